Context: an optimization exercise on an open-source flow, tuned for small area. The choices shown serve that exercise and are no tape-out recipe.
Only simulation tests tie the RTL to the original design; equivalence was not proved.
Runs are listed by start time; runs that overlapped did not see each other's results, and the first one shown may already differ from the original design.
Not every run is shown, and edits may drop behaviour that the tests do not exercise.
No activity file was given, so power comes from the tool's default toggle rates.

==> design.v <==
module Cpu_Alu #(
    parameter DATA_WIDTH = 32
)(
    input [DATA_WIDTH-1:0] A, 
    input [DATA_WIDTH-1:0] B, 
    input [4:0] ALU_Sel, 
    output reg [DATA_WIDTH-1:0] ALU_Out, 
    output reg CarryOut, Zero, Overflow, Negative  
);
    always @(*) begin
        CarryOut = 0;
        Zero = 0;
        Overflow = 0;
        Negative = 0;
        case (ALU_Sel)
            5'b00000: {CarryOut, ALU_Out} = A + B;  
            5'b00001: {CarryOut, ALU_Out} = A - B;  
            5'b00010: ALU_Out = A & B;  
            5'b00011: ALU_Out = A | B;  
            5'b00100: ALU_Out = A ^ B;  
            5'b00101: ALU_Out = ~(A | B);  
            5'b00110: ALU_Out = ($signed(A) < $signed(B)) ? {DATA_WIDTH{1'b1}} : {DATA_WIDTH{1'b0}};  
            5'b00111: begin
                CarryOut = A[DATA_WIDTH-1];
                ALU_Out = A << 1;  
            end
            5'b01000: begin
                CarryOut = A[0];
                ALU_Out = A >> 1;  
            end
            5'b01001: ALU_Out = ~A;  
            5'b01010: ALU_Out = A + 1;  
            5'b01011: ALU_Out = A - 1;  
            5'b01100: begin
                CarryOut = A[DATA_WIDTH-1];
                ALU_Out = {A[DATA_WIDTH-2:0], A[DATA_WIDTH-1]};  
            end
            5'b01101: begin
                CarryOut = A[0];
                ALU_Out = {A[0], A[DATA_WIDTH-1:1]};  
            end
            5'b01110: ALU_Out = B;  
            5'b01111: ALU_Out = A;  
            default: ALU_Out = 32'b0;
        endcase
        Zero = (ALU_Out == 32'b0);
        Negative = ALU_Out[31];
        if (ALU_Sel == 5'b00000)
            Overflow = (A[DATA_WIDTH-1] == B[DATA_WIDTH-1]) && (ALU_Out[DATA_WIDTH-1] != A[DATA_WIDTH-1]);
        else if (ALU_Sel == 5'b00001)
            Overflow = (A[DATA_WIDTH-1] != B[DATA_WIDTH-1]) && (ALU_Out[DATA_WIDTH-1] != A[DATA_WIDTH-1]);
        else if (ALU_Sel == 5'b01010)
            Overflow = (A == {DATA_WIDTH{1'b1}} << (DATA_WIDTH-1));
        else if (ALU_Sel == 5'b01011)
            Overflow = (A == {DATA_WIDTH{1'b1}} << (DATA_WIDTH-1));
    end
endmodule
module Register_File #(
    parameter DATA_WIDTH = 32,
    parameter ADDR_WIDTH = 5 
)(
    input clk,
    input reset,  
    input write_en,
    input [ADDR_WIDTH-1:0] read_reg1, 
    input [ADDR_WIDTH-1:0] read_reg2,
    input [ADDR_WIDTH-1:0] write_reg,
    input [DATA_WIDTH-1:0] write_data,  
    output [DATA_WIDTH-1:0] read_data1,  
    output [DATA_WIDTH-1:0] read_data2  
);
    reg [DATA_WIDTH-1:0] registers [0:(1<<ADDR_WIDTH)-1];  
    assign read_data1 = registers[read_reg1];
    assign read_data2 = registers[read_reg2];
    always @(posedge clk or posedge reset) begin
        integer i;
        if (reset) begin
            for (i = 0; i < (1<<ADDR_WIDTH); i = i + 1) begin
                registers[i] <= {DATA_WIDTH{1'b0}};
            end
        end else if (write_en && write_reg != {ADDR_WIDTH{1'b0}}) begin
            registers[write_reg] <= write_data;
        end
    end
endmodule
module Instruction_Register #(
    parameter DATA_WIDTH = 32
)(  
    input clk,
    input reset,
    input load,
    input [DATA_WIDTH-1:0] data_in,
    output reg [DATA_WIDTH-1:0] instruction
);
    always @(posedge clk or posedge reset) begin
        if (reset) 
            instruction <= {DATA_WIDTH{1'b0}};  
        else if (load) 
            instruction <= data_in;  
    end
endmodule
module Program_Counter #(
    parameter DATA_WIDTH = 32
)(
    input clk,
    input reset,
    input increment,
    input load,
    input [DATA_WIDTH-1:0] pc_in,
    output reg [DATA_WIDTH-1:0] pc_out 
);
    always @(posedge clk or posedge reset) begin
        if (reset) 
            pc_out <= {DATA_WIDTH{1'b0}};  
        else if (load) 
            pc_out <= pc_in;  
        else if (increment) 
            pc_out <= pc_out + 4;  
    end
endmodule
module Memory_Address_Register #(
    parameter ADDR_WIDTH = 8
)(
    input clk,
    input reset,
    input load,
    input [ADDR_WIDTH-1:0] address_in,
    output reg [ADDR_WIDTH-1:0] address_out
);
    always @(posedge clk or posedge reset) begin
        if (reset)
            address_out <= {ADDR_WIDTH{1'b0}};
        else if (load)
            address_out <= address_in;
    end
endmodule
module Memory_Data_Register #(
    parameter DATA_WIDTH = 32
)(
    input wire clk,
    input wire reset,
    input wire [DATA_WIDTH-1:0] data_in,
    input wire write_enable,
    output reg [DATA_WIDTH-1:0] data_out
);
    always @(posedge clk or posedge reset) begin 
        if (reset) 
            data_out <= {DATA_WIDTH{1'b0}};
        else if (write_enable) 
            data_out <= data_in;
    end 
endmodule
module Control_Unit(
    input clk,
    input reset,
    input [31:0] instruction,
    input zero_flag,
    input negative_flag,
    output reg [4:0] AluControl,
    output reg AluSrc,  
    output reg MemtoReg,  
    output reg RegDst,  
    output reg RegWrite,  
    output reg MemRead,  
    output reg MemWrite,  
    output reg Jump,
    output reg Branch,  
    output reg branch_taken,  
    output reg [3:0] current_state 
);
    localparam FETCH= 4'b0000,
               DECODE= 4'b0001,
               EXECUTE= 4'b0010,
               MEMORY= 4'b0011,
               WRITEBACK= 4'b0100;
    reg [3:0] next_state;
    wire [4:0] opcode;
    assign opcode = instruction[31:27];
    always @(posedge clk or posedge reset) begin
        if (reset)
            current_state <= FETCH;
        else
            current_state <= next_state;
    end
    always @(*) begin 
        next_state = current_state;
        AluSrc   = 1'b0;
        MemtoReg = 1'b0;
        RegDst   = 1'b0;
        MemRead  = 1'b0;
        MemWrite = 1'b0;
        RegWrite = 1'b0;
        AluControl    = 5'b00000;
        Jump     = 1'b0;
        Branch   = 1'b0;
        branch_taken = 1'b0;
        case (current_state)
            FETCH: begin
                next_state = DECODE;
                AluSrc     = 1'b0;
                MemtoReg   = 1'b0;
                RegDst     = 1'b0;
                RegWrite   = 1'b0;
                MemRead    = 1'b1;
                MemWrite   = 1'b0;
            end
            DECODE: begin
                next_state = EXECUTE;
                AluSrc     = 1'b0;
                MemtoReg   = 1'b0;
                RegDst     = 1'b0;
                RegWrite   = 1'b0;
                MemRead    = 1'b0;
                MemWrite   = 1'b0;
            end
            EXECUTE: begin
                case (opcode)
                    5'b00000: begin  
                        next_state = WRITEBACK;
                        AluControl      = 5'b00000;
                        AluSrc     = 1'b0;
                        MemtoReg   = 1'b0;
                        RegDst     = 1'b1;
                        RegWrite   = 1'b1;
                        MemRead    = 1'b0;
                        MemWrite   = 1'b0;
                    end
                    5'b00001: begin  
                        next_state = WRITEBACK;
                        AluControl      = 5'b00001;
                        AluSrc     = 1'b0;
                        MemtoReg   = 1'b0;
                        RegDst     = 1'b1;
                        RegWrite   = 1'b1;
                        MemRead    = 1'b0;
                        MemWrite   = 1'b0;
                    end
                    5'b00010: begin  
                        next_state = WRITEBACK;
                        AluControl      = 5'b00010;
                        AluSrc     = 1'b0;
                        MemtoReg   = 1'b0;
                        RegDst     = 1'b1;
                        RegWrite   = 1'b1;
                        MemRead    = 1'b0;
                        MemWrite   = 1'b0;
                    end
                    5'b00011: begin  
                        next_state = WRITEBACK;
                        AluControl      = 5'b00011;
                        AluSrc     = 1'b0;
                        MemtoReg   = 1'b0;
                        RegDst     = 1'b1;
                        RegWrite   = 1'b1;
                        MemRead    = 1'b0;
                        MemWrite   = 1'b0;
                    end
                    5'b00100: begin  
                        next_state = WRITEBACK;
                        AluControl      = 5'b00100;
                        AluSrc     = 1'b0;
                        MemtoReg   = 1'b0;
                        RegDst     = 1'b1;
                        RegWrite   = 1'b1;
                        MemRead    = 1'b0;
                        MemWrite   = 1'b0;
                    end
                    5'b00101: begin  
                        next_state = WRITEBACK;
                        AluControl      = 5'b00101;
                        AluSrc     = 1'b0;
                        MemtoReg   = 1'b0;
                        RegDst     = 1'b1;
                        RegWrite   = 1'b1;
                        MemRead    = 1'b0;
                        MemWrite   = 1'b0;
                    end
                    5'b00110: begin  
                        next_state = WRITEBACK;
                        AluControl      = 5'b00110;
                        AluSrc     = 1'b0;
                        MemtoReg   = 1'b0;
                        RegDst     = 1'b1;
                        RegWrite   = 1'b1;
                        MemRead    = 1'b0;
                        MemWrite   = 1'b0;
                    end
                    5'b00111: begin  
                        next_state = WRITEBACK;
                        AluControl      = 5'b00111;
                        AluSrc     = 1'b0;
                        MemtoReg   = 1'b0;
                        RegDst     = 1'b1;
                        RegWrite   = 1'b1;
                        MemRead    = 1'b0;
                        MemWrite   = 1'b0;
                    end
                    5'b01000: begin  
                        next_state = WRITEBACK;
                        AluControl      = 5'b01000;
                        AluSrc     = 1'b0;
                        MemtoReg   = 1'b0;
                        RegDst     = 1'b1;
                        RegWrite   = 1'b1;
                        MemRead    = 1'b0;
                        MemWrite   = 1'b0;
                    end
                    5'b01001: begin  
                        next_state = WRITEBACK;
                        AluControl      = 5'b01001;
                        AluSrc     = 1'b0;
                        MemtoReg   = 1'b0;
                        RegDst     = 1'b1;
                        RegWrite   = 1'b1;
                        MemRead    = 1'b0;
                        MemWrite   = 1'b0;
                    end
                    5'b01010: begin  
                        next_state = WRITEBACK;
                        AluControl      = 5'b01010;
                        AluSrc     = 1'b0;
                        MemtoReg   = 1'b0;
                        RegDst     = 1'b1;
                        RegWrite   = 1'b1;
                        MemRead    = 1'b0;
                        MemWrite   = 1'b0;
                    end
                    5'b01011: begin  
                        next_state = WRITEBACK;
                        AluControl      = 5'b01011;
                        AluSrc     = 1'b0;
                        MemtoReg   = 1'b0;
                        RegDst     = 1'b1;
                        RegWrite   = 1'b1;
                        MemRead    = 1'b0;
                        MemWrite   = 1'b0;
                    end
                    5'b01100: begin  
                        next_state = WRITEBACK;
                        AluControl      = 5'b01100;
                        AluSrc     = 1'b0;
                        MemtoReg   = 1'b0;
                        RegDst     = 1'b1;
                        RegWrite   = 1'b1;
                        MemRead    = 1'b0;
                        MemWrite   = 1'b0;
                    end
                    5'b01101: begin  
                        next_state = WRITEBACK;
                        AluControl      = 5'b01101;
                        AluSrc     = 1'b0;
                        MemtoReg   = 1'b0;
                        RegDst     = 1'b1;
                        RegWrite   = 1'b1;
                        MemRead    = 1'b0;
                        MemWrite   = 1'b0;
                    end
                    5'b01110: begin  
                        next_state = WRITEBACK;
                        AluControl      = 5'b01110;
                        AluSrc     = 1'b0;
                        MemtoReg   = 1'b0;
                        RegDst     = 1'b1;
                        RegWrite   = 1'b1;
                        MemRead    = 1'b0;
                        MemWrite   = 1'b0;
                    end
                    5'b01111: begin  
                        next_state = WRITEBACK;
                        AluControl      = 5'b01111;
                        AluSrc     = 1'b0;
                        MemtoReg   = 1'b0;
                        RegDst     = 1'b1;
                        RegWrite   = 1'b1;
                        MemRead    = 1'b0;
                        MemWrite   = 1'b0;
                    end
                    5'b10000: begin  
                        next_state = MEMORY;
                        AluControl      = 5'b00000;  
                        AluSrc     = 1'b1;
                        MemtoReg   = 1'b1;
                        RegDst     = 1'b0;
                        RegWrite   = 1'b1;
                        MemRead    = 1'b1;
                        MemWrite   = 1'b0;
                    end
                    5'b10001: begin  
                        next_state = MEMORY;
                        AluControl      = 5'b00000;  
                        AluSrc     = 1'b1;
                        MemtoReg   = 1'b0;
                        RegDst     = 1'b0;
                        RegWrite   = 1'b0;
                        MemRead    = 1'b0;
                        MemWrite   = 1'b1;
                    end
                    5'b10010: begin  
                        next_state = FETCH;
                        Jump       = 1'b1;
                        AluSrc     = 1'b0;
                        MemtoReg   = 1'b0;
                        RegDst     = 1'b0;
                        RegWrite   = 1'b0;
                        MemRead    = 1'b0;
                        MemWrite   = 1'b0;
                    end
                    5'b10011: begin  
                        next_state = FETCH;
                        Branch     = 1'b1;
                        branch_taken = (zero_flag) ? 1'b1 : 1'b0;
                        AluSrc     = 1'b0;
                        MemtoReg   = 1'b0;
                        RegDst     = 1'b0;
                        RegWrite   = 1'b0;
                        MemRead    = 1'b0;
                        MemWrite   = 1'b0;
                    end
                    5'b10100: begin  
                        next_state = FETCH;
                        Branch=1'b1;
                        branch_taken = (!zero_flag) ? 1'b1 : 1'b0;
                        AluSrc     = 1'b0;
                        MemtoReg   = 1'b0;
                        RegDst     = 1'b0;
                        RegWrite   = 1'b0;
                        MemRead    = 1'b0;
                        MemWrite   = 1'b0;
                    end
                    5'b10101: begin  
                        next_state=FETCH;
                        Branch=1'b1;
                        branch_taken=(negative_flag)?1'b1:1'b0;
                        AluSrc=1'b0;
                        MemtoReg=1'b0;
                        RegDst=1'b0;
                        RegWrite=1'b0;
                        MemRead=1'b0;
                        MemWrite=1'b0;
                    end
                    5'b10110: begin  
                        next_state=FETCH;
                        Branch=1'b1;
                        branch_taken=(~negative_flag & ~zero_flag)?1'b1:1'b0;
                        AluSrc=1'b0;
                        MemtoReg=1'b0;
                        RegDst=1'b0;
                        RegWrite=1'b0;
                        MemRead=1'b0;
                        MemWrite=1'b0;
                    end
                    5'b10111: begin  
                        next_state=FETCH;
                        Branch=1'b1;
                        branch_taken=(~negative_flag)?1'b1:1'b0;
                        AluSrc=1'b0;
                        MemtoReg=1'b0;
                        RegDst=1'b0;
                        RegWrite=1'b0;
                        MemRead=1'b0;
                        MemWrite=1'b0;
                    end
                    5'b11000: begin  
                        next_state=FETCH;
                        Branch=1'b1;
                        branch_taken=(negative_flag | zero_flag)?1'b1:1'b0;
                        AluSrc=1'b0;
                        MemtoReg=1'b0;
                        RegDst=1'b0;
                        RegWrite=1'b0;
                        MemRead=1'b0;
                        MemWrite=1'b0;
                    end
                    default: begin  
                        next_state = FETCH;
                        AluSrc     = 1'b0;
                        MemtoReg   = 1'b0;
                        RegDst     = 1'b0;
                        RegWrite   = 1'b0;
                        MemRead    = 1'b0;
                        MemWrite   = 1'b0;
                    end
                endcase
            end
            MEMORY: begin
                case (opcode)
                    5'b10000: begin  
                        next_state = WRITEBACK;
                        AluSrc     = 1'b1;  
                        MemtoReg   = 1'b1;  
                        RegDst     = 1'b0;
                        RegWrite   = 1'b1;  
                        MemRead    = 1'b1;  
                        MemWrite   = 1'b0;
                    end
                    5'b10001: begin  
                        next_state = FETCH;
                        AluSrc     = 1'b1;  
                        MemtoReg   = 1'b0;
                        RegDst     = 1'b0;
                        RegWrite   = 1'b0;
                        MemRead    = 1'b0;
                        MemWrite   = 1'b1;  
                    end
                    default: begin
                        next_state = FETCH;
                        AluSrc     = 1'b0;
                        MemtoReg   = 1'b0;
                        RegDst     = 1'b0;
                        RegWrite   = 1'b0;
                        MemRead    = 1'b0;
                        MemWrite   = 1'b0;
                    end
                endcase
            end
            WRITEBACK: begin
                next_state = FETCH;
                case (opcode)
                    5'b10000: begin  
                        AluSrc   = 1'b1;
                        MemtoReg = 1'b1;
                        RegDst   = 1'b0;
                        RegWrite = 1'b1;
                    end
                    default:begin
                        AluSrc   = 1'b0;
                        MemtoReg = 1'b0;
                        RegDst   = 1'b0;
                        RegWrite = 1'b0;
                    end
                endcase
                MemRead  = 1'b0;
                MemWrite = 1'b0;
            end
        endcase
    end
endmodule
module CPU_Top #(
    parameter DATA_WIDTH = 32,
    parameter ADDR_WIDTH = 8
) (
    input clk,
    input reset, 
    input [DATA_WIDTH-1:0] instruction_data, 
    input [DATA_WIDTH-1:0] read_data, 
    output [ADDR_WIDTH-1:0] instruction_address, 
    output [ADDR_WIDTH-1:0] data_address, 
    output [DATA_WIDTH-1:0] write_data, 
    output write_enable 
);
wire [DATA_WIDTH-1:0] alu_A, alu_B, write_back, address_bus, pc_next, pc_current;
wire [DATA_WIDTH-1:0] jump_target, branch_target;
wire [DATA_WIDTH-1:0] reg_data1, reg_data2, mdr, ir, immediate;
wire [ADDR_WIDTH-1:0] mar;
wire [4:0] rs1_addr, rs2_addr, rd_addr;
wire ir_load, pc_inc, pc_load, mar_load, mdr_load;
wire [DATA_WIDTH-1:0] alu_result;
wire alu_carry, alu_zero, alu_overflow, alu_negative;
wire [4:0] AluControl;
wire AluSrc, MemtoReg, RegDst, RegWrite, MemRead, MemWrite, Jump, Branch, branch_taken;
wire [3:0] current_state;
Cpu_Alu #(.DATA_WIDTH(DATA_WIDTH)) alu (
    .A(alu_A),
    .B(alu_B),
    .ALU_Sel(AluControl),
    .ALU_Out(alu_result),
    .CarryOut(alu_carry),
    .Zero(alu_zero),
    .Overflow(alu_overflow),
    .Negative(alu_negative)
);
Register_File #(.DATA_WIDTH(DATA_WIDTH), .ADDR_WIDTH(5)) reg_file (
    .clk(clk),
    .reset(reset),
    .write_en(RegWrite),
    .read_reg1(rs1_addr),
    .read_reg2(rs2_addr),
    .write_reg(rd_addr),
    .write_data(write_back),
    .read_data1(reg_data1),
    .read_data2(reg_data2)
);
Instruction_Register #(.DATA_WIDTH(DATA_WIDTH)) ir_reg (
    .clk(clk),
    .reset(reset),
    .load(ir_load),
    .data_in(instruction_data),
    .instruction(ir)
);
Program_Counter #(.DATA_WIDTH(DATA_WIDTH)) pc_reg (
    .clk(clk),
    .reset(reset),
    .increment(pc_inc),
    .load(pc_load),
    .pc_in(pc_next),
    .pc_out(pc_current)
);
Memory_Address_Register #(.ADDR_WIDTH(ADDR_WIDTH)) mar_reg (
    .clk(clk),
    .reset(reset),
    .load(mar_load),
    .address_in(address_bus[ADDR_WIDTH-1:0]),
    .address_out(mar)
);
Memory_Data_Register #(.DATA_WIDTH(DATA_WIDTH)) mdr_reg (
    .clk(clk),
    .reset(reset),
    .data_in(read_data),
    .write_enable(mdr_load),
    .data_out(mdr)
);
Control_Unit cu (
    .clk(clk),
    .reset(reset),
    .instruction(ir),
    .zero_flag(alu_zero),
    .negative_flag(alu_negative),
    .AluControl(AluControl),
    .AluSrc(AluSrc),
    .MemtoReg(MemtoReg),
    .RegDst(RegDst),
    .RegWrite(RegWrite),
    .MemRead(MemRead),
    .MemWrite(MemWrite),
    .Jump(Jump),
    .Branch(Branch),
    .branch_taken(branch_taken),
    .current_state(current_state)
);
assign rd_addr = ir[26:22];    
assign rs1_addr = ir[21:17];  
assign rs2_addr = ir[16:12];  
assign immediate = {{20{ir[11]}}, ir[11:0]};  
assign jump_target = {pc_current[DATA_WIDTH-1:DATA_WIDTH-4], ir[25:0], 2'b00};  
assign branch_target = pc_current + 4 + (immediate << 2);  
assign alu_A = reg_data1; 
assign alu_B = AluSrc ? immediate : reg_data2; 
assign write_back = MemtoReg ? mdr : alu_result; 
assign address_bus = MemRead || MemWrite ? (reg_data1 + immediate) : pc_current; 
assign pc_next = Jump ? jump_target :
                 (Branch && branch_taken) ? branch_target :
                 pc_current + 4;
assign instruction_address=pc_current[9:2]; 
assign data_address=mar[7:0]; 
assign write_data=reg_data2; 
assign write_enable=MemWrite; 
assign ir_load = current_state == 4'b0000;  
assign pc_inc = current_state == 4'b0001;  
assign pc_load = Jump || (Branch && branch_taken);  
assign mar_load = MemRead || MemWrite;  
assign mdr_load = MemRead;  
endmodule
==> run.sh <==
#!/bin/bash
# synth_recipe.tcl (not shown) runs the flow's synth.tcl, then flattens the netlist and writes it again
# the make line also repeats each setting of config.mk as NAME=value (left out here)
make -C /OpenROAD-flow-scripts/flow DESIGN_CONFIG=/design/flow/config.mk WORK_HOME=/design/flow/orfs CLKGATE_MAP_FILE= SYNTH_SCRIPT=/design/flow/synth_recipe.tcl finish
==> config.mk <==
export PLATFORM = sky130hd
export DESIGN_NAME = CPU_Top
export DESIGN_NICKNAME = CPU_Top
export VERILOG_FILES = /design/flow/design.v
export SDC_FILE = /design/flow/constraint.sdc
export NUM_CORES = 4
export LEC_CHECK = 0
export CAP_MARGIN = 20
export CORE_MARGIN = 2
export CORE_UTILIZATION = 25
export GPL_ROUTABILITY_DRIVEN = 1
export PLACE_DENSITY = 0.35
export SLEW_MARGIN = 20
==> constraint.sdc <==
create_clock -name core_clock -period 17.5 [get_ports {clk}]
set_input_delay 3.5000 -clock core_clock [delete_from_list [all_inputs] [get_ports {clk}]]
set_output_delay 3.5000 -clock core_clock [all_outputs]
set_load 0.01 [all_outputs]
==> flow_metrics.tcl, run 1 <==
set metrics [dict create \
    status "complete, no violations" \
    async_reset_ff_share_pct 100 \
    cp.arrival_ps 13560 \
    synth-seq-area-share_pct 42.6 \
    ant_nets 0 \
    cp_max_fo 45 \
    rows 187 \
    ys_warn_count 8 \
    die_h_um 514 \
    clockBufferDepth 3 \
    tightest_slew_ps 1300 \
    finalNonFillerCells 11000 \
    synth_area_um2 65100 \
    reg2reg_slack_ps 4710 \
    worstPathRequired_ps 18270 \
    hpwl_um 319000 \
    min_period_over_period_pct 73.1 \
    worstSetupPathType "flop to flop" \
    fin_skew_ps 39.8 \
    synth.most_common_cell "nand2_1" \
    grt_pass1_wl_um 620000 \
    route.detailed.drc 0 \
    first_global_vias 63900 \
    numCtsBuffers 146 \
    r2r-end "pc_reg.pc_out[5]" \
    finalNetCount 7665 \
    yosys.area.top_type "dfrtp_1" \
    synth_top_area_share_pct 42.6 \
    core_region_area_um2 259000 \
    wl_met1_um 190000 \
    wirelength_um 469000 \
    start_util_pct 25.1 \
    ys_top_cells_by_area "dfrtp_1, o21ai_0, nand2_1" \
    rsz0062_at_grt "false" \
    rr_startpoint "ir_reg.instruction[15]" \
    grt.total_usage_pct 34.5 \
    detail_route.first_pass.iterations 9 \
    ctsResizeCount 0 \
    r2r_cells 33 \
    drt-initial-drc-count 10100 \
    synth_cells 7622 \
    synth-edff-count 0 \
    vias 68500 \
    ios 115 \
    clk_pin_slew_ps 60 \
    dieArea_um2 264000 \
    ys.flop_type "dfrtp_1" \
    whs_endpoint "reg_file.registers[0][6]" \
    cp-end-kind "flop" \
    ys_seq_elements 1107 \
    top_layer "met5" \
    holdBufCountCts 0 \
    hold_class "flop to flop" \
    avgSynthCellArea_um2 8.53 \
    max_stage_delay_ps 890 \
    routedWlPerCell_um 42.6 \
    relSlewSlack_pct 12.8 \
    synth_common_cells "nand2_1, o21ai_0, dfrtp_1" \
    cts_tree "yes" \
    clk_latency_ps 860 \
    final_max_slew_viol_count 0 \
    h-tree-depth 4 \
    io_buffer_count 114 \
    whs_ps 383 \
    dp_cells 10700 \
    cp_common_cell "a21oi_1" \
    finalCriticalPeriod_ps 12790 \
    grt_overflow 0 \
    setup_viol 0 \
    hp-start "reg_file.registers[0][6]" \
    crit_slowest_cell "or3_1" \
    tns_ps 0 \
    via_per_inst 6.23 \
    synth_nets 7835 \
    min_path_cells 0 \
    antenna_found_initial 49 \
    cp-start-kind "flop" \
    cts.sinks 1107 \
    place.gp.congestion 0.986 \
    layout-drive-gt1-share_pct 11.7 \
    met2_wirelength_um 196000 \
    ys_types 96 \
    finalHoldViolations 0 \
    fmax_ghz 0.0782 \
    fp.dieW_um 514 \
    fillCellCount 27600 \
    syn2layout_area_growth_pct 16.7 \
    grt_start_max_net_pins 167 \
    wl_met3_um 45600 \
    cap_violations 0 \
    root_buffer "clkbuf_16" \
    cts_setup_buffers 0 \
]
layer usage:
layer  GRT usage, %  vias to the layer above
met1           44.9                    34700
met5              0                        -
met2           50.5                     4749
li1               -                    27600
met4           22.9                       22
met3           8.51                     1330
cells in the final DEF, fill, tap and decap left out, types with 23 or more instances in the layout:
cell / Yosys / final
dfrtp_1: 1107 / 1097
and4_1: 35 / 35
nand3b_1: 53 / 53
a21o_1: 28 / 28
a22oi_1: 299 / 299
o211ai_1: 28 / 28
mux2_2: 98 / 98
clkbuf_16: 0 / 147
nand4_1: 161 / 161
nand2_1: 1246 / 1225
nand2b_1: 38 / 37
a21oi_1: 202 / 199
ha_1: 143 / 143
a2111oi_0: 116 / 114
a211oi_1: 34 / 33
nor4_1: 53 / 50
diode_2: 0 / 26
nor2_1: 242 / 178
clkbuf_1: 630 / 36
o22ai_1: 51 / 31
or3_1: 24 / 23
and3_1: 378 / 376
nor3_1: 94 / 84
nand3_1: 399 / 387
xnor2_1: 59 / 59
o21ai_0: 1122 / 1114
nor2_2: 0 / 49
nor2b_1: 37 / 32
a22o_1: 44 / 44
buf_4: 6 / 291
clkbuf_8: 0 / 33
mux2i_1: 136 / 133
inv_1: 108 / 107
a221oi_1: 64 / 64
a32oi_1: 23 / 23
clkdlybuf4s50_1: 0 / 114
xor2_1: 23 / 23
critical path, delay by kind of cell, from the launching register on:
kind                     cells  cell delay (ps)
AO/OA/AOI/OAI               12             3670
XOR/XNOR                     1              160
adder cells (fa/ha/maj)      2              890
buffers and inverters        2             1050
flip-flops                   1              630
multiplexers                 1              410
AND/OR/NAND/NOR             15             5810
kinds of logic after synthesis:
group / after synthesis / share of synthesized area [%]
AO/OA/AOI/OAI: 2277 / 22.1
XOR/XNOR: 82 / 1.10
adder cells (fa/ha/maj): 147 / 2.87
buffers and inverters: 843 / 5.10
flip-flops: 1107 / 42.6
multiplexers: 243 / 4.07
AND/OR/NAND/NOR: 2923 / 22.2
how the worst max path moves through the flow:
stage	cells past startpoint	startpoint	slack (ps)	end
after CTS	33	ir_reg.instruction[15]	4970	pc_reg.pc_out[5]
after floorplan	1	reset	-1270	cu.current_state[0]
after detailed placement	33	ir_reg.instruction[15]	5010	pc_reg.pc_out[5]
final	33	ir_reg.instruction[15]	4710	pc_reg.pc_out[5]
after global routing	33	ir_reg.instruction[15]	4390	pc_reg.pc_out[8]
after global placement	33	ir_reg.instruction[15]	5040	pc_reg.pc_out[9]
stage by stage:
step,area (µm²),worst slack (ps),util (%)
3_5_place_dp,70900,5010,27.4
4_1_cts,75800,4970,29.3
6_report,75900,4710,29.3
2_1_floorplan,65100,-1270,-
5_1_grt,75900,4390,29.3
3_3_place_gp,70900,5040,27.4
flip-flops by register name (all words and copies together), names as in the netlist:
register             count
reg_file.registers    1024
ir_reg.instruction      32
mdr_reg.data_out        32
mar_reg.address_out      8
pc_reg.pc_out            8
cu.current_state         3
cell type report:
| type | instances | area (µm²) | share of cell area [%] |
|---|---|---|---|
| multi-input combinational | 5672 | 35100 | 46.2 |
| antenna | 26 | 65.1 | 0.0857 |
| clock inverter | 48 | 646 | 0.850 |
| clock buffer | 216 | 4270 | 5.62 |
| timing repair buffer | 414 | 3490 | 4.60 |
| tap | 3402 | 4260 | 5.60 |
| inverter | 111 | 420 | 0.554 |
| sequential | 1107 | 27700 | 36.5 |
Power of run 1 is not shown: default switching activity piles up to over one toggle a cycle in this logic, so the estimate is an artifact.
==> run 2: changes to the inputs <==
==> design.v (replaced) <==
module CPU_Top #(
    parameter DATA_WIDTH = 32,
    parameter ADDR_WIDTH = 8
) (
    input clk,
    input reset,
    input [DATA_WIDTH-1:0] instruction_data,
    input [DATA_WIDTH-1:0] read_data,
    output [ADDR_WIDTH-1:0] instruction_address,
    output [ADDR_WIDTH-1:0] data_address,
    output [DATA_WIDTH-1:0] write_data,
    output write_enable
);
    localparam FETCH = 3'd0, DECODE = 3'd1, EXECUTE = 3'd2, MEMORY = 3'd3, WRITEBACK = 3'd4;
    reg  [2:0]  state;
    reg  [31:0] ir;
    reg  [31:0] mdr;
    reg  [7:0]  mar;
    reg  [7:0]  pc;
    reg  [31:0] wd_q;       
    reg  [31:1] valid;
    wire s_f = state == FETCH;
    wire s_d = state == DECODE;
    wire s_e = state == EXECUTE;
    wire s_m = state == MEMORY;
    wire s_w = state == WRITEBACK;
    wire [4:0] opcode = ir[31:27];
    wire [4:0] rd     = ir[26:22];
    wire [4:0] rs1    = ir[21:17];
    wire [4:0] rs2    = ir[16:12];
    wire [7:0] imm8   = ir[7:0];
    wire op_alu   = ~opcode[4];
    wire op_load  = opcode == 5'b10000;
    wire op_store = opcode == 5'b10001;
    wire op_jump  = opcode == 5'b10010;
    wire op_ls    = op_load | op_store;
    wire        reg_write = (s_e & (op_alu | op_load)) | ((s_m | s_w) & op_load);
    wire [31:0] alu_out;
    wire [31:0] wdata = opcode[4] ? mdr : alu_out;
    wire [4:0]  ridx  = s_d ? rs2 : rs1;
    wire [31:0] rf_q [1:31];
    wire [31:1] rsel;
    genvar gi;
    generate
        for (gi = 1; gi < 32; gi = gi + 1) begin : g_rf
            reg [31:0] r;
            always @(posedge clk)
                if (reg_write && rd == gi)
                    r <= wdata;
            assign rf_q[gi] = r;
            assign rsel[gi] = (ridx == gi) & valid[gi];
        end
    endgenerate
    always @(posedge clk or posedge reset)
        if (reset)
            valid <= 31'b0;
        else if (reg_write && rd != 5'd0)
            valid[rd] <= 1'b1;
    reg [31:0] port;
    integer k;
    always @(*) begin
        port = 32'b0;
        for (k = 1; k < 32; k = k + 1)
            port = port | (rf_q[k] & {32{rsel[k]}});
    end
    always @(posedge clk or posedge reset)
        if (reset)
            wd_q <= 32'b0;
        else if (s_d)
            wd_q <= port;
        else if (reg_write && rd == rs2 && rd != 5'd0)
            wd_q <= wdata;
    wire [31:0] a = port;
    wire [31:0] b = wd_q;
    wire [3:0] aop = opcode[3:0];
    wire alu = ~opcode[4];
    wire bsel = ~alu | aop == 4'd0 | aop == 4'd1 | aop == 4'd6;
    wire inv  = alu & (aop == 4'd1 | aop == 4'd6 | aop == 4'd11);
    wire cin  = alu & (aop == 4'd1 | aop == 4'd6 | aop == 4'd10);
    wire [31:0] x = (b & {32{bsel}}) ^ {32{inv}};
    wire [32:0] cy;
    wire [31:0] s;
    assign cy[0] = cin;
    genvar i;
    generate for (i = 0; i < 32; i = i + 1) begin : g
        assign s[i] = a[i] ^ x[i] ^ cy[i];
        assign cy[i+1] = (a[i] & x[i]) | (a[i] & cy[i]) | (x[i] & cy[i]);
    end endgenerate
    wire lt = (a[31] ^ b[31]) ? a[31] : s[31];
    wire e_sum = aop == 4'd0 | aop == 4'd1 | aop == 4'd10 | aop == 4'd11;
    wire e_and = aop == 4'd2, e_or = aop == 4'd3, e_xor = aop == 4'd4, e_nor = aop == 4'd5;
    wire e_slt = aop == 4'd6, e_not = aop == 4'd9, e_pb = aop == 4'd14, e_pa = aop == 4'd15;
    wire e_shl = aop == 4'd7 | aop == 4'd12, e_shr = aop == 4'd8 | aop == 4'd13, rot = aop[3] & aop[2];
    wire [31:0] shl = {a[30:0], rot & a[31]};
    wire [31:0] shr = {rot & a[0], a[31:1]};
    wire k11 = e_and | e_or | e_pb | e_pa;
    wire k10 = e_or | e_xor | e_pa;
    wire k01 = e_or | e_xor | e_not | e_pb;
    wire k00 = e_nor | e_not;
    wire [31:0] lg = (a & b & {32{k11}}) | (a & ~b & {32{k10}}) | (~a & b & {32{k01}}) | (~a & ~b & {32{k00}});
    wire [31:0] alu_r = ({32{e_sum}} & s) | lg | ({32{e_shl}} & shl) | ({32{e_shr}} & shr) | {32{e_slt & lt}};
    wire zero = ~|s;
    wire neg  = s[31];
    reg c;
    always @(*) begin
        case (opcode)
            5'd19: c = zero;
            5'd20: c = ~zero;
            5'd21: c = neg;
            5'd22: c = ~neg & ~zero;
            5'd23: c = ~neg;
            5'd24: c = neg | zero;
            default: c = 1'b0;
        endcase
    end
    assign alu_out = alu_r;
    wire cond = c;
    wire taken = s_e & cond;
    reg [2:0] next_state;
    always @(*) begin
        case (state)
            FETCH:     next_state = DECODE;
            DECODE:    next_state = EXECUTE;
            EXECUTE:   next_state = op_alu ? WRITEBACK : op_ls ? MEMORY : FETCH;
            MEMORY:    next_state = op_load ? WRITEBACK : FETCH;
            default:   next_state = FETCH;
        endcase
    end
    always @(posedge clk or posedge reset)
        if (reset)
            state <= FETCH;
        else
            state <= next_state;
    always @(posedge clk or posedge reset)
        if (reset)
            ir[7:0] <= 8'b0;
        else if (s_f)
            ir[7:0] <= instruction_data[7:0];
    always @(posedge clk)
        if (s_f)
            ir[31:8] <= instruction_data[31:8];
    wire mem_ls = (s_e | s_m) & op_ls;
    always @(posedge clk)
        if (s_f | (mem_ls & op_load))
            mdr <= read_data;
    wire [7:0] addr = a[7:0] + imm8;
    always @(posedge clk or posedge reset)
        if (reset)
            mar <= 8'b0;
        else if (s_f | mem_ls)
            mar <= addr;
    wire jump = s_e & op_jump;
    wire [7:0] pc_add = (taken ? imm8 : 8'b0) + {7'b0, s_d | taken};
    always @(posedge clk or posedge reset)
        if (reset)
            pc <= 8'b0;
        else if (jump)
            pc <= ir[7:0];
        else if (s_d | taken)
            pc <= pc + pc_add;
    assign instruction_address = pc;
    assign data_address = mar;
    assign write_data = s_d ? port : wd_q;
    assign write_enable = mem_ls & op_store;
endmodule
--- a/config.mk
+++ b/config.mk
@@ -5,9 +5,10 @@
 export SDC_FILE = /design/flow/constraint.sdc
 export NUM_CORES = 4
 export LEC_CHECK = 0
+export ABC_AREA = 1
 export CAP_MARGIN = 20
 export CORE_MARGIN = 2
-export CORE_UTILIZATION = 25
+export CORE_UTILIZATION = 55
 export GPL_ROUTABILITY_DRIVEN = 1
-export PLACE_DENSITY = 0.35
+export PLACE_DENSITY = 0.65
 export SLEW_MARGIN = 20
==> flow_metrics.tcl, run 2 <==
set metrics [dict create \
    grt_start_max_net_pins 60 \
    top_usage_layer "met2" \
    cap_violations 0 \
    detail_route.first_pass.iterations 8 \
    start_util_pct 55.7 \
    wirelength_um 155000 \
    synth_cells 3981 \
    fin_util_pct 65.7 \
    first_global_vias 31700 \
    holdBufCountCts 0 \
    antenna_found_initial 0 \
    grt_pass1_wl_um 221000 \
    syn2layout_area_growth_pct 18.0 \
    power_frac_seq_pct 44.4 \
    tns_ps 0 \
    fp.dieW_um 298 \
    hp-start "valid[13]" \
    clockBufferDepth 3 \
    io_buffer_count 110 \
    drt-initial-drc-count 4690 \
    combPwrFrac_pct 27.8 \
    synth-edff-count 1044 \
    rows 107 \
    powerDensity_nw_per_um2 152 \
    rr_startpoint "state[0]" \
    avgSynthCellArea_um2 12.0 \
    ir_worst_vdd_v 0.000122 \
    root_buffer "clkbuf_16" \
    cp-start-kind "flop" \
    p_int_uw 5730 \
    cp-end-kind "flop" \
    clk_pin_slew_ps 60 \
    min_path_cells 2 \
    cp.depth 79 \
    numCtsBuffers 112 \
    grt_overflow 0 \
    relSlewSlack_pct 23.6 \
    cp_max_fo 6 \
    synth_common_cells "nand2_1, edfxtp_1, inv_1" \
    grtUsageMet3_pct 5.86 \
    async_reset_ff_share_pct 7.94 \
    mostFrequentLayoutCell "nand2_1" \
    tightest_slew_ps 1140 \
    core_region_area_um2 85500 \
    synth_area_um2 47600 \
    p_sw_uw 2830 \
    status "complete, no violations" \
    layout-drive-gt1-share_pct 14.8 \
    setup_viol 0 \
    yosys.area.top_type "edfxtp_1" \
    critPathBufInv 14 \
    cp.arrival_ps 17310 \
    route.detailed.drc 0 \
    fin_skew_ps 40.5 \
    cp_common_cell "fa_2" \
    min_period_over_period_pct 95.5 \
    largest_reg_flops 992 \
    place.gp.congestion 0.907 \
    synth_top_area_share_pct 65.8 \
    synth.most_common_cell "nand2_1" \
    switching_share_pct 33.1 \
    hold_class "flop to flop" \
    finalNetCount 4484 \
    worstSetupPathType "flop to flop" \
    dieArea_um2 89000 \
    fmax_ghz 0.0598 \
    ys_seq_elements 1134 \
    synth-seq-area-share_pct 70.5 \
    multi_input_area_um2 13000 \
    top_regs "g_rf.r x992, mdr x32, wd_q x32" \
    h-tree-depth 3 \
    ys_types 55 \
    r2r_cells 79 \
    pwr-share-clk_pct 27.9 \
    final_max_slew_viol_count 0 \
    grt_use_met1_pct 49.0 \
    ys.flop_type "edfxtp_1" \
    final_cell_mix "nand2_1, edfxtp_1, buf_4" \
    vias 34100 \
    hpwl_um 95300 \
    grt.total_usage_pct 34.9 \
    clk_latency_ps 710 \
    worstPathRequired_ps 18090 \
    finalHoldViolations 0 \
    diodes 0 \
    cts.sinks 1134 \
    via_per_inst 6.10 \
    grt_use_met2_pct 54.2 \
    critical-path-top-delay-family "adder cells" \
    crit_slowest_cell "fa_1" \
    cts_tree "yes" \
    ios 115 \
    layout.area.seq_um2 33600 \
    routedWlPerCell_um 27.7 \
    ys_warn_count 1 \
    whs_ps 453 \
    cp-startpoint "state[0]" \
    synth_nets 4108 \
    die_h_um 298 \
    max_stage_delay_ps 550 \
    regMostFlops "g_rf.r" \
    finalCriticalPeriod_ps 16710 \
    ant_nets 0 \
    leakage_uw 0.0202 \
    fillCellCount 6366 \
    ys_top_cells_by_area "edfxtp_1, nand2_1, dfrtp_1" \
]
[run 2: cell types whose count changed after synthesis, sizes merged, moves of 69 or more]
cell     delta
edfxtp   +1044
o21ai    -1025
a22oi     -293
mux2       -98
a2111oi   -118
and3      -378
nand3     -269
dfrtp    -1017
mux2i     -136
nor3       -69
ha        -115
clkbuf    -558
a21oi     -138
inv       +149
[run 2: logic make-up after synthesis]
family,synth area share [%]
flip-flops,70.5
AND/OR/NAND/NOR,17.4
multiplexers,0.0473
XOR/XNOR,0.791
AO/OA/AOI/OAI,5.62
buffers and inverters,3.47
adder cells (fa/ha/maj),2.12
[run 2: final timing paths]
path                       slack [ps]        end
min reg2reg                       450  valid[13]
max reg2reg                       790      pc[7]
min                               450  valid[13]
max                               790      pc[7]
max in group asynchronous       13060   state[0]
min in group asynchronous        3150  valid[15]
[run 2: power groups by stage]
stage                     combinational [µW]  sequential [µW]  clock, µW
final                                   2380             3800       2390
after global routing                    2560             3810       2500
after CTS                               2310             3800       2400
after detailed placement                2260             3850          0
after global placement                  2230             3850          0
after floorplan                         1240             3840          0
[run 2: per-stage QoR]
step / instances / power [µW] / setup WS, ps / instance area [µm²]
after global routing: 5594 / 8870 / -11.2 / 56200
final: 5594 / 8560 / 787 / 56200
after detailed placement: 5382 / 6110 / -1070 / 52200
after CTS: 5592 / 8510 / 35.2 / 56100
after floorplan: 3981 / 5080 / 294 / 47600
after global placement: 5382 / 6080 / -926 / 52200
[run 2: area by class of cell]
class	instances	area share, %
Clock buffer	143	5.32
Inverter	262	1.77
Sequential cell	1134	59.8
Multi-Input combinational cell	2436	23.1
Tap cell	1144	2.55
Clock inverter	64	1.19
Timing Repair Buffer	411	6.25
[run 2: per-layer routing]
layer / wire, µm / share of wire [%] / vias to the layer above
met5: 0 / 0 / -
met2: 70000 / 45 / 2135
met4: 8040 / 5.2 / 0
met1: 59700 / 38 / 16800
met3: 17500 / 11 / 425
li1: - / - / 14800
[run 2: repair_timing]
action | CTS | global route
cloned | 1 | 0
buffers inserted | 2 | 1
pin swaps | 8 | 12
resized for setup | 58 | 26
setup endpoints to repair | 25 | 7
[run 2: tightest hold or removal path: stages (launching register included)]
cell and delay, ps:
dfrtp_1 320, inv_1 50, nand2_1 50
==> run 3: changes to the inputs <==
--- a/design.v
+++ b/design.v
@@ -38,31 +38,72 @@
     wire [31:0] alu_out;
     wire [31:0] wdata = opcode[4] ? mdr : alu_out;
     wire [4:0]  ridx  = s_d ? rs2 : rs1;
-    wire [31:0] rf_q [1:31];
-    wire [31:1] rsel;
-    genvar gi;
+    reg  [1:0]  phase;
+    always @(posedge clk or posedge reset)
+        if (reset)
+            phase <= 2'd0;
+        else
+            phase <= phase + 2'd1;
+    reg         p_v;
+    reg  [4:0]  p_rd;
+    reg  [31:0] p_data;
+    wire wn = reg_write & (rd != 5'd0);
+    wire [1:0] rd_pos = rd[1:0] + phase;
+    wire [1:0] p_pos  = p_rd[1:0] + phase;
+    wire p_commit = p_v & (p_pos == 2'd3) & ~(wn & (rd == p_rd));
+    wire direct   = wn & (rd_pos == 2'd3) & ~p_commit;
+    wire [31:0] cdata = p_commit ? p_data : wdata;
+    always @(posedge clk or posedge reset)
+        if (reset)
+            p_v <= 1'b0;
+        else if (wn)
+            p_v <= ~direct;
+        else if (p_commit)
+            p_v <= 1'b0;
+    always @(posedge clk)
+        if (wn) begin
+            p_rd   <= rd;
+            p_data <= wdata;
+        end
+    wire [1:0] r_pos = ridx[1:0] + phase;
+    wire [31:0] slot_q [0:31];
+    wire [31:0] slot_sel;
+    genvar gg, gi;
     generate
-        for (gi = 1; gi < 32; gi = gi + 1) begin : g_rf
-            reg [31:0] r;
-            always @(posedge clk)
-                if (reg_write && rd == gi)
-                    r <= wdata;
-            assign rf_q[gi] = r;
-            assign rsel[gi] = (ridx == gi) & valid[gi];
+        for (gg = 0; gg < 8; gg = gg + 1) begin : g_ring
+            reg [31:0] s0, s1, s2, s3;
+            wire commit_g = (p_commit & (p_rd[4:2] == gg)) | (direct & (rd[4:2] == gg));
+            always @(posedge clk) begin
+                s0 <= commit_g ? cdata : s3;
+                s1 <= s0;
+                s2 <= s1;
+                s3 <= s2;
+            end
+            assign slot_q[4*gg+0] = s0;
+            assign slot_q[4*gg+1] = s1;
+            assign slot_q[4*gg+2] = s2;
+            assign slot_q[4*gg+3] = s3;
+            for (gi = 0; gi < 4; gi = gi + 1) begin : g_sel
+                assign slot_sel[4*gg+gi] = (ridx[4:2] == gg) & (r_pos == gi);
+            end
         end
     endgenerate
     always @(posedge clk or posedge reset)
         if (reset)
             valid <= 31'b0;
-        else if (reg_write && rd != 5'd0)
+        else if (wn)
             valid[rd] <= 1'b1;
-    reg [31:0] port;
+    wire [31:0] valid0 = {valid, 1'b0};
+    wire r_valid = valid0[ridx];
+    wire r_fwd   = p_v & (p_rd == ridx);
+    reg [31:0] ring;
     integer k;
     always @(*) begin
-        port = 32'b0;
-        for (k = 1; k < 32; k = k + 1)
-            port = port | (rf_q[k] & {32{rsel[k]}});
+        ring = 32'b0;
+        for (k = 0; k < 32; k = k + 1)
+            ring = ring | (slot_q[k] & {32{slot_sel[k]}});
     end
+    wire [31:0] port = {32{r_valid}} & (r_fwd ? p_data : ring);
     always @(posedge clk or posedge reset)
         if (reset)
             wd_q <= 32'b0;
--- a/config.mk
+++ b/config.mk
@@ -9,6 +9,7 @@
 export CAP_MARGIN = 20
 export CORE_MARGIN = 2
 export CORE_UTILIZATION = 55
+export CTS_BUF_LIST = sky130_fd_sc_hd__clkbuf_8
 export GPL_ROUTABILITY_DRIVEN = 1
 export PLACE_DENSITY = 0.65
 export SLEW_MARGIN = 20
==> flow_metrics.tcl, run 3 <==
set metrics [dict create \
    status "complete, no violations" \
    max_stage_delay_ps 430 \
    wirelength_um 162000 \
    clk_latency_ps 930 \
    clk_pin_slew_ps 70 \
    min_path_cells 0 \
    min_period_over_period_pct 98.4 \
    detail_route.first_pass.iterations 8 \
    ys_top_cells_by_area "dfxtp_1, nand2_1, edfxtp_1" \
    cp-end-kind "flop" \
    ys_warn_count 1 \
    holdBufCountCts 0 \
    via_per_inst 5.52 \
    ant_nets 0 \
    r2r_cells 82 \
    cts_tree "yes" \
    cts.sinks 1206 \
    cp_max_fo 8 \
    leakage_uw 0.0245 \
    synth_area_um2 45100 \
    dieArea_um2 84300 \
    clockBufferDepth 3 \
    hpwl_um 102000 \
    synth_compound_area_share_pct 5.47 \
    synth-edff-count 89 \
    synth-simple-area-share_pct 29.4 \
    io_buffer_count 110 \
    powerDensity_nw_per_um2 198 \
    routedWlPerCell_um 22.8 \
    final_max_slew_viol_count 0 \
    synth_nets 5701 \
    reg2reg_slack_ps 270 \
    hold_class "flop to flop" \
    root_buffer "clkbuf_8" \
    vias 39300 \
    ir_worst_vdd_v 0.000117 \
    start_util_pct 55.3 \
    synth.most_common_cell "nand2_1" \
    drt-initial-drc-count 3940 \
    ys_types 53 \
    fp.dieW_um 290 \
    pwr-share-clk_pct 22.4 \
    whs_endpoint "g_ring[5].s1[17]" \
    final_cell_mix "nand2_1, dfxtp_1, inv_1" \
    synth_xor_area_share_pct 1.03 \
    worstPathRequired_ps 18280 \
    yosys.area.top_type "dfxtp_1" \
    tns_ps 0 \
    power_frac_seq_pct 39.5 \
    worstSetupPathType "flop to flop" \
    synth-seq-area-share_pct 56.5 \
    fin_skew_ps 70.5 \
    cp-start-kind "flop" \
    crit_slowest_cell "fa_2" \
    relSlewSlack_pct 18.1 \
    hp-start "g_ring[5].s0[17]" \
    total_power_uw 10500 \
    ios 115 \
    p_sw_uw 4390 \
    finalCriticalPeriod_ps 17230 \
    cap_violations 0 \
    place.gp.congestion 0.952 \
    ys_seq_elements 1206 \
    switching_share_pct 42.0 \
    antenna_found_initial 4 \
    grt_start_max_net_pins 62 \
    synth_top_area_share_pct 45.5 \
    cp_common_cell "fa_2" \
    core_region_area_um2 81600 \
    rr_startpoint "state[2]" \
    synth_cells 5573 \
    finalHoldViolations 0 \
    pre_cts_ws_ps -771 \
    syn2layout_area_growth_pct 17.4 \
    cp.arrival_ps 18000 \
    p_int_uw 6070 \
    r2r-end "pc[7]" \
    grt.total_usage_pct 38.2 \
    grt_overflow 0 \
    muxShareOfSynthArea_pct 0 \
    grt_pass1_wl_um 239000 \
    die_h_um 290 \
    fmax_ghz 0.0581 \
    finalNetCount 6049 \
    synth_top_family_by_area "simple AND/OR/NAND/NOR gates" \
    mostFrequentLayoutCell "nand2_1" \
    combPwrFrac_pct 38.0 \
    whs_ps 314 \
    numCtsBuffers 187 \
    layout-drive-gt1-share_pct 11.9 \
    avgSynthCellArea_um2 8.09 \
    synth_fa_ha_area_share_pct 2.29 \
    async_reset_ff_share_pct 7.71 \
    first_global_vias 38400 \
    setup_viol 0 \
    setup_ws_ps 274 \
    route.detailed.drc 0 \
    tightest_slew_ps 1230 \
    rows 105 \
    h-tree-depth 4 \
    synth_common_cells "nand2_1, dfxtp_1, nor2_1" \
    rsz0062_at_grt "true" \
    ys.flop_type "dfxtp_1" \
]
## run 3: cell count changes in the layout (fill, tap and decap cells not counted), sizes merged, moves of 84 or more
cell    before   now
clkbuf     143   227
dfxtp        0  1024
edfxtp    1044    89
inv        246   435
nand2     1282  2395
nand3      131   287
nor2       245   403
o21ai      100   188
## run 3: worst max-delay path, delay by kind of cell (launching register included)
family	cells	cell delay, ps
AO/OA/AOI/OAI	3	480
adder cells (fa/ha/maj)	32	11980
buffers and inverters	11	1000
flip-flops	1	400
AND/OR/NAND/NOR	36	3200
## run 3: layer usage
layer | up-vias | global-route usage (%) | part of all wire, %
met5 | - | 0 | 0.0049
met4 | 2 | 20.3 | 5.4
met3 | 476 | 7.71 | 11
met2 | 2122 | 60.1 | 44
met1 | 18400 | 49.9 | 39
li1 | 18300 | - | -
## run 3: through the flow
stage	cell area [µm²]	cells	utilization [%]
2_1_floorplan	45200	5573	-
3_3_place_gp	48800	6785	59.8
3_5_place_dp	48800	6785	59.8
4_1_cts	52500	7112	64.4
5_1_grt	52900	7125	64.9
6_report	53000	7127	64.9
## run 3: power by group through the flow
stage / combinational, µW / clock (µW) / sequential [µW]
finish: 3980 / 2350 / 4140
global placement: 3710 / 0 / 4150
CTS: 3780 / 2360 / 4120
floorplan: 2050 / 0 / 4020
detailed placement: 3730 / 0 / 4160
global route: 4250 / 2480 / 4220
## run 3: kinds of logic after synthesis
logic type	count (synthesis)
buffers and inverters	585
XOR/XNOR	53
flip-flops	1206
AND/OR/NAND/NOR	3271
AO/OA/AOI/OAI	396
adder cells (fa/ha/maj)	62
## run 3: timing repair
item / in CTS / in global routing
pin swaps: 16 / 90
resized for setup: 18 / 67
setup endpoints to repair: 7 / 5
setup buffers: 5 / 12
## run 3: how the worst max path moves through the flow
stage	start	end	slack (ps)	depth (start not counted)
floorplan	state[2]	pc[7]	9	84
global placement	state[2]	pc[7]	-700	83
detailed placement	state[2]	pc[7]	-770	83
CTS	state[1]	pc[7]	60	84
global route	state[2]	pc[7]	-310	84
finish	state[2]	pc[7]	270	82
## run 3: area by class of cell
class	count	area, µm²
repair buffers	382	3230
well taps	1070	1340
fillers	7056	28600
clock inverters	95	556
flip-flops and latches	1206	25500
clock buffers	227	3120
inverters	362	1370
diodes	3	7.51
multi-input cells	3782	17800
==> run 4: changes to the inputs <==
--- a/design.v
+++ b/design.v
@@ -191,14 +191,14 @@
         else if (s_f | mem_ls)
             mar <= addr;
     wire jump = s_e & op_jump;
-    wire [7:0] pc_add = (taken ? imm8 : 8'b0) + {7'b0, s_d | taken};
+    wire [7:0] pc_sum = pc + (s_e ? imm8 : 8'b0) + 8'd1;
     always @(posedge clk or posedge reset)
         if (reset)
             pc <= 8'b0;
         else if (jump)
             pc <= ir[7:0];
         else if (s_d | taken)
-            pc <= pc + pc_add;
+            pc <= pc_sum;
     assign instruction_address = pc;
     assign data_address = mar;
     assign write_data = s_d ? port : wd_q;
==> flow/run.sh (new file) <==
#!/bin/bash
# Own layout flow: the standard synthesis, then the combinational logic
# between the (unchanged) registers is re-mapped by ABC for area, then the standard flow's
# standard layout from floorplan to finish on that netlist.
# Each tool's full output goes to a log file of its own in this folder.
set -euo pipefail
WORK=$(pwd)
R=$WORK/orfs/results/$FLOW_PLATFORM/CPU_Top/base

# 1. standard synthesis (registers, their names and cell types come from here)
bash standard.sh synth > "$WORK/log_1_standard_synth.log" 2>&1

# 2. re-map the combinational logic for area
cp "$R/1_2_yosys.v" "$WORK/standard_1_2_yosys.v"
REOPT_IN="$WORK/standard_1_2_yosys.v" REOPT_OUT="$WORK/reopt_1_2_yosys.v" \
REOPT_SCRIPT="$WORK/flow/area.abc" \
  yosys -c flow/reopt.tcl > "$WORK/log_2_reopt.log" 2>&1
cp "$WORK/reopt_1_2_yosys.v" "$R/1_2_yosys.v"
rm -f "$R/1_synth.odb" "$R/1_synth.sdc"
touch "$R/1_2_yosys.v"

# 3. standard layout from the re-mapped netlist
bash standard.sh finish > "$WORK/log_3_standard_layout.log" 2>&1
==> flow/area.abc (new file) <==
strash
dch -f
amap
topo
==> flow/reopt.tcl (new file) <==
# Re-map the combinational cells of a mapped netlist for area, keeping every
# flip-flop instance (name and cell type) as it is.
yosys -import
set lib $::env(FLOW_HOME)/platforms/$::env(FLOW_PLATFORM)/lib/sky130_fd_sc_hd__tt_025C_1v80.lib
set top $::env(FLOW_TOP)
set dont_use {}
foreach c {
  sky130_fd_sc_hd__probe_p_8 sky130_fd_sc_hd__probec_p_8 sky130_fd_sc_hd__lpflow_bleeder_1
  sky130_fd_sc_hd__lpflow_clkbufkapwr_1 sky130_fd_sc_hd__lpflow_clkbufkapwr_16
  sky130_fd_sc_hd__lpflow_clkbufkapwr_2 sky130_fd_sc_hd__lpflow_clkbufkapwr_4
  sky130_fd_sc_hd__lpflow_clkbufkapwr_8 sky130_fd_sc_hd__lpflow_clkinvkapwr_1
  sky130_fd_sc_hd__lpflow_clkinvkapwr_16 sky130_fd_sc_hd__lpflow_clkinvkapwr_2
  sky130_fd_sc_hd__lpflow_clkinvkapwr_4 sky130_fd_sc_hd__lpflow_clkinvkapwr_8
  sky130_fd_sc_hd__lpflow_inputiso0n_1 sky130_fd_sc_hd__lpflow_inputiso0p_1
  sky130_fd_sc_hd__lpflow_inputiso1n_1 sky130_fd_sc_hd__lpflow_inputiso1p_1
  sky130_fd_sc_hd__lpflow_inputisolatch_1 sky130_fd_sc_hd__lpflow_isobufsrc_1
  sky130_fd_sc_hd__lpflow_isobufsrc_16 sky130_fd_sc_hd__lpflow_isobufsrc_2
  sky130_fd_sc_hd__lpflow_isobufsrc_4 sky130_fd_sc_hd__lpflow_isobufsrc_8
  sky130_fd_sc_hd__lpflow_isobufsrckapwr_16
} { lappend dont_use -dont_use $c }

# combinational cells as logic, sequential cells kept as instances
read_liberty -ignore_miss_func $lib
read_verilog $::env(REOPT_IN)
hierarchy -top $top
set seq {}
foreach c [regexp -all -inline {sky130_fd_sc_hd__[a-z0-9_]+} [read [open $::env(REOPT_IN)]]] {
  if {[regexp {__(df|edf|sdf|dl|sedf)} $c] && [lsearch $seq $c] < 0} { lappend seq $c }
}
puts "sequential cell types kept: $seq"
foreach c $seq { setattr -mod -set keep_hierarchy 1 $c }
tee -o before_stat.txt stat
flatten
opt_clean
abc -liberty $lib {*}$dont_use -script $::env(REOPT_SCRIPT)
opt_clean
read_liberty -lib -overwrite $lib
setattr -mod -unset keep_hierarchy
splitnets
opt_clean -purge
hilomap -singleton -hicell sky130_fd_sc_hd__conb_1 HI -locell sky130_fd_sc_hd__conb_1 LO
insbuf -buf sky130_fd_sc_hd__buf_4 A X
# left out here: clean up, hide names made inside functions
tee -o reopt_stat.txt stat -liberty $lib
check -assert -mapped
write_verilog -noattr -nohex -nodec $::env(REOPT_OUT)
==> standard.sh (new file) <==
#!/bin/bash
# synth_recipe.tcl (not shown) runs the flow's synth.tcl, then flattens the netlist and writes it again
# the make line also repeats each setting of config.mk as NAME=value (left out here)
make -C /OpenROAD-flow-scripts/flow DESIGN_CONFIG=/design/flow/config.mk WORK_HOME=/design/flow/orfs CLKGATE_MAP_FILE= SYNTH_SCRIPT=/design/flow/synth_recipe.tcl "${@:-finish}"
removed: run.sh
==> flow_metrics.tcl, run 4 <==
set metrics [dict create \
    first_global_vias 34300 \
    fp.dieW_um 272 \
    crit_slowest_cell "dfrtp_1" \
    detail_route.first_pass.iterations 7 \
    rows 98 \
    cp-start-kind "flop" \
    root_buffer "clkbuf_8" \
    cts.sinks 1206 \
    avgSynthCellArea_um2 10.7 \
    cp.arrival_ps 16580 \
    min_period_over_period_pct 90.8 \
    worstPathRequired_ps 18190 \
    relSlewSlack_pct 20.6 \
    fillCellCount 5631 \
    wirelength_um 153000 \
    routedWlPerCell_um 29.2 \
    fmax_ghz 0.0629 \
    worstSetupPathType "flop to flop" \
    finalCriticalPeriod_ps 15890 \
    cap_violations 0 \
    dp_cells 4888 \
    setup_viol 0 \
    numCtsBuffers 182 \
    drt-initial-drc-count 4715 \
    tns_ps 0 \
    layout-drive-gt1-share_pct 11.7 \
    hpwl_um 95500 \
    cp-end-kind "flop" \
    grt_start_max_net_pins 64 \
    grt_overflow 0 \
    route.detailed.drc 0 \
    synth_cells 3718 \
    mostFrequentLayoutCell "dfxtp_1" \
    synth_area_um2 39600 \
    ios 115 \
    syn2layout_area_growth_pct 18.8 \
    ys_warn_count 1 \
    dieArea_um2 74200 \
    place.gp.congestion 0.954 \
    ant_nets 0 \
    die_h_um 272 \
    tightest_slew_ps 1180 \
    whs_ps 320 \
    finalHoldViolations 0 \
    cp_common_cell "nor2_1" \
    via_per_inst 6.64 \
    holdBufCountCts 0 \
    start_util_pct 55.5 \
    vias 34700 \
    cts_tree "yes" \
    top_layer "met5" \
    final_cell_mix "dfxtp_1, nor2_1, o22ai_1" \
    rsz0062_at_grt "false" \
    hold_class "flop to flop" \
    finalNonFillerCells 5222 \
    clk_latency_ps 890 \
    wl_met1_um 57700 \
    met2_wirelength_um 66900 \
    max_stage_delay_ps 390 \
    status "complete, no violations" \
    fin_skew_ps 59.1 \
    clockBufferDepth 3 \
    wl_met3_um 19700 \
    finalNetCount 4192 \
    antenna_found_initial 5 \
    io_buffer_count 110 \
    final_max_slew_viol_count 0 \
    clk_pin_slew_ps 70 \
    grt_pass1_wl_um 222000 \
    h-tree-depth 4 \
    synth_nets 3784 \
    cp_max_fo 32 \
    core_region_area_um2 71400 \
    grt.total_usage_pct 40.6 \
]
==> run 4: worst paths after layout <==
kind	endpoint	slack, ps	from	cells after the start
setup / recovery	g_ring[5].s0[3]	1610	state[2]	95
hold / removal	g_ring[0].s3[7]	320	g_ring[0].s2[7]	0
setup reg to reg	g_ring[5].s0[3]	1610	state[2]	95
hold reg to reg	g_ring[0].s3[7]	320	g_ring[0].s2[7]	0
max in group asynchronous	pc[2]	13170	reset	3
min in group asynchronous	valid[10]	2990	reset	2
==> run 4: final cells by class <==
type                            count  area [µm²]  area share, %
Antenna cell                        2        5.00         0.0106
Tap cell                          950        1190           2.52
Inverter                          324        1220           2.60
Multi-Input combinational cell   2140       13100           27.7
Clock inverter                    101         659           1.40
Sequential cell                  1206       25500           54.2
Timing Repair Buffer              272        2330           4.95
Clock buffer                      227        3120           6.63
==> run 4: what timing repair did <==
item,4_1_cts,5_1_grt
resized for setup,11,33
pin swaps,1,3
setup endpoints to repair,174,328
gates cloned,0,0
buffers inserted,1,3
==> run 4: stage by stage <==
| step | worst slack [ps] | utilization (%) | cell area (µm²) |
|---|---|---|---|
| floorplan | 82.4 | - | 39700 |
| global placement | -69.8 | 60.5 | 43200 |
| finish | 1610 | 66.0 | 47100 |
| CTS | 267 | 65.9 | 47000 |
| global route | 21.6 | 66.0 | 47100 |
| detailed placement | -271 | 60.5 | 43200 |
==> run 4: critical path: cells and delay by family (launching register included) <==
kind                   cells  cell delay [ps]
DFF                        1              390
buffers and inverters     10             1850
AOI/OAI and AO/OA         39             7730
and+or+nand+nor           46             5680
==> run 4: per-layer routing <==
| layer | global-route usage (%) | vias to the layer above |
|---|---|---|
| met4 | 20.5 | 4 |
| met3 | 10.6 | 630 |
| met2 | 62.9 | 2599 |
| li1 | - | 14800 |
| met1 | 52.8 | 16600 |
| met5 | 0 | - |
Power of run 4 is not shown: the default activity estimate is doubtful for this run.
==> run 5: changes to the inputs <==
==> run.sh (new file) <==
#!/bin/bash
# synth_recipe.tcl (not shown) runs the flow's synth.tcl, then flattens the netlist and writes it again
# the make line also repeats each setting of config.mk as NAME=value (left out here)
make -C /OpenROAD-flow-scripts/flow DESIGN_CONFIG=/design/flow/config.mk WORK_HOME=/design/flow/orfs CLKGATE_MAP_FILE= SYNTH_SCRIPT=/design/flow/synth_recipe.tcl finish
--- a/config.mk
+++ b/config.mk
@@ -9,7 +9,9 @@
 export CAP_MARGIN = 20
 export CORE_MARGIN = 2
 export CORE_UTILIZATION = 55
-export CTS_BUF_LIST = sky130_fd_sc_hd__clkbuf_8
+export CTS_BUF_LIST = sky130_fd_sc_hd__clkbuf_16
+export CTS_CLUSTER_DIAMETER = 100
+export CTS_CLUSTER_SIZE = 30
 export GPL_ROUTABILITY_DRIVEN = 1
 export PLACE_DENSITY = 0.65
 export SLEW_MARGIN = 20
removed: flow/run.sh
removed: flow/area.abc
removed: flow/reopt.tcl
removed: standard.sh
==> flow_metrics.tcl, run 5 <==
set metrics [dict create \
    status "complete, no violations" \
    route.detailed.drc 0 \
    synth_nets 6028 \
    synth-edff-count 89 \
    powerDensity_nw_per_um2 190 \
    synth_area_um2 46300 \
    via_per_inst 5.61 \
    tightest_slew_ps 1210 \
    numCtsBuffers 48 \
    clk_latency_ps 690 \
    fin_skew_ps 40.6 \
    total_power_uw 9790 \
    detail_route.first_pass.iterations 7 \
    start_util_pct 55.4 \
    r2r_cells 65 \
    finalHoldViolations 0 \
    hold_class "flop to flop" \
    ys_top_cells_by_area "dfxtp_1, nand2_1, nand3_1" \
    grt_pass1_wl_um 238000 \
    yosys.area.top_type "dfxtp_1" \
    synth-seq-area-share_pct 55.1 \
    whs_endpoint "g_ring[0].s1[24]" \
    drt-initial-drc-count 4182 \
    r2r-end "pc[1]" \
    whs_ps 340 \
    crit_slowest_cell "fa_1" \
    antenna_found_initial 1 \
    finalCriticalPeriod_ps 16920 \
    leakage_uw 0.0247 \
    worstSetupPathType "flop to flop" \
    diodes 0 \
    relSlewSlack_pct 19.3 \
    synth_cells 5900 \
    async_reset_ff_share_pct 7.71 \
    hp-start "g_ring[0].s0[24]" \
    cts_tree "yes" \
    routedWlPerCell_um 22.5 \
    io_buffer_count 110 \
    fp.dieW_um 294 \
    min_path_cells 0 \
    cp_common_cell "fa_2" \
    synth_common_cells "nand2_1, dfxtp_1, nand3_1" \
    wirelength_um 161000 \
    cp-start-kind "flop" \
    max_stage_delay_ps 460 \
    ys_warn_count 1 \
    ios 115 \
    synth_top_area_share_pct 44.3 \
    min_period_over_period_pct 96.7 \
    fmax_ghz 0.0591 \
    rr_startpoint "state[2]" \
    finalNetCount 6195 \
    cp_max_fo 8 \
    mostFrequentLayoutCell "nand2_1" \
    pre_cts_ws_ps -1080 \
    rsz0062_at_grt "false" \
    cp-end-kind "flop" \
    ys_types 54 \
    first_global_vias 37800 \
    grt_start_max_net_pins 67 \
    avgSynthCellArea_um2 7.84 \
    cp.arrival_ps 17540 \
    final_max_slew_viol_count 0 \
    synth.most_common_cell "nand2_1" \
    root_buffer "clkbuf_16" \
    worstPathRequired_ps 18120 \
    rows 106 \
    final_cell_mix "nand2_1, dfxtp_1, nand3_1" \
    dieArea_um2 86400 \
    layout-drive-gt1-share_pct 7.99 \
    h-tree-depth 2 \
    ys.flop_type "dfxtp_1" \
    grt_overflow 0 \
    place.gp.congestion 0.947 \
    setup_ws_ps 584 \
    hpwl_um 104000 \
    die_h_um 294 \
    setup_viol 0 \
    ys_seq_elements 1206 \
    clk_pin_slew_ps 120 \
    vias 40200 \
    cap_violations 0 \
    ant_nets 0 \
    syn2layout_area_growth_pct 11.3 \
    core_region_area_um2 83400 \
    cts.sinks 1206 \
    ir_worst_vdd_v 0.000132 \
    grt.total_usage_pct 37.1 \
    clockBufferDepth 3 \
    fin_util_pct 61.7 \
    reg2reg_slack_ps 580 \
]
## run 5: worst max-delay path by stage
stage	from	end	cells after the start
2_1_floorplan	state[2]	pc[7]	66
3_3_place_gp	state[2]	pc[1]	65
3_5_place_dp	state[2]	pc[5]	65
4_1_cts	state[1]	pc[5]	65
5_1_grt	state[2]	pc[1]	65
6_report	state[2]	pc[1]	65
## run 5: critical path: cells and delay by family (launching register included)
family          cells  cell delay [ps]
flops               1              430
buf+inv             7              760
simple gates       25             3050
fa+ha+maj          32            12610
compound gates      1               40
## run 5: final cells by class
type	instances	area, µm²
fill	7627	32000
multi-input combinational	4175	18900
sequential	1206	25500
clock buffer	49	1230
timing repair buffer	373	3350
tap	1080	1350
clock inverter	15	169
inverter	263	991
## run 5: routing by layer
layer	part of all wire [%]	GRT usage [%]	routed length, µm
met5	0	0	0
met4	3.9	13.0	6340
met3	9.8	5.20	15700
met2	45	59.8	72600
met1	41	51.1	66800
## run 5: cells by family (layout without fill, tap and decap cells)
group,count (synthesis),after routing,share of synthesized area (%)
xor+xnor,56,56,1.06
simple gates,3775,3776,33.3
flops,1206,1206,55.1
compound gates,281,281,3.37
buf+inv,520,700,4.94
fa+ha+maj,62,62,2.21
## run 5: metrics by stage
step / instance area [µm²] / TNS [ps] / instances
floorplan: 46300 / 0 / 5900
global placement: 49900 / -104730 / 7093
detailed placement: 49900 / -202440 / 7093
CTS: 51400 / 0 / 7159
global route: 51500 / 0 / 7161
finish: 51500 / 0 / 7161
## run 5: what timing repair did
| action | 4_1_cts | 5_1_grt |
|---|---|---|
| hold buffers | 0 | 0 |
| endpoints found under the setup margin | 328 | 286 |
| setup buffers | 1 | 2 |
| gates resized for setup | 22 | 11 |
| cloned | 1 | 0 |
| pin swaps | 5 | 8 |
## run 5: where the power goes
part           total (µW)  switching [µW]  internal, µW
clock                1420             895           526
sequential           3980             422          3560
combinational        4390            3090          1300
==> run 6: changes to the inputs <==
--- a/design.v
+++ b/design.v
@@ -38,20 +38,33 @@
     wire [31:0] alu_out;
     wire [31:0] wdata = opcode[4] ? mdr : alu_out;
     wire [4:0]  ridx  = s_d ? rs2 : rs1;
-    reg  [1:0]  phase;
-    always @(posedge clk or posedge reset)
-        if (reset)
-            phase <= 2'd0;
-        else
-            phase <= phase + 2'd1;
+    reg  [1:0]  phase;      
+    reg  [1:0]  phase3;     
+    always @(posedge clk or posedge reset)
+        if (reset) begin
+            phase  <= 2'd0;
+            phase3 <= 2'd0;
+        end else begin
+            phase  <= phase + 2'd1;
+            phase3 <= (phase3 == 2'd2) ? 2'd0 : phase3 + 2'd1;
+        end
+    function at_head;
+        input [4:0] r;
+        input [1:0] ph;
+        input [1:0] ph3;
+        begin
+            if (r[4:2] == 3'd0)
+                at_head = r[1:0] == 2'd3 - ph3;
+            else
+                at_head = r[1:0] == ~ph;
+        end
+    endfunction
     reg         p_v;
     reg  [4:0]  p_rd;
     reg  [31:0] p_data;
     wire wn = reg_write & (rd != 5'd0);
-    wire [1:0] rd_pos = rd[1:0] + phase;
-    wire [1:0] p_pos  = p_rd[1:0] + phase;
-    wire p_commit = p_v & (p_pos == 2'd3) & ~(wn & (rd == p_rd));
-    wire direct   = wn & (rd_pos == 2'd3) & ~p_commit;
+    wire p_commit = p_v & at_head(p_rd, phase, phase3) & ~(wn & (rd == p_rd));
+    wire direct   = wn & at_head(rd, phase, phase3) & ~p_commit;
     wire [31:0] cdata = p_commit ? p_data : wdata;
     always @(posedge clk or posedge reset)
         if (reset)
@@ -65,26 +78,45 @@
             p_rd   <= rd;
             p_data <= wdata;
         end
-    wire [1:0] r_pos = ridx[1:0] + phase;
-    wire [31:0] slot_q [0:31];
-    wire [31:0] slot_sel;
+    wire [3:0] jdec = 4'b0001 << ridx[1:0];
+    wire [3:0] rot4 = {jdec, jdec} >> (3'd4 - {1'b0, phase});
+    wire [2:0] rot3 = (phase3 == 2'd0) ? jdec[3:1] :
+                      (phase3 == 2'd1) ? {jdec[2:1], jdec[3]} :
+                                         {jdec[1], jdec[3:2]};
+    wire [31:0] slot_q [1:31];
+    wire [31:1] slot_sel;
     genvar gg, gi;
     generate
         for (gg = 0; gg < 8; gg = gg + 1) begin : g_ring
-            reg [31:0] s0, s1, s2, s3;
             wire commit_g = (p_commit & (p_rd[4:2] == gg)) | (direct & (rd[4:2] == gg));
-            always @(posedge clk) begin
-                s0 <= commit_g ? cdata : s3;
-                s1 <= s0;
-                s2 <= s1;
-                s3 <= s2;
-            end
-            assign slot_q[4*gg+0] = s0;
-            assign slot_q[4*gg+1] = s1;
-            assign slot_q[4*gg+2] = s2;
-            assign slot_q[4*gg+3] = s3;
-            for (gi = 0; gi < 4; gi = gi + 1) begin : g_sel
-                assign slot_sel[4*gg+gi] = (ridx[4:2] == gg) & (r_pos == gi);
+            if (gg == 0) begin : g3
+                reg [31:0] s0, s1, s2;
+                always @(posedge clk) begin
+                    s0 <= commit_g ? cdata : s2;
+                    s1 <= s0;
+                    s2 <= s1;
+                end
+                assign slot_q[1] = s0;
+                assign slot_q[2] = s1;
+                assign slot_q[3] = s2;
+                for (gi = 0; gi < 3; gi = gi + 1) begin : g_sel
+                    assign slot_sel[1+gi] = (ridx[4:2] == gg) & rot3[gi];
+                end
+            end else begin : g4
+                reg [31:0] s0, s1, s2, s3;
+                always @(posedge clk) begin
+                    s0 <= commit_g ? cdata : s3;
+                    s1 <= s0;
+                    s2 <= s1;
+                    s3 <= s2;
+                end
+                assign slot_q[4*gg+0] = s0;
+                assign slot_q[4*gg+1] = s1;
+                assign slot_q[4*gg+2] = s2;
+                assign slot_q[4*gg+3] = s3;
+                for (gi = 0; gi < 4; gi = gi + 1) begin : g_sel
+                    assign slot_sel[4*gg+gi] = (ridx[4:2] == gg) & rot4[gi];
+                end
             end
         end
     endgenerate
@@ -100,7 +132,7 @@
     integer k;
     always @(*) begin
         ring = 32'b0;
-        for (k = 0; k < 32; k = k + 1)
+        for (k = 1; k < 32; k = k + 1)
             ring = ring | (slot_q[k] & {32{slot_sel[k]}});
     end
     wire [31:0] port = {32{r_valid}} & (r_fwd ? p_data : ring);
==> flow/run.sh (new file) <==
#!/bin/bash
# Own layout flow: the standard synthesis, then the combinational logic
# between the (unchanged) registers is re-mapped by ABC for area, then the standard flow's
# standard layout from floorplan to finish on that netlist.
# Each tool's full output goes to a log file of its own in this folder.
set -euo pipefail
WORK=$(pwd)
R=$WORK/orfs/results/$FLOW_PLATFORM/CPU_Top/base

# 1. standard synthesis (registers, their names and cell types come from here)
bash standard.sh synth > "$WORK/log_1_standard_synth.log" 2>&1

# 2. re-map the combinational logic for area
cp "$R/1_2_yosys.v" "$WORK/standard_1_2_yosys.v"
REOPT_IN="$WORK/standard_1_2_yosys.v" REOPT_OUT="$WORK/reopt_1_2_yosys.v" \
REOPT_SCRIPT="$WORK/flow/area.abc" \
  yosys -c flow/reopt.tcl > "$WORK/log_2_reopt.log" 2>&1
cp "$WORK/reopt_1_2_yosys.v" "$R/1_2_yosys.v"
rm -f "$R/1_synth.odb" "$R/1_synth.sdc"
touch "$R/1_2_yosys.v"

# 3. standard layout from the re-mapped netlist
bash standard.sh finish > "$WORK/log_3_standard_layout.log" 2>&1
==> flow/area.abc (new file) <==
strash
&get -n
&dch -f
&nf -a -R 1000
&put
topo
==> flow/reopt.tcl (new file) <==
# Re-map the combinational cells of a mapped netlist for area, keeping every
# flip-flop instance (name and cell type) as it is.
yosys -import
set lib $::env(FLOW_HOME)/platforms/$::env(FLOW_PLATFORM)/lib/sky130_fd_sc_hd__tt_025C_1v80.lib
set top $::env(FLOW_TOP)
set dont_use {}
foreach c {
  sky130_fd_sc_hd__probe_p_8 sky130_fd_sc_hd__probec_p_8 sky130_fd_sc_hd__lpflow_bleeder_1
  sky130_fd_sc_hd__lpflow_clkbufkapwr_1 sky130_fd_sc_hd__lpflow_clkbufkapwr_16
  sky130_fd_sc_hd__lpflow_clkbufkapwr_2 sky130_fd_sc_hd__lpflow_clkbufkapwr_4
  sky130_fd_sc_hd__lpflow_clkbufkapwr_8 sky130_fd_sc_hd__lpflow_clkinvkapwr_1
  sky130_fd_sc_hd__lpflow_clkinvkapwr_16 sky130_fd_sc_hd__lpflow_clkinvkapwr_2
  sky130_fd_sc_hd__lpflow_clkinvkapwr_4 sky130_fd_sc_hd__lpflow_clkinvkapwr_8
  sky130_fd_sc_hd__lpflow_inputiso0n_1 sky130_fd_sc_hd__lpflow_inputiso0p_1
  sky130_fd_sc_hd__lpflow_inputiso1n_1 sky130_fd_sc_hd__lpflow_inputiso1p_1
  sky130_fd_sc_hd__lpflow_inputisolatch_1 sky130_fd_sc_hd__lpflow_isobufsrc_1
  sky130_fd_sc_hd__lpflow_isobufsrc_16 sky130_fd_sc_hd__lpflow_isobufsrc_2
  sky130_fd_sc_hd__lpflow_isobufsrc_4 sky130_fd_sc_hd__lpflow_isobufsrc_8
  sky130_fd_sc_hd__lpflow_isobufsrckapwr_16
} { lappend dont_use -dont_use $c }

# combinational cells as logic, sequential cells kept as instances
read_liberty -ignore_miss_func $lib
read_verilog $::env(REOPT_IN)
hierarchy -top $top
set seq {}
foreach c [regexp -all -inline {sky130_fd_sc_hd__[a-z0-9_]+} [read [open $::env(REOPT_IN)]]] {
  if {[regexp {__(df|edf|sdf|dl|sedf)} $c] && [lsearch $seq $c] < 0} { lappend seq $c }
}
puts "sequential cell types kept: $seq"
foreach c $seq { setattr -mod -set keep_hierarchy 1 $c }
tee -o before_stat.txt stat
flatten
opt_clean
abc -liberty $lib {*}$dont_use -script $::env(REOPT_SCRIPT)
opt_clean
read_liberty -lib -overwrite $lib
setattr -mod -unset keep_hierarchy
splitnets
opt_clean -purge
hilomap -singleton -hicell sky130_fd_sc_hd__conb_1 HI -locell sky130_fd_sc_hd__conb_1 LO
insbuf -buf sky130_fd_sc_hd__buf_4 A X
# left out here: clean up, hide names made inside functions
tee -o reopt_stat.txt stat -liberty $lib
check -assert -mapped
write_verilog -noattr -nohex -nodec $::env(REOPT_OUT)
==> standard.sh (new file) <==
#!/bin/bash
# synth_recipe.tcl (not shown) runs the flow's synth.tcl, then flattens the netlist and writes it again
# the make line also repeats each setting of config.mk as NAME=value (left out here)
make -C /OpenROAD-flow-scripts/flow DESIGN_CONFIG=/design/flow/config.mk WORK_HOME=/design/flow/orfs CLKGATE_MAP_FILE= SYNTH_SCRIPT=/design/flow/synth_recipe.tcl "${@:-finish}"
--- a/config.mk
+++ b/config.mk
@@ -8,10 +8,10 @@
 export ABC_AREA = 1
 export CAP_MARGIN = 20
 export CORE_MARGIN = 2
-export CORE_UTILIZATION = 55
+export CORE_UTILIZATION = 60
 export CTS_BUF_LIST = sky130_fd_sc_hd__clkbuf_16
 export CTS_CLUSTER_DIAMETER = 100
-export CTS_CLUSTER_SIZE = 30
+export CTS_CLUSTER_SIZE = 24
 export GPL_ROUTABILITY_DRIVEN = 1
-export PLACE_DENSITY = 0.65
+export PLACE_DENSITY = 0.7
 export SLEW_MARGIN = 20
removed: run.sh
==> flow_metrics.tcl, run 6 <==
set metrics [dict create \
    layout-drive-gt1-share_pct 6.67 \
    syn2layout_area_growth_pct 12.0 \
    ant_nets 0 \
    via_per_inst 6.84 \
    rsz0062_at_grt "true" \
    cap_violations 0 \
    cp_common_cell "nor2_1" \
    fp.dieW_um 260 \
    pre_cts_ws_ps 1100 \
    holdBufCountCts 0 \
    root_buffer "clkbuf_16" \
    avgSynthCellArea_um2 11.0 \
    vias 32100 \
    antenna_found_initial 2 \
    reg2reg_slack_ps 1460 \
    leakage_uw 0.0168 \
    top_layer "met5" \
    ctsResizeCount 0 \
    crit_slowest_cell "a21o_2" \
    cts_setup_buffers 0 \
    tightest_slew_ps 1200 \
    finalHoldViolations 0 \
    numCtsBuffers 54 \
    die_h_um 260 \
    clockBufferDepth 3 \
    rr_startpoint "state[0]" \
    wl_met3_um 19300 \
    route.detailed.drc 0 \
    finalCriticalPeriod_ps 16040 \
    max_stage_delay_ps 520 \
    grt_start_max_net_pins 65 \
    ir_worst_vdd_v 0.000132 \
    place.gp.congestion 0.952 \
    core_region_area_um2 64500 \
    cp-start-kind "flop" \
    mostFrequentLayoutCell "dfxtp_1" \
    finalNetCount 3874 \
    detail_route.first_pass.iterations 9 \
    min_path_cells 0 \
    powerDensity_nw_per_um2 206 \
    first_global_vias 31600 \
    cp.arrival_ps 16530 \
    final_max_slew_viol_count 0 \
    clk_pin_slew_ps 110 \
    start_util_pct 60.8 \
    io_buffer_count 110 \
    met2_wirelength_um 58300 \
    dp_cells 4607 \
    status "complete, no violations" \
    cts_tree "yes" \
    hpwl_um 81200 \
    h-tree-depth 2 \
    fillCellCount 4913 \
    fin_skew_ps 27.5 \
    ys_warn_count 1 \
    hp-start "g_ring[2].g4.s2[2]" \
    grt_pass1_wl_um 200000 \
    relSlewSlack_pct 19.8 \
    setup_viol 0 \
    clk_latency_ps 660 \
    synth_area_um2 39200 \
    cp_max_fo 49 \
    dieArea_um2 67300 \
    cp-end-kind "flop" \
    rows 93 \
    setup_ws_ps 1460 \
    min_period_over_period_pct 91.7 \
    whs_endpoint "g_ring[2].g4.s3[2]" \
    worstSetupPathType "flop to flop" \
    ios 115 \
    routedWlPerCell_um 29.2 \
    synth_nets 3639 \
    finalNonFillerCells 4693 \
    fmax_ghz 0.0623 \
    hold_class "flop to flop" \
    synth_cells 3573 \
    r2r-end "g_ring[6].g4.s0[19]" \
    wl_met1_um 50600 \
    final_cell_mix "dfxtp_1, nand2_1, nor2_1" \
    grt_overflow 0 \
    worstPathRequired_ps 17990 \
    wirelength_um 137000 \
    drt-initial-drc-count 4545 \
    grt.total_usage_pct 40.0 \
    r2r_cells 87 \
    cts.sinks 1176 \
]
## run 6: changes by cell type in the layout (fill, tap and decap cells not counted), sizes merged, moves of 41 or more
cell,before,now
a21oi,54,314
buf,263,116
mux2i,0,41
inv,268,31
nand2,2513,412
a22oi,1,168
nor2,490,406
a221oi,1,43
xnor2,9,64
a222oi,0,140
nand3,671,54
a22o,1,46
## run 6: worst max-delay path: cells and delay by family (launching register included)
family | cells | cell delay (ps)
xor gates and xnor gates | 1 | 490
AOI/OAI and AO/OA | 16 | 3020
adders and majority gates | 9 | 2760
buffers and inverters | 6 | 1490
DFF | 1 | 500
and+or+nand+nor | 52 | 6540
muxes | 3 | 1080
## run 6: through the flow
| step | instance area (µm²) | power, µW | hold WS (ps) | setup TNS, ps | util (%) |
|---|---|---|---|---|---|
| after CTS | 43800 | 8870 | 342 | 0 | 67.9 |
| after global placement | 42300 | 7380 | 332 | 0 | 65.6 |
| after global routing | 43900 | 9420 | 347 | -1290 | 68.1 |
| after floorplan | 39200 | 6050 | 323 | 0 | - |
| final | 43900 | 9060 | 345 | 0 | 68.1 |
| after detailed placement | 42300 | 7490 | 336 | 0 | 65.6 |
## run 6: power by group
| part | leakage (µW) | internal [µW] | switching, µW |
|---|---|---|---|
| sequential | 0.0102 | 3760 | 624 |
| combinational | 0.00571 | 1020 | 2250 |
| clock | 0.000831 | 570 | 833 |
## run 6: layout make-up
class	instances	area, µm²	share of cell area, %
diodes	2	5.00	0.0114
clock buffers	55	1380	3.14
clock inverters	29	114	0.259
inverters	23	88.8	0.202
multi-input cells	2326	14300	32.7
flip-flops and latches	1176	24900	56.8
well taps	855	1070	2.44
repair buffers	227	1990	4.52
## run 6: worst max-delay path by stage
stage	endpoint	from	cells after the start
CTS	g_ring[2].g4.s0[19]	state[0]	83
finish	g_ring[6].g4.s0[19]	state[0]	87
detailed placement	g_ring[1].g4.s0[19]	state[0]	83
global route	g_ring[3].g4.s0[19]	state[0]	87
global placement	g_ring[6].g4.s0[19]	state[0]	87
floorplan	g_ring[2].g4.s0[19]	state[0]	81
## run 6: layer usage
layer | up-vias | global-route usage [%]
met2 | 2342 | 60.3
met5 | - | 0.641
li1 | 13800 | -
met3 | 548 | 9.78
met1 | 15400 | 54.0
met4 | 4 | 20.1
==> run 7: changes to the inputs <==
--- a/design.v
+++ b/design.v
@@ -136,58 +136,64 @@
             ring = ring | (slot_q[k] & {32{slot_sel[k]}});
     end
     wire [31:0] port = {32{r_valid}} & (r_fwd ? p_data : ring);
-    always @(posedge clk or posedge reset)
-        if (reset)
-            wd_q <= 32'b0;
+    reg wd_v;
+    always @(posedge clk or posedge reset)
+        if (reset)
+            wd_v <= 1'b0;
         else if (s_d)
+            wd_v <= 1'b1;
+    always @(posedge clk)
+        if (s_d)
             wd_q <= port;
-        else if (reg_write && rd == rs2 && rd != 5'd0)
+        else if (wn && rd == rs2)
             wd_q <= wdata;
     wire [31:0] a = port;
     wire [31:0] b = wd_q;
     wire [3:0] aop = opcode[3:0];
     wire alu = ~opcode[4];
-    wire bsel = ~alu | aop == 4'd0 | aop == 4'd1 | aop == 4'd6;
-    wire inv  = alu & (aop == 4'd1 | aop == 4'd6 | aop == 4'd11);
-    wire cin  = alu & (aop == 4'd1 | aop == 4'd6 | aop == 4'd10);
+    wire o0 = aop == 4'd0, o1 = aop == 4'd1, o2 = aop == 4'd2, o3 = aop == 4'd3;
+    wire o4 = aop == 4'd4, o5 = aop == 4'd5, o6 = aop == 4'd6, o7 = aop == 4'd7;
+    wire o8 = aop == 4'd8, o9 = aop == 4'd9, o10 = aop == 4'd10, o11 = aop == 4'd11;
+    wire o12 = aop == 4'd12, o13 = aop == 4'd13, o14 = aop == 4'd14, o15 = aop == 4'd15;
+    wire bsel = ~alu | ~(o7 | o8 | o9 | o10 | o11 | o12 | o13 | o15);
+    wire inv  = alu & (o1 | o6 | o9 | o11);
+    wire cin  = alu & (o1 | o6 | o10);
     wire [31:0] x = (b & {32{bsel}}) ^ {32{inv}};
-    wire [32:0] cy;
-    wire [31:0] s;
-    assign cy[0] = cin;
-    genvar i;
-    generate for (i = 0; i < 32; i = i + 1) begin : g
-        assign s[i] = a[i] ^ x[i] ^ cy[i];
-        assign cy[i+1] = (a[i] & x[i]) | (a[i] & cy[i]) | (x[i] & cy[i]);
+    wire [31:0] p = a ^ x;
+    wire [31:0] g = a & x;
+    wire [32:0] c;
+    assign c[0] = cin;
+    genvar ci;
+    generate for (ci = 0; ci < 32; ci = ci + 1) begin : gc
+        assign c[ci+1] = g[ci] | (p[ci] & c[ci]);
     end endgenerate
+    wire [31:0] s = p ^ c[31:0];
     wire lt = (a[31] ^ b[31]) ? a[31] : s[31];
-    wire e_sum = aop == 4'd0 | aop == 4'd1 | aop == 4'd10 | aop == 4'd11;
-    wire e_and = aop == 4'd2, e_or = aop == 4'd3, e_xor = aop == 4'd4, e_nor = aop == 4'd5;
-    wire e_slt = aop == 4'd6, e_not = aop == 4'd9, e_pb = aop == 4'd14, e_pa = aop == 4'd15;
-    wire e_shl = aop == 4'd7 | aop == 4'd12, e_shr = aop == 4'd8 | aop == 4'd13, rot = aop[3] & aop[2];
+    wire sel_s = o0 | o1 | o10 | o11;
+    wire sel_p = o3 | o4 | o9 | o15;
+    wire sel_g = o2 | o3;
+    wire sel_n = o5;
+    wire sel_x = o14;
+    wire sel_l = o7 | o12, sel_r = o8 | o13, rot = o12 | o13;
     wire [31:0] shl = {a[30:0], rot & a[31]};
     wire [31:0] shr = {rot & a[0], a[31:1]};
-    wire k11 = e_and | e_or | e_pb | e_pa;
-    wire k10 = e_or | e_xor | e_pa;
-    wire k01 = e_or | e_xor | e_not | e_pb;
-    wire k00 = e_nor | e_not;
-    wire [31:0] lg = (a & b & {32{k11}}) | (a & ~b & {32{k10}}) | (~a & b & {32{k01}}) | (~a & ~b & {32{k00}});
-    wire [31:0] alu_r = ({32{e_sum}} & s) | lg | ({32{e_shl}} & shl) | ({32{e_shr}} & shr) | {32{e_slt & lt}};
+    wire [31:0] alu_r = ({32{sel_s}} & s) | ({32{sel_p}} & p) | ({32{sel_g}} & g) | ({32{sel_n}} & ~(p | g))
+                   | ({32{sel_x}} & x) | ({32{sel_l}} & shl) | ({32{sel_r}} & shr) | {32{o6 & lt}};
+    assign alu_out = alu_r;
     wire zero = ~|s;
     wire neg  = s[31];
-    reg c;
+    reg cond;
     always @(*) begin
         case (opcode)
-            5'd19: c = zero;
-            5'd20: c = ~zero;
-            5'd21: c = neg;
-            5'd22: c = ~neg & ~zero;
-            5'd23: c = ~neg;
-            5'd24: c = neg | zero;
-            default: c = 1'b0;
+            5'd19: cond = zero;
+            5'd20: cond = ~zero;
+            5'd21: cond = neg;
+            5'd22: cond = ~neg & ~zero;
+            5'd23: cond = ~neg;
+            5'd24: cond = neg | zero;
+            default: cond = 1'b0;
         endcase
     end
-    assign alu_out = alu_r;
-    wire cond = c;
     wire taken = s_e & cond;
     reg [2:0] next_state;
     always @(*) begin
@@ -233,6 +239,6 @@
             pc <= pc_sum;
     assign instruction_address = pc;
     assign data_address = mar;
-    assign write_data = s_d ? port : wd_q;
+    assign write_data = s_d ? port : (wd_q & {32{wd_v}});
     assign write_enable = mem_ls & op_store;
 endmodule
==> flow/area.abc (replaced) <==
strash
&get -n
&deepsyn -T 120
&put
dc2
&get -n
&dch -f
&nf -a -R 2000
&put
topo
==> flow_metrics.tcl, run 7 <==
set metrics [dict create \
    holdBufCountCts 0 \
    cap_violations 0 \
    crit_slowest_cell "buf_4" \
    fin_skew_ps 25.8 \
    ctsResizeCount 0 \
    status "complete, no violations" \
    tightest_slew_ps 1140 \
    start_util_pct 60.9 \
    root_buffer "clkbuf_16" \
    finalHoldViolations 0 \
    layout.area.seq_um2 25100 \
    clk_pin_slew_ps 100 \
    vias 31500 \
    drt-initial-drc-count 4819 \
    whs_ps 340 \
    ys_warn_count 1 \
    route.detailed.drc 0 \
    cp_common_cell "maj3_1" \
    fillCellCount 4818 \
    grt.total_usage_pct 40.7 \
    fin_util_pct 68.2 \
    grtUsageMet3_pct 9.59 \
    dieArea_um2 66300 \
    grt_use_met2_pct 60.0 \
    relSlewSlack_pct 23.0 \
    finalCriticalPeriod_ps 16300 \
    antenna_found_initial 3 \
    worstPathRequired_ps 18000 \
    fmax_ghz 0.0614 \
    die_h_um 257 \
    core_region_area_um2 63300 \
    hpwl_um 83500 \
    grt_start_max_net_pins 65 \
    grt_overflow 0 \
    ant_nets 0 \
    via_per_inst 6.98 \
    syn2layout_area_growth_pct 12.1 \
    clockBufferDepth 3 \
    top_usage_layer "met2" \
    tns_ps 0 \
    synth_cells 3410 \
    synth_nets 3476 \
    fp.dieW_um 257 \
    ios 115 \
    rsz0062_at_grt "false" \
    final_cell_mix "dfxtp_1, nand2_1, o21ai_0" \
    cp.arrival_ps 16800 \
    cp-start-kind "flop" \
    max_stage_delay_ps 730 \
    rows 92 \
    grt_use_met1_pct 54.1 \
    io_buffer_count 110 \
    min_period_over_period_pct 93.1 \
    setup_viol 0 \
    place.gp.congestion 0.975 \
    cp_max_fo 31 \
    cts_tree "yes" \
    first_global_vias 31300 \
    hold_class "flop to flop" \
    synth_area_um2 38500 \
    clk_latency_ps 670 \
    mostFrequentLayoutCell "dfxtp_1" \
    cts_setup_buffers 0 \
    finalInstanceArea_um2 43200 \
    wirelength_um 138000 \
    layout-drive-gt1-share_pct 6.06 \
    final_max_slew_viol_count 0 \
    h-tree-depth 2 \
    cts.sinks 1177 \
    worstSetupPathType "flop to flop" \
    grt_pass1_wl_um 201000 \
    detail_route.first_pass.iterations 9 \
    placedInstanceArea_um2 41600 \
    leakage_uw 0.0163 \
    finalNetCount 3702 \
    cp-end-kind "flop" \
    powerDensity_nw_per_um2 215 \
    multi_input_area_um2 13300 \
    ir_worst_vdd_v 0.000134 \
    numCtsBuffers 55 \
    routedWlPerCell_um 30.6 \
    avgSynthCellArea_um2 11.3 \
]
-- run 7: report_power, final --
part / internal [µW] / total, µW / switching [µW]
registers: 3740 / 4320 / 576
logic: 1090 / 3500 / 2420
clock network: 592 / 1450 / 857
-- run 7: worst max-delay path, delay by kind of cell (launching register included) --
| kind | cells | cell delay (ps) |
|---|---|---|
| fa+ha+maj | 13 | 5100 |
| mux | 2 | 1180 |
| simple gates | 14 | 2280 |
| buf+inv | 7 | 1900 |
| xor+xnor | 2 | 620 |
| compound gates | 24 | 4580 |
| flops | 1 | 410 |
-- run 7: layer usage --
metal | vias to the layer above | part of all wire [%]
met1 | 15000 | 36
met2 | 2470 | 42
li1 | 13400 | -
met3 | 642 | 14
met5 | - | 0.020
met4 | 4 | 7.6
-- run 7: final cells by class --
class	count	share of cell area [%]
diodes	2	0.0116
clock buffers	57	3.30
clock inverters	28	0.325
inverters	48	0.417
multi-input cells	2137	30.9
flip-flops and latches	1177	58.1
well taps	846	2.45
repair buffers	217	4.47
-- run 7: worst paths after layout --
path                                startpoint                   to  slack, ps  cells past startpoint
setup / recovery                      state[1]  g_ring[1].g4.s0[14]       1200                     62
hold / removal             g_ring[3].g4.s1[31]  g_ring[3].g4.s2[31]        340                      0
setup reg to reg                      state[1]  g_ring[1].g4.s0[14]       1200                     62
hold reg to reg            g_ring[3].g4.s1[31]  g_ring[3].g4.s2[31]        340                      0
max in group asynchronous                reset               mar[2]      13530                      3
min in group asynchronous                reset            valid[12]       3390                      3
-- run 7: metrics by stage --
stage / std cells / power, µW / worst slack, ps
6_report: 4512 / 9270 / 1200
5_1_grt: 4510 / 9610 / 345
4_1_cts: 4510 / 9110 / 1380
3_5_place_dp: 4425 / 7700 / 1560
3_3_place_gp: 4425 / 7600 / 1760
2_1_floorplan: 3410 / 6200 / 233
==> run 8: changes to the inputs <==
--- a/config.mk
+++ b/config.mk
@@ -6,7 +6,7 @@
 export NUM_CORES = 4
 export LEC_CHECK = 0
 export ABC_AREA = 1
-export CAP_MARGIN = 20
+export CAP_MARGIN = 5
 export CORE_MARGIN = 2
 export CORE_UTILIZATION = 60
 export CTS_BUF_LIST = sky130_fd_sc_hd__clkbuf_16
@@ -14,4 +14,4 @@
 export CTS_CLUSTER_SIZE = 24
 export GPL_ROUTABILITY_DRIVEN = 1
 export PLACE_DENSITY = 0.7
-export SLEW_MARGIN = 20
+export SLEW_MARGIN = 5
==> flow_metrics.tcl, run 8 <==
set metrics [dict create \
    status "complete, no violations" \
    cp-end-kind "flop" \
    rows 92 \
    min_period_over_period_pct 93.8 \
    worstPathRequired_ps 18000 \
    clockBufferDepth 3 \
    fin_skew_ps 27.0 \
    cts.sinks 1177 \
    max_stage_delay_ps 880 \
    layout-drive-gt1-share_pct 6.06 \
    clk_latency_ps 670 \
    core_region_area_um2 63300 \
    dieArea_um2 66300 \
    grt.total_usage_pct 40.7 \
    leakage_uw 0.0163 \
    crit_slowest_cell "or2_0" \
    placedInstanceArea_um2 41600 \
    routedWlPerCell_um 30.5 \
    h-tree-depth 2 \
    antenna_found_initial 3 \
    place.gp.congestion 0.975 \
    finalNonFillerCells 4513 \
    drt-initial-drc-count 4892 \
    powerDensity_nw_per_um2 215 \
    synth_nets 3476 \
    rsz0062_at_grt "false" \
    fin_util_pct 68.2 \
    holdBufCountCts 0 \
    vias 31600 \
    io_buffer_count 110 \
    setup_ws_ps 1080 \
    detail_route.first_pass.iterations 10 \
    ys_warn_count 1 \
    relSlewSlack_pct 18.5 \
    finalNetCount 3702 \
    ant_nets 0 \
    synth_cells 3410 \
    mostFrequentLayoutCell "dfxtp_1" \
    cts_tree "yes" \
    hpwl_um 83500 \
    finalCriticalPeriod_ps 16420 \
    cp_max_fo 25 \
    synth_area_um2 38500 \
    ir_worst_vdd_v 0.000131 \
    cp.arrival_ps 16920 \
    cp_common_cell "maj3_1" \
    pre_cts_ws_ps 1560 \
    avgSynthCellArea_um2 11.3 \
    ctsResizeCount 0 \
    finalHoldViolations 0 \
    via_per_inst 6.99 \
    tns_ps 0 \
    dp_cells 4425 \
    cap_violations 0 \
    clk_pin_slew_ps 100 \
    tightest_slew_ps 1220 \
    wirelength_um 138000 \
    finalInstanceArea_um2 43200 \
    fp.dieW_um 257 \
    cp-start-kind "flop" \
    cts_setup_buffers 0 \
    ios 115 \
    start_util_pct 60.9 \
    grt_start_max_net_pins 65 \
    numCtsBuffers 55 \
    first_global_vias 31300 \
    worstSetupPathType "flop to flop" \
    hold_class "flop to flop" \
    grt_overflow 0 \
    grt_pass1_wl_um 201000 \
    final_cell_mix "dfxtp_1, nand2_1, o21ai_0" \
    die_h_um 257 \
    syn2layout_area_growth_pct 12.0 \
    root_buffer "clkbuf_16" \
    final_max_slew_viol_count 0 \
    setup_viol 0 \
    fmax_ghz 0.0609 \
    route.detailed.drc 0 \
]
-- run 8: report_power, final --
group,leakage [µW],total [µW],switching [µW],internal [µW]
combinational,0.00537,3500,2410,1090
clock,0.000853,1450,854,592
sequential,0.0101,4320,577,3740
total,0.0163,9260,3840,5420
-- run 8: worst paths after layout --
kind	depth (start not counted)	startpoint	endpoint	slack (ps)
max	61	state[1]	g_ring[1].g4.s0[14]	1080
min	0	g_ring[3].g4.s1[31]	g_ring[3].g4.s2[31]	340
max reg2reg	61	state[1]	g_ring[1].g4.s0[14]	1080
min reg2reg	0	g_ring[3].g4.s1[31]	g_ring[3].g4.s2[31]	340
max in group asynchronous	3	reset	mar[2]	13530
min in group asynchronous	3	reset	valid[3]	3390
-- run 8: area by class of cell --
| cell class | count | area [µm²] |
|---|---|---|
| fill | 4818 | 20100 |
| multi-input combinational | 2137 | 13300 |
| inverter | 48 | 180 |
| clock inverter | 28 | 140 |
| tap | 846 | 1060 |
| clock buffer | 57 | 1430 |
| sequential | 1177 | 25100 |
| timing repair buffer | 217 | 1930 |
| antenna | 3 | 7.51 |
-- run 8: metal layers --
metal	global-route usage (%)	wire length, µm	part of all wire (%)	vias up
met3	9.59	19100	14	647
met4	26.1	10700	7.8	2
met2	60.0	57300	42	2414
li1	-	-	-	13400
met1	54.1	50700	37	15200
met5	0	12	0.0087	-
-- run 8: metrics by stage --
step	hold WS (ps)	power [µW]
after detailed placement	336	7700
after global placement	333	7600
after floorplan	326	6200
after CTS	338	9110
final	339	9260
after global routing	339	9610
-- run 8: worst max-delay path, delay by kind of cell (launching register included) --
family	cells	cell delay (ps)
compound gates	23	4870
xor+xnor	2	590
fa+ha+maj	13	5110
buf+inv	4	640
flops	1	410
mux	2	1190
simple gates	17	3400
==> run 9: changes to the inputs <==
--- a/design.v
+++ b/design.v
@@ -18,7 +18,6 @@
     reg  [7:0]  mar;
     reg  [7:0]  pc;
     reg  [31:0] wd_q;       
-    reg  [31:1] valid;
     wire s_f = state == FETCH;
     wire s_d = state == DECODE;
     wire s_e = state == EXECUTE;
@@ -91,42 +90,49 @@
             wire commit_g = (p_commit & (p_rd[4:2] == gg)) | (direct & (rd[4:2] == gg));
             if (gg == 0) begin : g3
                 reg [31:0] s0, s1, s2;
+                reg        v0, v1, v2;      
                 always @(posedge clk) begin
                     s0 <= commit_g ? cdata : s2;
                     s1 <= s0;
                     s2 <= s1;
                 end
+                always @(posedge clk or posedge reset)
+                    if (reset)
+                        {v0, v1, v2} <= 3'b0;
+                    else
+                        {v0, v1, v2} <= {commit_g | v2, v0, v1};
+                wire [2:0] vq = {v2, v1, v0};
                 assign slot_q[1] = s0;
                 assign slot_q[2] = s1;
                 assign slot_q[3] = s2;
                 for (gi = 0; gi < 3; gi = gi + 1) begin : g_sel
-                    assign slot_sel[1+gi] = (ridx[4:2] == gg) & rot3[gi];
+                    assign slot_sel[1+gi] = (ridx[4:2] == gg) & rot3[gi] & vq[gi];
                 end
             end else begin : g4
                 reg [31:0] s0, s1, s2, s3;
+                reg        v0, v1, v2, v3;  
                 always @(posedge clk) begin
                     s0 <= commit_g ? cdata : s3;
                     s1 <= s0;
                     s2 <= s1;
                     s3 <= s2;
                 end
+                always @(posedge clk or posedge reset)
+                    if (reset)
+                        {v0, v1, v2, v3} <= 4'b0;
+                    else
+                        {v0, v1, v2, v3} <= {commit_g | v3, v0, v1, v2};
+                wire [3:0] vq = {v3, v2, v1, v0};
                 assign slot_q[4*gg+0] = s0;
                 assign slot_q[4*gg+1] = s1;
                 assign slot_q[4*gg+2] = s2;
                 assign slot_q[4*gg+3] = s3;
                 for (gi = 0; gi < 4; gi = gi + 1) begin : g_sel
-                    assign slot_sel[4*gg+gi] = (ridx[4:2] == gg) & rot4[gi];
+                    assign slot_sel[4*gg+gi] = (ridx[4:2] == gg) & rot4[gi] & vq[gi];
                 end
             end
         end
     endgenerate
-    always @(posedge clk or posedge reset)
-        if (reset)
-            valid <= 31'b0;
-        else if (wn)
-            valid[rd] <= 1'b1;
-    wire [31:0] valid0 = {valid, 1'b0};
-    wire r_valid = valid0[ridx];
     wire r_fwd   = p_v & (p_rd == ridx);
     reg [31:0] ring;
     integer k;
@@ -135,7 +141,7 @@
         for (k = 1; k < 32; k = k + 1)
             ring = ring | (slot_q[k] & {32{slot_sel[k]}});
     end
-    wire [31:0] port = {32{r_valid}} & (r_fwd ? p_data : ring);
+    wire [31:0] port = r_fwd ? p_data : ring;
     reg wd_v;
     always @(posedge clk or posedge reset)
         if (reset)
@@ -158,11 +164,13 @@
     wire bsel = ~alu | ~(o7 | o8 | o9 | o10 | o11 | o12 | o13 | o15);
     wire inv  = alu & (o1 | o6 | o9 | o11);
     wire cin  = alu & (o1 | o6 | o10);
-    wire [31:0] x = (b & {32{bsel}}) ^ {32{inv}};
+    wire use_imm = s_f | s_m | (s_e & op_ls);
+    wire [31:0] xb = (b & {32{bsel}}) ^ {32{inv}};
+    wire [31:0] x = {xb[31:8], use_imm ? imm8 : xb[7:0]};
     wire [31:0] p = a ^ x;
     wire [31:0] g = a & x;
     wire [32:0] c;
-    assign c[0] = cin;
+    assign c[0] = cin & ~use_imm;
     genvar ci;
     generate for (ci = 0; ci < 32; ci = ci + 1) begin : gc
         assign c[ci+1] = g[ci] | (p[ci] & c[ci]);
@@ -178,7 +186,7 @@
     wire [31:0] shl = {a[30:0], rot & a[31]};
     wire [31:0] shr = {rot & a[0], a[31:1]};
     wire [31:0] alu_r = ({32{sel_s}} & s) | ({32{sel_p}} & p) | ({32{sel_g}} & g) | ({32{sel_n}} & ~(p | g))
-                   | ({32{sel_x}} & x) | ({32{sel_l}} & shl) | ({32{sel_r}} & shr) | {32{o6 & lt}};
+                   | ({32{sel_x}} & xb) | ({32{sel_l}} & shl) | ({32{sel_r}} & shr) | {32{o6 & lt}};
     assign alu_out = alu_r;
     wire zero = ~|s;
     wire neg  = s[31];
@@ -222,7 +230,7 @@
     always @(posedge clk)
         if (s_f | (mem_ls & op_load))
             mdr <= read_data;
-    wire [7:0] addr = a[7:0] + imm8;
+    wire [7:0] addr = s[7:0];
     always @(posedge clk or posedge reset)
         if (reset)
             mar <= 8'b0;
--- a/config.mk
+++ b/config.mk
@@ -6,7 +6,7 @@
 export NUM_CORES = 4
 export LEC_CHECK = 0
 export ABC_AREA = 1
-export CAP_MARGIN = 5
+export CAP_MARGIN = 20
 export CORE_MARGIN = 2
 export CORE_UTILIZATION = 60
 export CTS_BUF_LIST = sky130_fd_sc_hd__clkbuf_16
@@ -14,4 +14,4 @@
 export CTS_CLUSTER_SIZE = 24
 export GPL_ROUTABILITY_DRIVEN = 1
 export PLACE_DENSITY = 0.7
-export SLEW_MARGIN = 5
+export SLEW_MARGIN = 20
==> flow_metrics.tcl, run 9 <==
set metrics [dict create \
    power_frac_seq_pct 52.6 \
    cp-start-kind "flop" \
    mostFrequentLayoutCell "dfxtp_1" \
    first_global_vias 30700 \
    drt-initial-drc-count 5097 \
    fin_skew_ps 20.4 \
    synth_cells 3404 \
    rsz0062_at_grt "false" \
    critical-path-top-delay-family "adder cells" \
    setup_viol 0 \
    ys_warn_count 1 \
    hp-start "g_ring[5].g4.s1[21]" \
    cap_violations 0 \
    antenna_found_initial 3 \
    critPathBufInv 7 \
    cp.arrival_ps 17380 \
    grt_start_max_net_pins 66 \
    h-tree-depth 2 \
    p_sw_uw 3470 \
    syn2layout_area_growth_pct 12.1 \
    cp-end-kind "flop" \
    diodes 0 \
    finalNetCount 3713 \
    cp-startpoint "state[0]" \
    powerDensity_nw_per_um2 208 \
    final_max_slew_viol_count 0 \
    worstSetupPathType "flop to flop" \
    whs_ps 348 \
    ir_worst_vdd_v 0.000132 \
    finalHoldViolations 0 \
    ant_nets 0 \
    leakage_uw 0.0165 \
    synth_area_um2 38300 \
    ios 115 \
    tightest_slew_ps 1130 \
    worstPathRequired_ps 18020 \
    clockBufferDepth 3 \
    finalCriticalPeriod_ps 16860 \
    clk_latency_ps 680 \
    reg2reg_slack_ps 640 \
    core_region_area_um2 63100 \
    cp_max_fo 22 \
    route.detailed.drc 0 \
    fp.dieW_um 257 \
    p_int_uw 5480 \
    tns_ps 0 \
    root_buffer "clkbuf_16" \
    r2r-end "g_ring[2].g4.s0[16]" \
    cts_tree "yes" \
    setup.worst_path.end "g_ring[2].g4.s0[16]" \
    r2r_cells 60 \
    grt_overflow 0 \
    combPwrFrac_pct 31.3 \
    start_util_pct 60.8 \
    clk_pin_slew_ps 100 \
    routedWlPerCell_um 30.8 \
    final_cell_mix "dfxtp_1, nand2_1, o21ai_0" \
    hold_class "flop to flop" \
    rr_startpoint "state[0]" \
    grt_pass1_wl_um 202000 \
    io_buffer_count 110 \
    rows 92 \
    numCtsBuffers 55 \
    crit_slowest_cell "a21oi_1" \
    relSlewSlack_pct 24.7 \
    fmax_ghz 0.0593 \
    cp.depth 60 \
    cp_common_cell "maj3_1" \
    place.gp.congestion 0.945 \
    max_stage_delay_ps 650 \
    hpwl_um 88700 \
    pwr-share-clk_pct 16.1 \
    avgSynthCellArea_um2 11.3 \
    die_h_um 257 \
    layout-drive-gt1-share_pct 6.31 \
    wirelength_um 139000 \
    vias 31200 \
    dieArea_um2 65900 \
    min_period_over_period_pct 96.3 \
    grt.total_usage_pct 41.4 \
    switching_share_pct 38.8 \
    holdBufCountCts 0 \
    cts.sinks 1177 \
    detail_route.first_pass.iterations 9 \
    synth_nets 3470 \
    status "complete, no violations" \
    via_per_inst 6.90 \
]
[run 9: cell count changes in the layout (fill, tap and decap cells not counted), moves of 12 or more]
cell	previous run	this run
and3_1	4	18
a221oi_1	79	51
or3_1	6	19
nor2_4	28	16
a21oi_1	193	231
nand3_1	41	76
buf_4	105	122
o21bai_1	17	4
nand4_1	83	51
a22oi_1	119	104
a222oi_1	179	165
[run 9: metrics by stage]
step	utilization (%)	power, µW	cells	worst slack [ps]	instance area (µm²)
finish	68.1	8940	4523	644	43000
global route	68.1	9300	4523	77.0	43000
CTS	68.0	8810	4522	643	42900
detailed placement	65.6	7400	4435	699	41400
global placement	65.6	7300	4435	965	41400
floorplan	-	6150	3404	691	38300
[run 9: power groups by stage]
stage	Combinational (µW)	Sequential [µW]	Clock [µW]
2_1_floorplan	1710	4440	0
3_3_place_gp	2620	4680	0
3_5_place_dp	2680	4720	0
4_1_cts	2700	4670	1430
5_1_grt	2970	4810	1520
6_report	2800	4710	1440
[run 9: worst min path at each step]
stage	endpoint	slack, ps	depth (start not counted)
after global routing	g_ring[5].g4.s3[12]	350	0
after floorplan	g_ring[3].g4.s3[1]	320	0
final	g_ring[5].g4.s2[21]	350	0
after CTS	g_ring[7].g4.s2[29]	350	0
after global placement	g_ring[5].g4.s3[30]	330	0
after detailed placement	g_ring[5].g4.s3[30]	330	0
[run 9: timing repair]
action                     in CTS  in global routing
hold endpoints to repair        0                  0
resized for setup               0                  5
setup endpoints to repair       0                180
setup buffers                   0                  0
[run 9: layout make-up]
type | count | area (µm²)
sequential | 1177 | 25100
fill | 4818 | 20100
multi-input combinational | 2141 | 13000
timing repair buffer | 234 | 2060
clock buffer | 55 | 1380
tap | 846 | 1060
clock inverter | 32 | 179
inverter | 38 | 143
[run 9: routing by layer]
metal / GRT usage (%) / part of all wire [%]
met1: 55.4 / 37
met2: 62.1 / 42
met3: 10.2 / 14
met4: 22.6 / 6.4
met5: 0 / 0.045
[run 9: worst reg2reg max path, delay by kind of cell (launching register included)]
kind | cells | cell delay, ps
buffers and inverters | 7 | 1510
DFF | 1 | 460
AOI/OAI and AO/OA | 17 | 4690
and+or+nand+nor | 19 | 3430
adders and majority gates | 15 | 5700
muxes | 1 | 550
xor gates and xnor gates | 1 | 370
==> run 10: changes to the inputs <==
--- a/config.mk
+++ b/config.mk
@@ -8,10 +8,10 @@
 export ABC_AREA = 1
 export CAP_MARGIN = 20
 export CORE_MARGIN = 2
-export CORE_UTILIZATION = 60
+export CORE_UTILIZATION = 70
 export CTS_BUF_LIST = sky130_fd_sc_hd__clkbuf_16
 export CTS_CLUSTER_DIAMETER = 100
-export CTS_CLUSTER_SIZE = 24
+export CTS_CLUSTER_SIZE = 28
 export GPL_ROUTABILITY_DRIVEN = 1
-export PLACE_DENSITY = 0.7
+export PLACE_DENSITY = 0.8
 export SLEW_MARGIN = 20
==> flow_metrics.tcl, run 10 <==
set metrics [dict create \
    antenna_found_initial 6 \
    status "complete, no violations" \
    cts.sinks 1177 \
    grt_overflow 0 \
    grt_start_max_net_pins 66 \
    numCtsBuffers 48 \
    route.detailed.drc 0 \
    detail_route.first_pass.iterations 10 \
    powerDensity_nw_per_um2 209 \
    clk_pin_slew_ps 110 \
    via_per_inst 7.23 \
    min_period_over_period_pct 94.0 \
    synth_cells 3404 \
    grt_pass1_wl_um 193000 \
    start_util_pct 71.1 \
    grt.total_usage_pct 45.9 \
    avgSynthCellArea_um2 11.3 \
    ir_worst_vdd_v 0.000167 \
    cp.arrival_ps 16930 \
    syn2layout_area_growth_pct 11.0 \
    dieArea_um2 56600 \
    ant_nets 0 \
    vias 31400 \
    cap_violations 0 \
    io_buffer_count 110 \
    cp_max_fo 20 \
    place.gp.congestion 0.950 \
    crit_slowest_cell "mux2i_1" \
    hold_class "flop to flop" \
    finalNetCount 3695 \
    final_max_slew_viol_count 0 \
    tightest_slew_ps 1140 \
    whs_ps 350 \
    hpwl_um 82300 \
    core_region_area_um2 53900 \
    mostFrequentLayoutCell "dfxtp_1" \
    worstPathRequired_ps 17990 \
    fmax_ghz 0.0608 \
    wirelength_um 131000 \
    relSlewSlack_pct 24.2 \
    ios 115 \
    cp-start-kind "flop" \
    max_stage_delay_ps 730 \
    root_buffer "clkbuf_16" \
    finalHoldViolations 0 \
    rsz0062_at_grt "false" \
    clk_latency_ps 650 \
    cp_common_cell "maj3_1" \
    ys_warn_count 1 \
    finalCriticalPeriod_ps 16440 \
    cts_tree "yes" \
    drt-initial-drc-count 5124 \
    final_cell_mix "dfxtp_1, nand2_1, o21ai_0" \
    clockBufferDepth 3 \
    routedWlPerCell_um 30.3 \
    cp-end-kind "flop" \
    tns_ps 0 \
    holdBufCountCts 0 \
    setup_viol 0 \
    synth_nets 3470 \
    fp.dieW_um 238 \
    worstSetupPathType "flop to flop" \
    synth_area_um2 38300 \
    rows 85 \
    first_global_vias 31500 \
    fin_skew_ps 36.1 \
    h-tree-depth 2 \
    layout-drive-gt1-share_pct 6.12 \
    die_h_um 238 \
    leakage_uw 0.0162 \
]
[run 10: final timing paths]
check | from | end | slack (ps) | cells past startpoint
min | g_ring[1].g4.s2[4] | g_ring[1].g4.s3[4] | 350 | 0
min reg2reg | g_ring[1].g4.s2[4] | g_ring[1].g4.s3[4] | 350 | 0
min in group asynchronous | reset | pc[3] | 3410 | 3
max in group asynchronous | reset | wd_v | 13530 | 3
max | state[0] | g_ring[3].g4.s0[4] | 1060 | 60
max reg2reg | state[0] | g_ring[3].g4.s0[4] | 1060 | 60
[run 10: area by class of cell]
| cell class | count | area (µm²) |
|---|---|---|
| Sequential cell | 1177 | 25100 |
| Multi-Input combinational cell | 2141 | 13100 |
| Clock buffer | 49 | 1230 |
| Tap cell | 696 | 871 |
| Timing Repair Buffer | 223 | 1960 |
| Inverter | 38 | 143 |
| Antenna cell | 3 | 7.51 |
| Clock inverter | 16 | 123 |
| Fill cell | 3380 | 11400 |
[run 10: where the power goes]
group	total (µW)	internal [µW]	switching [µW]	leakage [µW]
registers	4720	3970	748	0.0101
clock network	1350	529	819	0.000702
logic	2840	948	1890	0.00543
total	8910	5450	3460	0.0162
[run 10: stage by stage]
stage	std cells	utilization (%)	total power, µW	worst slack (ps)	instance area (µm²)
final	4343	78.9	8910	1060	42500
after global routing	4340	78.9	9230	88.8	42500
after detailed placement	4269	76.1	7390	757	41100
after global placement	4269	76.1	7250	1140	41100
after CTS	4334	78.6	8700	640	42400
after floorplan	3404	-	6150	691	38300
[run 10: worst max-delay path: cells and delay by family, from the launching register on]
family	cells	cell delay [ps]
AOI/OAI and AO/OA	17	3890
adders and majority gates	15	5690
muxes	2	1000
buffers and inverters	6	990
and+or+nand+nor	19	3610
xor gates and xnor gates	1	600
DFF	1	460
[run 10: repair_timing]
| action | CTS | global route |
|---|---|---|
| setup endpoints to repair | 0 | 280 |
| gates resized for setup | 0 | 21 |
| buffers inserted | 0 | 6 |
[run 10: metal layers]
layer | global-route usage [%] | wire, µm | vias up
li1 | - | - | 13200
met1 | 58.5 | 45900 | 14900
met2 | 68.9 | 56200 | 2624
met3 | 14.9 | 20200 | 711
met4 | 27.0 | 9010 | 10
met5 | 0 | 138 | -
==> run 11: changes to the inputs <==
--- a/config.mk
+++ b/config.mk
@@ -8,10 +8,10 @@
 export ABC_AREA = 1
 export CAP_MARGIN = 20
 export CORE_MARGIN = 2
-export CORE_UTILIZATION = 70
+export CORE_UTILIZATION = 80
 export CTS_BUF_LIST = sky130_fd_sc_hd__clkbuf_16
 export CTS_CLUSTER_DIAMETER = 100
-export CTS_CLUSTER_SIZE = 28
+export CTS_CLUSTER_SIZE = 26
 export GPL_ROUTABILITY_DRIVEN = 1
-export PLACE_DENSITY = 0.8
+export PLACE_DENSITY = 0.9
 export SLEW_MARGIN = 20
==> flow_metrics.tcl, run 11 <==
set metrics [dict create \
    status "complete, no violations" \
    start_util_pct 80.6 \
    fillCellCount 2020 \
    relSlewSlack_pct 13.4 \
    powerDensity_nw_per_um2 214 \
    setup_viol 0 \
    setup_ws_ps 470 \
    synth_area_um2 38300 \
    ir_worst_vdd_v 0.000153 \
    r2r-end "g_ring[2].g4.s0[19]" \
    finalCriticalPeriod_ps 17030 \
    die_h_um 223 \
    tns_ps 0 \
    layout.area.seq_um2 25100 \
    ant_nets 0 \
    rr_startpoint "state[0]" \
    finalNonFillerCells 4282 \
    critPathBufInv 7 \
    rsz0062_at_grt "false" \
    layout-drive-gt1-share_pct 6.04 \
    fmax_ghz 0.0587 \
    ios 115 \
    core_region_area_um2 47500 \
    detail_route.first_pass.iterations 13 \
    clockBufferDepth 3 \
    finalHoldViolations 0 \
    rows 80 \
    synth_cells 3404 \
    fin_skew_ps 52.1 \
    reg2reg_slack_ps 470 \
    cp.arrival_ps 17520 \
    numCtsBuffers 51 \
    root_buffer "clkbuf_16" \
    grt.total_usage_pct 54.9 \
    hold_class "flop to flop" \
    ys_warn_count 1 \
    grt_overflow 0 \
    cts.sinks 1177 \
    routedWlPerCell_um 32.3 \
    hp-start "g_ring[6].g4.s1[1]" \
    finalNetCount 3711 \
    whs_endpoint "g_ring[6].g4.s2[1]" \
    clk_pin_slew_ps 100 \
    via_per_inst 7.83 \
    place.gp.congestion 0.976 \
    first_global_vias 33900 \
    crit_slowest_cell "nor3_1" \
    multi_input_area_um2 13000 \
    antenna_found_initial 10 \
    clk_latency_ps 690 \
    cap_violations 0 \
    leakage_uw 0.0163 \
    min_period_over_period_pct 97.3 \
    fp.dieW_um 223 \
    max_stage_delay_ps 900 \
    r2r_cells 56 \
    grt_pass1_wl_um 204000 \
    cp-start-kind "flop" \
    worstSetupPathType "flop to flop" \
    cp-startpoint "state[0]" \
    cp_common_cell "maj3_1" \
    mostFrequentLayoutCell "dfxtp_1" \
    grt_start_max_net_pins 66 \
    drt-initial-drc-count 6942 \
    wirelength_um 138000 \
    hpwl_um 84200 \
    cp_max_fo 25 \
    route.detailed.drc 0 \
    dieArea_um2 49700 \
    pre_cts_ws_ps 1090 \
    syn2layout_area_growth_pct 11.0 \
    io_buffer_count 110 \
    cp-end-kind "flop" \
    dp_cells 4206 \
    min_path_cells 0 \
    cts_tree "yes" \
    h-tree-depth 2 \
    synth_nets 3470 \
    final_cell_mix "dfxtp_1, nand2_1, o21ai_0" \
    worstPathRequired_ps 17990 \
    avgSynthCellArea_um2 11.3 \
    vias 33500 \
    critical-path-top-delay-family "adder cells" \
    tightest_slew_ps 1290 \
    final_max_slew_viol_count 0 \
]
[run 11: power by group]
part           leakage [µW]  switching (µW)  internal, µW  total (µW)
logic               0.00549            1990           963        2950
registers            0.0101             805          3970        4780
clock network      0.000741             843           545        1390
[run 11: area by class of cell]
type,count,area share (%)
clock inverters,16,0.280
diodes,7,0.0412
inverters,38,0.335
multi-input cells,2141,30.6
flip-flops and latches,1177,59.0
repair buffers,236,4.84
clock buffers,52,3.06
well taps,615,1.81
[run 11: how the worst max path moves through the flow]
| stage | to | slack (ps) | depth (start not counted) |
|---|---|---|---|
| floorplan | g_ring[4].g4.s0[25] | 690 | 60 |
| global placement | g_ring[4].g4.s0[8] | 1530 | 60 |
| detailed placement | g_ring[0].g3.s0[8] | 1090 | 59 |
| CTS | g_ring[0].g3.s0[8] | 1010 | 59 |
| global route | g_ring[5].g4.s0[2] | 90 | 61 |
| finish | g_ring[2].g4.s0[19] | 470 | 56 |
[run 11: timing repair]
item	CTS	global route
setup buffers	0	0
resized for setup	0	3
hold endpoints to repair	0	0
hold buffers	0	0
setup endpoints to repair	0	36
[run 11: metrics by stage]
stage / util (%) / power [µW] / area [µm²] / hold WS (ps)
after floorplan: - / 6150 / 38300 / 323
after global placement: 86.3 / 7220 / 41100 / 329
after detailed placement: 86.3 / 7430 / 41100 / 335
after CTS: 89.3 / 8830 / 42500 / 345
after global routing: 89.4 / 9330 / 42500 / 339
final: 89.4 / 9120 / 42500 / 330
[run 11: worst register-to-register path, delay by kind of cell (launching register included)]
family          cells  cell delay [ps]
compound gates     16             3580
fa+ha+maj          15             5690
simple gates       16             4380
flops               1              470
mux                 2             1280
buf+inv             7             1460
[run 11: routing by layer]
layer	part of all wire, %	vias up	GRT usage, %	wire length, µm
li1	-	13200	-	-
met1	31	15400	65.7	43200
met2	41	3654	79.8	56900
met3	18	1254	22.7	24700
met4	9.8	10	40.8	13600
met5	0.043	-	0.391	60
==> run 12: changes to the inputs <==
--- a/config.mk
+++ b/config.mk
@@ -8,10 +8,10 @@
 export ABC_AREA = 1
 export CAP_MARGIN = 20
 export CORE_MARGIN = 2
-export CORE_UTILIZATION = 80
+export CORE_UTILIZATION = 75
 export CTS_BUF_LIST = sky130_fd_sc_hd__clkbuf_16
 export CTS_CLUSTER_DIAMETER = 100
-export CTS_CLUSTER_SIZE = 26
+export CTS_CLUSTER_SIZE = 24
 export GPL_ROUTABILITY_DRIVEN = 1
-export PLACE_DENSITY = 0.9
+export PLACE_DENSITY = 0.85
 export SLEW_MARGIN = 20
==> flow_metrics.tcl, run 12 <==
set metrics [dict create \
    status "complete, no violations" \
    tightest_slew_ps 1200 \
    tns_ps 0 \
    switching_share_pct 39.1 \
    hold_class "flop to flop" \
    h-tree-depth 2 \
    numCtsBuffers 55 \
    placedInstanceArea_um2 41000 \
    finalNetCount 3695 \
    cp_max_fo 19 \
    root_buffer "clkbuf_16" \
    final_max_slew_viol_count 0 \
    fin_skew_ps 41.4 \
    finalHoldViolations 0 \
    wirelength_um 141000 \
    cp.arrival_ps 17350 \
    reg2reg_slack_ps 660 \
    synth_cells 3404 \
    grt_start_max_net_pins 66 \
    clockBufferDepth 3 \
    relSlewSlack_pct 20.0 \
    die_h_um 230 \
    power_frac_seq_pct 53.1 \
    syn2layout_area_growth_pct 11.3 \
    pwr-share-clk_pct 16.0 \
    min_period_over_period_pct 96.2 \
    core_region_area_um2 50300 \
    drt-initial-drc-count 6280 \
    route.detailed.drc 0 \
    cp-startpoint "state[0]" \
    grt_pass1_wl_um 205000 \
    cap_violations 0 \
    clk_pin_slew_ps 100 \
    layout-drive-gt1-share_pct 5.79 \
    setup_viol 0 \
    ir_worst_vdd_v 0.000172 \
    holdBufCountCts 0 \
    cts_tree "yes" \
    fmax_ghz 0.0594 \
    start_util_pct 76.2 \
    hpwl_um 84400 \
    rows 82 \
    place.gp.congestion 1.00 \
    mostFrequentLayoutCell "dfxtp_1" \
    avgSynthCellArea_um2 11.3 \
    leakage_uw 0.0164 \
    antenna_found_initial 3 \
    cts.sinks 1177 \
    synth_nets 3470 \
    cp_common_cell "maj3_1" \
    powerDensity_nw_per_um2 210 \
    rr_startpoint "state[0]" \
    fin_util_pct 84.8 \
    total_power_uw 8950 \
    dieArea_um2 52900 \
    ant_nets 0 \
    grt_overflow 0 \
    max_stage_delay_ps 740 \
    finalCriticalPeriod_ps 16840 \
    rsz0062_at_grt "false" \
    fp.dieW_um 230 \
    via_per_inst 7.57 \
    final_cell_mix "dfxtp_1, nand2_1, o21ai_0" \
    p_sw_uw 3500 \
    worstSetupPathType "flop to flop" \
    worstPathRequired_ps 18010 \
    crit_slowest_cell "o32ai_1" \
    cp-start-kind "flop" \
    synth_area_um2 38300 \
    hp-start "g_ring[4].g4.s1[1]" \
    grt.total_usage_pct 52.3 \
    ys_warn_count 1 \
    vias 32800 \
    p_int_uw 5450 \
    ios 115 \
    whs_ps 348 \
    clk_latency_ps 670 \
    cp-end-kind "flop" \
    routedWlPerCell_um 32.4 \
    detail_route.first_pass.iterations 9 \
    first_global_vias 32800 \
    finalInstanceArea_um2 42600 \
    io_buffer_count 110 \
    combPwrFrac_pct 30.8 \
]
-- run 12: changes by cell type in the layout (fill, tap and decap cells not counted), moves of 4 or more --
cell / delta
buf_4: -22
inv_1: +17
diode_2: -4
clkbuf_16: +4
-- run 12: stage by stage --
stage                     std cells  setup WS [ps]
after global routing           4333            109
after floorplan                3404            691
after detailed placement       4239            995
after global placement         4239           1280
after CTS                      4328            823
final                          4336            660
-- run 12: layout make-up --
class                   count  area, µm²
flip-flops and latches   1177      25100
multi-input cells        2141      13000
fillers                  2694       7630
repair buffers            216       1940
clock buffers              56       1400
well taps                 672        841
clock inverters            33        168
inverters                  38        143
diodes                      3       7.51
-- run 12: layer usage --
| layer | part of all wire (%) | up-vias | global-route usage (%) |
|---|---|---|---|
| li1 | - | 13200 | - |
| met1 | 32 | 15200 | 65.3 |
| met2 | 40 | 3328 | 75.1 |
| met3 | 18 | 1078 | 18.9 |
| met4 | 9.8 | 7 | 38.5 |
| met5 | 0.11 | - | 0 |
-- run 12: power groups by stage --
stage                     Sequential (µW)  Combinational [µW]  Clock, µW
after floorplan                      4440                1710          0
after global placement               4650                2480          0
after detailed placement             4720                2580          0
after CTS                            4700                2620       1410
after global routing                 4830                2880       1500
final                                4760                2760       1440
-- run 12: timing repair --
action / CTS / global route
buffers inserted: 0 / 4
setup endpoints to repair: 0 / 47
hold endpoints to repair: 0 / 0
resized for setup: 0 / 7
-- run 12: worst max-delay path: cells and delay by family (launching register included) --
| family | cells | cell delay, ps |
|---|---|---|
| AOI/OAI and AO/OA | 21 | 5080 |
| adders and majority gates | 15 | 5710 |
| buffers and inverters | 5 | 730 |
| DFF | 1 | 470 |
| muxes | 1 | 640 |
| and+or+nand+nor | 17 | 4050 |
-- run 12: worst paths after layout --
path / endpoint / depth (start not counted)
worst max register to register: g_ring[2].g4.s0[17] / 59
worst min register to register: g_ring[4].g4.s2[1] / 0
worst max-delay path: g_ring[2].g4.s0[17] / 59
max in group asynchronous: g_ring[5].g4.v3 / 3
min in group asynchronous: ir[7] / 3
worst min-delay path: g_ring[4].g4.s2[1] / 0
==> run 13: changes to the inputs <==
--- a/config.mk
+++ b/config.mk
@@ -8,10 +8,11 @@
 export ABC_AREA = 1
 export CAP_MARGIN = 20
 export CORE_MARGIN = 2
-export CORE_UTILIZATION = 75
+export CORE_UTILIZATION = 70
 export CTS_BUF_LIST = sky130_fd_sc_hd__clkbuf_16
 export CTS_CLUSTER_DIAMETER = 100
-export CTS_CLUSTER_SIZE = 24
+export CTS_CLUSTER_SIZE = 30
 export GPL_ROUTABILITY_DRIVEN = 1
-export PLACE_DENSITY = 0.85
+export GPL_TIMING_DRIVEN = 0
+export PLACE_DENSITY = 0.8
 export SLEW_MARGIN = 20
==> flow_metrics.tcl, run 13 <==
set metrics [dict create \
    core_region_area_um2 53900 \
    dp_cells 4306 \
    p_sw_uw 3490 \
    layout-drive-gt1-share_pct 8.43 \
    grt.total_usage_pct 47.0 \
    cts.sinks 1177 \
    powerDensity_nw_per_um2 204 \
    finalCriticalPeriod_ps 16810 \
    reg2reg_slack_ps 690 \
    min_path_cells 0 \
    mostFrequentLayoutCell "dfxtp_1" \
    whs_ps 334 \
    fp.dieW_um 238 \
    hp-start "g_ring[1].g4.s2[12]" \
    start_util_pct 71.1 \
    cp.arrival_ps 17330 \
    antenna_found_initial 5 \
    final_cell_mix "dfxtp_1, nand2_1, o21ai_0" \
    routedWlPerCell_um 30.9 \
    cts_tree "yes" \
    io_buffer_count 110 \
    dieArea_um2 56600 \
    detail_route.first_pass.iterations 15 \
    p_int_uw 5500 \
    ys_warn_count 1 \
    r2r-end "g_ring[0].g3.s0[30]" \
    relSlewSlack_pct 23.1 \
    ir_worst_vdd_v 0.000137 \
    grt_overflow 0 \
    clk_latency_ps 680 \
    clockBufferDepth 3 \
    avgSynthCellArea_um2 11.3 \
    status "complete, no violations" \
    ant_nets 0 \
    grt_use_met1_pct 60.6 \
    r2r_cells 59 \
    tightest_slew_ps 1150 \
    finalNonFillerCells 4393 \
    finalInstanceArea_um2 44100 \
    ios 115 \
    cap_violations 0 \
    switching_share_pct 38.8 \
    grt_pass1_wl_um 197000 \
    final_max_slew_viol_count 0 \
    fin_skew_ps 44.7 \
    worstPathRequired_ps 18030 \
    crit_slowest_cell "nor2_2" \
    finalNetCount 3737 \
    cp_max_fo 39 \
    finalHoldViolations 0 \
    grt_use_met2_pct 68.1 \
    cp_common_cell "maj3_1" \
    vias 32200 \
    wirelength_um 136000 \
    place.gp.congestion 0.964 \
    whs_endpoint "g_ring[1].g4.s3[12]" \
    cp-start-kind "flop" \
    min_period_over_period_pct 96.0 \
    pwr-share-clk_pct 14.6 \
    leakage_uw 0.0168 \
    die_h_um 238 \
    drt-initial-drc-count 6219 \
    route.detailed.drc 0 \
    root_buffer "clkbuf_16" \
    hold_class "flop to flop" \
    clk_pin_slew_ps 120 \
    fmax_ghz 0.0595 \
    cp-end-kind "flop" \
    setup_viol 0 \
    power_frac_seq_pct 52.6 \
    synth_cells 3404 \
    synth_area_um2 38300 \
    placedInstanceArea_um2 42500 \
    via_per_inst 7.34 \
    combPwrFrac_pct 32.8 \
    worstSetupPathType "flop to flop" \
    hpwl_um 88900 \
    syn2layout_area_growth_pct 15.1 \
    total_power_uw 8990 \
    rows 85 \
    h-tree-depth 2 \
    max_stage_delay_ps 670 \
    numCtsBuffers 45 \
    rr_startpoint "state[0]" \
    synth_nets 3470 \
    first_global_vias 31600 \
    top_usage_layer "met2" \
    holdBufCountCts 0 \
    fin_util_pct 81.8 \
    grtUsageMet3_pct 13.9 \
    grt_start_max_net_pins 65 \
]
run 13: worst max path at each step:
| stage | start | to | slack (ps) | cells after the start |
|---|---|---|---|---|
| 2_1_floorplan | state[0] | g_ring[4].g4.s0[25] | 690 | 60 |
| 3_3_place_gp | state[0] | g_ring[4].g4.s0[17] | -8090 | 58 |
| 3_5_place_dp | state[0] | g_ring[3].g4.s0[17] | -170 | 61 |
| 4_1_cts | state[0] | g_ring[3].g4.s0[17] | 30 | 60 |
| 5_1_grt | state[0] | g_ring[6].g4.s0[8] | -40 | 62 |
| 6_report | state[0] | g_ring[0].g3.s0[30] | 690 | 59 |
run 13: cell type report:
class,instances,area (µm²)
repair buffers,219,3010
inverters,38,150
diodes,6,15.0
multi-input cells,2142,13300
well taps,696,871
fillers,3069,9820
clock buffers,46,1150
clock inverters,21,123
plain buffers,48,360
flip-flops and latches,1177,25100
run 13: what timing repair did:
item | CTS | global route
setup endpoints to repair | 69 | 328
gates resized for setup | 1 | 50
cloned | 0 | 1
buffers inserted | 0 | 13
pin swaps | 0 | 4
run 13: power groups by stage:
| stage | registers (µW) | logic, µW | clock network (µW) |
|---|---|---|---|
| 6_report | 4730 | 2950 | 1310 |
| 5_1_grt | 4810 | 3120 | 1390 |
| 4_1_cts | 4680 | 2740 | 1290 |
| 3_5_place_dp | 4720 | 2720 | 0 |
| 3_3_place_gp | 4660 | 2510 | 0 |
| 2_1_floorplan | 4440 | 1710 | 0 |
run 13: through the flow:
step	setup WS (ps)	TNS (ps)
after detailed placement	-175	-4060
after CTS	32.0	0
after floorplan	691	0
final	694	0
after global placement	-8090	-2413360
after global routing	-37.6	-66.0
run 13: critical path, delay by kind of cell, from the launching register on:
family                     cells  cell delay (ps)
adders and majority gates     15             5700
buffers and inverters          5              680
muxes                          2              930
DFF                            1              450
AOI/OAI and AO/OA             21             4960
and+or+nand+nor               16             3920
run 13: layer usage:
metal	up-vias	share of wire, %	routed length, µm
li1	13300	-	-
met1	15100	34	46500
met2	2968	41	55900
met3	829	16	21600
met4	4	8.6	11600
met5	-	0.078	106
==> run 14: changes to the inputs <==
--- a/config.mk
+++ b/config.mk
@@ -11,8 +11,7 @@
 export CORE_UTILIZATION = 70
 export CTS_BUF_LIST = sky130_fd_sc_hd__clkbuf_16
 export CTS_CLUSTER_DIAMETER = 100
-export CTS_CLUSTER_SIZE = 30
+export CTS_CLUSTER_SIZE = 26
 export GPL_ROUTABILITY_DRIVEN = 1
-export GPL_TIMING_DRIVEN = 0
 export PLACE_DENSITY = 0.8
 export SLEW_MARGIN = 20
==> flow_metrics.tcl, run 14 <==
set metrics [dict create \
    worstPathRequired_ps 18000 \
    worstSetupPathType "flop to flop" \
    finalInstanceArea_um2 42700 \
    combPwrFrac_pct 31.8 \
    core_region_area_um2 53900 \
    io_buffer_count 110 \
    rows 85 \
    grt_use_met1_pct 59.5 \
    ys_warn_count 1 \
    numCtsBuffers 52 \
    cp-start-kind "flop" \
    clk_latency_ps 690 \
    vias 31600 \
    p_int_uw 5480 \
    tightest_slew_ps 1190 \
    crit_slowest_cell "and2_0" \
    cp_common_cell "maj3_1" \
    antenna_found_initial 4 \
    layout-drive-gt1-share_pct 6.30 \
    status "complete, no violations" \
    avgSynthCellArea_um2 11.3 \
    setup_viol 0 \
    cp.arrival_ps 17180 \
    cp-end-kind "flop" \
    die_h_um 238 \
    via_per_inst 7.27 \
    dp_cells 4269 \
    hpwl_um 82300 \
    wirelength_um 132000 \
    start_util_pct 71.1 \
    grt_use_met2_pct 69.8 \
    power_frac_seq_pct 52.5 \
    clk_pin_slew_ps 100 \
    finalNonFillerCells 4348 \
    fmax_ghz 0.0599 \
    finalNetCount 3699 \
    mostFrequentLayoutCell "dfxtp_1" \
    tns_ps 0 \
    grtUsageMet3_pct 13.6 \
    final_cell_mix "dfxtp_1, nand2_1, o21ai_0" \
    cts.sinks 1177 \
    powerDensity_nw_per_um2 211 \
    leakage_uw 0.0163 \
    max_stage_delay_ps 840 \
    h-tree-depth 2 \
    holdBufCountCts 0 \
    detail_route.first_pass.iterations 9 \
    synth_area_um2 38300 \
    grt_pass1_wl_um 194000 \
    finalCriticalPeriod_ps 16680 \
    fin_skew_ps 57.7 \
    fin_util_pct 79.2 \
    switching_share_pct 39.0 \
    route.detailed.drc 0 \
    dieArea_um2 56600 \
    fillCellCount 3374 \
    hold_class "flop to flop" \
    clockBufferDepth 3 \
    synth_nets 3470 \
    syn2layout_area_growth_pct 11.4 \
    top_usage_layer "met2" \
    root_buffer "clkbuf_16" \
    finalHoldViolations 0 \
    ir_worst_vdd_v 0.000134 \
    first_global_vias 31700 \
    grt_start_max_net_pins 66 \
    p_sw_uw 3510 \
    whs_ps 323 \
    cp_max_fo 20 \
    grt_overflow 0 \
    grt.total_usage_pct 46.2 \
    synth_cells 3404 \
    min_period_over_period_pct 95.3 \
    ios 115 \
    drt-initial-drc-count 5402 \
    cap_violations 0 \
    final_max_slew_viol_count 0 \
    placedInstanceArea_um2 41100 \
    ant_nets 0 \
    fp.dieW_um 238 \
    place.gp.congestion 0.950 \
    cts_tree "yes" \
    pwr-share-clk_pct 15.7 \
    routedWlPerCell_um 30.4 \
    relSlewSlack_pct 19.8 \
]
## run 14: worst paths after layout
path	from	endpoint	slack, ps	cells past startpoint
max in group asynchronous	reset	phase3[1]	13560	3
setup / recovery	state[0]	g_ring[3].g4.s0[4]	820	58
setup reg to reg	state[0]	g_ring[3].g4.s0[4]	820	58
hold reg to reg	g_ring[2].g4.s1[1]	g_ring[2].g4.s2[1]	320	0
min in group asynchronous	reset	mar[0]	3390	3
hold / removal	g_ring[2].g4.s1[1]	g_ring[2].g4.s2[1]	320	0
## run 14: cell type report
type,count,area [µm²],share of cell area (%)
clock buffer,53,1330,3.11
sequential,1177,25100,58.8
tap,696,871,2.04
multi-input combinational,2141,13100,30.7
antenna,2,5.00,0.0117
inverter,38,143,0.334
clock inverter,18,159,0.372
timing repair buffer,223,1990,4.65
## run 14: power groups by stage
stage               clock (µW)  combinational (µW)  sequential [µW]
global placement             0                2590             4650
floorplan                    0                1710             4440
detailed placement           0                2680             4710
CTS                       1390                2700             4680
global route              1490                3000             4820
finish                    1410                2860             4720
## run 14: repair_timing
action	in CTS	in global routing
endpoints found under the setup margin	0	252
resized for setup	0	21
buffers inserted	0	6
## run 14: per-layer routing
layer	routed length, µm	vias to the layer above
met5	46	-
met4	9080	6
met3	19800	700
met2	56600	2658
met1	46700	15000
li1	-	13200
## run 14: per-stage QoR
step,setup slack [ps],power (µW)
6_report,818,8990
2_1_floorplan,691,6150
3_3_place_gp,1140,7250
4_1_cts,697,8770
3_5_place_dp,757,7390
5_1_grt,-15.3,9300
## run 14: worst max-delay path, delay by kind of cell, from the launching register on
family,cells,cell delay [ps]
fa+ha+maj,15,5660
simple gates,16,3980
compound gates,18,3960
mux,2,1280
buf+inv,7,1130
flops,1,460
==> run 15: changes to the inputs <==
--- a/config.mk
+++ b/config.mk
@@ -8,10 +8,10 @@
 export ABC_AREA = 1
 export CAP_MARGIN = 20
 export CORE_MARGIN = 2
-export CORE_UTILIZATION = 70
+export CORE_UTILIZATION = 65
 export CTS_BUF_LIST = sky130_fd_sc_hd__clkbuf_16
 export CTS_CLUSTER_DIAMETER = 100
 export CTS_CLUSTER_SIZE = 26
 export GPL_ROUTABILITY_DRIVEN = 1
-export PLACE_DENSITY = 0.8
+export PLACE_DENSITY = 0.75
 export SLEW_MARGIN = 20
==> flow_metrics.tcl, run 15 <==
set metrics [dict create \
    die_h_um 247 \
    first_global_vias 30300 \
    cap_violations 0 \
    cts.sinks 1177 \
    cp_max_fo 21 \
    cp-end-kind "flop" \
    crit_slowest_cell "mux2i_1" \
    final_cell_mix "dfxtp_1, nand2_1, o21ai_0" \
    status "complete, no violations" \
    hold_class "flop to flop" \
    ios 115 \
    worstSetupPathType "flop to flop" \
    clockBufferDepth 3 \
    routedWlPerCell_um 30.4 \
    clk_latency_ps 660 \
    top_layer "met5" \
    mostFrequentLayoutCell "dfxtp_1" \
    place.gp.congestion 0.987 \
    setup_ws_ps 959 \
    vias 31100 \
    io_buffer_count 110 \
    grt_start_max_net_pins 66 \
    root_buffer "clkbuf_16" \
    drt-initial-drc-count 5138 \
    fin_skew_ps 27.2 \
    route.detailed.drc 0 \
    fmax_ghz 0.0605 \
    fin_util_pct 72.7 \
    syn2layout_area_growth_pct 11.3 \
    critical-path-top-delay-family "adder cells" \
    rsz0062_at_grt "false" \
    total_power_uw 8780 \
    ir_worst_vdd_v 0.000135 \
    tightest_slew_ps 1230 \
    finalInstanceArea_um2 42700 \
    cp_common_cell "maj3_1" \
    pre_cts_ws_ps 931 \
    cts_tree "yes" \
    ys_warn_count 1 \
    min_period_over_period_pct 94.5 \
    h-tree-depth 2 \
    dieArea_um2 60900 \
    core_region_area_um2 58700 \
    leakage_uw 0.0163 \
    clk_pin_slew_ps 110 \
    wirelength_um 135000 \
    placedInstanceArea_um2 41100 \
    finalCriticalPeriod_ps 16540 \
    antenna_found_initial 3 \
    cp.arrival_ps 17030 \
    synth_area_um2 38300 \
    met2_wirelength_um 54800 \
    tns_ps 0 \
    worstPathRequired_ps 17990 \
    rows 89 \
    hpwl_um 83900 \
    synth_nets 3470 \
    grt.total_usage_pct 43.6 \
    ant_nets 0 \
    grt_pass1_wl_um 194000 \
    relSlewSlack_pct 17.9 \
    numCtsBuffers 51 \
    setup_viol 0 \
    wl_met3_um 20800 \
    cp-start-kind "flop" \
    via_per_inst 7.03 \
    max_stage_delay_ps 670 \
    layout-drive-gt1-share_pct 6.08 \
    detail_route.first_pass.iterations 9 \
    avgSynthCellArea_um2 11.3 \
    wl_met1_um 48700 \
    grt_overflow 0 \
    finalNetCount 3698 \
    finalHoldViolations 0 \
    critPathBufInv 6 \
    powerDensity_nw_per_um2 206 \
    synth_cells 3404 \
    final_max_slew_viol_count 0 \
    start_util_pct 65.3 \
    fp.dieW_um 247 \
]
-- run 15: cell type report --
class	count	area (µm²)
clock buffer	53	1330
clock inverter	21	90.1
multi-input combinational	2141	13100
sequential	1177	25100
fill	4075	16000
tap	773	967
inverter	38	143
timing repair buffer	223	1960
antenna	3	7.51
-- run 15: repair_timing --
| action | in CTS | in global routing |
|---|---|---|
| hold buffers | 0 | 0 |
| gates resized for setup | 0 | 10 |
| endpoints found under the hold margin | 0 | 0 |
| endpoints found under the setup margin | 0 | 191 |
| buffers inserted | 0 | 7 |
-- run 15: routing by layer --
layer  vias up  GRT usage, %
met1     14600          58.2
met3       682          12.7
li1      13200             -
met5         -             0
met2      2592          62.4
met4         2          27.3
-- run 15: power breakdown --
part / internal [µW] / total [µW] / switching [µW]
Combinational: 894 / 2700 / 1810
Sequential: 3970 / 4710 / 737
Clock: 550 / 1360 / 814
Total: 5420 / 8780 / 3360
-- run 15: per-stage QoR --
step	hold WS, ps	std cells
6_report	338	4429
5_1_grt	351	4426
4_1_cts	342	4419
3_5_place_dp	333	4345
3_3_place_gp	331	4345
2_1_floorplan	323	3404
-- run 15: final timing paths --
check / from / cells after the start / slack (ps) / endpoint
min in group asynchronous: reset / 3 / 3430 / phase[0]
hold reg to reg: g_ring[4].g4.s1[3] / 0 / 340 / g_ring[4].g4.s2[3]
max in group asynchronous: reset / 3 / 13500 / mar[4]
hold / removal: g_ring[4].g4.s1[3] / 0 / 340 / g_ring[4].g4.s2[3]
setup reg to reg: state[0] / 60 / 960 / g_ring[3].g4.s0[22]
setup / recovery: state[0] / 60 / 960 / g_ring[3].g4.s0[22]

what the ideal ports hide:
The results above use ideal ports. As a check the final layouts listed here were re-extracted and re-timed, cells and wires unchanged. Step 1, drivers: a clkbuf_16 drives clk and a buf_2 each remaining input, both assumed. Step 2 adds t to the input delays and takes it off the output delays; t is the mean of the earliest and latest rising clock arrival at the registers after step 1. Input paths then give back, and output paths get back, about the clock's delay inside the block. Three values: ideal, step 1, step 2; two values: the first two.
run	t, ns	slack for setup (ns)	hold slack, ns	worst register clock-pin slew, ns	cell pins on the clock port's net
run 1	0.950	4.711 / 4.711 / 4.711	0.383 / 0.383 / 0.383	0.07 / 0.07	1
run 2	0.762	0.787 / 0.787 / 0.787	0.453 / 0.453 / 0.453	0.07 / 0.07	1
run 3	0.967	0.274 / 0.274 / 0.274	0.314 / 0.314 / 0.314	0.07 / 0.07	1
run 4	0.924	1.613 / 1.613 / 1.613	0.320 / 0.320 / 0.320	0.08 / 0.08	1
run 5	0.740	0.584 / 0.584 / 0.584	0.340 / 0.340 / 0.340	0.12 / 0.12	1
run 6	0.720	1.456 / 1.456 / 1.456	0.345 / 0.345 / 0.345	0.11 / 0.11	1
run 7	0.734	1.203 / 1.203 / 1.203	0.340 / 0.340 / 0.340	0.11 / 0.11	1
run 8	0.734	1.077 / 1.077 / 1.077	0.339 / 0.339 / 0.339	0.11 / 0.11	1
run 9	0.740	0.644 / 0.644 / 0.644	0.348 / 0.348 / 0.348	0.10 / 0.10	1
run 10	0.703	1.056 / 1.056 / 1.056	0.350 / 0.350 / 0.350	0.12 / 0.12	1
run 11	0.732	0.470 / 0.470 / 0.470	0.330 / 0.330 / 0.330	0.11 / 0.11	1
run 12	0.718	0.660 / 0.660 / 0.660	0.348 / 0.348 / 0.348	0.10 / 0.10	1
run 13	0.722	0.694 / 0.694 / 0.694	0.334 / 0.334 / 0.334	0.12 / 0.12	1
run 14	0.725	0.818 / 0.818 / 0.818	0.323 / 0.323 / 0.323	0.11 / 0.11	1
run 15	0.716	0.959 / 0.959 / 0.959	0.338 / 0.338 / 0.338	0.11 / 0.11	1
After both steps setup and hold are still met in every run listed.
